Source: an optimization exercise on an open RTL-to-GDS flow (aim: small area). Production flows keep margins and buffers that such runs may drop.
Where RTL was checked, it was by simulation tests only, not by an equivalence proof against the original.
The runs stand in the order in which they began. Some may have run side by side, so a run need not build on the results above it, and the first need not be the original design.
Not every run is shown, and edits may drop behaviour that the tests do not exercise.
Function not checked in runs 1 to 4: the RTL went through the layout flow alone.
Power and IR drop assume default switching activity.

File: config.mk
export PLATFORM = sky130hd
export DESIGN_NAME = RISCy_CPU
export DESIGN_NICKNAME = RISCy_CPU
export VERILOG_FILES = /design/flow/design.v
export SDC_FILE = /design/flow/constraint.sdc
export NUM_CORES = 4
export LEC_CHECK = 0
export CAP_MARGIN = 20
export CORE_MARGIN = 2
export CORE_UTILIZATION = 40
export SLEW_MARGIN = 20
File: constraint.sdc
create_clock -name core_clock -period 14.0 [get_ports {clk}]
set_input_delay 2.8000 -clock core_clock [delete_from_list [all_inputs] [get_ports {clk}]]
set_output_delay 2.8000 -clock core_clock [all_outputs]
set_load 0.01 [all_outputs]
File: design.v
`timescale 1ns / 1ps
module adder_1bit(input in1, input in2, input cin, output out, output P, output G);
	xor g1(P,in1,in2);
	and g2(G,in1,in2);
	xor g3(out,P,cin);
endmodule
`timescale 1ns / 1ps
module adder_4bit(input[3:0] in1, input[3:0] in2, input c_in, output[3:0] out, output Pn, output Gn);
wire[3:0] G;
wire[3:0] P;
wire[3:0] C;
wire p0c0, p1p0c0, p1g0, p2p1p0c0, p2p1g0, p2g1, p3p2p1g0, p3p2g1, p3g2;
assign C[0] = c_in;
adder_1bit a1(.in1(in1[0]), .in2(in2[0]), .cin(C[0]), .out(out[0]), .P(P[0]), .G(G[0]));
and g1(p0c0, P[0], C[0]);
or g2(C[1], p0c0, G[0]);
adder_1bit a2(.in1(in1[1]), .in2(in2[1]), .cin(C[1]), .out(out[1]), .P(P[1]), .G(G[1]));
and g3(p1p0c0, P[1], P[0], C[0]);
and g4(p1g0, P[1], G[0]);
or g5(C[2], p1p0c0, p1g0, G[1]);
adder_1bit a3(.in1(in1[2]), .in2(in2[2]), .cin(C[2]), .out(out[2]), .P(P[2]), .G(G[2]));
and g6(p2p1p0c0, P[2], P[1], P[0], C[0]);
and g7(p2p1g0, P[2], P[1], G[0]);
and g8(p2g1, P[2], G[1]);
or g9(C[3], p2p1p0c0, p2p1g0, p2g1, G[2]);
adder_1bit a4(.in1(in1[3]), .in2(in2[3]), .cin(C[3]), .out(out[3]), .P(P[3]), .G(G[3]));
and g10(p3p2p1g0, P[3], P[2], P[1], G[0]);
and g11(p3p2g1, P[3], P[2], G[1]);
and g12(p3g2, P[3], G[2]);
and g13(Pn, P[3], P[2], P[1], P[0]);
or g14(Gn, p3p2p1g0, p3p2g1, p3g2, G[3]);
endmodule
`timescale 1ns / 1ps
module adder_16bit(input[15:0] in1, input[15:0] in2, input c_in, output[15:0] sum, output Pnn, output Gnn);
wire[3:0] C, P, G;
wire p0c0, p1p0c0, p1g0, p2p1p0c0, p2p1g0, p2g1, p3p2p1g0, p3p2g1, p3g2;
assign C[0] = c_in;
adder_4bit CLA1(.in1(in1[3:0]), .in2(in2[3:0]), .c_in(C[0]), .out(sum[3:0]), .Pn(P[0]), .Gn(G[0]));
adder_4bit CLA2(.in1(in1[7:4]), .in2(in2[7:4]), .c_in(C[1]), .out(sum[7:4]), .Pn(P[1]), .Gn(G[1]));
adder_4bit CLA3(.in1(in1[11:8]), .in2(in2[11:8]), .c_in(C[2]), .out(sum[11:8]), .Pn(P[2]), .Gn(G[2]));
adder_4bit CLA4(.in1(in1[15:12]), .in2(in2[15:12]), .c_in(C[3]), .out(sum[15:12]), .Pn(P[3]), .Gn(G[3]));
and g1(p0c0, P[0], C[0]);
or g2(C[1], p0c0, G[0]);
and g3(p1p0c0, P[1], P[0], C[0]);
and g4(p1g0, P[1], G[0]);
or g5(C[2], p1p0c0, p1g0, G[1]);
and g6(p2p1p0c0, P[2], P[1], P[0], C[0]);
and g7(p2p1g0, P[2], P[1], G[0]);
and g8(p2g1, P[2], G[1]);
or g9(C[3], p2p1p0c0, p2p1g0, p2g1, G[2]);
and g11(p3p2p1g0, P[3], P[2], P[1], G[0]);
and g12(p3p2g1, P[3], P[2], G[1]);
and g13(p3g2, P[3], G[2]);
and g15(Pnn, P[3], P[2], P[1], P[0]);
or g16(Gnn, p3p2p1g0, p3p2g1, p3g2, G[3]);
endmodule
`timescale 1ns / 1ps
module adder_32bit(input [31:0] in1, input [31:0] in2, input c_in, output [31:0] sum, output c_out);
wire[1:0] P, G;
wire[2:0] C;
wire p0c0, p1p0c0, p1g0;
assign C[0] = c_in;
adder_16bit CLA1(.in1(in1[15:0]), .in2(in2[15:0]), .c_in(C[0]), .sum(sum[15:0]), .Pnn(P[0]), .Gnn(G[0]));
adder_16bit CLA2(.in1(in1[31:16]), .in2(in2[31:16]), .c_in(C[1]), .sum(sum[31:16]), .Pnn(P[1]), .Gnn(G[1]));
and g1(p0c0, P[0], C[0]);
or g2(C[1], p0c0, G[0]);
and g3(p1p0c0, P[1], P[0], C[0]);
and g4(p1g0, P[1], G[0]);
or g5(C[2], p1p0c0, p1g0, G[1]);
assign c_out = C[2];
endmodule
`timescale 1ns / 1ps
module diff(input [31:0] in, output reg [31:0] out);
integer N;
always @(in)
	begin 
		out = 32'b11111111111111111111111111111111;
		for(N=31;N>=0;N=N-1)
			if(in[N])
				begin
					out = N;
				end
	end
endmodule
`timescale 1ns / 1ps
module ALU(input clk, input rst, input [31:0] in1, input [31:0] in2_old, input [9:0] shamt, input [3:0] control, output reg[2:0] flag, output reg[31:0] out);
wire [31:0] diff,add, comp, band, bxor, sll, srl, sra, in2;
wire carry;
assign in2 = ((control[3] == 1) ? $signed(shamt) : in2_old);
assign band = in1 & in2;
assign bxor = in1 ^ in2;
assign sll = in1 << in2;
assign srl = in1 >> in2;
assign sra = $signed(in1) >>> in2;
assign comp = ((~in2) + 32'd1);
adder_32bit adder(.in1(in1), .in2(in2), .c_in(1'b0), .sum(add), .c_out(carry));
diff dif(.in(bxor), .out(diff));
always @(*)
	begin 
		flag[1] <= 1'b0;
		if (in1 == 32'b0)
			flag[1] <= 1'b1;
		flag[2] <= 0;
		if (in1[31] == 1'b1)
			flag[2] <= 1;
		case(control[2:0])
		   3'b000 : out <= diff;
			3'b001 : out <= add;
			3'b010 : out <= comp;
			3'b011 : out <= band;
			3'b100 : out <= bxor;
			3'b101 : out <= srl;
			3'b110 : out <= sll;
			3'b111 : out <= sra;
		endcase
	end
reg carry_q;
always @(posedge clk)
	begin
		if (rst)
			carry_q <= 1'b0;
		else
			carry_q <= carry;
	end
always @(*) flag[0] = carry_q;
endmodule
`timescale 1ns / 1ps
module ALU_controller(input [5:0] fn_code, input[2:0] x_ALU, output reg[3:0] control); 
always @(fn_code or x_ALU) 
	begin
		casex(x_ALU)
			3'b000 : control <= 4'b0111;
			3'b001 : 
				begin
					casex(fn_code)
						6'd1: control <= 4'b0001;
						6'd2: control <= 4'b0010;
						6'd3: control <= 4'b0011;
						6'd4: control <= 4'b0100;
						6'd5: control <= 4'b0000;
						6'd6: control <= 4'b1110;
						6'd7: control <= 4'b1101;
						6'd8: control <= 4'b0110;
						6'd9: control <= 4'b0101;
						6'd10: control <= 4'b1111;
						6'd11: control <= 4'b0111;
						default : control <= 4'bxxxx;
					endcase
				end
			3'b010 : control <= 4'b0001;
			3'b011 : control <= 4'b0010;
			default : control <= 4'bxxxx;
		endcase
	end
endmodule
`timescale 1ns / 1ps
module CONTROLLER(input [5:0] op_code, output reg [2:0] B_op, output reg [1:0] x_out, output reg x_imm, output reg [2:0] x_ALU, output reg [1:0] write_dest, output reg mem_write, output reg instr_enable);
always @(op_code)
	begin
		casex(op_code)
			6'd0: begin
						B_op <= 3'b111;
						x_out <= 2'b01;
						x_imm <= 1'b0;
						x_ALU <= 3'b001;
						write_dest <= 2'b01;
						mem_write <= 1'b0;
						instr_enable <= 1'b1;
					end
			6'd15: begin
						B_op <= 3'b000;
						x_out <= 2'b01;
						x_imm <= 1'b0;
						x_ALU <= 3'b000;
						write_dest <= 2'b00;
						mem_write <= 1'b0;
						instr_enable <= 1'b1;
					end
			6'd16: begin
						B_op <= 3'b001;
						x_out <= 2'b01;
						x_imm <= 1'b0;
						x_ALU <= 3'b000;
						write_dest <= 2'b00;
						mem_write <= 1'b0;
						instr_enable <= 1'b1;
					end
			6'd17: begin
						B_op <= 3'b010;
						x_out <= 2'b01;
						x_imm <= 1'b0;
						x_ALU <= 3'b000;
						write_dest <= 2'b00;
						mem_write <= 1'b0;
						instr_enable <= 1'b1;
					end
			6'd18: begin
						B_op <= 3'b011;
						x_out <= 2'b01;
						x_imm <= 1'b0;
						x_ALU <= 3'b000;
						write_dest <= 2'b00;
						mem_write <= 1'b0;
						instr_enable <= 1'b1;
					end
			6'd19: begin
						B_op <= 3'b100;
						x_out <= 2'b01;
						x_imm <= 1'b0;
						x_ALU <= 3'b000;
						write_dest <= 2'b00;
						mem_write <= 1'b0;
						instr_enable <= 1'b1;
					end
			6'd20: begin
						B_op <= 3'b000;
						x_out <= 2'b00;
						x_imm <= 1'b0;
						x_ALU <= 3'b000;
						write_dest <= 2'b11;
						mem_write <= 1'b0;
						instr_enable <= 1'b1;
					end
			6'd21: begin
						B_op <= 3'b101;
						x_out <= 2'b01;
						x_imm <= 1'b0;
						x_ALU <= 3'b000;
						write_dest <= 2'b00;
						mem_write <= 1'b0;
						instr_enable <= 1'b1;
					end
			6'd22: begin
						B_op <= 3'b110;
						x_out <= 2'b01;
						x_imm <= 1'b0;
						x_ALU <= 3'b000;
						write_dest <= 2'b00;
						mem_write <= 1'b0;
						instr_enable <= 1'b1;
					end
			6'd63: begin
						B_op <= 3'b111;
						x_out <= 2'b01;
						x_imm <= 1'b1;
						x_ALU <= 3'b010;
						write_dest <= 2'b01;
						mem_write <= 1'b0;
						instr_enable <= 1'b1;
					end
			6'd62: begin
						B_op <= 3'b111;
						x_out <= 2'b01;
						x_imm <= 1'b1;
						x_ALU <= 3'b011;
						write_dest <= 2'b01;
						mem_write <= 1'b0;
						instr_enable <= 1'b1;
					end
			6'd61: begin
						B_op <= 3'b111;
						x_out <= 2'b10;
						x_imm <= 1'b1;
						x_ALU <= 3'b010;
						write_dest <= 2'b10;
						mem_write <= 1'b0;
						instr_enable <= 1'b1;
					end
			6'd60: begin
						B_op <= 3'b111;
						x_out <= 2'b01;
						x_imm <= 1'b1;
						x_ALU <= 3'b010;
						write_dest <= 2'b00;
						mem_write <= 1'b1;
						instr_enable <= 1'b1;
					end
			6'd45: begin
						B_op <= 3'bxxx;
						x_out <= 2'bxx;
						x_imm <= 1'bx;
						x_ALU <= 3'bxxx;
						write_dest <= 2'b00;
						mem_write <= 1'b0;
						instr_enable <= 1'b0;
					end
			default: begin
							B_op <= 3'bxxx;
							x_out <= 2'bxx;
							x_imm <= 1'bx;
							x_ALU <= 3'bxxx;
							write_dest <= 2'bxx;
							mem_write <= 1'bx;
							instr_enable <= 1'bx;
						end
		endcase
	end
endmodule
`timescale 1ns / 1ps
module PC_combinational_unit(input B1, input B2, input B3, input C, input L, input E, output [1:0] sel);
wire S1n, S2n, B1n, B2n, B3n, Cn, En, Ln, B1nB2nB3n, B1nB2nB3, B1B2nB3C, B1B2B3nCn, B1nB2B3nEnL, B1nB2B3ELn, B1B2nB3nEn, B1nB2nB3_s2;
not g13(B1n, B1);
not g14(B2n, B2);
not g15(B3n, B3);
not g16(Cn, C);
not g17(En, E);
not g18(Ln, L);
and g1(B1nB2nB3n, B1n, B2n, B3n);
and g2(B1nB2nB3, B1n, B2n, B3);
and g3(B1B2nB3C, B1, B2n, B3, C);
and g4(B1B2B3nCn, B1, B2, B3n, Cn);
or g5(S1n, B1nB2nB3n, B1nB2nB3, B1B2nB3C, B1B2B3nCn);
not g6(sel[1], S1n);
and g7(B1nB2nB3_s2, B1n, B2n, B3);
and g8(B1nB2B3nEnL, B1n, B2, B3n, En, L);
and g9(B1nB2B3ELn, B1n, B2, B3, E, Ln);
and g10(B1B2nB3nEn, B1, B2n, B3n, En);
or g11(S2n, B1nB2nB3_s2, B1nB2B3nEnL, B1nB2B3ELn, B1B2nB3nEn);
not g12(sel[0], S2n);
endmodule
`timescale 1ns / 1ps
module PC_unit(input B1, input B2, input B3, input C, input L, input E, input [31:0] rs, input [25:0] abs_add, input [20:0] PC_rel_add, input clk, input rst, output [31:0] ret_add, output [31:0] PC_out, input instr_enable);
	reg [31:0] PC;
	wire [1:0] sel;
	wire [31:0] final_PC_rel_add, inc_PC, ext_PC_rel_add, final_abs_add;
	always @(posedge clk)
		begin
			if(rst)
				PC <= 32'd0;
			else if(instr_enable == 1'b1)
				begin
					case(sel)
						2'b00: PC <= rs;
						2'b01: PC <= final_abs_add;
						2'b10: PC <= final_PC_rel_add;
						2'b11: PC <= inc_PC;
						default: PC <= inc_PC;
					endcase
				end
		end
	assign ret_add = inc_PC;
	assign final_abs_add = {inc_PC[31:26], abs_add};
	assign ext_PC_rel_add = $signed(PC_rel_add);
	adder_32bit pc_increment(.in1(PC), .in2(32'd1), .c_in(1'b0), .sum(inc_PC), .c_out());
	adder_32bit pc_relative_addressing(.in1(inc_PC), .in2(ext_PC_rel_add), .c_in(1'b0), .sum(final_PC_rel_add), .c_out());
	PC_combinational_unit pc_comb(.B1(B1), .B2(B2), .B3(B3), .C(C), .L(L), .E(E), .sel(sel));
	assign PC_out = PC;
endmodule
`timescale 1ns / 1ps
module reg_file(input clk, input rst, input [4:0] rs_add, input [4:0] rt_add, input [1:0] w_dest, input [31:0] reg_write_data, output [31:0] rs_data, output [31:0] rt_data);
	reg [31:0] reg_file[31:0];
	always @(posedge clk) 
		begin
			if (rst)
				begin
					reg_file[0] <= 32'd0;
					reg_file[1] <= 32'd0;
					reg_file[2] <= 32'd0;
					reg_file[3] <= 32'd0;
					reg_file[4] <= 32'd0;
					reg_file[5] <= 32'd0;
					reg_file[6] <= 32'd0;
					reg_file[7] <= 32'd0;
					reg_file[8] <= 32'd0;
					reg_file[9] <= 32'd0;
					reg_file[10] <= 32'd0;
					reg_file[11] <= 32'd0;
					reg_file[12] <= 32'd0;
					reg_file[13] <= 32'd0;
					reg_file[14] <= 32'd0;
					reg_file[15] <= 32'd0;
					reg_file[16] <= 32'd0;
					reg_file[17] <= 32'd0;
					reg_file[18] <= 32'd0;
					reg_file[19] <= 32'd0;
					reg_file[20] <= 32'd0;
					reg_file[21] <= 32'd0;
					reg_file[22] <= 32'd0;
					reg_file[23] <= 32'd0;
					reg_file[24] <= 32'd0;
					reg_file[25] <= 32'd0;
					reg_file[26] <= 32'd0;
					reg_file[27] <= 32'd0;
					reg_file[28] <= 32'd0;
					reg_file[29] <= 32'd0;
					reg_file[30] <= 32'd0;
					reg_file[31] <= 32'd0;
				end
			else
				begin
					case (w_dest)
					2'b00 : ;
					2'b01 : reg_file[rs_add] <= reg_write_data;
					2'b10 : reg_file[rt_add] <= reg_write_data;
					2'b11 : reg_file[5'd31] <= reg_write_data;
					default : ;
					endcase
				end
		end
		assign rs_data = reg_file[rs_add];
		assign rt_data = reg_file[rt_add];
endmodule
`timescale 1ns / 1ps
module RISCy_CPU(input clk, input rst,
	output [11:0] imem_addr, input [31:0] imem_rdata,
	output [11:0] dmem_addr, output [31:0] dmem_wdata, output dmem_we, input [31:0] dmem_rdata);
	wire x_imm, mem_write, instr_enable;
	wire [1:0] x_out, write_dest;
	wire [31:0] instruction, instruction_address, rs_data, rt_data, ALU_in1, ALU_in2, ALU_out, extended_imm, mem_out, return_address;
	reg [31:0] reg_write_data;
	wire [2:0] B_op, x_ALU;
	wire [3:0] ALU_control_line;
	wire [2:0] flag;
	assign instruction = imem_rdata;
	assign imem_addr = instruction_address[11:0];
	PC_unit PC(.B1(B_op[2]), .B2(B_op[1]), .B3(B_op[0]), .C(flag[0]), .L(flag[2]), .E(flag[1]), .rs(rs_data), .abs_add(instruction[25:0]), .PC_rel_add(instruction[20:0]), .clk(clk), .rst(rst), .ret_add(return_address), .PC_out(instruction_address), .instr_enable(instr_enable));
	CONTROLLER Controller(.op_code(instruction[31:26]), .B_op(B_op), .x_out(x_out), .x_imm(x_imm), .x_ALU(x_ALU), .write_dest(write_dest), .mem_write(mem_write), .instr_enable(instr_enable));
	reg_file REG_file(.clk(clk), .rst(rst), .rs_add(instruction[25:21]), .rt_add(instruction[20:16]), .w_dest(write_dest), .reg_write_data(reg_write_data), .rs_data(rs_data), .rt_data(rt_data));
	assign extended_imm = $signed(instruction[15:0]);
	assign ALU_in2 = ((x_imm == 1'b1)? extended_imm : rt_data);
	assign ALU_in1 = rs_data;
	ALU_controller ALU_control(.fn_code(instruction[5:0]), .x_ALU(x_ALU), .control(ALU_control_line));
	ALU ALU_CPU(.clk(clk), .rst(rst), .in1(ALU_in1), .in2_old(ALU_in2), .shamt(instruction[15:6]), .control(ALU_control_line), .flag(flag), .out(ALU_out));
	assign dmem_addr = ALU_out[11:0];
	assign dmem_wdata = rt_data;
	assign dmem_we = mem_write & ~rst;
	assign mem_out = dmem_rdata;
	always @(x_out or ALU_out or return_address or mem_out)
		begin
			casex(x_out)
				2'b00: reg_write_data = return_address;
				2'b01: reg_write_data = ALU_out;
				2'b10: reg_write_data = mem_out;
				default: reg_write_data = 32'bxxxxxxxxxxxxxxxxxxxxxxxxxxxxxxxx;
			endcase
		end
endmodule
File: run.sh
#!/bin/bash
# synth_recipe.tcl (not shown) runs the flow's synth.tcl, then flattens the netlist and writes it again
# the make line also repeats each setting of config.mk as NAME=value (left out here)
make -C /OpenROAD-flow-scripts/flow DESIGN_CONFIG=/design/flow/config.mk WORK_HOME=/design/flow/orfs CLKGATE_MAP_FILE= SYNTH_SCRIPT=/design/flow/synth_recipe.tcl finish
==> run_results.csv, run 1 <==
group,metric,value,unit
cts,cts_tree,"done",
setup_path,timing.critical_path.buf_inv,4,
cells_and_area,drive_gt1_share,14.8,%
yosys,synth_adder_area_share,1.95,%
cells_and_area,nets,6339,
die,num_io_pins,123,
setup_path,slowest_stage,"nor4_2",
setup_path,crit_chain,"buf_8 -> buf_4 -> buf_4 -> mux2i_1 -> a22oi_1 -> a21oi_1 -> nor4_2 -> mux2i_1 -> nor2_1 -> ha_1 -> nor4_1 -> nand3_1 -> and3_1 -> a21oi_1 -> o22ai_1 -> a21oi_1 -> o31ai_1 -> a41oi_1 -> nand2b_1 -> clkdlybuf4s50_1",
drt,drc,0,
cts,clk_pin_slew_worst_paths,0.07,ns
placement,gp_congestion,1.09,
power_and_ir_drop,leakage,27.3,nW
drt,drt_iter0_drc,9928,
placement,dpl_cell_area,0.0711,mm²
cts,holdBufCountCts,0,
die,core_area,0.168,mm²
yosys,synth_compound_area_share,14.2,%
cts,ctsResizeCount,0,
drt,wl_per_cell,40.0,µm
yosys,yosysMostFrequentCell,"nor2_1",
sta,fin_tns_setup,0,ns
yosys,yosys_register_bits,1057,
grt,grt_usage,38.0,%
die,rows,150,
die,fp.dieW,415,µm
power_and_ir_drop,p_per_area,125,mW/mm²
sta,final-hold-violation-count,0,
setup_path,worstPathRequired,11.20,ns
setup_path,reg2reg_depth,23,
setup_path,endpoint_kind,"output pin",
yosys,synth_top_area_share,45.5,%
sta,timing.hold.ws,0.483,ns
job,drv_cap,0,
yosys,yosysUniqueCellTypes,112,
setup_path,cp_slowest_stage_delay,1.01,ns
yosys,synth_warnings,7,
sta,finalSetupViolCount,0,
sta,max_slew_margin,16.9,%
cells_and_area,final_core_util,44.7,%
drt,vias_per_cell,7.07,
sta,finalCriticalPeriod,12.85,ns
min_path,min_path_cells,2,
drt,dr.pass1.iters,7,
yosys,synth_xor_area_share,0.881,%
drt,drtAntennaViolNets,0,
yosys,synth_top_family_by_area,"multiplexers",
cells_and_area,syn_to_final_growth,10.8,%
power_and_ir_drop,ir_worst_vdd,104,µV
yosys,synth_area,0.0676,mm²
grt,grt_overflow,0,
cts,post_cts_buffers,0,
setup_path,critPathLaunchType,"input pin",
drt,drt-total-wl,339000,µm
yosys,synthSimpleGateAreaFrac,13.3,%
setup_path,worstSetupPathType,"in -> out",
cts,root_buffer,"clkbuf_16",
grt,grt_pass1_wl,458000,µm
sta,clock_skew,0.0564,ns
setup_path,critPathTopFamily,"simple AND/OR/NAND/NOR gates",
grt,grt_pass1_vias,56300,
placement,hpwl,219000,µm
setup_path,path_depth,20,
yosys,async_reset_ff_share,0,%
sta,period_share,91.8,%
cells_and_area,fin_area,0.0750,mm²
yosys,seq_area_frac_synth,46.4,%
yosys,synth_area_leaders,"edfxtp_1, mux2i_1, mux4_2",
cts,cts_buffers,111,
min_path,hp-class,"reg -> reg",
sta,finalMaxSlewViolations,0,
yosys,synthMuxAreaShare,17.8,%
yosys,synth_cells,6273,
grt,grt_max_degree,84,
sta,tightest_slew,1.25,ns
cts,cts_buffer_depth,3,
yosys,synthTopCellsByCount,"nor2_1, edfxtp_1, mux2i_1",
yosys,synth_enable_flop_cells,1024,
setup_path,crit_arrival,10.05,ns
yosys,post-synth-top-area-cell,"edfxtp_1",
cts,clk_latency,0.79,ns
yosys,avgSynthCellArea,10.8,µm²
setup_path,crit_fanout,52,
die,initial_utilization,40.4,%
cts,htreeDepth,3,
outcome,status,"no timing/DRC/antenna violations",
grt,grt_antenna_before_repair,11,
setup_path,cpMostUsedCell,"a21oi_1",
drt,route.vias.total,59900,
placement,io_buffer_count,122,
yosys,synthFlopType,"edfxtp_1",
sta,fmax,77.8,MHz
die,die_area,0.172,mm²
die,fp.dieH,415,µm
cts,clock-sinks,1057,
sta,rsz0062_at_grt,"no",
[cells in the final DEF (no fill, tap or decap), types with 25 or more instances in the layout]
| cell | n |
|---|---|
| clkinv_2 | 27 |
| nand2b_1 | 25 |
| nor3_1 | 152 |
| nand3_1 | 151 |
| a211oi_1 | 57 |
| o211ai_1 | 50 |
| and3_1 | 45 |
| xor2_1 | 27 |
| ha_1 | 78 |
| or3_1 | 29 |
| buf_4 | 274 |
| nand2_1 | 237 |
| nor4_1 | 40 |
| o22ai_1 | 83 |
| mux2i_1 | 663 |
| nor2_1 | 1059 |
| clkdlybuf4s50_1 | 112 |
| dfxtp_1 | 33 |
| o21ai_0 | 141 |
| nand2b_2 | 30 |
| inv_1 | 84 |
| a22oi_1 | 295 |
| mux4_2 | 225 |
| xnor2_1 | 40 |
| clkbuf_16 | 112 |
| a21o_1 | 46 |
| a31oi_1 | 27 |
| edfxtp_1 | 1024 |
| a21oi_1 | 425 |
| nand2_2 | 33 |
| nand4_1 | 32 |
[path summary, 6_finish.rpt]
check / to / slack (ns) / start
setup / recovery: dmem_addr[3] / 1.15 / imem_rdata[17]
hold / removal: PC.PC[30] / 0.48 / PC.PC[30]
setup reg to reg: REG_file.reg_file[28][25] / 6.09 / REG_file.reg_file[30][3]
hold reg to reg: PC.PC[30] / 0.48 / PC.PC[30]
[logic make-up after synthesis]
| kind of cell | Yosys count |
|---|---|
| and+or+nand+nor | 1998 |
| adders and majority gates | 96 |
| buffers and inverters | 709 |
| AOI/OAI and AO/OA | 1430 |
| DFF | 1057 |
| xor gates and xnor gates | 68 |
| muxes | 915 |
[flip-flops by register name, summed over array words and instances (netlist names)]
signal and count:
ALU_CPU.carry_q 1, REG_file.reg_file 1024, PC.PC 32
[cell type report]
| type | instances | area (µm²) |
|---|---|---|
| well taps | 2204 | 2760 |
| diodes | 6 | 15.0 |
| fillers | 15500 | 92600 |
| flip-flops and latches | 1057 | 31400 |
| inverters | 91 | 342 |
| multi-input cells | 4507 | 33100 |
| repair buffers | 409 | 3530 |
| clock inverters | 79 | 895 |
| clock buffers | 129 | 2870 |
[power by group]
part | switching, mW | internal, mW | leakage, nW | total (mW)
clock network | 1.36 | 1.78 | 1.83 | 3.14
logic | 1.81 | 0.738 | 14.6 | 2.54
registers | 0.0774 | 3.59 | 10.8 | 3.67
total | 3.24 | 6.11 | 27.3 | 9.35
[routing by layer]
layer | track usage (%) | part of all wire (%) | up-vias
met4 | 30.0 | 9.7 | 14
met2 | 55.7 | 42 | 5415
met1 | 45.8 | 33 | 29500
met3 | 12.7 | 15 | 1417
li1 | - | - | 23600
met5 | 0 | 0.028 | -
[worst reg2reg max path, delay by kind of cell, from the launching register on]
family          cells  cell delay (ns)
flops               1             0.41
buf+inv             2             0.46
compound gates     13             4.01
simple gates        5             1.16
mux                 1             0.63
fa+ha+maj           2             0.97
[stage by stage]
stage	cells	total power, mW	setup WS [ns]
after floorplan	6273	5.12	3.24
after global placement	8263	6.13	1.44
after CTS	8472	9.20	1.52
after global routing	8476	9.51	0.980
after detailed placement	8264	6.13	1.55
final	8482	9.35	1.15
==> run 2: changes to the inputs <==
==> design.v (replaced) <==
module ALU(input [31:0] a, input [31:0] b,
	input sel_add, input sel_neg, input sel_and, input sel_xor, input sel_diff,
	input sel_shr, input sel_shl, input arith,
	output [31:0] sum, output carry, output [31:0] out);
	wire [32:0] c;
	assign c[0] = 1'b0;
	genvar i;
	generate
		for (i = 0; i < 32; i = i + 1) begin : fa
			assign sum[i] = a[i] ^ b[i] ^ c[i];
			assign c[i+1] = (a[i] & b[i]) | (c[i] & (a[i] ^ b[i]));
		end
	endgenerate
	assign carry = c[32];
	wire [32:0] lo_or;
	assign lo_or[0] = 1'b0;
	generate
		for (i = 0; i < 32; i = i + 1) begin : ng
			assign lo_or[i+1] = lo_or[i] | b[i];
		end
	endgenerate
	wire [31:0] neg = b ^ lo_or[31:0];
	wire [31:0] x = a ^ b;
	wire [31:0] y = a & b;
	reg [4:0] idx;
	integer n;
	always @(*) begin
		idx = 5'd0;
		for (n = 31; n >= 0; n = n - 1)
			if (x[n]) idx = n;
	end
	wire none = ~|x;
	wire [31:0] diff = {{27{none}}, idx | {5{none}}};
	wire [31:0] a_rev;
	generate
		for (i = 0; i < 32; i = i + 1) begin : rv
			assign a_rev[i] = a[31-i];
		end
	endgenerate
	wire [31:0] s_in = sel_shl ? a_rev : a;
	wire fill = arith & a[31];
	wire big = |b[31:5];
	wire [31:0] s0 = b[0] ? {fill, s_in[31:1]} : s_in;
	wire [31:0] s1 = b[1] ? {{2{fill}}, s0[31:2]} : s0;
	wire [31:0] s2 = b[2] ? {{4{fill}}, s1[31:4]} : s1;
	wire [31:0] s3 = b[3] ? {{8{fill}}, s2[31:8]} : s2;
	wire [31:0] s4 = b[4] ? {{16{fill}}, s3[31:16]} : s3;
	wire [31:0] sh = big ? {32{fill}} : s4;
	wire [31:0] sh_rev;
	generate
		for (i = 0; i < 32; i = i + 1) begin : rv2
			assign sh_rev[i] = sh[31-i];
		end
	endgenerate
	assign out = ({32{sel_add}} & sum) | ({32{sel_neg}} & neg) |
		({32{sel_and}} & y) | ({32{sel_xor}} & x) | ({32{sel_diff}} & diff) |
		({32{sel_shr}} & sh) | ({32{sel_shl}} & sh_rev);
endmodule
module PC_unit(input clk, input rst, input hold, input take_rs, input take_abs,
	input take_rel, input [31:0] rs, input [25:0] target,
	output reg [31:0] pc, output [31:0] next);
	wire [32:0] ic;
	assign ic[0] = 1'b1;
	genvar i;
	generate
		for (i = 0; i < 32; i = i + 1) begin : inc
			assign next[i] = pc[i] ^ ic[i];
			assign ic[i+1] = pc[i] & ic[i];
		end
	endgenerate
	wire [31:0] off = {{11{target[20]}}, target[20:0]};
	wire [31:0] rel;
	wire [32:0] c;
	assign c[0] = 1'b0;
	generate
		for (i = 0; i < 32; i = i + 1) begin : ra
			assign rel[i] = next[i] ^ off[i] ^ c[i];
			assign c[i+1] = (next[i] & off[i]) | (c[i] & (next[i] ^ off[i]));
		end
	endgenerate
	wire [31:0] absa = {next[31:26], target};
	always @(posedge clk)
		if (rst)
			pc <= 32'd0;
		else if (!hold)
			pc <= take_rs ? rs : take_abs ? absa : take_rel ? rel : next;
endmodule
module reg_file(input clk, input rst, input [4:0] rs_add, input [4:0] rt_add,
	input we, input [4:0] w_add, input [31:0] wd,
	output reg [31:0] rs_data, output reg [31:0] rt_data);
	wire [1023:0] flat;
	wire [31:0] wd_g = rst ? 32'd0 : wd;
	genvar i;
	generate
		for (i = 0; i < 32; i = i + 1) begin : r
			reg [31:0] q;
			always @(posedge clk)
				if (rst | (we & (w_add == i)))
					q <= wd_g;
			assign flat[i*32 +: 32] = q;
		end
	endgenerate
	wire [31:0] rs_sel = 32'd1 << rs_add;
	wire [31:0] rt_sel = 32'd1 << rt_add;
	integer k;
	always @(*) begin
		rs_data = 32'd0;
		rt_data = 32'd0;
		for (k = 0; k < 32; k = k + 1) begin
			rs_data = rs_data | (flat[k*32 +: 32] & {32{rs_sel[k]}});
			rt_data = rt_data | (flat[k*32 +: 32] & {32{rt_sel[k]}});
		end
	end
endmodule
module RISCy_CPU(input clk, input rst,
	output [11:0] imem_addr, input [31:0] imem_rdata,
	output [11:0] dmem_addr, output [31:0] dmem_wdata, output dmem_we, input [31:0] dmem_rdata);
	wire [31:0] ins = imem_rdata;
	wire [5:0] op = ins[31:26];
	wire [3:0] fn = ins[3:0];
	wire [4:0] rs_a = ins[25:21];
	wire [4:0] rt_a = ins[20:16];
	wire op_r    = ~op[4] & ~op[3];               
	wire op_imm  = op[5] & op[4];                 
	wire op_sw   = op_imm & ~op[1] & ~op[0];      
	wire op_lw   = op_imm & ~op[1] & op[0];       
	wire op_neg  = op_imm & op[1] & ~op[0];       
	wire op_addi = op_imm & op[1] & op[0];        
	wire op_halt = op[5] & ~op[4];                
	wire op_b    = ~op[5] & op[3];                
	wire op_grp  = ~op[5] & op[4];                
	wire op_br   = op_grp & (op[2:0] == 3'd0);    
	wire op_bltz = op_grp & (op[2:0] == 3'd1);    
	wire op_bz   = op_grp & (op[2:0] == 3'd2);    
	wire op_bnz  = op_grp & (op[2:0] == 3'd3);    
	wire op_call = op_grp & (op[2:0] == 3'd4);    
	wire op_bcy  = op_grp & (op[2:0] == 3'd5);    
	wire op_bncy = op_grp & (op[2:0] == 3'd6);    
	wire f_add  = (fn == 4'd1);
	wire f_neg  = (fn == 4'd2);
	wire f_and  = (fn == 4'd3);
	wire f_xor  = (fn == 4'd4);
	wire f_diff = (fn == 4'd5);
	wire f_sham = (fn == 4'd6) | (fn == 4'd7) | (fn == 4'd10);
	wire f_shl  = (fn == 4'd6) | (fn == 4'd8);
	wire f_shr  = (fn == 4'd7) | (fn == 4'd9) | (fn == 4'd10) | (fn == 4'd11);
	wire f_ari  = (fn == 4'd10) | (fn == 4'd11);
	wire [31:0] rs_d, rt_d;
	reg C;
	wire [31:0] b = op_imm ? {{16{ins[15]}}, ins[15:0]} :
	                (op_r & f_sham) ? {22'd0, ins[15:6]} : rt_d;
	wire [31:0] sum, alu_out;
	wire carry;
	ALU alu(.a(rs_d), .b(b),
		.sel_add(op_addi | (op_r & f_add)), .sel_neg(op_neg | (op_r & f_neg)),
		.sel_and(op_r & f_and), .sel_xor(op_r & f_xor), .sel_diff(op_r & f_diff),
		.sel_shr(op_r & f_shr), .sel_shl(op_r & f_shl), .arith(f_ari),
		.sum(sum), .carry(carry), .out(alu_out));
	always @(posedge clk)
		if (rst) C <= 1'b0;
		else C <= carry;
	wire [31:0] pc, next;
	wire rs_zero = ~|rs_d;
	wire take_abs = op_b | op_call | (op_bcy & C) | (op_bncy & ~C);
	wire take_rel = (op_bltz & rs_d[31]) | (op_bz & rs_zero) | (op_bnz & ~rs_zero);
	PC_unit pcu(.clk(clk), .rst(rst), .hold(op_halt), .take_rs(op_br),
		.take_abs(take_abs), .take_rel(take_rel), .rs(rs_d), .target(ins[25:0]),
		.pc(pc), .next(next));
	wire we = op_r | op_neg | op_addi | op_lw | op_call;
	wire [4:0] w_add = op_lw ? rt_a : op_call ? 5'd31 : rs_a;
	wire [31:0] wd = op_lw ? dmem_rdata : op_call ? next : alu_out;
	reg_file rf(.clk(clk), .rst(rst), .rs_add(rs_a), .rt_add(rt_a),
		.we(we), .w_add(w_add), .wd(wd), .rs_data(rs_d), .rt_data(rt_d));
	assign imem_addr = pc[11:0];
	assign dmem_addr = sum[11:0];
	assign dmem_wdata = rt_d;
	assign dmem_we = op_sw & ~rst;
endmodule
--- a/config.mk
+++ b/config.mk
@@ -11 +11,2 @@
 export SLEW_MARGIN = 20
+export SYNTH_HIERARCHICAL = 1
==> run 2 against run 1 <==
Setup slack got worse by 3.6 ns. Clock skew rose by 0.016 ns. First-iteration DRC count rose by 3.6%. Power fell by 5.0%. Sequential power rose by 8.2%. Sequential share of layout area rose by 5.3 points. Synthesized area fell by 19%. Count of clock-buffer cells in the layout rose by 10. Now fails the layout checks on negative setup slack. Clock power fell by 3%. Flip-flop and latch count did not move. Critical path type is now in -> reg.
==> run_results.csv, run 2 <==
group,metric,value,unit
outcome,status,"complete, but fails checks",
outcome,check.faults,"negative setup slack",
cts,clk_latency,0.79,ns
sta,finalCriticalPeriod,16.50,ns
sta,finalSetupViolCount,259,
die,num_io_pins,123,
grt,grtUsageMet3,17.0,%
sta,period_share,118,%
cts,root_buffer,"clkbuf_16",
drt,drc,0,
sta,fmax,60.6,MHz
drt,drt_iter0_drc,10300,
drt,vias_per_cell,7.39,
setup_path,cp_slowest_stage_delay,0.39,ns
cts,cts_tree,"done",
placement,dpl_worst_slack,-3.78,ns
grt,grt_use_met1,53.2,%
yosys,synth_area,0.0548,mm²
setup_path,crit_arrival,16.94,ns
grt,busiest_layer,"met2",
cells_and_area,layout_commonest_cell,"edfxtp_1",
sta,finalMaxSlewViolations,0,
yosys,synth_cells,4369,
sta,rsz0062_at_grt,"yes",
sta,tightest_slew,1.18,ns
drt,drtAntennaViolNets,0,
cts,cts_buffer_depth,3,
cells_and_area,syn_to_final_growth,21.4,%
sta,final-hold-violation-count,0,
power_and_ir_drop,leakage,25.2,nW
die,fp.dieW,374,µm
grt,grt_pass1_vias,47400,
cts,clock-sinks,1057,
job,drv_cap,0,
setup_path,critPathLaunchType,"input pin",
cells_and_area,nets,5081,
grt,grt_max_degree,60,
grt,grt_usage,43.6,%
power_and_ir_drop,p_per_area,134,mW/mm²
cts,htreeDepth,3,
setup_path,crit_fanout,8,
placement,io_buffer_count,122,
setup_path,worstSetupPathType,"in -> reg",
setup_path,endpoint_kind,"register",
drt,wl_per_cell,46.4,µm
power_and_ir_drop,ir_worst_vdd,111,µV
cells_and_area,largest_reg_flops,1024,
die,rows,135,
setup_path,worstPathRequired,14.44,ns
sta,clock_skew,0.0728,ns
cts,holdBufCountCts,0,
drt,route.vias.total,49900,
drt,dr.pass1.iters,9,
cts,cts_buffers,113,
sta,fin_ws,-2.50,ns
drt,drt-total-wl,313000,µm
setup_path,cpMostUsedCell,"fa_2",
cells_and_area,final_cell_mix,"edfxtp_1, a22oi_1, buf_4",
sta,max_slew_margin,21.3,%
grt,grt_overflow,0,
cells_and_area,top_register,"rf.r.q",
min_path,hp-class,"reg -> reg",
setup_path,slowest_stage,"fa_2",
die,core_area,0.136,mm²
cts,clk_pin_slew_worst_paths,0.06,ns
die,fp.dieH,374,µm
cells_and_area,top_regs,"rf.r.q x1024, pcu.pc x32, C x1",
cells_and_area,drive_gt1_share,23.3,%
die,die_area,0.140,mm²
placement,hpwl,209000,µm
yosys,synth_warnings,10,
grt,grt_pass1_wl,415000,µm
die,initial_utilization,40.4,%
sta,fin_tns_setup,-401.46,ns
yosys,avgSynthCellArea,12.5,µm²
placement,gp_congestion,1.08,
power_and_ir_drop,fin_total_pwr,8.89,mW
grt,grt_antenna_before_repair,27,
grt,use_met2,62.8,%
[run 2: cell count changes in the layout (fill, tap and decap cells not counted), sizes merged, moves of 140 or more]
cell   delta
nor2    -942
a22oi   +547
a21oi   -318
and3    +140
nand4   +165
mux4    -185
mux2i   -557
buf     +331
[run 2: worst paths after layout]
| kind | startpoint | to | slack, ns | cells past startpoint |
|---|---|---|---|---|
| worst min register to register | pcu.pc[14] | pcu.pc[14] | 0.48 | 2 |
| worst min-delay path | pcu.pc[14] | pcu.pc[14] | 0.48 | 2 |
| worst max-delay path | imem_rdata[17] | rf.r[0].q[31] | -2.50 | 53 |
| worst max register to register | rf.r[5].q[0] | rf.r[0].q[31] | -0.30 | 50 |
[run 2: area by class of cell]
type / count / area (µm²)
well taps: 1781 / 2230
clock buffers: 139 / 2990
flip-flops and latches: 1057 / 31400
clock inverters: 67 / 674
fillers: 12000 / 69300
inverters: 177 / 664
repair buffers: 743 / 6370
diodes: 20 / 50.0
multi-input cells: 2769 / 22200
[run 2: report_power, final]
| part | leakage, nW | total (mW) | switching (mW) | internal (mW) |
|---|---|---|---|---|
| Sequential | 10.8 | 3.97 | 0.182 | 3.79 |
| Clock | 1.76 | 3.05 | 1.35 | 1.70 |
| Combinational | 12.6 | 1.86 | 1.23 | 0.630 |
| Total | 25.2 | 8.89 | 2.76 | 6.12 |
[run 2: routing by layer]
layer | part of all wire [%] | routed length [µm] | up-vias
met3 | 15 | 46400 | 1351
met5 | 0.17 | 519 | -
li1 | - | - | 18800
met1 | 35 | 109000 | 24600
met2 | 42 | 130000 | 5090
met4 | 8.7 | 27200 | 28
[run 2: what timing repair did]
item	in CTS	in global routing
pin swaps	25	19
resized for setup	120	49
setup endpoints to repair	323	325
gates cloned	11	0
buffers inserted	17	16
[run 2: worst max-delay path: cells and delay by family]
family	cells	cell delay [ns]
buffers and inverters	7	0.65
and+or+nand+nor	7	1.25
AOI/OAI and AO/OA	5	0.87
adders and majority gates	32	11.07
muxes	2	0.27
[run 2: through the flow]
| stage | hold WS [ns] | utilization, % | instance area, µm² | std cells |
|---|---|---|---|---|
| final | 0.480 | 49.0 | 66600 | 6753 |
| after floorplan | 0.455 | - | 55200 | 4369 |
| after CTS | 0.481 | 48.8 | 66200 | 6718 |
| after global routing | 0.497 | 49.0 | 66500 | 6735 |
| after detailed placement | 0.472 | 45.6 | 61900 | 6484 |
| after global placement | 0.463 | 45.6 | 61900 | 6484 |
==> run 3: changes to the inputs <==
--- a/design.v
+++ b/design.v
@@ -4,12 +4,30 @@
 	output [31:0] sum, output carry, output [31:0] out);
-	wire [32:0] c;
-	assign c[0] = 1'b0;
-	genvar i;
-	generate
-		for (i = 0; i < 32; i = i + 1) begin : fa
-			assign sum[i] = a[i] ^ b[i] ^ c[i];
-			assign c[i+1] = (a[i] & b[i]) | (c[i] & (a[i] ^ b[i]));
-		end
-	endgenerate
-	assign carry = c[32];
+	genvar i, k;
+	wire [8:0] cl;
+	assign cl[0] = 1'b0;
+	generate
+		for (i = 0; i < 8; i = i + 1) begin : fa
+			assign sum[i] = a[i] ^ b[i] ^ cl[i];
+			assign cl[i+1] = (a[i] & b[i]) | (cl[i] & (a[i] ^ b[i]));
+		end
+	endgenerate
+	wire [4:0] cb;
+	assign cb[1] = cl[8];
+	generate
+		for (k = 1; k < 4; k = k + 1) begin : blk
+			wire [8:0] c0, c1;
+			wire [7:0] h0, h1;
+			assign c0[0] = 1'b0;
+			assign c1[0] = 1'b1;
+			for (i = 0; i < 8; i = i + 1) begin : fa
+				assign h0[i] = a[8*k+i] ^ b[8*k+i] ^ c0[i];
+				assign c0[i+1] = (a[8*k+i] & b[8*k+i]) | (c0[i] & (a[8*k+i] ^ b[8*k+i]));
+				assign h1[i] = a[8*k+i] ^ b[8*k+i] ^ c1[i];
+				assign c1[i+1] = (a[8*k+i] & b[8*k+i]) | (c1[i] & (a[8*k+i] ^ b[8*k+i]));
+			end
+			assign sum[8*k +: 8] = (h1 & {8{cb[k]}}) | (h0 & {8{~cb[k]}});
+			assign cb[k+1] = (c1[8] & cb[k]) | (c0[8] & ~cb[k]);
+		end
+	endgenerate
+	assign carry = cb[4];
 	wire [32:0] lo_or;
@@ -70,12 +88,25 @@
 	endgenerate
-	wire [31:0] off = {{11{target[20]}}, target[20:0]};
 	wire [31:0] rel;
-	wire [32:0] c;
-	assign c[0] = 1'b0;
-	generate
-		for (i = 0; i < 32; i = i + 1) begin : ra
-			assign rel[i] = next[i] ^ off[i] ^ c[i];
-			assign c[i+1] = (next[i] & off[i]) | (c[i] & (next[i] ^ off[i]));
-		end
-	endgenerate
+	wire [21:0] c;
+	assign c[0] = 1'b1;
+	generate
+		for (i = 0; i < 21; i = i + 1) begin : ra
+			assign rel[i] = pc[i] ^ target[i] ^ c[i];
+			assign c[i+1] = (pc[i] & target[i]) | (c[i] & (pc[i] ^ target[i]));
+		end
+	endgenerate
+	wire [10:0] hi = pc[31:21];
+	wire [11:0] up, dn;
+	assign up[0] = 1'b1;
+	assign dn[0] = 1'b1;
+	generate
+		for (i = 0; i < 11; i = i + 1) begin : ud
+			assign up[i+1] = up[i] & hi[i];
+			assign dn[i+1] = dn[i] & ~hi[i];
+		end
+	endgenerate
+	wire [10:0] hi_p = hi ^ up[10:0];
+	wire [10:0] hi_m = hi ^ dn[10:0];
+	wire s = target[20];
+	assign rel[31:21] = (s == c[21]) ? hi : s ? hi_m : hi_p;
 	wire [31:0] absa = {next[31:26], target};
@@ -89,6 +120,6 @@
 	input we, input [4:0] w_add, input [31:0] wd,
-	output reg [31:0] rs_data, output reg [31:0] rt_data);
+	output [31:0] rs_data, output [31:0] rt_data);
 	wire [1023:0] flat;
-	wire [31:0] wd_g = rst ? 32'd0 : wd;
-	genvar i;
+	wire [31:0] wsel = 32'd1 << w_add;
+	genvar i, j;
 	generate
@@ -97,4 +128,4 @@
 			always @(posedge clk)
-				if (rst | (we & (w_add == i)))
-					q <= wd_g;
+				if (rst | (we & wsel[i]))
+					q <= wd;
 			assign flat[i*32 +: 32] = q;
@@ -104,11 +135,31 @@
 	wire [31:0] rt_sel = 32'd1 << rt_add;
-	integer k;
-	always @(*) begin
-		rs_data = 32'd0;
-		rt_data = 32'd0;
-		for (k = 0; k < 32; k = k + 1) begin
-			rs_data = rs_data | (flat[k*32 +: 32] & {32{rs_sel[k]}});
-			rt_data = rt_data | (flat[k*32 +: 32] & {32{rt_sel[k]}});
-		end
-	end
+	generate
+		for (j = 0; j < 32; j = j + 1) begin : b
+			wire [31:0] col;
+			for (i = 0; i < 32; i = i + 1) begin : c
+				assign col[i] = flat[i*32 + j];
+			end
+			rf_rd rd_s(.d(col), .s(rs_sel), .y(rs_data[j]));
+			rf_rd rd_t(.d(col), .s(rt_sel), .y(rt_data[j]));
+		end
+	endgenerate
+endmodule
+module rf_rd(input [31:0] d, input [31:0] s, output y);
+	wire [11:0] t;
+	genvar i;
+	generate
+		for (i = 0; i < 10; i = i + 1) begin : g
+			rf_aoi222 u(.a1(d[3*i]), .a2(s[3*i]), .b1(d[3*i+1]), .b2(s[3*i+1]),
+				.c1(d[3*i+2]), .c2(s[3*i+2]), .y(t[i]));
+		end
+	endgenerate
+	rf_nand2 u10(.a(d[30]), .b(s[30]), .y(t[10]));
+	rf_nand2 u11(.a(d[31]), .b(s[31]), .y(t[11]));
+	assign y = ~&t;
+endmodule
+module rf_aoi222(input a1, input a2, input b1, input b2, input c1, input c2, output y);
+	assign y = ~((a1 & a2) | (b1 & b2) | (c1 & c2));
+endmodule
+module rf_nand2(input a, input b, output y);
+	assign y = ~(a & b);
 endmodule
@@ -148,2 +199,3 @@
 	wire [31:0] rs_d, rt_d;
+	wire nr = ~rst;
 	reg C;
@@ -154,5 +206,5 @@
 	ALU alu(.a(rs_d), .b(b),
-		.sel_add(op_addi | (op_r & f_add)), .sel_neg(op_neg | (op_r & f_neg)),
-		.sel_and(op_r & f_and), .sel_xor(op_r & f_xor), .sel_diff(op_r & f_diff),
-		.sel_shr(op_r & f_shr), .sel_shl(op_r & f_shl), .arith(f_ari),
+		.sel_add(nr & (op_addi | (op_r & f_add))), .sel_neg(nr & (op_neg | (op_r & f_neg))),
+		.sel_and(nr & op_r & f_and), .sel_xor(nr & op_r & f_xor), .sel_diff(nr & op_r & f_diff),
+		.sel_shr(nr & op_r & f_shr), .sel_shl(nr & op_r & f_shl), .arith(f_ari),
 		.sum(sum), .carry(carry), .out(alu_out));
@@ -170,3 +222,3 @@
 	wire [4:0] w_add = op_lw ? rt_a : op_call ? 5'd31 : rs_a;
-	wire [31:0] wd = op_lw ? dmem_rdata : op_call ? next : alu_out;
+	wire [31:0] wd = ({32{nr & op_lw}} & dmem_rdata) | ({32{nr & op_call}} & next) | alu_out;
 	reg_file rf(.clk(clk), .rst(rst), .rs_add(rs_a), .rt_add(rt_a),
==> run 3 against run 2 <==
The run now finishes clean. Largest cell class unchanged. Via count shrank 14%. Count of clock-buffer cells in the layout shrank 11. Critical path depth shrank 34. Non-clock buffer count shrank 404. Final area shrank 9.6%.
==> run_results.csv, run 3 <==
group,metric,value,unit
outcome,status,"no timing/DRC/antenna violations",
cells_and_area,nets,4108,
sta,finalMaxSlewViolations,0,
yosys,synth_cells,3542,
setup_path,cpMostUsedCell,"fa_1",
setup_path,rrSetupSlack,3.93,ns
drt,drt_iter0_drc,11500,
die,initial_utilization,40.3,%
power_and_ir_drop,switching_share,30.4,%
die,die_area,0.132,mm²
drt,route.vias.total,42900,
power_and_ir_drop,leakage,21.0,nW
die,fp.dieH,363,µm
setup_path,crit_chain,"clkdlybuf4s50_1 -> nand2b_1 -> nor2_2 -> a222oi_1 -> nand4_1 -> or3_1 -> mux2i_1 -> o21ai_4 -> buf_4 -> fa_1 -> fa_1 -> inv_1 -> fa_1 -> fa_1 -> fa_1 -> fa_1 -> fa_1 -> mux2i_1 -> clkdlybuf4s50_1",
cts,clock-sinks,1057,
drt,wl_per_cell,41.5,µm
placement,gp_congestion,1.05,
die,core_area,0.128,mm²
setup_path,worstSetupPathType,"in -> out",
power_and_ir_drop,internal-power,6.03,mW
setup_path,critPathLaunchType,"input pin",
grt,grt_max_degree,57,
cells_and_area,drive_gt1_share,14.3,%
power_and_ir_drop,ir_worst_vdd,117,µV
cts,cts_buffers,108,
setup_path,crit_arrival,10.20,ns
power_and_ir_drop,combPwrFrac,20.5,%
sta,max_slew_margin,19.6,%
setup_path,worstPathRequired,11.20,ns
cts,htreeDepth,3,
cells_and_area,final_cell_mix,"edfxtp_1, a222oi_1, nand2_1",
cells_and_area,top_register,"rf.r.q",
cts,cts_buffer_depth,3,
cts,root_buffer,"clkbuf_16",
yosys,avgSynthCellArea,14.5,µm²
power_and_ir_drop,switchingPower,2.64,mW
drt,vias_per_cell,7.59,
placement,io_buffer_count,122,
cts,cts_tree,"done",
sta,fmax,76.9,MHz
cells_and_area,top_regs,"rf.r.q x1024, pcu.pc x32, C x1",
die,rows,131,
sta,rsz0062_at_grt,"no",
sta,finalCriticalPeriod,13.00,ns
cts,post_cts_buffers,0,
setup_path,crit_fanout,42,
die,fp.dieW,363,µm
cells_and_area,fin_area,0.0601,mm²
min_path,hp-class,"reg -> reg",
grt,grt_pass1_wl,319000,µm
cts,clk_pin_slew_worst_paths,0.06,ns
power_and_ir_drop,power_frac_seq,46.3,%
cts,ctsResizeCount,0,
placement,dpl_worst_slack,0.887,ns
job,drv_cap,0,
sta,fin_ws,0.995,ns
setup_path,cp_slowest_stage_delay,0.89,ns
placement,dp.cells,5429,
cells_and_area,final_cells,5647,
power_and_ir_drop,p_clk_share,33.2,%
setup_path,critPathTopFamily,"adder cells",
setup_path,endpoint_kind,"output pin",
cts,clk_latency,0.72,ns
power_and_ir_drop,p_per_area,144,mW/mm²
drt,drc,0,
drt,drt-total-wl,234000,µm
placement,dpl_cell_area,0.0566,mm²
setup_path,slowest_stage,"nor2_2",
sta,final-hold-violation-count,0,
grt,grt_usage,34.5,%
grt,grt_overflow,0,
setup_path,timing.critical_path.buf_inv,4,
sta,fin_tns_setup,0,ns
grt,grt_pass1_vias,39200,
cts,holdBufCountCts,0,
sta,clock_skew,0.0527,ns
cells_and_area,layout_commonest_cell,"edfxtp_1",
die,num_io_pins,123,
grt,grt_antenna_before_repair,27,
cells_and_area,largest_reg_flops,1024,
drt,drtAntennaViolNets,0,
sta,tightest_slew,1.21,ns
drt,dr.pass1.iters,17,
placement,hpwl,158000,µm
yosys,synth_warnings,10,
power_and_ir_drop,fin_total_pwr,8.67,mW
sta,period_share,92.9,%
cells_and_area,syn_to_final_growth,16.9,%
yosys,synth_area,0.0515,mm²
sta,finalSetupViolCount,0,
-- run 3: final cells by class --
type,instances,area [µm²]
antenna,19,47.5
clock buffer,128,2820
tap,1662,2080
sequential,1057,31400
fill,11000,67500
multi-input combinational,2250,19800
timing repair buffer,339,2900
clock inverter,71,676
inverter,121,454
-- run 3: final timing paths --
| path | start | endpoint | cells after the start |
|---|---|---|---|
| setup / recovery | imem_rdata[19] | dmem_addr[10] | 19 |
| hold / removal | pcu.pc[16] | pcu.pc[16] | 2 |
| setup reg to reg | pcu.pc[0] | pcu.pc[26] | 29 |
| hold reg to reg | pcu.pc[16] | pcu.pc[16] | 2 |
-- run 3: power groups by stage --
stage	Clock (mW)	Combinational, mW	Sequential [mW]
floorplan	0	0.900	4.01
global placement	0	1.71	4.06
detailed placement	0	1.71	4.06
CTS	2.89	1.71	4.00
global route	3.01	1.83	4.04
finish	2.88	1.78	4.01
-- run 3: worst reg2reg max path, delay by kind of cell (launching register included) --
| kind | cells | cell delay [ns] |
|---|---|---|
| AO/OA/AOI/OAI | 2 | 1.07 |
| flip-flops | 1 | 0.39 |
| buffers and inverters | 4 | 0.39 |
| AND/OR/NAND/NOR | 1 | 0.09 |
| XOR/XNOR | 1 | 0.26 |
| adder cells (fa/ha/maj) | 21 | 7.77 |
-- run 3: per-stage QoR --
stage | hold WS [ns] | utilization, %
floorplan | 0.492 | -
global placement | 0.510 | 44.3
detailed placement | 0.514 | 44.3
CTS | 0.524 | 47.1
global route | 0.554 | 47.1
finish | 0.520 | 47.1
-- run 3: metal layers --
metal  routed length [µm]  GRT usage [%]  vias to the layer above
met4                18600           22.6                       22
li1                     -              -                    16700
met2                99400           50.8                     4119
met5                  265          0.777                        -
met1                79900           43.5                    21300
met3                36200           11.3                      695
==> run 4: changes to the inputs <==
--- a/design.v
+++ b/design.v
@@ -4,27 +4,41 @@
 	output [31:0] sum, output carry, output [31:0] out);
+	wire [31:0] neg, diff, sh, sh_rev;
+	alu_add add(.a(a), .b(b), .sum(sum), .carry(carry));
+	alu_neg ng(.b(b), .neg(neg));
+	wire [31:0] x = a ^ b;
+	wire [31:0] y = a & b;
+	alu_diff df(.x(x), .diff(diff));
+	wire fill = arith & a[31];
+	wire big = |b[31:5];
+	alu_shift shf(.a(a), .amt(b[4:0]), .left(sel_shl), .fill(fill), .sh(sh), .sh_rev(sh_rev));
+	wire shr_n = sel_shr & ~big;
+	wire shl_n = sel_shl & ~big;
+	wire sh_big = sel_shr & big & fill;
+	assign out = ({32{sel_add}} & sum) | ({32{sel_neg}} & neg) |
+		({32{sel_and}} & y) | ({32{sel_xor}} & x) | ({32{sel_diff}} & diff) |
+		({32{shr_n}} & sh) | ({32{shl_n}} & sh_rev) | {32{sh_big}};
+endmodule
+module alu_add(input [31:0] a, input [31:0] b, output [31:0] sum, output carry);
 	genvar i, k;
-	wire [8:0] cl;
-	assign cl[0] = 1'b0;
-	generate
-		for (i = 0; i < 8; i = i + 1) begin : fa
-			assign sum[i] = a[i] ^ b[i] ^ cl[i];
-			assign cl[i+1] = (a[i] & b[i]) | (cl[i] & (a[i] ^ b[i]));
-		end
-	endgenerate
 	wire [4:0] cb;
-	assign cb[1] = cl[8];
-	generate
-		for (k = 1; k < 4; k = k + 1) begin : blk
-			wire [8:0] c0, c1;
-			wire [7:0] h0, h1;
-			assign c0[0] = 1'b0;
-			assign c1[0] = 1'b1;
+	assign cb[0] = 1'b0;
+	generate
+		for (k = 0; k < 4; k = k + 1) begin : blk
+			wire [8:0] c;
+			wire [7:0] h;
+			wire [8:0] pre;
+			assign c[0] = 1'b0;
+			assign pre[0] = 1'b1;
 			for (i = 0; i < 8; i = i + 1) begin : fa
-				assign h0[i] = a[8*k+i] ^ b[8*k+i] ^ c0[i];
-				assign c0[i+1] = (a[8*k+i] & b[8*k+i]) | (c0[i] & (a[8*k+i] ^ b[8*k+i]));
-				assign h1[i] = a[8*k+i] ^ b[8*k+i] ^ c1[i];
-				assign c1[i+1] = (a[8*k+i] & b[8*k+i]) | (c1[i] & (a[8*k+i] ^ b[8*k+i]));
-			end
-			assign sum[8*k +: 8] = (h1 & {8{cb[k]}}) | (h0 & {8{~cb[k]}});
-			assign cb[k+1] = (c1[8] & cb[k]) | (c0[8] & ~cb[k]);
+				assign h[i] = a[8*k+i] ^ b[8*k+i] ^ c[i];
+				assign c[i+1] = (a[8*k+i] & b[8*k+i]) | (c[i] & (a[8*k+i] ^ b[8*k+i]));
+				assign pre[i+1] = pre[i] & h[i];
+			end
+			if (k == 0) begin : b0
+				assign sum[7:0] = h;
+				assign cb[1] = c[8];
+			end else begin : bk
+				assign sum[8*k +: 8] = h ^ ({8{cb[k]}} & pre[7:0]);
+				assign cb[k+1] = c[8] | (cb[k] & pre[8]);
+			end
 		end
@@ -32,4 +46,7 @@
 	assign carry = cb[4];
+endmodule
+module alu_neg(input [31:0] b, output [31:0] neg);
 	wire [32:0] lo_or;
 	assign lo_or[0] = 1'b0;
+	genvar i;
 	generate
@@ -39,5 +56,5 @@
 	endgenerate
-	wire [31:0] neg = b ^ lo_or[31:0];
-	wire [31:0] x = a ^ b;
-	wire [31:0] y = a & b;
+	assign neg = b ^ lo_or[31:0];
+endmodule
+module alu_diff(input [31:0] x, output [31:0] diff);
 	reg [4:0] idx;
@@ -50,27 +67,29 @@
 	wire none = ~|x;
-	wire [31:0] diff = {{27{none}}, idx | {5{none}}};
-	wire [31:0] a_rev;
-	generate
-		for (i = 0; i < 32; i = i + 1) begin : rv
-			assign a_rev[i] = a[31-i];
-		end
-	endgenerate
-	wire [31:0] s_in = sel_shl ? a_rev : a;
-	wire fill = arith & a[31];
-	wire big = |b[31:5];
-	wire [31:0] s0 = b[0] ? {fill, s_in[31:1]} : s_in;
-	wire [31:0] s1 = b[1] ? {{2{fill}}, s0[31:2]} : s0;
-	wire [31:0] s2 = b[2] ? {{4{fill}}, s1[31:4]} : s1;
-	wire [31:0] s3 = b[3] ? {{8{fill}}, s2[31:8]} : s2;
-	wire [31:0] s4 = b[4] ? {{16{fill}}, s3[31:16]} : s3;
-	wire [31:0] sh = big ? {32{fill}} : s4;
-	wire [31:0] sh_rev;
-	generate
-		for (i = 0; i < 32; i = i + 1) begin : rv2
+	assign diff = {{27{none}}, idx | {5{none}}};
+endmodule
+module alu_shift(input [31:0] a, input [4:0] amt, input left, input fill,
+	output [31:0] sh, output [31:0] sh_rev);
+	genvar i, k;
+	wire [31:0] lv [0:5];
+	wire fp = fill;
+	wire fn = ~fill;
+	generate
+		for (i = 0; i < 32; i = i + 1) begin : in
+			alu_mx2i m(.d0(a[i]), .d1(a[31-i]), .s(left), .y(lv[0][i]));
 			assign sh_rev[i] = sh[31-i];
 		end
-	endgenerate
-	assign out = ({32{sel_add}} & sum) | ({32{sel_neg}} & neg) |
-		({32{sel_and}} & y) | ({32{sel_xor}} & x) | ({32{sel_diff}} & diff) |
-		({32{sel_shr}} & sh) | ({32{sel_shl}} & sh_rev);
+		for (k = 0; k < 5; k = k + 1) begin : lvl
+			for (i = 0; i < 32; i = i + 1) begin : b
+				if (i + (1 << k) < 32) begin : m
+					alu_mx2i m(.d0(lv[k][i]), .d1(lv[k][i + (1 << k)]), .s(amt[k]), .y(lv[k+1][i]));
+				end else begin : f
+					alu_mx2i m(.d0(lv[k][i]), .d1((k % 2) ? fp : fn), .s(amt[k]), .y(lv[k+1][i]));
+				end
+			end
+		end
+	endgenerate
+	assign sh = lv[5];
+endmodule
+module alu_mx2i(input d0, input d1, input s, output y);
+	assign y = ~(s ? d1 : d0);
 endmodule
@@ -111,8 +130,12 @@
 	assign rel[31:21] = (s == c[21]) ? hi : s ? hi_m : hi_p;
+	wire s_hold = ~rst & hold;
+	wire s_rs   = ~rst & ~hold & take_rs;
+	wire s_abs  = ~rst & ~hold & take_abs;
+	wire s_rel  = ~rst & ~hold & take_rel;
+	wire s_next = ~rst & ~hold & ~take_rs & ~take_abs & ~take_rel;
 	wire [31:0] absa = {next[31:26], target};
+	wire [31:0] pc_n = ({32{s_hold}} & pc) | ({32{s_rs}} & rs) | ({32{s_abs}} & absa) |
+		({32{s_rel}} & rel) | ({32{s_next}} & next);
 	always @(posedge clk)
-		if (rst)
-			pc <= 32'd0;
-		else if (!hold)
-			pc <= take_rs ? rs : take_abs ? absa : take_rel ? rel : next;
+		pc <= pc_n;
 endmodule
--- a/config.mk
+++ b/config.mk
@@ -10,2 +10,4 @@
 export CORE_UTILIZATION = 40
+export CTS_CLUSTER_DIAMETER = 100
+export CTS_CLUSTER_SIZE = 25
 export SLEW_MARGIN = 20
==> run 4 against run 3 <==
Still clean on timing, DRC and antenna. Clock power shrank 41%. Synthesized cell count fell by 2.9%. Setup slack worse by 0.20 ns. Count of clock-buffer cells in the layout shrank 69. Final cell count decreased by 5.8%. Die area decreased by 2.0%. Final area decreased by 6.4%. Critical endpoint is now dmem_addr[11].
==> run_results.csv, run 4 <==
group,metric,value,unit
cells_and_area,syn_to_final_growth,11.6,%
yosys,synth_enable_flop_cells,1024,
cts,holdBufCountCts,0,
die,fp.dieW,359,µm
placement,io_buffer_count,122,
drt,drc,0,
placement,dpl_cell_area,0.0548,mm²
setup_path,r2r-start,"pcu.pc[0]",
sta,rsz0062_at_grt,"no",
cells_and_area,top_register,"rf.r.q",
yosys,post-synth-top-area-cell,"edfxtp_1",
grt,grt_antenna_before_repair,17,
die,core_area,0.125,mm²
cells_and_area,final_cells,5322,
yosys,yosysMostFrequentCell,"edfxtp_1",
drt,route.vias.total,39800,
yosys,avgSynthCellArea,14.7,µm²
setup_path,timing.rr.end,"pcu.pc[26]",
cells_and_area,layout_commonest_cell,"edfxtp_1",
die,rows,130,
drt,drt_iter0_drc,11000,
cts,clock-sinks,1057,
power_and_ir_drop,internal-power,4.90,mW
cells_and_area,fillCellCount,11100,
cts,htreeDepth,2,
yosys,async_reset_ff_share,0,%
setup_path,endpoint_kind,"output pin",
yosys,synth_area_leaders,"edfxtp_1, a222oi_1, mux2i_1",
drt,drtAntennaViolNets,0,
setup_path,reg2reg_depth,28,
placement,dpl_worst_slack,0.949,ns
drt,drt-total-wl,210000,µm
yosys,synth_cells,3439,
setup_path,crit_chain,"clkdlybuf4s50_1 -> nand2b_1 -> nor2_4 -> a222oi_1 -> nand4_1 -> or3_1 -> ha_1 -> fa_1 -> fa_1 -> fa_1 -> fa_1 -> fa_1 -> fa_1 -> fa_1 -> nand4bb_1 -> xor2_1 -> clkdlybuf4s50_1",
yosys,synthFlopType,"edfxtp_1",
yosys,synth_area,0.0504,mm²
yosys,synth_warnings,11,
sta,period_share,94.3,%
setup_path,slowest_stage,"nand2b_1",
cts,ctsResizeCount,0,
min_path,whs_endpoint,"pcu.pc[17]",
min_path,hp-class,"reg -> reg",
sta,finalSetupViolCount,0,
grt,grt_overflow,0,
sta,finalMaxSlewViolations,0,
cells_and_area,top_regs,"rf.r.q x1024, pcu.pc x32, C x1",
power_and_ir_drop,power_frac_seq,55.1,%
cells_and_area,final_cell_mix,"edfxtp_1, a222oi_1, mux2i_1",
cells_and_area,largest_reg_flops,1024,
setup_path,critPathLaunchType,"input pin",
cts,cts_buffers,50,
setup_path,crit_arrival,10.40,ns
sta,fin_tns_setup,0,ns
die,initial_utilization,40.2,%
placement,hpwl,140000,µm
cells_and_area,final_core_util,44.9,%
die,fp.dieH,359,µm
die,die_area,0.129,mm²
cells_and_area,nets,3854,
min_path,min_path_cells,2,
grt,grt_pass1_wl,289000,µm
cells_and_area,seq_area,0.0314,mm²
min_path,worstHoldStart,"pcu.pc[17]",
placement,dp.cells,5238,
sta,fin_ws,0.797,ns
power_and_ir_drop,ir_worst_vdd,89.6,µV
cts,clk_latency,0.71,ns
sta,max_slew_margin,28.0,%
grt,grt_pass1_vias,37200,
sta,finalCriticalPeriod,13.20,ns
cts,post_cts_buffers,0,
placement,gp_congestion,0.984,
die,num_io_pins,123,
yosys,yosysUniqueCellTypes,88,
sta,timing.hold.ws,0.551,ns
yosys,yosys_register_bits,1057,
cells_and_area,fin_area,0.0563,mm²
setup_path,worstSetupPathType,"in -> out",
setup_path,cp_slowest_stage_delay,0.88,ns
drt,vias_per_cell,7.49,
yosys,synth_top_area_share,61.0,%
cts,cts_buffer_depth,3,
job,drv_cap,0,
setup_path,worstPathRequired,11.20,ns
power_and_ir_drop,p_per_area,126,mW/mm²
setup_path,rrSetupSlack,4.02,ns
cts,clk_pin_slew_worst_paths,0.09,ns
drt,dr.pass1.iters,15,
power_and_ir_drop,fin_total_pwr,7.08,mW
setup_path,cpMostUsedCell,"fa_1",
setup_path,crit_fanout,11,
yosys,seq_area_frac_synth,62.3,%
sta,tightest_slew,1.08,ns
power_and_ir_drop,combPwrFrac,20.7,%
outcome,status,"no timing/DRC/antenna violations",
cts,cts_tree,"done",
cells_and_area,drive_gt1_share,10.3,%
power_and_ir_drop,leakage,19.4,nW
yosys,synthTopCellsByCount,"edfxtp_1, a222oi_1, mux2i_1",
drt,wl_per_cell,39.4,µm
grt,grt_max_degree,35,
power_and_ir_drop,switching_share,30.8,%
cts,root_buffer,"clkbuf_16",
sta,fmax,75.7,MHz
power_and_ir_drop,p_clk_share,24.2,%
sta,clock_skew,0.0379,ns
grt,grt_usage,31.3,%
cells_and_area,multi_input_area,0.0184,mm²
sta,final-hold-violation-count,0,
power_and_ir_drop,switchingPower,2.18,mW
-- run 4: power by group through the flow --
stage / Sequential (mW) / Combinational, mW / Clock, mW
3_3_place_gp: 3.96 / 1.41 / 0
2_1_floorplan: 3.92 / 0.807 / 0
4_1_cts: 3.89 / 1.42 / 1.72
3_5_place_dp: 3.96 / 1.41 / 0
5_1_grt: 3.92 / 1.52 / 1.82
6_report: 3.90 / 1.47 / 1.71
-- run 4: how the worst max path moves through the flow --
stage	startpoint	to	cells after the start
finish	imem_rdata[22]	dmem_addr[11]	17
global route	imem_rdata[16]	dmem_addr[11]	19
CTS	imem_rdata[22]	dmem_addr[11]	17
detailed placement	imem_rdata[20]	rf.r[5].q[31]	45
global placement	imem_rdata[20]	rf.r[15].q[31]	45
floorplan	imem_rdata[17]	rf.r[0].q[31]	43
-- run 4: critical path, delay by kind of cell --
kind / cells / cell delay (ns)
simple gates: 5 / 2.27
buf+inv: 2 / 1.45
fa+ha+maj: 8 / 3.20
xor+xnor: 1 / 0.34
compound gates: 1 / 0.32
-- run 4: area by class of cell --
class / count / share of cell area, %
clock inverter: 12 / 0.291
inverter: 126 / 0.840
antenna: 13 / 0.0578
timing repair buffer: 286 / 4.39
clock buffer: 59 / 2.28
sequential: 1057 / 55.8
tap: 1650 / 3.67
multi-input combinational: 2119 / 32.7
-- run 4: per-module statistics from Yosys (local to each module, per instance) --
module,area [µm²],copies in the design
rf_rd,25.0,64
rf_aoi222,10.0,640
alu_neg,508,1
ALU,1660,1
PC_unit,2870,1
reg_file,31600,1
rf_nand2,3.75,128
alu_mx2i,10.0,192
RISCy_CPU,1310,1
alu_add,1190,1
alu_shift,244,1
alu_diff,666,1
-- run 4: logic make-up after synthesis --
family                     synth area share, %
DFF                                       62.3
adders and majority gates                 4.38
AOI/OAI and AO/OA                         17.7
xor gates and xnor gates                 0.503
muxes                                     4.11
buffers and inverters                     2.67
and+or+nand+nor                           8.40
-- run 4: routing by layer --
metal	vias up	global-route usage, %	part of all wire, %
li1	15800	-	-
met1	19900	41.5	36
met2	3517	47.2	44
met3	594	8.04	14
met4	4	16.5	6.2
met5	-	0.111	0.013
==> run 5: changes to the inputs <==
--- a/design.v
+++ b/design.v
@@ -3,4 +3,7 @@
 	input sel_shr, input sel_shl, input arith,
+	input [31:0] mem, input sel_mem, input [31:0] nxt, input sel_nxt,
 	output [31:0] sum, output carry, output [31:0] out);
-	wire [31:0] neg, diff, sh, sh_rev;
+	wire [31:0] neg, sh, sh_rev;
+	wire [4:0] idx;
+	wire none;
 	alu_add add(.a(a), .b(b), .sum(sum), .carry(carry));
@@ -9,3 +12,4 @@
 	wire [31:0] y = a & b;
-	alu_diff df(.x(x), .diff(diff));
+	alu_diff df(.x(x), .idx(idx), .none(none));
+	wire dn = sel_diff & none;
 	wire fill = arith & a[31];
@@ -16,5 +20,20 @@
 	wire sh_big = sel_shr & big & fill;
-	assign out = ({32{sel_add}} & sum) | ({32{sel_neg}} & neg) |
-		({32{sel_and}} & y) | ({32{sel_xor}} & x) | ({32{sel_diff}} & diff) |
-		({32{shr_n}} & sh) | ({32{shl_n}} & sh_rev) | {32{sh_big}};
+	wire hi_one = dn | sh_big;
+	wire n_sh_big = ~sh_big;
+	genvar i;
+	generate
+		for (i = 0; i < 32; i = i + 1) begin : o
+			wire l0, l1, l2;
+			alu_aoi222 u0(.a1(sum[i]), .a2(sel_add), .b1(neg[i]), .b2(sel_neg), .c1(y[i]), .c2(sel_and), .y(l0));
+			alu_aoi222 u1(.a1(x[i]), .a2(sel_xor), .b1(sh[i]), .b2(shr_n), .c1(sh_rev[i]), .c2(shl_n), .y(l1));
+			if (i < 5) begin : lo
+				wire l3;
+				alu_aoi222 u2(.a1(mem[i]), .a2(sel_mem), .b1(nxt[i]), .b2(sel_nxt), .c1(idx[i]), .c2(sel_diff), .y(l2));
+				alu_nand4 n(.a(l0), .b(l1), .c(l2), .d(n_sh_big), .y(out[i]));
+			end else begin : hi
+				alu_aoi222 u2(.a1(mem[i]), .a2(sel_mem), .b1(nxt[i]), .b2(sel_nxt), .c1(hi_one), .c2(1'b1), .y(l2));
+				alu_nand3 n(.a(l0), .b(l1), .c(l2), .y(out[i]));
+			end
+		end
+	endgenerate
 endmodule
@@ -23,3 +42,2 @@
 	wire [4:0] cb;
-	assign cb[0] = 1'b0;
 	generate
@@ -29,7 +47,8 @@
 			wire [8:0] pre;
-			assign c[0] = 1'b0;
 			assign pre[0] = 1'b1;
-			for (i = 0; i < 8; i = i + 1) begin : fa
-				assign h[i] = a[8*k+i] ^ b[8*k+i] ^ c[i];
-				assign c[i+1] = (a[8*k+i] & b[8*k+i]) | (c[i] & (a[8*k+i] ^ b[8*k+i]));
+			alu_ha h0(.a(a[8*k]), .b(b[8*k]), .s(h[0]), .co(c[1]));
+			for (i = 1; i < 8; i = i + 1) begin : fa
+				alu_fa f(.a(a[8*k+i]), .b(b[8*k+i]), .ci(c[i]), .s(h[i]), .co(c[i+1]));
+			end
+			for (i = 0; i < 8; i = i + 1) begin : pr
 				assign pre[i+1] = pre[i] & h[i];
@@ -47,2 +66,10 @@
 endmodule
+module alu_fa(input a, input b, input ci, output s, output co);
+	assign s = a ^ b ^ ci;
+	assign co = (a & b) | (ci & (a ^ b));
+endmodule
+module alu_ha(input a, input b, output s, output co);
+	assign s = a ^ b;
+	assign co = a & b;
+endmodule
 module alu_neg(input [31:0] b, output [31:0] neg);
@@ -58,12 +85,31 @@
 endmodule
-module alu_diff(input [31:0] x, output [31:0] diff);
-	reg [4:0] idx;
-	integer n;
-	always @(*) begin
-		idx = 5'd0;
-		for (n = 31; n >= 0; n = n - 1)
-			if (x[n]) idx = n;
-	end
-	wire none = ~|x;
-	assign diff = {{27{none}}, idx | {5{none}}};
+module alu_diff(input [31:0] x, output [4:0] idx, output none);
+	wire [15:0] any0, i0;
+	wire [7:0] any1;
+	wire [1:0] i1 [0:7];
+	wire [3:0] any2;
+	wire [2:0] i2 [0:3];
+	wire [1:0] any3;
+	wire [3:0] i3 [0:1];
+	genvar p;
+	generate
+		for (p = 0; p < 16; p = p + 1) begin : l0
+			assign any0[p] = x[2*p] | x[2*p+1];
+			assign i0[p] = ~x[2*p];
+		end
+		for (p = 0; p < 8; p = p + 1) begin : l1
+			assign any1[p] = any0[2*p] | any0[2*p+1];
+			assign i1[p] = {~any0[2*p], any0[2*p] ? i0[2*p] : i0[2*p+1]};
+		end
+		for (p = 0; p < 4; p = p + 1) begin : l2
+			assign any2[p] = any1[2*p] | any1[2*p+1];
+			assign i2[p] = {~any1[2*p], any1[2*p] ? i1[2*p] : i1[2*p+1]};
+		end
+		for (p = 0; p < 2; p = p + 1) begin : l3
+			assign any3[p] = any2[2*p] | any2[2*p+1];
+			assign i3[p] = {~any2[2*p], any2[2*p] ? i2[2*p] : i2[2*p+1]};
+		end
+	endgenerate
+	assign idx = {~any3[0], any3[0] ? i3[0] : i3[1]};
+	assign none = ~(any3[0] | any3[1]);
 endmodule
@@ -95,2 +141,11 @@
 endmodule
+module alu_aoi222(input a1, input a2, input b1, input b2, input c1, input c2, output y);
+	assign y = ~((a1 & a2) | (b1 & b2) | (c1 & c2));
+endmodule
+module alu_nand3(input a, input b, input c, output y);
+	assign y = ~(a & b & c);
+endmodule
+module alu_nand4(input a, input b, input c, input d, output y);
+	assign y = ~(a & b & c & d);
+endmodule
 module PC_unit(input clk, input rst, input hold, input take_rs, input take_abs,
@@ -98,9 +153,9 @@
 	output reg [31:0] pc, output [31:0] next);
+	genvar i;
 	wire [32:0] ic;
-	assign ic[0] = 1'b1;
-	genvar i;
-	generate
-		for (i = 0; i < 32; i = i + 1) begin : inc
-			assign next[i] = pc[i] ^ ic[i];
-			assign ic[i+1] = pc[i] & ic[i];
+	assign next[0] = ~pc[0];
+	assign ic[1] = pc[0];
+	generate
+		for (i = 1; i < 32; i = i + 1) begin : inc
+			alu_ha h(.a(pc[i]), .b(ic[i]), .s(next[i]), .co(ic[i+1]));
 		end
@@ -109,7 +164,7 @@
 	wire [21:0] c;
-	assign c[0] = 1'b1;
-	generate
-		for (i = 0; i < 21; i = i + 1) begin : ra
-			assign rel[i] = pc[i] ^ target[i] ^ c[i];
-			assign c[i+1] = (pc[i] & target[i]) | (c[i] & (pc[i] ^ target[i]));
+	assign rel[0] = ~(pc[0] ^ target[0]);
+	assign c[1] = pc[0] | target[0];
+	generate
+		for (i = 1; i < 21; i = i + 1) begin : ra
+			alu_fa f(.a(pc[i]), .b(target[i]), .ci(c[i]), .s(rel[i]), .co(c[i+1]));
 		end
@@ -126,6 +181,6 @@
 	endgenerate
-	wire [10:0] hi_p = hi ^ up[10:0];
-	wire [10:0] hi_m = hi ^ dn[10:0];
 	wire s = target[20];
-	assign rel[31:21] = (s == c[21]) ? hi : s ? hi_m : hi_p;
+	wire do_up = ~s & c[21];
+	wire do_dn = s & ~c[21];
+	assign rel[31:21] = hi ^ ({11{do_up}} & up[10:0]) ^ ({11{do_dn}} & dn[10:0]);
 	wire s_hold = ~rst & hold;
@@ -135,7 +190,24 @@
 	wire s_next = ~rst & ~hold & ~take_rs & ~take_abs & ~take_rel;
-	wire [31:0] absa = {next[31:26], target};
-	wire [31:0] pc_n = ({32{s_hold}} & pc) | ({32{s_rs}} & rs) | ({32{s_abs}} & absa) |
-		({32{s_rel}} & rel) | ({32{s_next}} & next);
+	wire s_nxab = s_next | s_abs;
+	wire [31:0] pc_n;
+	generate
+		for (i = 0; i < 32; i = i + 1) begin : m
+			wire l0, n3;
+			alu_aoi222 a(.a1(pc[i]), .a2(s_hold), .b1(rs[i]), .b2(s_rs), .c1(rel[i]), .c2(s_rel), .y(l0));
+			if (i < 26) begin : lo
+				wire n4;
+				alu_nand2 t(.a(target[i]), .b(s_abs), .y(n3));
+				alu_nand2 n(.a(next[i]), .b(s_next), .y(n4));
+				alu_nand3 o(.a(l0), .b(n3), .c(n4), .y(pc_n[i]));
+			end else begin : hi
+				alu_nand2 n(.a(next[i]), .b(s_nxab), .y(n3));
+				alu_nand2 o(.a(l0), .b(n3), .y(pc_n[i]));
+			end
+		end
+	endgenerate
 	always @(posedge clk)
 		pc <= pc_n;
+endmodule
+module alu_nand2(input a, input b, output y);
+	assign y = ~(a & b);
 endmodule
@@ -150,5 +222,10 @@
 			reg [31:0] q;
+			wire e = rst | (we & wsel[i]);
+			wire ne = ~e;
+			wire [31:0] d;
+			for (j = 0; j < 32; j = j + 1) begin : h
+				rf_hold u(.wd(wd[j]), .e(e), .q(q[j]), .ne(ne), .d(d[j]));
+			end
 			always @(posedge clk)
-				if (rst | (we & wsel[i]))
-					q <= wd;
+				q <= d;
 			assign flat[i*32 +: 32] = q;
@@ -187,2 +264,5 @@
 	assign y = ~(a & b);
+endmodule
+module rf_hold(input wd, input e, input q, input ne, output d);
+	assign d = (wd & e) | (q & ne);
 endmodule
@@ -232,2 +312,3 @@
 		.sel_shr(nr & op_r & f_shr), .sel_shl(nr & op_r & f_shl), .arith(f_ari),
+		.mem(dmem_rdata), .sel_mem(nr & op_lw), .nxt(next), .sel_nxt(nr & op_call),
 		.sum(sum), .carry(carry), .out(alu_out));
@@ -245,3 +326,3 @@
 	wire [4:0] w_add = op_lw ? rt_a : op_call ? 5'd31 : rs_a;
-	wire [31:0] wd = ({32{nr & op_lw}} & dmem_rdata) | ({32{nr & op_call}} & next) | alu_out;
+	wire [31:0] wd = alu_out;
 	reg_file rf(.clk(clk), .rst(rst), .rs_add(rs_a), .rt_add(rt_a),
==> flow/run.sh (new file) <==
#!/bin/bash
# The standard layout (standard.sh: ORFS with the standard synthesis)
# with two changes, passed to ORFS through its environment variables:
#  - port buffers use the smallest buffer cell (buf_1) instead of ORFS's
#    default choice; every input and output port still gets its buffer;
#  - clock tree synthesis clusters sinks by size 25 / diameter 100 um and
#    inserts no dummy loads.
# make's full output goes to make.log in this folder; ORFS writes each
# tool's own log under orfs/logs/.
set -euo pipefail
export BUFFER_PORTS_ARGS="-buffer_cell sky130_fd_sc_hd__buf_1"
export CTS_ARGS="-sink_clustering_enable -repair_clock_nets -sink_clustering_size 25 -sink_clustering_max_diameter 100 -dont_use_dummy_load"
bash standard.sh > make.log 2>&1
==> standard.sh (new file) <==
#!/bin/bash
# synth_recipe.tcl (not shown) runs the flow's synth.tcl, then flattens the netlist and writes it again
# the make line also repeats each setting of config.mk as NAME=value (left out here)
make -C /OpenROAD-flow-scripts/flow DESIGN_CONFIG=/design/flow/config.mk WORK_HOME=/design/flow/orfs CLKGATE_MAP_FILE= SYNTH_SCRIPT=/design/flow/synth_recipe.tcl "${@:-finish}"
removed: run.sh
==> run 5 against run 4 <==
Still clean on timing, DRC and antenna. Flip-flop and latch count is the same. Critical path depth grew 3. Register-to-register slack lost 0.56 ns. Die area shrank 4.4%. Critical path type unchanged. Largest power group unchanged.
==> run_results.csv, run 5 <==
group,metric,value,unit
yosys,yosysUniqueCellTypes,82,
setup_path,slowest_stage,"nand2b_1",
setup_path,rrSetupSlack,3.46,ns
cells_and_area,top_regs,"rf.r.q x1024, pcu.pc x32, C x1",
setup_path,crit_arrival,10.04,ns
cells_and_area,top_register,"rf.r.q",
sta,finalCriticalPeriod,12.84,ns
yosys,synth_warnings,11,
cells_and_area,nets,4834,
yosys,synth_area_leaders,"dfxtp_1, a22o_1, a222oi_1",
setup_path,timing.critical_path.buf_inv,3,
sta,final-hold-violation-count,0,
power_and_ir_drop,ir_worst_vdd,99.2,µV
sta,fin_ws,1.16,ns
drt,dr_wl_met2,101000,µm
setup_path,worstSetupPathType,"in -> out",
setup_path,endpoint_kind,"output pin",
yosys,post-synth-top-area-cell,"dfxtp_1",
sta,max_slew_margin,17.3,%
cells_and_area,drive_gt1_share,9.58,%
cts,holdBufCountCts,0,
setup_path,critPathTopFamily,"adder cells",
cells_and_area,final_cell_mix,"dfxtp_1, a22o_1, a222oi_1",
cells_and_area,final_core_util,45.4,%
drt,vias_per_cell,7.86,
power_and_ir_drop,switching_share,31.6,%
placement,gp_congestion,1.03,
cts,clk_latency,0.72,ns
yosys,synth_cells,4279,
cts,ctsResizeCount,0,
die,initial_utilization,40.2,%
job,drv_cap,0,
grt,grt_overflow,0,
drt,drt-total-wl,249000,µm
drt,wl_met3,37300,µm
setup_path,timing.rr.end,"pcu.pc[29]",
min_path,hp-class,"reg -> reg",
sta,tightest_slew,1.23,ns
die,core_area,0.120,mm²
yosys,synth_top_area_share,43.9,%
yosys,avgSynthCellArea,11.3,µm²
die,die_area,0.123,mm²
power_and_ir_drop,internal-power,4.19,mW
cts,post_cts_buffers,0,
sta,fin_tns_setup,0,ns
power_and_ir_drop,p_clk_share,27.3,%
drt,wl_per_cell,40.0,µm
yosys,synthTopCellsByCount,"dfxtp_1, a22o_1, a222oi_1",
setup_path,worstPathRequired,11.20,ns
cts,cts_buffer_depth,3,
placement,hpwl,159000,µm
grt,grt_pass1_wl,345000,µm
die,rows,127,
outcome,status,"no timing/DRC/antenna violations",
power_and_ir_drop,combPwrFrac,18.3,%
yosys,async_reset_ff_share,0,%
cts,cts_buffers,51,
setup_path,critPathLaunchType,"input pin",
die,fp.dieH,351,µm
grt,grt_pass1_vias,44700,
drt,drc,0,
placement,dpl_worst_slack,0.890,ns
yosys,synth_area,0.0482,mm²
grt,grt_usage,38.4,%
setup_path,crit_chain,"buf_1 -> nand2b_1 -> nor2_2 -> a222oi_1 -> nand4_1 -> or3_1 -> mux2i_1 -> o21ai_4 -> buf_4 -> ha_1 -> fa_1 -> fa_1 -> fa_1 -> fa_1 -> fa_1 -> fa_1 -> fa_1 -> ha_1 -> xor2_1 -> buf_1",
min_path,min_path_cells,1,
drt,route.vias.total,49000,
cts,root_buffer,"clkbuf_16",
sta,fmax,77.9,MHz
yosys,synth_enable_flop_cells,0,
yosys,seq_area_frac_synth,43.9,%
drt,highest_layer,"met5",
drt,dr.pass1.iters,14,
cts,htreeDepth,2,
power_and_ir_drop,leakage,20.1,nW
power_and_ir_drop,power_frac_seq,54.5,%
cts,clk_pin_slew_worst_paths,0.10,ns
yosys,yosys_register_bits,1057,
sta,clock_skew,0.0840,ns
grt,grt_max_degree,39,
setup_path,reg2reg_depth,29,
setup_path,r2r-start,"pcu.pc[0]",
yosys,yosysMostFrequentCell,"dfxtp_1",
setup_path,crit_fanout,35,
die,fp.dieW,351,µm
sta,period_share,91.7,%
setup_path,cpMostUsedCell,"fa_1",
min_path,worstHoldStart,"rf.r[21].q[23]",
placement,io_buffer_count,122,
yosys,synthFlopType,"dfxtp_1",
min_path,whs_endpoint,"rf.r[21].q[23]",
die,num_io_pins,123,
power_and_ir_drop,p_per_area,113,mW/mm²
cells_and_area,syn_to_final_growth,12.8,%
setup_path,path_depth,20,
drt,drtAntennaViolNets,0,
cts,cts_tree,"done",
power_and_ir_drop,switchingPower,1.94,mW
sta,rsz0062_at_grt,"no",
grt,grt_antenna_before_repair,27,
setup_path,cp_slowest_stage_delay,0.64,ns
sta,finalMaxSlewViolations,0,
drt,drt_iter0_drc,12800,
cts,clock-sinks,1057,
cells_and_area,largest_reg_flops,1024,
cells_and_area,layout_commonest_cell,"dfxtp_1",
drt,met1_length,91600,µm
sta,finalSetupViolCount,0,
==> run 5: changes by cell type after synthesis, sizes merged, moves of 54 or more <==
cell,change
dfxtp,+1024
a222oi,+86
inv,-81
a22oi,-54
edfxtp,-1024
a22o,+1024
a221o,-64
==> run 5: how the worst max path moves through the flow <==
| stage | startpoint | slack (ns) | endpoint |
|---|---|---|---|
| 2_1_floorplan | imem_rdata[18] | 0.006 | rf.r[0].q[31] |
| 3_3_place_gp | imem_rdata[0] | 0.91 | pcu.pc[30] |
| 3_5_place_dp | imem_rdata[0] | 0.89 | pcu.pc[31] |
| 4_1_cts | imem_rdata[18] | 1.43 | dmem_addr[11] |
| 5_1_grt | imem_rdata[18] | 0.97 | dmem_addr[9] |
| 6_report | imem_rdata[18] | 1.16 | dmem_addr[9] |
==> run 5: power groups by stage <==
stage	clock [mW]	combinational (mW)	sequential [mW]
floorplan	0	0.608	3.36
global placement	0	1.05	3.39
detailed placement	0	1.06	3.39
CTS	1.68	1.06	3.33
global route	1.77	1.14	3.36
finish	1.67	1.12	3.34
==> run 5: metal layers <==
layer	track usage, %	vias to the layer above
met3	14.5	849
met5	0.157	-
met2	54.2	4338
met4	26.1	26
met1	48.4	24000
li1	-	19800
==> run 5: final cells by class <==
type                    count  area (µm²)
diodes                     11        27.5
fillers                 11200       65400
multi-input cells        3127       27600
inverters                  45         169
well taps                1612        2020
flip-flops and latches   1057       21200
clock buffers              51        1280
repair buffers            336        2150
==> run 5: kinds of logic (layout without fill, tap and decap cells) <==
group                    count (synthesis)  count (layout)  share of synthesized area (%)
AO/OA/AOI/OAI                         1935            1935                           36.6
multiplexers                           207             207                           4.30
other                                    1              38                        0.00778
adder cells (fa/ha/maj)                150             150                           4.64
AND/OR/NAND/NOR                        774             774                           8.61
XOR/XNOR                                34              34                          0.618
buffers and inverters                  121             432                           1.33
flip-flops                            1057            1057                           43.9
==> run 5: modules after synthesis, one instance, submodules excluded, excerpt <==
module | times used | cells
RISCy_CPU | 1 | 144
alu_add | 1 | 55
alu_aoi222 | 128 | 1
alu_mx2i | 192 | 1
alu_nand3 | 53 | 1
alu_neg | 1 | 63
rf_hold | 1024 | 1
rf_nand2 | 128 | 1
==> run 5: per-stage QoR <==
step                      area, µm²  power [mW]  hold slack, ns  instances
after floorplan               48300        3.97           0.464       4305
after global placement        53000        4.44           0.477       6173
after detailed placement      53000        4.45           0.476       6175
after CTS                     54300        6.07           0.507       6226
after global routing          54400        6.27           0.521       6232
final                         54400        6.13           0.507       6239
==> run 6: changes to the inputs <==
==> run.sh (new file) <==
#!/bin/bash
# synth_recipe.tcl (not shown) runs the flow's synth.tcl, then flattens the netlist and writes it again
# the make line also repeats each setting of config.mk as NAME=value (left out here)
make -C /OpenROAD-flow-scripts/flow DESIGN_CONFIG=/design/flow/config.mk WORK_HOME=/design/flow/orfs CLKGATE_MAP_FILE= SYNTH_SCRIPT=/design/flow/synth_recipe.tcl finish
removed: flow/run.sh
removed: standard.sh
==> run 6 against run 5 <==
Still clean. Non-clock buffer count shrank 18. Die area is the same. Clock skew fell by 0.033 ns. Routed wire length down 0.16%. Global-route usage is 0.11 points lower. Hold slack better by 0.0031 ns. Count of clock-buffer cells in the layout grew 2. Synthesized area unchanged. Core utilization increased by 0.75 points. Setup slack got worse by 0.32 ns. Sequential share of layout area decreased by 0.63 points. Critical path type unchanged.
==> run_results.csv, run 6 <==
group,metric,value,unit
job,drv_cap,0,
setup_path,cpMostUsedCell,"fa_1",
grt,grt_pass1_wl,343000,µm
setup_path,endpoint_kind,"output pin",
yosys,synth_cells,4279,
yosys,yosysMostFrequentCell,"dfxtp_1",
cts,htreeDepth,2,
yosys,synthTopCellsByCount,"dfxtp_1, a22o_1, a222oi_1",
setup_path,crit_chain,"clkdlybuf4s50_1 -> nand2b_1 -> buf_4 -> nor2_4 -> a222oi_1 -> nand4_1 -> or3_1 -> mux2i_1 -> o21ai_4 -> buf_4 -> fa_1 -> fa_1 -> fa_1 -> fa_1 -> fa_1 -> fa_1 -> fa_1 -> ha_1 -> xor2_1 -> clkdlybuf4s50_1",
sta,rsz0062_at_grt,"no",
sta,fin_tns_setup,0,ns
cts,cts_tree,"done",
sta,tightest_slew,1.17,ns
min_path,hp-class,"reg -> reg",
cells_and_area,largest_reg_flops,1024,
drt,drc,0,
yosys,yosysUniqueCellTypes,82,
sta,fmax,76.0,MHz
cells_and_area,top_regs,"rf.r.q x1024, pcu.pc x32, C x1",
cells_and_area,final_cells,6232,
cts,holdBufCountCts,0,
setup_path,cp_slowest_stage_delay,0.74,ns
yosys,async_reset_ff_share,0,%
setup_path,crit_arrival,10.36,ns
setup_path,timing.critical_path.buf_inv,4,
drt,vias_per_cell,7.82,
yosys,post-synth-top-area-cell,"dfxtp_1",
placement,hpwl,159000,µm
yosys,avgSynthCellArea,11.3,µm²
cts,ctsResizeCount,0,
cts,post_cts_buffers,0,
setup_path,crit_fanout,34,
grt,use_met2,54.2,%
cells_and_area,multi_input_area,0.0276,mm²
cells_and_area,layout_commonest_cell,"dfxtp_1",
cts,clk_latency,0.73,ns
yosys,synth_top_area_share,43.9,%
die,fp.dieW,351,µm
cells_and_area,seq_area,0.0212,mm²
setup_path,slowest_stage,"clkdlybuf4s50_1",
grt,grt_antenna_before_repair,23,
drt,dr.pass1.iters,15,
die,initial_utilization,40.2,%
cells_and_area,nets,4817,
yosys,synth_area_leaders,"dfxtp_1, a22o_1, a222oi_1",
cells_and_area,syn_to_final_growth,14.7,%
sta,finalCriticalPeriod,13.16,ns
power_and_ir_drop,ir_worst_vdd,106,µV
grt,grt_max_degree,43,
placement,io_buffer_count,122,
setup_path,worstPathRequired,11.20,ns
yosys,synth_warnings,11,
cts,clock-sinks,1057,
die,die_area,0.123,mm²
sta,clock_skew,0.0514,ns
power_and_ir_drop,leakage,20.5,nW
sta,period_share,94.0,%
cts,clk_pin_slew_worst_paths,0.09,ns
sta,finalMaxSlewViolations,0,
grt,grtUsageMet3,14.2,%
die,rows,127,
drt,drt-total-wl,249000,µm
drt,drt_iter0_drc,12800,
placement,gp_congestion,1.05,
yosys,seq_area_frac_synth,43.9,%
die,fp.dieH,351,µm
yosys,synth_enable_flop_cells,0,
cells_and_area,final_cell_mix,"dfxtp_1, a22o_1, a222oi_1",
sta,max_slew_margin,21.6,%
drt,drtAntennaViolNets,0,
cells_and_area,fillCellCount,11100,
setup_path,critPathTopFamily,"adder cells",
yosys,synth_area,0.0482,mm²
cts,cts_buffers,52,
drt,route.vias.total,48800,
cells_and_area,top_register,"rf.r.q",
placement,dp.cells,6152,
drt,wl_per_cell,39.9,µm
cts,cts_buffer_depth,3,
die,core_area,0.120,mm²
sta,finalSetupViolCount,0,
cells_and_area,drive_gt1_share,9.46,%
setup_path,worstSetupPathType,"in -> out",
grt,grt_use_met1,48.9,%
die,num_io_pins,123,
grt,grt_pass1_vias,43900,
cts,root_buffer,"clkbuf_16",
grt,busiest_layer,"met2",
power_and_ir_drop,p_per_area,114,mW/mm²
setup_path,critPathLaunchType,"input pin",
sta,final-hold-violation-count,0,
yosys,synthFlopType,"dfxtp_1",
outcome,status,"no timing/DRC/antenna violations",
grt,grt_usage,38.3,%
grt,grt_overflow,0,
yosys,yosys_register_bits,1057,
==> run 6: cell counts after synthesis <==
No cell type changed its count.
==> run 6: metrics by stage <==
stage | util (%) | total power, mW | setup slack (ns) | cell area (µm²) | hold slack [ns]
global placement | 44.7 | 4.47 | 0.727 | 53500 | 0.477
CTS | 46.0 | 6.22 | 0.971 | 55100 | 0.509
finish | 46.1 | 6.28 | 0.837 | 55300 | 0.510
global route | 46.1 | 6.43 | 0.676 | 55300 | 0.521
detailed placement | 44.7 | 4.48 | 0.756 | 53600 | 0.478
floorplan | - | 3.97 | 0.00643 | 48300 | 0.464
==> run 6: worst register-to-register path: cells and delay by family (launching register included) <==
kind | cells | cell delay [ns]
AO/OA/AOI/OAI | 2 | 0.48
XOR/XNOR | 1 | 0.15
adder cells (fa/ha/maj) | 21 | 8.31
buffers and inverters | 2 | 0.20
flip-flops | 1 | 0.35
AND/OR/NAND/NOR | 3 | 0.93
==> run 6: logic make-up (layout without fill, tap and decap cells) <==
family	count (synthesis)	in the layout	share of synthesized area (%)
multiplexers	207	207	4.30
XOR/XNOR	34	34	0.618
AND/OR/NAND/NOR	774	774	8.61
AO/OA/AOI/OAI	1935	1935	36.6
adder cells (fa/ha/maj)	150	150	4.64
flip-flops	1057	1057	43.9
buffers and inverters	121	426	1.33
other	1	37	0.00778
==> run 6: path summary, 6_finish.rpt <==
path / startpoint / end / slack [ns] / depth (start not counted)
setup / recovery: imem_rdata[19] / dmem_addr[9] / 0.84 / 20
hold / removal: rf.r[31].q[20] / rf.r[31].q[20] / 0.51 / 1
setup reg to reg: pcu.pc[0] / pcu.pc[28] / 3.49 / 29
hold reg to reg: rf.r[31].q[20] / rf.r[31].q[20] / 0.51 / 1
==> run 6: layout make-up <==
type,instances,share of cell area [%]
Inverter,45,0.306
Sequential cell,1057,38.3
Antenna cell,10,0.0453
Clock inverter,10,0.337
Multi-Input combinational cell,3127,49.9
Timing Repair Buffer,318,5.12
Tap cell,1612,3.65
Clock buffer,53,2.40
==> run 6: report_power, final <==
group	leakage (nW)	total (mW)	internal (mW)	switching, mW
logic	11.2	1.14	0.386	0.759
clock network	0.735	1.80	0.706	1.09
registers	8.59	3.34	3.19	0.153
==> run 6: layer usage <==
metal,up-vias,part of all wire (%)
met4,22,7.4
met5,-,0.14
li1,19800,-
met1,24000,37
met3,733,15
met2,4239,40
==> run 6: modules after synthesis, one instance, submodules excluded, excerpt <==
module / flip-flops and latches / area (µm²) / cells / times used
alu_mx2i: 0 / 10.0 / 1 / 192
rf_hold: 0 / 8.76 / 1 / 1024
ALU: 0 / 524 / 52 / 1
alu_nand3: 0 / 5.00 / 1 / 53
rf_rd: 0 / 25.0 / 4 / 64
rf_nand2: 0 / 3.75 / 1 / 128
alu_nand4: 0 / 6.26 / 1 / 5
reg_file: 1024 / 21500 / 1215 / 1
==> run 7: changes to the inputs <==
==> flow/run.sh (new file) <==
#!/bin/bash
# The standard layout (standard.sh: ORFS with the standard synthesis)
# with two changes, passed to ORFS through its environment variables:
#  - port buffers use the smallest buffer cell (buf_1) instead of ORFS's
#    default choice; every input and output port still gets its buffer;
#  - clock tree synthesis clusters sinks by size 25 / diameter 100 um and
#    inserts no dummy loads.
# make's full output goes to make.log in this folder; ORFS writes each
# tool's own log under orfs/logs/.
set -euo pipefail
export BUFFER_PORTS_ARGS="-buffer_cell sky130_fd_sc_hd__buf_1"
export CTS_ARGS="-sink_clustering_enable -repair_clock_nets -sink_clustering_size 25 -sink_clustering_max_diameter 100 -dont_use_dummy_load"
bash standard.sh > make.log 2>&1
==> standard.sh (new file) <==
#!/bin/bash
# synth_recipe.tcl (not shown) runs the flow's synth.tcl, then flattens the netlist and writes it again
# the make line also repeats each setting of config.mk as NAME=value (left out here)
make -C /OpenROAD-flow-scripts/flow DESIGN_CONFIG=/design/flow/config.mk WORK_HOME=/design/flow/orfs CLKGATE_MAP_FILE= SYNTH_SCRIPT=/design/flow/synth_recipe.tcl "${@:-finish}"
--- a/config.mk
+++ b/config.mk
@@ -9,5 +9,3 @@
 export CORE_MARGIN = 2
-export CORE_UTILIZATION = 40
-export CTS_CLUSTER_DIAMETER = 100
-export CTS_CLUSTER_SIZE = 25
+export CORE_UTILIZATION = 55
 export SLEW_MARGIN = 20
removed: run.sh
==> run 7 against run 6 <==
Via count increased by 0.65%. Synthesized area unchanged. Clock skew increased by 0.037 ns. Power decreased by 3.6%. Critical path type unchanged. Setup slack improved by 0.33 ns.
==> run_results.csv, run 7 <==
group,metric,value,unit
power_and_ir_drop,leakage,20.0,nW
grt,grt_usage,49.3,%
sta,finalMaxSlewViolations,0,
die,num_io_pins,123,
placement,gp_congestion,1.03,
drt,drc,0,
yosys,synth_warnings,11,
cts,cts_tree,"done",
power_and_ir_drop,ir_worst_vdd,128,µV
drt,wl_per_cell,40.5,µm
setup_path,cp_slowest_stage_delay,0.73,ns
yosys,synth_enable_flop_cells,0,
cts,ctsResizeCount,0,
die,core_area,0.0868,mm²
cts,post_cts_buffers,0,
power_and_ir_drop,internal-power,4.17,mW
drt,drt-total-wl,234000,µm
die,die_area,0.0900,mm²
drt,drt_iter0_drc,13500,
power_and_ir_drop,combPwrFrac,17.8,%
cells_and_area,fillCellCount,7186,
setup_path,worstSetupPathType,"in -> out",
setup_path,crit_arrival,10.03,ns
grt,grt_pass1_vias,44200,
power_and_ir_drop,p_per_area,113,mW/mm²
cells_and_area,final_cell_mix,"dfxtp_1, a22o_1, a222oi_1",
power_and_ir_drop,p_clk_share,27.0,%
sta,fmax,77.9,MHz
yosys,synth_top_area_share,43.9,%
die,rows,108,
yosys,synth_area_leaders,"dfxtp_1, a22o_1, a222oi_1",
placement,io_buffer_count,122,
sta,period_share,91.6,%
die,fp.dieH,300,µm
yosys,seq_area_frac_synth,43.9,%
power_and_ir_drop,switching_share,31.1,%
cells_and_area,layout_commonest_cell,"dfxtp_1",
cells_and_area,top_regs,"rf.r.q x1024, pcu.pc x32, C x1",
cts,htreeDepth,2,
yosys,synthTopCellsByCount,"dfxtp_1, a22o_1, a222oi_1",
yosys,synth_cells,4279,
placement,dpl_worst_slack,0.966,ns
setup_path,crit_fanout,35,
setup_path,timing.critical_path.buf_inv,3,
cts,holdBufCountCts,0,
drt,dr.pass1.iters,19,
sta,clock_skew,0.0886,ns
setup_path,slowest_stage,"nand2b_1",
cts,clk_pin_slew_worst_paths,0.04,ns
outcome,status,"no timing/DRC/antenna violations",
setup_path,endpoint_kind,"output pin",
cells_and_area,nets,4812,
cts,cts_buffers,50,
cells_and_area,drive_gt1_share,9.12,%
sta,rsz0062_at_grt,"no",
sta,max_slew_margin,19.6,%
drt,route.vias.total,49100,
cells_and_area,final_core_util,61.9,%
power_and_ir_drop,power_frac_seq,55.2,%
grt,grt_max_degree,40,
yosys,post-synth-top-area-cell,"dfxtp_1",
power_and_ir_drop,switchingPower,1.88,mW
drt,vias_per_cell,8.50,
drt,drtAntennaViolNets,0,
sta,fin_ws,1.17,ns
cells_and_area,syn_to_final_growth,11.4,%
setup_path,critPathTopFamily,"adder cells",
yosys,synthFlopType,"dfxtp_1",
grt,grt_overflow,0,
die,fp.dieW,300,µm
cts,cts_buffer_depth,3,
yosys,async_reset_ff_share,0,%
setup_path,crit_chain,"buf_1 -> nand2b_1 -> nor2_4 -> a222oi_1 -> nand4_1 -> or3_1 -> mux2i_1 -> o21ai_4 -> buf_4 -> ha_1 -> fa_1 -> fa_1 -> fa_1 -> fa_1 -> fa_1 -> fa_1 -> fa_1 -> ha_1 -> xor2_1 -> buf_1",
sta,finalSetupViolCount,0,
yosys,avgSynthCellArea,11.3,µm²
yosys,yosysUniqueCellTypes,82,
sta,final-hold-violation-count,0,
cts,clk_latency,0.72,ns
setup_path,worstPathRequired,11.20,ns
job,drv_cap,0,
grt,grt_pass1_wl,326000,µm
cts,clock-sinks,1057,
sta,fin_tns_setup,0,ns
yosys,yosys_register_bits,1057,
cts,root_buffer,"clkbuf_16",
placement,hpwl,151000,µm
yosys,yosysMostFrequentCell,"dfxtp_1",
grt,grt_antenna_before_repair,60,
sta,tightest_slew,1.20,ns
die,initial_utilization,55.6,%
setup_path,cpMostUsedCell,"fa_1",
setup_path,critPathLaunchType,"input pin",
cells_and_area,top_register,"rf.r.q",
cells_and_area,largest_reg_flops,1024,
sta,finalCriticalPeriod,12.83,ns
yosys,synth_area,0.0482,mm²
min_path,hp-class,"reg -> reg",
-- run 7: worst paths after layout --
path,startpoint,end,slack [ns],cells after the start
setup / recovery,imem_rdata[18],dmem_addr[9],1.17,20
hold / removal,rf.r[31].q[18],rf.r[31].q[18],0.50,1
setup reg to reg,pcu.pc[0],pcu.pc[30],3.50,29
hold reg to reg,rf.r[31].q[18],rf.r[31].q[18],0.50,1
-- run 7: routing by layer --
metal | global-route usage (%) | wire length [µm] | vias to the layer above
met2 | 68.8 | 94000 | 4636
li1 | - | - | 19800
met1 | 61.2 | 81600 | 23700
met4 | 32.5 | 18100 | 62
met5 | 0 | 414 | -
met3 | 21.8 | 39900 | 914
-- run 7: kinds of logic (layout without fill, tap and decap cells) --
group,count (synthesis),in the layout,share of synthesized area [%]
xor gates and xnor gates,34,34,0.618
DFF,1057,1057,43.9
adders and majority gates,150,150,4.64
muxes,207,207,4.30
buffers and inverters,121,410,1.33
other,1,55,0.00778
and+or+nand+nor,774,774,8.61
AOI/OAI and AO/OA,1935,1935,36.6
-- run 7: power groups by stage --
stage                     registers (mW)  logic (mW)  clock network (mW)
after floorplan                     3.36       0.608                   0
after global placement              3.39       0.997                   0
after detailed placement            3.39        1.01                   0
after CTS                           3.33        1.01                1.62
after global routing                3.36        1.10                1.73
final                               3.34        1.08                1.64
-- run 7: area by class of cell --
class	instances	area, µm²	share of cell area, %
flip-flops and latches	1057	21200	39.4
inverters	45	169	0.314
multi-input cells	3127	27600	51.4
clock buffers	50	1250	2.33
diodes	28	70.1	0.130
well taps	1155	1450	2.69
repair buffers	315	2030	3.78
-- run 7: per-stage QoR --
stage | hold WS [ns] | cell area (µm²) | power (mW) | instances
3_5_place_dp | 0.477 | 52200 | 4.40 | 5693
6_report | 0.504 | 53700 | 6.05 | 5777
5_1_grt | 0.516 | 53700 | 6.18 | 5755
2_1_floorplan | 0.464 | 48300 | 3.97 | 4305
3_3_place_gp | 0.477 | 52200 | 4.39 | 5692
4_1_cts | 0.504 | 53500 | 5.96 | 5743
-- run 7: modules after synthesis (local to each module, per instance), a selection --
module | flops+latches | copies in the design
alu_neg | 0 | 1
alu_shift | 0 | 1
reg_file | 1024 | 1
alu_mx2i | 0 | 192
ALU | 0 | 1
alu_ha | 0 | 35
alu_nand4 | 0 | 5
rf_hold | 0 | 1024
==> run 8: changes to the inputs <==
--- a/design.v
+++ b/design.v
@@ -33,3 +33,3 @@
 			end else begin : hi
-				alu_aoi222 u2(.a1(mem[i]), .a2(sel_mem), .b1(nxt[i]), .b2(sel_nxt), .c1(hi_one), .c2(1'b1), .y(l2));
+				alu_aoi222 u2(.a1(mem[i]), .a2(sel_mem), .b1(nxt[i]), .b2(sel_nxt), .c1(hi_one), .c2(hi_one), .y(l2));
 				alu_nand3 n(.a(l0), .b(l1), .c(l2), .y(out[i]));
--- a/flow/run.sh
+++ b/flow/run.sh
@@ -2,3 +2,3 @@
 # The standard layout (standard.sh: ORFS with the standard synthesis)
-# with two changes, passed to ORFS through its environment variables:
+# with these changes, passed to ORFS through its environment variables:
 #  - port buffers use the smallest buffer cell (buf_1) instead of ORFS's
@@ -6,3 +6,5 @@
 #  - clock tree synthesis clusters sinks by size 25 / diameter 100 um and
-#    inserts no dummy loads.
+#    inserts no dummy loads;
+#  - after global routing, ORFS's power recovery downsizes gates on paths
+#    with positive slack (RECOVER_POWER).
 # make's full output goes to make.log in this folder; ORFS writes each
@@ -12,2 +14,3 @@
 export CTS_ARGS="-sink_clustering_enable -repair_clock_nets -sink_clustering_size 25 -sink_clustering_max_diameter 100 -dont_use_dummy_load"
+export RECOVER_POWER=100
 bash standard.sh > make.log 2>&1
--- a/config.mk
+++ b/config.mk
@@ -9,3 +9,3 @@
 export CORE_MARGIN = 2
-export CORE_UTILIZATION = 55
+export CORE_UTILIZATION = 40
 export SLEW_MARGIN = 20
==> run 8 against run 7 <==
The layout now fails its checks (max-capacitance violations, max-slew violations). Count of clock-buffer cells in the layout stayed put. Core utilization down 17 points. Synthesized area about the same. Combinational power about the same. Global-route usage fell by 11 points. Setup slack worse by 0.73 ns. Sequential power about the same. Register-to-register slack got worse by 0.19 ns. Via count down 0.69%. Clock power hardly changed. Power increased by 0.54%. Routed wire length grew 6.7%. Largest cell class unchanged. Largest power group unchanged.
==> run_results.csv, run 8 <==
group,metric,value,unit
outcome,status,"complete, but fails checks",
outcome,check.faults,"max-capacitance violations, max-slew violations",
cts,htreeDepth,2,
yosys,synth_warnings,11,
sta,finalMaxSlewViolations,384,
drt,drtAntennaViolNets,0,
sta,rsz0062_at_grt,"no",
drt,drc,0,
sta,clock_skew,0.107,ns
sta,final-hold-violation-count,0,
setup_path,timing.critical_path.buf_inv,4,
power_and_ir_drop,fin_total_pwr,6.09,mW
grt,grt_max_degree,49,
cts,holdBufCountCts,0,
die,initial_utilization,40.2,%
sta,fin_tns_setup,0,ns
setup_path,worstPathRequired,14.66,ns
yosys,seq_area_frac_synth,43.9,%
setup_path,worstSetupPathType,"in -> reg",
power_and_ir_drop,power_frac_seq,54.9,%
cells_and_area,syn_to_final_growth,12.0,%
yosys,synth_area,0.0482,mm²
drt,dr.pass1.iters,17,
cells_and_area,fin_area,0.0540,mm²
drt,route.vias.total,48700,
yosys,synth_top_area_share,43.9,%
placement,hpwl,162000,µm
grt,grt_usage,38.6,%
yosys,synth_adder_area_share,4.64,%
cells_and_area,layout_commonest_cell,"dfxtp_1",
drt,drt_iter0_drc,13000,
min_path,min_path_cells,1,
yosys,synth_top_family_by_area,"compound AO/OA/AOI/OAI gates",
setup_path,timing.rr.end,"pcu.pc[28]",
die,die_area,0.123,mm²
placement,gp_congestion,1.06,
die,rows,127,
setup_path,critPathTopFamily,"simple AND/OR/NAND/NOR gates",
yosys,synth_cells,4278,
grt,grt_pass1_wl,346000,µm
setup_path,critPathLaunchType,"input pin",
drt,vias_per_cell,7.87,
min_path,hp-class,"reg -> reg",
setup_path,r2r-start,"pcu.pc[0]",
setup_path,rrSetupSlack,3.31,ns
sta,period_share,96.8,%
cells_and_area,drive_gt1_share,8.67,%
power_and_ir_drop,combPwrFrac,18.2,%
grt,grt_overflow,0,
cells_and_area,top_regs,"rf.r.q x1024, pcu.pc x32, C x1",
cts,cts_tree,"done",
yosys,yosysMostFrequentCell,"dfxtp_1",
power_and_ir_drop,p_per_area,113,mW/mm²
min_path,whs_endpoint,"rf.r[27].q[2]",
sta,finalCriticalPeriod,13.56,ns
power_and_ir_drop,switchingPower,1.91,mW
yosys,synthTopCellsByCount,"dfxtp_1, a22o_1, a222oi_1",
yosys,avgSynthCellArea,11.3,µm²
drt,drt-total-wl,250000,µm
setup_path,crit_fanout,48,
cells_and_area,top_register,"rf.r.q",
sta,tightest_slew,2.56,ns
yosys,yosysUniqueCellTypes,81,
sta,max_slew_margin,-70.4,%
power_and_ir_drop,leakage,19.8,nW
min_path,worstHoldStart,"rf.r[27].q[2]",
setup_path,endpoint_kind,"register",
cts,clk_pin_slew_worst_paths,0.10,ns
yosys,synthMuxAreaShare,4.30,%
grt,grt_pass1_vias,44000,
cts,clk_latency,0.72,ns
cts,post_cts_buffers,0,
placement,dpl_worst_slack,0.941,ns
cts,root_buffer,"clkbuf_16",
yosys,synthSimpleGateAreaFrac,8.61,%
placement,io_buffer_count,122,
power_and_ir_drop,internal-power,4.17,mW
yosys,synth_area_leaders,"dfxtp_1, a22o_1, a222oi_1",
die,num_io_pins,123,
cts,cts_buffer_depth,3,
cells_and_area,final_cell_mix,"dfxtp_1, a22o_1, a222oi_1",
cts,clock-sinks,1057,
die,core_area,0.120,mm²
yosys,synth_xor_area_share,0.618,%
setup_path,crit_chain,"clkbuf_1 -> nand2b_1 -> nor2_1 -> clkbuf_1 -> a222oi_1 -> nand4_1 -> or3_1 -> ha_1 -> nor4_1 -> nand4_1 -> nor4bb_1 -> nand2_1 -> nand4_1 -> a2bb2oi_4 -> clkbuf_1 -> a222oi_1 -> nand3_1 -> buf_4 -> a22o_1",
die,fp.dieW,351,µm
sta,fin_ws,0.444,ns
sta,finalSetupViolCount,0,
cts,ctsResizeCount,0,
setup_path,cp_slowest_stage_delay,1.43,ns
yosys,async_reset_ff_share,0,%
power_and_ir_drop,switching_share,31.4,%
power_and_ir_drop,p_clk_share,26.9,%
placement,dpl_cell_area,0.0527,mm²
drt,wl_per_cell,40.3,µm
setup_path,reg2reg_depth,29,
power_and_ir_drop,ir_worst_vdd,104,µV
yosys,synth_enable_flop_cells,0,
yosys,synth_compound_area_share,36.6,%
sta,fmax,73.8,MHz
cells_and_area,nets,4785,
cells_and_area,largest_reg_flops,1024,
die,fp.dieH,351,µm
yosys,synthFlopType,"dfxtp_1",
setup_path,slowest_stage,"clkbuf_1",
job,drv_cap,14,
yosys,yosys_register_bits,1057,
grt,grt_antenna_before_repair,15,
cts,cts_buffers,50,
yosys,post-synth-top-area-cell,"dfxtp_1",
setup_path,crit_arrival,14.22,ns
## run 8: through the flow
step                      hold slack [ns]  util, %  cells
final                               0.510     45.0   6191
after floorplan                     0.464        -   4278
after global routing                0.516     45.0   6180
after global placement              0.477     44.0   6124
after detailed placement            0.479     44.0   6124
after CTS                           0.503     45.1   6174
## run 8: worst max-delay path by stage
stage	cells after the start	start	slack (ns)	endpoint
after floorplan	43	imem_rdata[18]	0.006	rf.r[0].q[31]
after global placement	43	imem_rdata[19]	1.12	rf.r[22].q[31]
after detailed placement	42	imem_rdata[19]	0.94	rf.r[7].q[30]
after CTS	20	imem_rdata[19]	1.31	dmem_addr[11]
after global routing	20	imem_rdata[19]	0.43	rf.r[10].q[26]
final	19	imem_rdata[25]	0.44	rf.r[27].q[11]
## run 8: area by class of cell
class                   count  area (µm²)
diodes                     12        30.0
repair buffers            315        1900
flip-flops and latches   1057       21200
clock buffers              50        1250
well taps                1612        2020
fillers                 11300       65800
multi-input cells        3100       27500
inverters                  45         169
## run 8: per-module statistics from Yosys (local to each module, per instance), a selection
module / area (µm²) / flops+latches / copies in the design
ALU: 520 / 0 / 1
alu_mx2i: 10.0 / 0 / 192
reg_file: 21500 / 1024 / 1
alu_ha: 12.5 / 0 / 35
alu_diff: 349 / 0 / 1
alu_nand2: 3.75 / 0 / 64
alu_aoi222: 10.0 / 0 / 128
alu_nand4: 6.26 / 0 / 5
alu_neg: 508 / 0 / 1
alu_add: 438 / 0 / 1
## run 8: logic make-up (layout without fill, tap and decap cells)
family | Yosys count | count (layout)
DFF | 1057 | 1057
buffers and inverters | 121 | 410
other | 0 | 12
xor gates and xnor gates | 34 | 34
adders and majority gates | 150 | 150
muxes | 207 | 207
AOI/OAI and AO/OA | 1935 | 1935
and+or+nand+nor | 774 | 774
## run 8: power by group through the flow
stage | sequential, mW | combinational [mW] | clock (mW)
final | 3.34 | 1.11 | 1.64
after global routing | 3.36 | 1.13 | 1.74
after CTS | 3.33 | 1.05 | 1.64
after detailed placement | 3.39 | 1.05 | 0
after global placement | 3.39 | 1.04 | 0
after floorplan | 3.36 | 0.605 | 0
## run 8: metal layers
metal	routed length, µm	vias to the layer above	share of wire (%)	global-route usage [%]
li1	-	19700	-	-
met1	92300	24000	37	49.2
met2	98100	4202	39	53.3
met3	38000	784	15	14.8
met4	21300	10	8.5	26.5
met5	59	-	0.024	0
==> run 9: changes to the inputs <==
==> flow/run.sh (replaced) <==
#!/bin/bash
# The standard layout (standard.sh: ORFS with the standard synthesis)
# with two changes, passed to ORFS through its environment variables:
#  - port buffers use the smallest buffer cell (buf_1) instead of ORFS's
#    default choice; every input and output port still gets its buffer;
#  - clock tree synthesis clusters sinks by size 25 / diameter 100 um and
#    inserts no dummy loads.
# make's full output goes to make.log in this folder; ORFS writes each
# tool's own log under orfs/logs/.
set -euo pipefail
export BUFFER_PORTS_ARGS="-buffer_cell sky130_fd_sc_hd__buf_1"
export CTS_ARGS="-sink_clustering_enable -repair_clock_nets -sink_clustering_size 25 -sink_clustering_max_diameter 100 -dont_use_dummy_load"
bash standard.sh > make.log 2>&1
--- a/config.mk
+++ b/config.mk
@@ -7,6 +7,6 @@
 export LEC_CHECK = 0
-export CAP_MARGIN = 20
+export CAP_MARGIN = 10
 export CORE_MARGIN = 2
-export CORE_UTILIZATION = 40
-export SLEW_MARGIN = 20
+export CORE_UTILIZATION = 55
+export SLEW_MARGIN = 10
 export SYNTH_HIERARCHICAL = 1
==> run 9 against run 8 <==
Now clean on timing, DRC and antenna. Routed wire length decreased by 1.9%. Clock skew decreased by 0.0067 ns. Synthesized area unchanged. Clock power about the same. Hold slack improved by 0.0026 ns. Critical endpoint is now rf.r[28].q[31].
==> run_results.csv, run 9 <==
group,metric,value,unit
setup_path,worstSetupPathType,"in -> reg",
job,drv_cap,0,
yosys,synth_area_leaders,"dfxtp_1, a22o_1, a222oi_1",
yosys,synthSimpleGateAreaFrac,8.61,%
setup_path,timing.rr.end,"pcu.pc[31]",
yosys,synth_compound_area_share,36.6,%
setup_path,worstPathRequired,14.56,ns
yosys,synth_adder_area_share,4.64,%
cells_and_area,top_regs,"rf.r.q x1024, pcu.pc x32, C x1",
sta,max_slew_margin,7.06,%
drt,drtAntennaViolNets,0,
setup_path,rrSetupSlack,3.60,ns
grt,grt_antenna_before_repair,60,
yosys,yosysUniqueCellTypes,81,
cells_and_area,layout_commonest_cell,"dfxtp_1",
yosys,synth_cells,4278,
setup_path,crit_fanout,32,
drt,drc,0,
grt,grt_pass1_wl,339000,µm
die,initial_utilization,55.6,%
cts,holdBufCountCts,0,
setup_path,reg2reg_depth,29,
yosys,synthMuxAreaShare,4.30,%
cts,clk_latency,0.71,ns
grt,grt_pass1_vias,44700,
drt,drt_iter0_drc,14600,
cts,post_cts_buffers,0,
power_and_ir_drop,leakage,19.9,nW
sta,finalSetupViolCount,0,
min_path,hp-class,"reg -> reg",
cells_and_area,final_cell_mix,"dfxtp_1, a22o_1, a222oi_1",
die,fp.dieW,300,µm
cts,cts_buffer_depth,3,
sta,fin_tns_setup,0,ns
sta,finalMaxSlewViolations,0,
die,num_io_pins,123,
die,fp.dieH,300,µm
yosys,synthFlopType,"dfxtp_1",
yosys,synth_enable_flop_cells,0,
sta,tightest_slew,1.39,ns
sta,final-hold-violation-count,0,
grt,grt_overflow,0,
yosys,yosysMostFrequentCell,"dfxtp_1",
cts,cts_tree,"done",
sta,period_share,91.3,%
cells_and_area,syn_to_final_growth,10.9,%
yosys,post-synth-top-area-cell,"dfxtp_1",
die,rows,108,
die,core_area,0.0868,mm²
grt,busiest_layer,"met2",
cts,clock-sinks,1057,
yosys,synth_warnings,11,
placement,io_buffer_count,122,
cts,cts_buffers,49,
grt,use_met2,68.0,%
setup_path,crit_arrival,13.35,ns
sta,clock_skew,0.101,ns
setup_path,cp_slowest_stage_delay,0.81,ns
cells_and_area,final_core_util,61.6,%
yosys,synth_top_area_share,43.9,%
power_and_ir_drop,ir_worst_vdd,125,µV
min_path,worstHoldStart,"rf.r[15].q[9]",
grt,grtUsageMet3,26.0,%
power_and_ir_drop,p_per_area,114,mW/mm²
drt,dr.pass1.iters,17,
setup_path,critPathLaunchType,"input pin",
drt,vias_per_cell,8.79,
cells_and_area,nets,4778,
yosys,seq_area_frac_synth,43.9,%
drt,wl_per_cell,42.6,µm
yosys,synth_xor_area_share,0.618,%
setup_path,cpMostUsedCell,"ha_1",
setup_path,slowest_stage,"nand3_2",
setup_path,endpoint_kind,"register",
cells_and_area,drive_gt1_share,8.99,%
placement,hpwl,153000,µm
yosys,synthTopCellsByCount,"dfxtp_1, a22o_1, a222oi_1",
yosys,synth_area,0.0482,mm²
die,die_area,0.0900,mm²
cts,clk_pin_slew_worst_paths,0.10,ns
grt,grt_use_met1,65.0,%
drt,drt-total-wl,245000,µm
cts,ctsResizeCount,0,
yosys,avgSynthCellArea,11.3,µm²
cells_and_area,top_register,"rf.r.q",
grt,grt_max_degree,39,
sta,fmax,78.2,MHz
yosys,async_reset_ff_share,0,%
setup_path,r2r-start,"pcu.pc[0]",
drt,route.vias.total,50500,
sta,timing.hold.ws,0.512,ns
cells_and_area,largest_reg_flops,1024,
min_path,min_path_cells,1,
placement,gp_congestion,1.04,
cts,htreeDepth,2,
cts,root_buffer,"clkbuf_16",
min_path,whs_endpoint,"rf.r[15].q[9]",
power_and_ir_drop,fin_total_pwr,6.07,mW
sta,rsz0062_at_grt,"no",
grt,grt_usage,51.7,%
sta,finalCriticalPeriod,12.79,ns
yosys,yosys_register_bits,1057,
yosys,synth_top_family_by_area,"compound AO/OA/AOI/OAI gates",
outcome,status,"no timing/DRC/antenna violations",
==> run 9: through the flow <==
step	worst slack [ns]	instances	cell area, µm²
5_1_grt	1.07	5721	53400
3_5_place_dp	0.957	5665	52100
6_report	1.21	5750	53400
3_3_place_gp	1.13	5665	52100
2_1_floorplan	0.00640	4278	48200
4_1_cts	1.57	5714	53300
==> run 9: worst max-delay path: cells and delay by family <==
| kind | cells | cell delay (ns) |
|---|---|---|
| buffers and inverters | 2 | 0.59 |
| adder cells (fa/ha/maj) | 30 | 5.45 |
| XOR/XNOR | 1 | 0.12 |
| AND/OR/NAND/NOR | 5 | 2.83 |
| AO/OA/AOI/OAI | 4 | 1.29 |
| multiplexers | 1 | 0.17 |
==> run 9: worst max-delay path by stage <==
stage / end / startpoint / cells past startpoint / slack [ns]
finish: rf.r[28].q[31] / imem_rdata[20] / 43 / 1.21
global route: rf.r[28].q[31] / imem_rdata[20] / 43 / 1.07
CTS: dmem_addr[9] / imem_rdata[18] / 20 / 1.57
detailed placement: rf.r[28].q[31] / imem_rdata[20] / 43 / 0.96
global placement: rf.r[8].q[31] / imem_rdata[20] / 43 / 1.13
floorplan: rf.r[0].q[31] / imem_rdata[18] / 43 / 0.006
==> run 9: power breakdown <==
part	switching, mW	leakage (nW)	total (mW)	internal (mW)
Combinational	0.754	10.7	1.10	0.345
Sequential	0.160	8.59	3.34	3.18
Clock	1.00	0.604	1.63	0.626
Total	1.92	19.9	6.07	4.16
==> run 9: final cells by class <==
type,count,area (µm²)
clock buffer,49,1230
fill,7205,33300
antenna,35,87.6
multi-input combinational,3100,27500
tap,1155,1450
timing repair buffer,309,1880
sequential,1057,21200
inverter,45,169
==> run 9: modules after synthesis, one instance, submodules excluded, a selection <==
module | copies in the design | cells
ALU | 1 | 51
RISCy_CPU | 1 | 144
rf_nand2 | 128 | 1
alu_shift | 1 | 33
alu_nand2 | 64 | 1
PC_unit | 1 | 87
alu_mx2i | 192 | 1
rf_hold | 1024 | 1
alu_nand4 | 5 | 1
rf_rd | 64 | 4
reg_file | 1 | 1215
alu_ha | 35 | 1
alu_nand3 | 53 | 1
alu_fa | 48 | 1
==> run 9: cells by family after synthesis <==
logic type,after synthesis
buffers and inverters,121
and+or+nand+nor,774
AOI/OAI and AO/OA,1935
adders and majority gates,150
xor gates and xnor gates,34
DFF,1057
muxes,207
==> run 9: routing by layer <==
layer  vias to the layer above  wire length (µm)
met5                         -               460
li1                      19700                 -
met2                      5274             93500
met3                      1180             45100
met1                     24300             84900
met4                        58             21100
==> run 10: changes to the inputs <==
--- a/config.mk
+++ b/config.mk
@@ -7,6 +7,6 @@
 export LEC_CHECK = 0
-export CAP_MARGIN = 10
+export CAP_MARGIN = 5
 export CORE_MARGIN = 2
 export CORE_UTILIZATION = 55
-export SLEW_MARGIN = 10
+export SLEW_MARGIN = 5
 export SYNTH_HIERARCHICAL = 1
==> run 10 against run 9 <==
Clock skew rose by 0.0012 ns. Maximum frequency rose by 0.76%. Non-clock buffer count fell by 1. Core utilization barely moved. Die area did not move. First-iteration DRC count rose by 1.3%. Global-route usage did not move. Count of clock-buffer cells in the layout did not move. Combinational power barely moved. Register-to-register slack got worse by 0.03 ns.
==> run_results.csv, run 10 <==
group,metric,value,unit
sta,fmax,78.8,MHz
power_and_ir_drop,leakage,19.8,nW
cts,cts_buffers,49,
yosys,synthFlopType,"dfxtp_1",
sta,finalSetupViolCount,0,
yosys,synthTopCellsByCount,"dfxtp_1, a22o_1, a222oi_1",
cells_and_area,largest_reg_flops,1024,
min_path,min_path_cells,1,
yosys,synth_top_area_share,43.9,%
drt,vias_per_cell,8.81,
setup_path,worstPathRequired,14.56,ns
setup_path,endpoint_kind,"register",
sta,fin_ws,1.31,ns
power_and_ir_drop,power_frac_seq,55.0,%
grt,grt_antenna_before_repair,60,
cts,ctsResizeCount,0,
drt,drtAntennaViolNets,0,
placement,io_buffer_count,122,
sta,finalCriticalPeriod,12.69,ns
cts,root_buffer,"clkbuf_16",
setup_path,slowest_stage,"nand3_2",
grt,grt_overflow,0,
yosys,yosys_register_bits,1057,
cells_and_area,fin_area,0.0534,mm²
power_and_ir_drop,p_clk_share,26.9,%
drt,drc,0,
cts,cts_tree,"done",
setup_path,crit_fanout,32,
cts,post_cts_buffers,0,
die,fp.dieH,300,µm
setup_path,timing.rr.end,"pcu.pc[31]",
drt,drt_iter0_drc,14800,
yosys,synth_warnings,11,
die,rows,108,
job,drv_cap,0,
yosys,synth_cells,4278,
setup_path,worstSetupPathType,"in -> reg",
cts,htreeDepth,2,
cts,holdBufCountCts,0,
min_path,hp-class,"reg -> reg",
setup_path,startpoint,"imem_rdata[16]",
cts,clk_pin_slew_worst_paths,0.10,ns
yosys,post-synth-top-area-cell,"dfxtp_1",
sta,period_share,90.7,%
yosys,yosysMostFrequentCell,"dfxtp_1",
power_and_ir_drop,switching_share,31.6,%
drt,dr.pass1.iters,17,
setup_path,r2r-start,"pcu.pc[0]",
power_and_ir_drop,switchingPower,1.92,mW
cells_and_area,final_cells,5750,
cells_and_area,drive_gt1_share,8.97,%
yosys,yosysUniqueCellTypes,81,
placement,gp_congestion,1.04,
grt,grt_max_degree,39,
sta,tightest_slew,1.40,ns
setup_path,worstSetupEndpoint,"rf.r[28].q[31]",
drt,drt-total-wl,245000,µm
die,fp.dieW,300,µm
cts,cts_buffer_depth,3,
setup_path,cpMostUsedCell,"ha_1",
die,initial_utilization,55.6,%
yosys,synth_enable_flop_cells,0,
setup_path,rrSetupSlack,3.57,ns
cts,clock-sinks,1057,
sta,rsz0062_at_grt,"no",
drt,route.vias.total,50700,
cells_and_area,top_regs,"rf.r.q x1024, pcu.pc x32, C x1",
power_and_ir_drop,internal-power,4.16,mW
sta,fin_tns_setup,0,ns
grt,grt_usage,51.7,%
placement,dp.cells,5665,
cells_and_area,nets,4777,
yosys,avgSynthCellArea,11.3,µm²
die,num_io_pins,123,
grt,grt_pass1_vias,44700,
sta,final-hold-violation-count,0,
setup_path,crit_arrival,13.25,ns
sta,max_slew_margin,6.55,%
setup_path,reg2reg_depth,29,
setup_path,cp_slowest_stage_delay,0.83,ns
yosys,synth_area_leaders,"dfxtp_1, a22o_1, a222oi_1",
die,core_area,0.0868,mm²
drt,wl_per_cell,42.7,µm
placement,hpwl,153000,µm
outcome,status,"no timing/DRC/antenna violations",
power_and_ir_drop,ir_worst_vdd,126,µV
sta,finalMaxSlewViolations,0,
placement,dpl_cell_area,0.0521,mm²
grt,grt_pass1_wl,339000,µm
die,die_area,0.0900,mm²
power_and_ir_drop,combPwrFrac,18.1,%
yosys,synth_area,0.0482,mm²
yosys,async_reset_ff_share,0,%
cells_and_area,syn_to_final_growth,10.8,%
setup_path,critPathLaunchType,"input pin",
cts,clk_latency,0.71,ns
placement,dpl_worst_slack,0.957,ns
cells_and_area,top_register,"rf.r.q",
sta,clock_skew,0.102,ns
power_and_ir_drop,p_per_area,114,mW/mm²
yosys,seq_area_frac_synth,43.9,%
cells_and_area,final_cell_mix,"dfxtp_1, a22o_1, a222oi_1",
cells_and_area,layout_commonest_cell,"dfxtp_1",
## run 10: power by group through the flow
stage                     Combinational, mW  Clock [mW]  Sequential, mW
after floorplan                       0.605           0            3.36
after global placement                 1.01           0            3.40
after detailed placement               1.02           0            3.40
after CTS                              1.02        1.61            3.33
after global routing                   1.11        1.71            3.36
final                                  1.10        1.64            3.34
## run 10: area by class of cell
class | instances | area (µm²)
clock buffers | 49 | 1230
diodes | 36 | 90.1
multi-input cells | 3100 | 27500
repair buffers | 308 | 1860
fillers | 7202 | 33300
inverters | 45 | 169
flip-flops and latches | 1057 | 21200
well taps | 1155 | 1450
## run 10: worst min path at each step
stage | startpoint | to | slack, ns
2_1_floorplan | rf.r[0].q[0] | rf.r[0].q[0] | 0.46
3_3_place_gp | rf.r[3].q[29] | rf.r[3].q[29] | 0.48
3_5_place_dp | rf.r[18].q[9] | rf.r[18].q[9] | 0.48
4_1_cts | rf.r[30].q[23] | rf.r[30].q[23] | 0.51
5_1_grt | rf.r[7].q[23] | rf.r[7].q[23] | 0.52
6_report | rf.r[18].q[22] | rf.r[18].q[22] | 0.51
## run 10: critical path, delay by kind of cell
family                   cells  cell delay, ns
AO/OA/AOI/OAI                4            1.66
XOR/XNOR                     1            0.12
adder cells (fa/ha/maj)     26            4.78
buffers and inverters        3            0.93
multiplexers                 1            0.19
AND/OR/NAND/NOR              5            2.68
## run 10: modules after synthesis (local to each module, per instance), excerpt
module	area, µm²	cells inside	times used
alu_diff	349	57	1
alu_nand4	6.26	1	5
reg_file	21500	1215	1
rf_hold	8.76	1	1024
rf_rd	25.0	4	64
alu_add	438	55	1
rf_nand2	3.75	1	128
## run 10: cell families after synthesis
kind of cell | count (synthesis) | synth area share [%]
XOR/XNOR | 34 | 0.618
AND/OR/NAND/NOR | 774 | 8.61
buffers and inverters | 121 | 1.33
flip-flops | 1057 | 43.9
AO/OA/AOI/OAI | 1935 | 36.6
multiplexers | 207 | 4.30
adder cells (fa/ha/maj) | 150 | 4.64
## run 10: routing by layer
layer / GRT usage (%) / wire length, µm / vias to the layer above
li1: - / - / 19700
met1: 65.0 / 85300 / 24300
met2: 68.0 / 94200 / 5404
met3: 26.0 / 45100 / 1143
met4: 36.1 / 20400 / 52
met5: 0.847 / 497 / -
## run 10: stage by stage
step	power [mW]	utilization (%)	hold slack, ns
2_1_floorplan	3.96	-	0.464
3_3_place_gp	4.41	60.1	0.477
3_5_place_dp	4.42	60.1	0.476
4_1_cts	5.96	61.5	0.509
5_1_grt	6.18	61.5	0.521
6_report	6.08	61.6	0.508
==> run 11: changes to the inputs <==
--- a/flow/run.sh
+++ b/flow/run.sh
@@ -5,3 +5,3 @@
 #    default choice; every input and output port still gets its buffer;
-#  - clock tree synthesis clusters sinks by size 25 / diameter 100 um and
+#  - clock tree synthesis clusters sinks by size 28 / diameter 120 um and
 #    inserts no dummy loads.
@@ -11,3 +11,3 @@
 export BUFFER_PORTS_ARGS="-buffer_cell sky130_fd_sc_hd__buf_1"
-export CTS_ARGS="-sink_clustering_enable -repair_clock_nets -sink_clustering_size 25 -sink_clustering_max_diameter 100 -dont_use_dummy_load"
+export CTS_ARGS="-sink_clustering_enable -repair_clock_nets -sink_clustering_size 28 -sink_clustering_max_diameter 120 -dont_use_dummy_load"
 bash standard.sh > make.log 2>&1
--- a/config.mk
+++ b/config.mk
@@ -10,2 +10,3 @@
 export CORE_UTILIZATION = 55
+export PLACE_DENSITY = 0.65
 export SLEW_MARGIN = 5
==> run 11 against run 10 <==
Routed wire length decreased by 0.27%. Via count decreased by 1.1%. Count of clock-buffer cells in the layout decreased by 5. Flip-flop and latch count unchanged. Setup slack got worse by 0.024 ns. Clock skew increased by 0.038 ns. Power decreased by 1.4%.
==> run_results.csv, run 11 <==
group,metric,value,unit
outcome,status,"no timing/DRC/antenna violations",
cts,ctsResizeCount,0,
sta,finalSetupViolCount,0,
drt,drt_iter0_drc,14700,
die,rows,108,
power_and_ir_drop,internal-power,4.10,mW
cts,post_cts_buffers,0,
drt,drt-total-wl,245000,µm
cts,clk_latency,0.72,ns
job,drv_cap,0,
placement,io_buffer_count,122,
yosys,seq_area_frac_synth,43.9,%
yosys,synth_top_area_share,43.9,%
die,initial_utilization,55.6,%
drt,wl_per_cell,42.7,µm
grt,grt_usage,51.6,%
yosys,synth_warnings,11,
yosys,synth_enable_flop_cells,0,
die,num_io_pins,123,
yosys,yosysUniqueCellTypes,81,
min_path,hp-class,"reg -> reg",
cells_and_area,final_cell_mix,"dfxtp_1, a22o_1, a222oi_1",
cells_and_area,top_regs,"rf.r.q x1024, pcu.pc x32, C x1",
sta,max_slew_margin,7.25,%
sta,rsz0062_at_grt,"no",
yosys,synth_area,0.0482,mm²
drt,drc,0,
cts,clk_pin_slew_worst_paths,0.12,ns
cts,htreeDepth,2,
cells_and_area,largest_reg_flops,1024,
min_path,worstHoldStart,"rf.r[15].q[9]",
yosys,synthTopCellsByCount,"dfxtp_1, a22o_1, a222oi_1",
sta,final-hold-violation-count,0,
cells_and_area,seq_area,0.0212,mm²
setup_path,endpoint_kind,"register",
placement,dpl_worst_slack,0.957,ns
sta,period_share,90.8,%
cts,cts_buffer_depth,3,
cells_and_area,multi_input_area,0.0275,mm²
grt,use_met2,67.8,%
setup_path,startpoint,"imem_rdata[20]",
yosys,synth_area_leaders,"dfxtp_1, a22o_1, a222oi_1",
yosys,avgSynthCellArea,11.3,µm²
grt,grt_overflow,0,
setup_path,cpMostUsedCell,"ha_1",
grt,grtUsageMet3,25.7,%
yosys,post-synth-top-area-cell,"dfxtp_1",
cells_and_area,nets,4772,
drt,drtAntennaViolNets,0,
die,core_area,0.0868,mm²
grt,grt_pass1_wl,338000,µm
yosys,synthFlopType,"dfxtp_1",
cts,cts_tree,"done",
power_and_ir_drop,combPwrFrac,18.3,%
power_and_ir_drop,power_frac_seq,55.8,%
drt,dr.pass1.iters,21,
power_and_ir_drop,p_clk_share,25.9,%
drt,route.vias.total,50100,
sta,tightest_slew,1.39,ns
cts,holdBufCountCts,0,
yosys,yosys_register_bits,1057,
cells_and_area,drive_gt1_share,8.87,%
sta,finalMaxSlewViolations,0,
grt,busiest_layer,"met2",
die,fp.dieH,300,µm
placement,hpwl,153000,µm
setup_path,slowest_stage,"nand3_2",
sta,fmax,78.6,MHz
cts,cts_buffers,44,
cells_and_area,layout_commonest_cell,"dfxtp_1",
setup_path,crit_fanout,32,
cells_and_area,top_register,"rf.r.q",
sta,finalCriticalPeriod,12.72,ns
yosys,async_reset_ff_share,0,%
cells_and_area,syn_to_final_growth,10.5,%
sta,fin_ws,1.28,ns
cells_and_area,fillCellCount,7218,
sta,clock_skew,0.140,ns
power_and_ir_drop,switchingPower,1.90,mW
die,die_area,0.0900,mm²
cts,clock-sinks,1057,
grt,grt_antenna_before_repair,52,
setup_path,crit_arrival,13.29,ns
power_and_ir_drop,leakage,19.8,nW
grt,grt_use_met1,64.7,%
yosys,synth_cells,4278,
yosys,yosysMostFrequentCell,"dfxtp_1",
placement,gp_congestion,1.04,
sta,fin_tns_setup,0,ns
drt,vias_per_cell,8.74,
setup_path,worstSetupPathType,"in -> reg",
die,fp.dieW,300,µm
setup_path,worstPathRequired,14.58,ns
grt,grt_pass1_vias,44500,
cts,root_buffer,"clkbuf_16",
grt,grt_max_degree,39,
power_and_ir_drop,p_per_area,112,mW/mm²
power_and_ir_drop,ir_worst_vdd,131,µV
setup_path,r2r-start,"pcu.pc[0]",
power_and_ir_drop,switching_share,31.6,%
setup_path,cp_slowest_stage_delay,0.82,ns
setup_path,critPathLaunchType,"input pin",
setup_path,reg2reg_depth,29,
min_path,min_path_cells,1,
==> run 11: cell counts after synthesis <==
No cell type changed its count.
==> run 11: kinds of logic after synthesis <==
| family | after synthesis | share of synthesized area, % |
|---|---|---|
| buffers and inverters | 121 | 1.33 |
| and+or+nand+nor | 774 | 8.61 |
| DFF | 1057 | 43.9 |
| adders and majority gates | 150 | 4.64 |
| muxes | 207 | 4.30 |
| AOI/OAI and AO/OA | 1935 | 36.6 |
| xor gates and xnor gates | 34 | 0.618 |
==> run 11: metal layers <==
layer,vias up,share of wire [%]
li1,19700,-
met1,24000,35
met2,5202,38
met3,1120,18
met4,64,8.6
met5,-,0.25
==> run 11: stage by stage <==
stage | total power [mW] | util [%] | hold slack [ns] | instance area, µm² | instances
4_1_cts | 5.89 | 61.3 | 0.511 | 53200 | 5709
5_1_grt | 6.10 | 61.4 | 0.523 | 53200 | 5715
3_5_place_dp | 4.42 | 60.1 | 0.476 | 52100 | 5665
3_3_place_gp | 4.41 | 60.1 | 0.477 | 52100 | 5665
2_1_floorplan | 3.96 | - | 0.464 | 48200 | 4278
6_report | 5.99 | 61.4 | 0.514 | 53300 | 5738
==> run 11: area by class of cell <==
class | count | area share (%)
Multi-Input combinational cell | 3100 | 51.6
Tap cell | 1155 | 2.71
Sequential cell | 1057 | 39.7
Inverter | 45 | 0.317
Clock buffer | 44 | 2.07
Timing Repair Buffer | 308 | 3.49
Antenna cell | 29 | 0.136
==> run 11: modules after synthesis (local to each module, per instance), a selection <==
module	area (µm²)	flip-flops and latches	times used	cells
alu_nand4	6.26	0	5	1
reg_file	21500	1024	1	1215
alu_shift	244	0	1	33
alu_fa	20.0	0	48	1
alu_nand2	3.75	0	64	1
alu_ha	12.5	0	35	1
alu_nand3	5.00	0	53	1
PC_unit	1040	32	1	87
rf_rd	25.0	0	64	4
alu_add	438	0	1	55
rf_hold	8.76	0	1024	1
rf_nand2	3.75	0	128	1
==> run 11: worst max-delay path, delay by kind of cell <==
kind                       cells  cell delay [ns]
and+or+nand+nor                6             2.80
muxes                          1             0.18
AOI/OAI and AO/OA              3             1.08
buffers and inverters          3             0.96
xor gates and xnor gates       1             0.12
adders and majority gates     29             5.27
==> run 11: worst paths after layout <==
path / endpoint / slack [ns]
setup / recovery: rf.r[28].q[31] / 1.28
hold reg to reg: rf.r[15].q[9] / 0.51
hold / removal: rf.r[15].q[9] / 0.51
setup reg to reg: pcu.pc[30] / 3.55
==> run 11: power groups by stage <==
stage                     registers (mW)  logic [mW]  clock network (mW)
after floorplan                     3.36       0.605                   0
after global placement              3.40        1.01                   0
after detailed placement            3.40        1.02                   0
after CTS                           3.33        1.02                1.53
after global routing                3.36        1.11                1.63
final                               3.35        1.10                1.55
==> run 12: changes to the inputs <==
--- a/flow/run.sh
+++ b/flow/run.sh
@@ -5,3 +5,3 @@
 #    default choice; every input and output port still gets its buffer;
-#  - clock tree synthesis clusters sinks by size 28 / diameter 120 um and
+#  - clock tree synthesis clusters sinks by size 25 / diameter 100 um and
 #    inserts no dummy loads.
@@ -11,3 +11,3 @@
 export BUFFER_PORTS_ARGS="-buffer_cell sky130_fd_sc_hd__buf_1"
-export CTS_ARGS="-sink_clustering_enable -repair_clock_nets -sink_clustering_size 28 -sink_clustering_max_diameter 120 -dont_use_dummy_load"
+export CTS_ARGS="-sink_clustering_enable -repair_clock_nets -sink_clustering_size 25 -sink_clustering_max_diameter 100 -dont_use_dummy_load"
 bash standard.sh > make.log 2>&1
--- a/config.mk
+++ b/config.mk
@@ -9,4 +9,4 @@
 export CORE_MARGIN = 2
-export CORE_UTILIZATION = 55
-export PLACE_DENSITY = 0.65
+export CORE_UTILIZATION = 60
+export PLACE_DENSITY = 0.7
 export SLEW_MARGIN = 5
==> run 12 against run 11 <==
Now fails the layout checks on max-capacitance violations, max-slew violations. Clock skew fell by 0.016 ns. First-iteration DRC count decreased by 1.5%. Die area shrank 8.2%. Largest cell class unchanged.
==> run_results.csv, run 12 <==
group,metric,value,unit
cts,ctsResizeCount,0,
drt,drtAntennaViolNets,0,
die,fp.dieW,287,µm
setup_path,worstSetupPathType,"in -> reg",
drt,vias_per_cell,8.96,
yosys,synth_top_family_by_area,"compound AO/OA/AOI/OAI gates",
yosys,synth_enable_flop_cells,0,
cts,cts_buffers,49,
power_and_ir_drop,p_per_area,114,mW/mm²
yosys,synth_warnings,11,
yosys,synth_top_area_share,43.9,%
placement,gp_congestion,1.05,
placement,dp.cells,5542,
yosys,synth_adder_area_share,4.64,%
sta,final-hold-violation-count,0,
cells_and_area,multi_input_area,0.0274,mm²
sta,finalMaxSlewViolations,33,
yosys,yosys_register_bits,1057,
setup_path,critPathLaunchType,"input pin",
sta,rsz0062_at_grt,"no",
sta,finalSetupViolCount,0,
sta,fmax,77.9,MHz
yosys,seq_area_frac_synth,43.9,%
yosys,synth_xor_area_share,0.618,%
yosys,synth_area,0.0482,mm²
sta,period_share,91.7,%
setup_path,worstPathRequired,14.52,ns
setup_path,slowest_stage,"nand3_2",
cells_and_area,layout_commonest_cell,"dfxtp_1",
setup_path,cpMostUsedCell,"ha_1",
die,fp.dieH,287,µm
cts,clock-sinks,1057,
setup_path,crit_fanout,32,
cells_and_area,top_regs,"rf.r.q x1024, pcu.pc x32, C x1",
setup_path,endpoint_kind,"register",
cells_and_area,seq_area,0.0212,mm²
setup_path,crit_arrival,13.36,ns
yosys,yosysMostFrequentCell,"dfxtp_1",
yosys,synthSimpleGateAreaFrac,8.61,%
yosys,synthTopCellsByCount,"dfxtp_1, a22o_1, a222oi_1",
cts,cts_tree,"done",
yosys,avgSynthCellArea,11.3,µm²
power_and_ir_drop,ir_worst_vdd,108,µV
outcome,check.faults,"max-capacitance violations, max-slew violations",
cts,clk_pin_slew_worst_paths,0.10,ns
cts,root_buffer,"clkbuf_16",
grt,grt_usage,53.8,%
yosys,synth_compound_area_share,36.6,%
yosys,synth_area_leaders,"dfxtp_1, a22o_1, a222oi_1",
drt,dr.pass1.iters,17,
yosys,synthMuxAreaShare,4.30,%
yosys,async_reset_ff_share,0,%
die,core_area,0.0793,mm²
grt,grt_pass1_vias,45400,
drt,drt-total-wl,234000,µm
drt,drc,0,
cts,cts_buffer_depth,3,
cells_and_area,top_register,"rf.r.q",
placement,hpwl,148000,µm
sta,fin_tns_setup,0,ns
cells_and_area,largest_reg_flops,1024,
sta,clock_skew,0.124,ns
outcome,status,"complete, but fails checks",
sta,finalCriticalPeriod,12.84,ns
die,num_io_pins,123,
cells_and_area,fillCellCount,6342,
cells_and_area,final_cell_mix,"dfxtp_1, a22o_1, a222oi_1",
die,die_area,0.0826,mm²
grt,grt_overflow,0,
cells_and_area,drive_gt1_share,8.54,%
grt,grt_max_degree,39,
sta,tightest_slew,1.51,ns
drt,drt_iter0_drc,14500,
min_path,hp-class,"reg -> reg",
cts,post_cts_buffers,0,
drt,wl_per_cell,41.7,µm
drt,route.vias.total,50400,
job,drv_cap,1,
grt,grt_pass1_wl,328000,µm
die,rows,103,
yosys,synth_cells,4278,
cells_and_area,final_cells,5623,
cells_and_area,nets,4759,
placement,io_buffer_count,122,
yosys,yosysUniqueCellTypes,81,
yosys,post-synth-top-area-cell,"dfxtp_1",
yosys,synthFlopType,"dfxtp_1",
cts,holdBufCountCts,0,
grt,grt_antenna_before_repair,40,
sta,max_slew_margin,-0.703,%
die,initial_utilization,60.8,%
cts,clk_latency,0.69,ns
power_and_ir_drop,leakage,19.7,nW
cells_and_area,syn_to_final_growth,10.1,%
cts,htreeDepth,2,
setup_path,cp_slowest_stage_delay,0.79,ns
## run 12: cell counts after synthesis
No cell type changed its count.
## run 12: final cells by class
cell class / count / area share [%]
Multi-Input combinational cell: 3100 / 51.6
Sequential cell: 1057 / 39.9
Inverter: 45 / 0.318
Antenna cell: 32 / 0.151
Clock buffer: 49 / 2.31
Tap cell: 1050 / 2.47
Timing Repair Buffer: 290 / 3.24
## run 12: per-module statistics from Yosys (local to each module, per instance), a selection
module | area (µm²) | flops+latches | cells inside
reg_file | 21500 | 1024 | 1215
rf_hold | 8.76 | 0 | 1
rf_aoi222 | 10.0 | 0 | 1
alu_shift | 244 | 0 | 33
RISCy_CPU | 967 | 1 | 144
alu_add | 438 | 0 | 55
## run 12: report_power, final
group          switching (mW)  internal (mW)  leakage (nW)
sequential              0.158           3.18          8.59
combinational           0.736          0.342          10.5
clock                   0.980          0.626         0.604
## run 12: metrics by stage
| step | worst slack (ns) | hold slack (ns) | utilization [%] | area [µm²] | power, mW |
|---|---|---|---|---|---|
| after floorplan | 0.00640 | 0.464 | - | 48200 | 3.96 |
| after global placement | 1.03 | 0.477 | 65.3 | 51800 | 4.38 |
| after detailed placement | 0.897 | 0.477 | 65.3 | 51800 | 4.40 |
| after CTS | 1.44 | 0.504 | 66.9 | 53000 | 5.92 |
| after global routing | 0.910 | 0.517 | 66.9 | 53000 | 6.13 |
| final | 1.16 | 0.505 | 67.0 | 53100 | 6.03 |
## run 12: worst paths after layout
kind	end	cells past startpoint	startpoint	slack, ns
hold / removal	rf.r[31].q[22]	1	rf.r[31].q[22]	0.50
setup / recovery	rf.r[19].q[30]	42	imem_rdata[20]	1.16
hold reg to reg	rf.r[31].q[22]	1	rf.r[31].q[22]	0.50
setup reg to reg	pcu.pc[30]	29	pcu.pc[0]	3.50
## run 12: logic make-up (layout without fill, tap and decap cells)
logic type | after synthesis | count (layout)
AO/OA/AOI/OAI | 1935 | 1935
flip-flops | 1057 | 1057
AND/OR/NAND/NOR | 774 | 774
multiplexers | 207 | 207
adder cells (fa/ha/maj) | 150 | 150
buffers and inverters | 121 | 384
XOR/XNOR | 34 | 34
other | 0 | 32
## run 12: per-layer routing
| layer | up-vias | share of wire, % | GRT usage (%) |
|---|---|---|---|
| met5 | - | 0.17 | 0.698 |
| met4 | 38 | 9.2 | 37.6 |
| met3 | 1257 | 18 | 25.6 |
| met2 | 5541 | 39 | 72.9 |
| met1 | 23900 | 33 | 66.7 |
| li1 | 19700 | - | - |
## run 12: worst max-delay path: cells and delay by family
| kind | cells | cell delay (ns) |
|---|---|---|
| buffers and inverters | 3 | 1.05 |
| AOI/OAI and AO/OA | 4 | 1.12 |
| and+or+nand+nor | 5 | 2.75 |
| muxes | 1 | 0.20 |
| adders and majority gates | 29 | 5.38 |

-- static timing again, ports no longer ideal --
Ports are ideal in the flow. The routed layouts listed here were re-timed in OpenROAD.
Step 1 (the two cells are an assumption about what drives the block):
set clk [get_ports {clk}]
set_driving_cell -lib_cell sky130_fd_sc_hd__clkbuf_16 $clk
set_driving_cell -lib_cell sky130_fd_sc_hd__buf_2 [delete_from_list [all_inputs] $clk]
Step 2, shift: input delay + t, output delay - t, t = (earliest + latest rising clock arrival at the registers) / 2. This alone moves slack from input paths to output paths.
Slacks: ideal ports / drivers / drivers and shift; pairs: ideal ports / drivers.
run | t (ns) | setup WS [ns] | worst setup path after step 2 | worst register clock-pin slew, ns | cell pins on the clock port's net
run 1 | 0.835 | 1.151 / 1.100 / 1.100 | input to output | 0.08 / 0.08 | 1
run 2 | 0.834 | -2.497 / -2.472 / -3.306 | input to register | 0.08 / 0.08 | 1
run 3 | 0.769 | 0.995 / 0.969 / 0.697 | input to register | 0.08 / 0.08 | 1
run 4 | 0.767 | 0.797 / 0.763 / 0.620 | input to register | 0.11 / 0.11 | 1
run 5 | 0.749 | 1.158 / 1.034 / 0.519 | input to register | 0.11 / 0.11 | 1
run 6 | 0.779 | 0.837 / 0.795 / 0.566 | input to register | 0.11 / 0.11 | 1
run 7 | 0.749 | 1.171 / 1.147 / 0.847 | input to register | 0.11 / 0.11 | 1
run 8 | 0.739 | 0.444 / 0.486 / -0.253 | input to register | 0.11 / 0.11 | 1
run 9 | 0.729 | 1.211 / 1.259 / 0.530 | input to register | 0.11 / 0.11 | 1
run 10 | 0.730 | 1.308 / 1.350 / 0.620 | input to register | 0.11 / 0.11 | 1
run 11 | 0.720 | 1.284 / 1.333 / 0.613 | input to register | 0.12 / 0.12 | 1
run 12 | 0.708 | 1.158 / 1.183 / 0.502 | input to register | 0.11 / 0.11 | 1
The setup slack of run 2, which loses most, moves by +0.025 ns with the drivers and by -0.809 ns with both steps.
